Context: an optimization exercise on an open-source flow, tuned for small area and a short achievable clock period. The choices shown serve that exercise and are no tape-out recipe. RTL that was checked went through simulation tests only; none was proved equivalent to the original. Order is by start time. A run may have started before the one above it ended, and the first run may already hold edits. The series may have gaps, and a smaller design here may also do less where the tests do not look. The RTL of runs 2 and 5 to 10 was laid out without a check of its function. Power is estimated from default activity; no workload was simulated.

File: design/flow/config.mk
export PLATFORM = sky130hd
export DESIGN_NAME = multiplier_pipelined
export DESIGN_NICKNAME = multiplier_pipelined
export VERILOG_FILES = /design/flow/design.v
export SDC_FILE = /design/flow/constraint.sdc
export NUM_CORES = 4
export LEC_CHECK = 0
export CAP_MARGIN = 20
export CORE_MARGIN = 2
export CORE_UTILIZATION = 40
export SLEW_MARGIN = 20
File: design/flow/constraint.sdc
create_clock -name core_clock -period 9.0 [get_ports {clk}]
set_input_delay 1.8000 -clock core_clock [delete_from_list [all_inputs] [get_ports {clk}]]
set_output_delay 1.8000 -clock core_clock [all_outputs]
set_load 0.01 [all_outputs]
File: design/flow/design.v
module multiplier_pipelined(
    input logic clk,
    input logic[31:0] a,
    input logic[31:0] b,
    output logic[63:0] r
);
    logic [32:0][63:0] acc;
    logic [32:0][63:0] mp;
    logic [32:0][31:0] mc;
    always_ff @(posedge clk) begin
        mp[0] <= a;
        mc[0] <= b;
    end
    assign acc[0]=0;
    genvar i;
    for(i=0; i<32; i++) begin
        assign acc[i+1] = acc[i] + ((mc[i]&1) ? mp[i] : 0);
        assign mp[i+1] = mp[i]<<1;
        assign mc[i+1] = mc[i]>>1;
    end
    always_ff @(posedge clk) begin
        r <= acc[32];
    end
endmodule
File: design/flow/run.sh
#!/bin/bash
# synth_recipe.tcl (not shown) runs the flow's synth.tcl, then flattens the netlist and writes it again
# the make line also repeats each setting of config.mk as NAME=value (left out here)
make -C /OpenROAD-flow-scripts/flow DESIGN_CONFIG=/design/flow/config.mk WORK_HOME=/design/flow/orfs CLKGATE_MAP_FILE= SYNTH_SCRIPT=/design/flow/synth_recipe.tcl finish
==> flow_summary.toml, run 1 <==
[clock_tree]
cts_made_buffers = 17
root_buffer = "clkbuf_16"
holdBufCountCts = 0
cts_tree = "done"
clk-insertion-delay-late_ns = 0.53
htree_levels = 4
postCtsSetupRepairBufs = 0
cts_max_path_buffers = 2
clkSlewWorstSetupHoldPaths_ns = 0.07
cts-resized-gates = 0
cts_sinks = 128

[hold_path]
hold_path.class = "reg -> reg"

[synthesis]
yosysTopAreaCell = "fa_1"
ys.flop_type = "dfxtp_1"
synth_seq_cells = 128
netlist_area_mm2 = 0.03502
yosys.area.top_type_share_pct = 51.56
avgSynthCellArea_um2 = 9.253
ys_top_cells_by_area = "fa_1, inv_1, ha_1"
synth-edff-count = 0
seq_area_frac_synth_pct = 7.317
syn_inst = 3785
synth_warnings = 65
ys_types = 54
async_flop_share_pct = 0

[die]
die_y_um = 299.9
num_rows = 108
start_util_pct = 40.37
coreArea_mm2 = 0.08675
chipWidth_um = 299.9
die-area_mm2 = 0.08994
io_pins = 129

[global_route]
grt_max_degree = 33
antenna_found_initial = 2
grt_pass1_vias = 28441
grt.overflow.total = 0
grt_pass1_wl_um = 168500
grtUsageTotal_pct = 25.44

[critical_path]
cp-start-kind = "flip-flop"
crit_type = "reg -> reg"
end_kind = "flip-flop"
arrival_ns = 8.44
cp_max_fo = 21
required_ns = 9.40

[sta]
period_needed_ns = 8.040
timing.slew.headroom_pct = 27.54
rsz0062_at_grt = "false"
hold_viol = 0
tightest_slew_ns = 1.085
slew_viol_final = 0
max_freq_ghz = 0.1244
setup_viol = 0
setup_tns_ns = 0
fin_crit_sh_pct = 89.34
whs_ns = 0.8402
finalClockSkew_ns = 0.02429

[run]
drv_cap = 0

[drt]
wl_per_cell_um = 21.83
postRouteAntennaNets = 0
drcViolationCount = 0
viasPerCell = 5.204
vias = 26087
wirelength_um = 109400
drt_iter0_markers = 1623
firstDrtPassIters = 5

[place]
dp_hpwl_um = 85590
port_buffers = 128
place_congestion = 0.9072

[layout]
fillers = 8507
area_growth_pct = 10.04
seqCellArea_mm2 = 0.002562
diodes = 0
multi_input_area_mm2 = 0.02844
fin_nets = 5070
drive_above_1_share_pct = 4.199

[status]
status = "complete, no violations"
-- path summary, 6_finish.rpt --
path                            slack, ns  cells after the start    from  endpoint
worst max-delay path                 0.96                     23  mc[17]     r[57]
worst min-delay path                 0.84                      1   mc[0]      r[0]
worst max register to register       0.96                     23  mc[17]     r[57]
worst min register to register       0.84                      1   mc[0]      r[0]
-- state kept, by name, indices dropped and copies added (netlist names) --
signal	flops
r	64
mc	32
mp	32
-- layer usage --
layer  part of all wire, %  global-route usage, %  vias to the layer above
met1                    36                  29.74                    13652
met5                     0                      0                        -
met4                   6.3                  14.86                        0
met3                   5.9                  3.411                      327
li1                      -                      -                    11077
met2                    52                  44.75                     1031
-- final cells by class --
class | count | area share [%]
multi-input cells | 2590 | 73.80
clock inverters | 12 | 0.4091
clock buffers | 19 | 1.175
well taps | 1155 | 3.750
repair buffers | 252 | 5.870
inverters | 857 | 8.347
flip-flops and latches | 128 | 6.649
-- cell families after synthesis --
kind of cell / share of synthesized area [%]
and+or+nand+nor: 15.24
adders and majority gates: 60.74
buffers and inverters: 11.47
AOI/OAI and AO/OA: 3.823
DFF: 7.317
xor gates and xnor gates: 1.375
muxes: 0.02858
-- metrics by stage --
stage / util (%) / cells / area (um2) / setup slack (ns)
after floorplan: - / 3785 / 35020 / 1.925
after global placement: 43.72 / 4982 / 37930 / 1.028
after detailed placement: 43.72 / 4982 / 37930 / 0.9724
after CTS: 44.42 / 5013 / 38540 / 0.9501
after global routing: 44.42 / 5013 / 38540 / 0.5317
final: 44.42 / 5013 / 38540 / 0.9598
-- Yosys cell counts (2+ instances only) --
cell	count
nand2b_1	5
xnor2_1	37
a31oi_1	12
or2_1	2
o211ai_1	5
nand4_1	14
a211oi_1	9
o2111ai_1	3
nor4_1	3
buf_2	10
nor3_1	8
ha_1	257
o21ai_0	26
o21a_1	4
o41ai_1	2
and2_1	317
xor2_1	18
o21ai_1	18
and3_1	12
a21o_1	25
o21bai_1	10
a221oi_1	4
nand3_1	16
nor2b_1	2
a21oi_1	64
o31ai_1	3
nor2_1	32
dfxtp_1	128
nand2_1	757
and4_1	2
clkbuf_1	200
inv_1	857
fa_1	902
-- placed cells by master (no fill, tap or decap), drive strengths merged, types with 5 or more instances in the layout --
cell type | netlist | final
ha | 257 | 257
nand2 | 757 | 757
a21o | 25 | 25
o211ai | 5 | 5
inv | 857 | 860
clkdlybuf4s50 | 0 | 128
o21bai | 10 | 10
and2 | 317 | 317
nand4 | 14 | 14
a31oi | 13 | 13
and3 | 12 | 12
nor3 | 8 | 8
o21ai | 44 | 44
nand3 | 16 | 16
fa | 902 | 902
nand2b | 5 | 5
a21oi | 64 | 64
a211oi | 9 | 9
buf | 10 | 124
dfxtp | 128 | 128
nor2 | 32 | 32
xnor2 | 37 | 37
xor2 | 18 | 18
a221oi | 5 | 5
clkbuf | 200 | 19
-- worst max-delay path, cell delays in order (launching register included) --
cell       delay, ns
dfxtp_1         1.00
nand2_1         0.28
fa_1            0.58
inv_1           0.05
fa_1            0.41
fa_1            0.52
inv_1           0.05
fa_1            0.51
fa_1            0.61
fa_1            0.51
inv_1           0.06
fa_1            0.48
inv_1           0.05
fa_1            0.47
inv_1           0.04
ha_1            0.43
and4_1          0.26
and3_1          0.18
a22oi_2         0.10
a2111oi_4       0.38
a221oi_2        0.18
o41ai_4         0.45
a31oi_1         0.16
xnor2_1         0.15
Power of run 1 is not shown: default switching activity piles up to over one toggle a cycle in this logic, so the estimate is an artifact.
## Run 2: large edit since run 1, in outline
design/flow/design.v: 24 -> 2118 lines; modules unchanged: 0
  multiplier_pipelined: edited, 24 -> 2110 lines, shown in part
  mul_fa: new, 4 lines
  mul_ha: new, 4 lines
==> module multiplier_pipelined, changes in run 2, first 100 of 2123 lines <==
@@ -4,21 +4,2107 @@
     input logic[31:0] b,
     output logic[63:0] r
 );
-    logic [32:0][63:0] acc;
-    logic [32:0][63:0] mp;
-    logic [32:0][31:0] mc;
+    logic ra1;
+    logic ra2;
+    logic ra3;
+    logic ra4;
+    logic ra5;
+    logic ra6;
+    logic ra7;
+    logic ra8;
+    logic ra9;
+    logic ra10;
+    logic ra11;
+    logic ra12;
+    logic ra13;
+    logic ra14;
+    logic ra15;
+    logic ra16;
+    logic ra17;
+    logic ra18;
+    logic ra19;
+    logic ra20;
+    logic ra21;
+    logic ra22;
+    logic ra23;
+    logic ra24;
+    logic ra25;
+    logic ra26;
+    logic ra27;
+    logic ra28;
+    logic ra29;
+    logic ra30;
+    logic ra31;
+    logic ra32;
+    logic rt34;
+    logic rt35;
+    logic rt36;
+    logic rt37;
+    logic rt38;
+    logic rt39;
+    logic rt40;
+    logic rt41;
+    logic rt42;
+    logic rt43;
+    logic rt44;
+    logic rt45;
+    logic rt46;
+    logic rt47;
+    logic rt48;
+    logic rt49;
+    logic rt50;
+    logic rt51;
+    logic rt52;
+    logic rt53;
+    logic rt54;
+    logic rt55;
+    logic rt56;
+    logic rt57;
+    logic rt58;
+    logic rt59;
+    logic rt60;
+    logic rt61;
+    logic rt62;
+    logic rt63;
+    logic rt64;
+    logic rt65;
+    logic rt66;
+    logic rs1_67;
+    logic rs2_68;
+    logic rs3_69;
+    logic rs4_70;
+    logic rneg71;
+    logic rs1_72;
+    logic rs2_73;
+    logic rs3_74;
+    logic rs4_75;
+    logic rneg76;
+    logic rs1_77;
+    logic rs2_78;
+    logic rs3_79;
+    logic rs4_80;
+    logic rneg81;
+    logic rs1_82;
+    logic rs2_83;
+    logic rs3_84;
+    logic rs4_85;
+    logic rneg86;
+    logic rs1_87;
+    logic rs2_88;
+    logic rs3_89;
+    logic rs4_90;
+    logic rneg91;
+    logic rs1_92;
+    logic rs2_93;
+    logic rs3_94;
==> module mul_fa as of run 2 <==
module mul_fa(input logic x, input logic y, input logic z, output logic s, output logic c);
    assign s = x ^ y ^ z;
    assign c = (x & y) | (z & (x ^ y));
endmodule
==> module mul_ha as of run 2 <==
module mul_ha(input logic x, input logic y, output logic s, output logic c);
    assign s = x ^ y;
    assign c = x & y;
endmodule
--- a/design/flow/config.mk
+++ b/design/flow/config.mk
@@ -8,4 +8,7 @@
 export CAP_MARGIN = 20
 export CORE_MARGIN = 2
 export CORE_UTILIZATION = 40
+export SETUP_SLACK_MARGIN = 3.5
 export SLEW_MARGIN = 20
+export SYNTH_HIERARCHICAL = 1
+export SYNTH_MINIMUM_KEEP_SIZE = 0
==> flow_summary.toml, run 2 <==
[place]
port_buffers = 128
dp_hpwl_um = 78420
place_congestion = 0.9930
dp_cells = 3565

[synthesis]
yosys.area.top_type_share_pct = 20.44
ys_top_cells_by_area = "fa_1, dfxtp_1, xnor2_1"
synth-edff-count = 0
synth_seq_cells = 183
netlist_area_mm2 = 0.02645
ys.flop_type = "dfxtp_1"
yosysMostFrequentCell = "xnor2_1"
ys_types = 68
async_flop_share_pct = 0
synth_warnings = 7
seq_area_frac_synth_pct = 13.85
synthTopCellsByCount = "xnor2_1, clkbuf_1, a221oi_1"
yosysTopAreaCell = "fa_1"
syn_inst = 2857
avgSynthCellArea_um2 = 9.257

[drt]
firstDrtPassIters = 8
wirelength_um = 122300
viasPerCell = 6.991
wl_per_cell_um = 32.18
drcViolationCount = 0
drt_iter0_markers = 4278
postRouteAntennaNets = 0
vias = 26578

[critical_path]
rrSetupSlack_ns = 2.77
slowest_delay_ns = 0.64
end_kind = "flip-flop"
crit_type = "reg -> reg"
required_ns = 9.40
crit_chain = "buf_12 -> a222oi_1 -> xnor2_1 -> fa_2 -> fa_2 -> fa_2 -> fa_2 -> fa_2 -> fa_2 -> ha_4 -> a21o_1 -> a21oi_2 -> o211a_1 -> a211oi_4 -> buf_4 -> nor4_4 -> buf_6 -> buf_6 -> o2111ai_4 -> nand3_4 -> a21o_1 -> a211o_1"
cp-start-kind = "flip-flop"
cp_max_fo = 5
cpMaxStageDelayCell = "a222oi_1"
cp_common_cell = "fa_2"
arrival_ns = 6.63

[sta]
whs_ns = 0.8641
setup_tns_ns = 0
hold_viol = 0
rsz0062_at_grt = "true"
period_needed_ns = 6.226
slew_viol_final = 0
timing.slew.headroom_pct = 30.31
setup_viol = 0
tightest_slew_ns = 1.045
fin_crit_sh_pct = 69.18
max_freq_ghz = 0.1606
finalClockSkew_ns = 0.01970

[layout]
area_growth_pct = 27.17
fillers = 5998
largest_reg_flops = 64
fin_nets = 3420
drive_above_1_share_pct = 26.48
post-route-util_pct = 51.24
mostFrequentLayoutCell = "xnor2_1"
multi_input_area_mm2 = 0.02336
instances_no_fill = 3802
seqCellArea_mm2 = 0.003989
layout_common_cells = "xnor2_1, a22o_1, fa_1"
diodes = 0
top_register = "r"

[run]
drv_cap = 0

[status]
status = "complete, no violations"

[die]
chipWidth_um = 261.1
num_rows = 94
io_pins = 129
start_util_pct = 40.30
die-area_mm2 = 0.06819
die_y_um = 261.1
coreArea_mm2 = 0.06563

[clock_tree]
clkSlewWorstSetupHoldPaths_ns = 0.08
cts_made_buffers = 17
root_buffer = "clkbuf_16"
cts_sinks = 183
clk-insertion-delay-late_ns = 0.52
holdBufCountCts = 0
cts_max_path_buffers = 2
htree_levels = 4
cts_tree = "done"

[global_route]
antenna_found_initial = 1
grt.overflow.total = 0
grt_pass1_wl_um = 175400
grt_max_degree = 35
grtUsageTotal_pct = 35.01
grt_pass1_vias = 25985

[hold_path]
hold_path.class = "reg -> reg"
run 2: kinds of logic (layout without fill, tap and decap cells):
group	after synthesis	in the layout	synth area share, %
AO/OA/AOI/OAI	1018	1018	30.56
XOR/XNOR	446	446	14.77
buffers and inverters	432	513	6.160
adder cells (fa/ha/maj)	430	430	28.01
AND/OR/NAND/NOR	346	346	6.562
flip-flops	183	183	13.85
multiplexers	2	2	0.08515
run 2: area by class of cell:
| cell class | instances | area share, % |
|---|---|---|
| multi-input cells | 2242 | 69.47 |
| repair buffers | 397 | 12.62 |
| flip-flops and latches | 183 | 11.86 |
| well taps | 864 | 3.214 |
| clock buffers | 18 | 1.306 |
| inverters | 84 | 0.9413 |
| clock inverters | 14 | 0.5953 |
run 2: layer usage:
layer / GRT usage [%] / vias up / wire, um
met4: 14.82 / 4 / 6800
met3: 15.23 / 507 / 18350
li1: - / 10842 / -
met1: 45.06 / 13042 / 46730
met2: 50.94 / 2183 / 50360
met5: 0 / - / 86
run 2: path summary, 6_finish.rpt:
path | startpoint | end | cells after the start
hold reg to reg | rneg71 | r[0] | 2
setup reg to reg | ra2 | r[60] | 22
hold / removal | rneg71 | r[0] | 2
setup / recovery | ra2 | r[60] | 22
run 2: per-module statistics from Yosys (local to each module, per instance):
module	copies in the design	flip-flops and latches
mul_ha	46	0
multiplier_pipelined	1	183
mul_fa	269	0
run 2: repair_timing:
item | in CTS | in global routing
endpoints found under the setup margin | 42 | 35
gates resized for setup | 401 | 136
hold endpoints to repair | 0 | 0
buffers inserted | 160 | 42
gates cloned | 3 | 0
pin swaps | 85 | 106
run 2: critical path: cells and delay by family (launching register included):
| kind | cells | cell delay (ns) |
|---|---|---|
| adders and majority gates | 7 | 2.73 |
| AOI/OAI and AO/OA | 8 | 2.05 |
| buffers and inverters | 4 | 0.55 |
| DFF | 1 | 0.36 |
| xor gates and xnor gates | 1 | 0.24 |
| and+or+nand+nor | 2 | 0.17 |
run 2: through the flow:
| stage | worst slack (ns) | area, um2 |
|---|---|---|
| floorplan | 3.339 | 27270 |
| global placement | 1.788 | 28610 |
| detailed placement | 1.684 | 28610 |
| CTS | 2.940 | 32560 |
| global route | 2.664 | 33630 |
| finish | 2.774 | 33630 |
Power of run 2 is left out for the same reason.
==> run 3: changes to the inputs <==
--- a/design/flow/design.v
+++ b/design/flow/design.v
@@ -123,6 +123,77 @@
     logic rs2_118;
     logic rs3_119;
     logic rs4_120;
+    logic rs1178;
+    logic rs1179;
+    logic rs1180;
+    logic rs1181;
+    logic rs1182;
+    logic rs1183;
+    logic rs1184;
+    logic rs1185;
+    logic rc1186;
+    logic rs1188;
+    logic rs1189;
+    logic rs1190;
+    logic rs1191;
+    logic rs1192;
+    logic rs1193;
+    logic rs1194;
+    logic rs1195;
+    logic rc1196;
+    logic rs1198;
+    logic rs1199;
+    logic rs1200;
+    logic rs1201;
+    logic rs1202;
+    logic rs1203;
+    logic rs1204;
+    logic rs1205;
+    logic rc1206;
+    logic rs1208;
+    logic rs1209;
+    logic rs1210;
+    logic rs1211;
+    logic rs1212;
+    logic rs1213;
+    logic rs1214;
+    logic rs1215;
+    logic rc1216;
+    logic rs1218;
+    logic rs1219;
+    logic rs1220;
+    logic rs1221;
+    logic rs1222;
+    logic rs1223;
+    logic rs1224;
+    logic rs1225;
+    logic rc1226;
+    logic rs1228;
+    logic rs1229;
+    logic rs1230;
+    logic rs1231;
+    logic rs1232;
+    logic rs1233;
+    logic rs1234;
+    logic rs1235;
+    logic rc1236;
+    logic rs1238;
+    logic rs1239;
+    logic rs1240;
+    logic rs1241;
+    logic rs1242;
+    logic rs1243;
+    logic rs1244;
+    logic rs1245;
+    logic rc1246;
+    logic rs1248;
+    logic rs1249;
+    logic rs1250;
+    logic rs1251;
+    logic rs1252;
+    logic rs1253;
+    logic rs1254;
+    logic rs1255;
     logic pp121;
     logic pp122;
     logic pp123;
@@ -1299,70 +1370,77 @@
         rs2_118 <= (~b[31] & b[30] & b[29]) | (b[31] & ~b[30] & ~b[29]);
         rs3_119 <= (b[31] & ~b[30] & b[29]) | (b[31] & b[30] & ~b[29]);
         rs4_120 <= (b[31] & b[30] & b[29]);
-        r[0] <= sum1177[0];
-        r[1] <= sum1177[1];
-        r[2] <= sum1177[2];
-        r[3] <= sum1177[3];
-        r[4] <= sum1177[4];
-        r[5] <= sum1177[5];
-        r[6] <= sum1177[6];
-        r[7] <= sum1177[7];
-        r[8] <= sum1177[8];
-        r[9] <= sum1177[9];
-        r[10] <= sum1177[10];
-        r[11] <= sum1177[11];
-        r[12] <= sum1177[12];
-        r[13] <= sum1177[13];
-        r[14] <= sum1177[14];
-        r[15] <= sum1177[15];
-        r[16] <= sum1177[16];
-        r[17] <= sum1177[17];
-        r[18] <= sum1177[18];
-        r[19] <= sum1177[19];
-        r[20] <= sum1177[20];
-        r[21] <= sum1177[21];
-        r[22] <= sum1177[22];
-        r[23] <= sum1177[23];
-        r[24] <= sum1177[24];
-        r[25] <= sum1177[25];
-        r[26] <= sum1177[26];
-        r[27] <= sum1177[27];
-        r[28] <= sum1177[28];
-        r[29] <= sum1177[29];
-        r[30] <= sum1177[30];
-        r[31] <= sum1177[31];
-        r[32] <= sum1177[32];
-        r[33] <= sum1177[33];
-        r[34] <= sum1177[34];
-        r[35] <= sum1177[35];
-        r[36] <= sum1177[36];
-        r[37] <= sum1177[37];
-        r[38] <= sum1177[38];
-        r[39] <= sum1177[39];
-        r[40] <= sum1177[40];
-        r[41] <= sum1177[41];
-        r[42] <= sum1177[42];
-        r[43] <= sum1177[43];
-        r[44] <= sum1177[44];
-        r[45] <= sum1177[45];
-        r[46] <= sum1177[46];
-        r[47] <= sum1177[47];
-        r[48] <= sum1177[48];
-        r[49] <= sum1177[49];
-        r[50] <= sum1177[50];
-        r[51] <= sum1177[51];
-        r[52] <= sum1177[52];
-        r[53] <= sum1177[53];
-        r[54] <= sum1177[54];
-        r[55] <= sum1177[55];
-        r[56] <= sum1177[56];
-        r[57] <= sum1177[57];
-        r[58] <= sum1177[58];
-        r[59] <= sum1177[59];
-        r[60] <= sum1177[60];
-        r[61] <= sum1177[61];
-        r[62] <= sum1177[62];
-        r[63] <= sum1177[63];
+        rs1178 <= bs1177[0];
+        rs1179 <= bs1177[1];
+        rs1180 <= bs1177[2];
+        rs1181 <= bs1177[3];
+        rs1182 <= bs1177[4];
+        rs1183 <= bs1177[5];
+        rs1184 <= bs1177[6];
+        rs1185 <= bs1177[7];
+        rc1186 <= bs1177[8];
+        rs1188 <= bs1187[0];
+        rs1189 <= bs1187[1];
+        rs1190 <= bs1187[2];
+        rs1191 <= bs1187[3];
+        rs1192 <= bs1187[4];
+        rs1193 <= bs1187[5];
+        rs1194 <= bs1187[6];
+        rs1195 <= bs1187[7];
+        rc1196 <= bs1187[8];
+        rs1198 <= bs1197[0];
+        rs1199 <= bs1197[1];
+        rs1200 <= bs1197[2];
+        rs1201 <= bs1197[3];
+        rs1202 <= bs1197[4];
+        rs1203 <= bs1197[5];
+        rs1204 <= bs1197[6];
+        rs1205 <= bs1197[7];
+        rc1206 <= bs1197[8];
+        rs1208 <= bs1207[0];
+        rs1209 <= bs1207[1];
+        rs1210 <= bs1207[2];
+        rs1211 <= bs1207[3];
+        rs1212 <= bs1207[4];
+        rs1213 <= bs1207[5];
+        rs1214 <= bs1207[6];
+        rs1215 <= bs1207[7];
+        rc1216 <= bs1207[8];
+        rs1218 <= bs1217[0];
+        rs1219 <= bs1217[1];
+        rs1220 <= bs1217[2];
+        rs1221 <= bs1217[3];
+        rs1222 <= bs1217[4];
+        rs1223 <= bs1217[5];
+        rs1224 <= bs1217[6];
+        rs1225 <= bs1217[7];
+        rc1226 <= bs1217[8];
+        rs1228 <= bs1227[0];
+        rs1229 <= bs1227[1];
+        rs1230 <= bs1227[2];
+        rs1231 <= bs1227[3];
+        rs1232 <= bs1227[4];
+        rs1233 <= bs1227[5];
+        rs1234 <= bs1227[6];
+        rs1235 <= bs1227[7];
+        rc1236 <= bs1227[8];
+        rs1238 <= bs1237[0];
+        rs1239 <= bs1237[1];
+        rs1240 <= bs1237[2];
+        rs1241 <= bs1237[3];
+        rs1242 <= bs1237[4];
+        rs1243 <= bs1237[5];
+        rs1244 <= bs1237[6];
+        rs1245 <= bs1237[7];
+        rc1246 <= bs1237[8];
+        rs1248 <= bs1247[0];
+        rs1249 <= bs1247[1];
+        rs1250 <= bs1247[2];
+        rs1251 <= bs1247[3];
+        rs1252 <= bs1247[4];
+        rs1253 <= bs1247[5];
+        rs1254 <= bs1247[6];
+        rs1255 <= bs1247[7];
     end
     wire [33:0] t333 = {2'b0, a} + {1'b0, a, 1'b0};
     assign pp121 = ((rs1_67 & ra1) | (rs3_69 & ra1)) ^ rneg71;
@@ -1791,7 +1869,15 @@
     assign c1174 = pp503 | c1172;
     assign s1175 = ~(pp504 ^ c1174);
     assign c1176 = pp504 | c1174;
-    wire [63:0] sum1177 = {s1175, s1173, c1170, c1166, c1162, c1158, c1152, c1146, c1140, c1132, c1124, c1116, c1106, c1096, c1086, c1074, c1062, c1050, c1036, c1022, c1008, c992, c976, c960, c942, c924, c906, c886, c866, c846, c828, c810, c792, c774, c756, s753, c720, c704, c688, c672, c658, c644, c630, c618, s615, c594, c584, c574, c564, c556, s553, c540, c534, c528, s525, c518, c514, s511, c508, c506, pp156, pp123, pp122, pp121} + {1'b0, 1'b0, s1171, s1169, s1165, s1161, s1157, s1151, s1145, s1139, s1131, s1123, s1115, s1105, s1095, s1085, s1073, s1061, s1049, s1035, s1021, s1007, s991, s975, s959, s941, s923, s905, s885, s865, s845, s827, s809, s791, s773, s755, s737, s719, s703, s687, s671, s657, s643, s629, s617, s605, s593, s583, s573, s563, s555, s547, s539, s533, s527, s521, s517, s513, s509, s507, s505, 1'b0, 1'b0, rneg71};
+    wire [8:0] bs1177 = {c514, s511, c508, c506, pp156, pp123, pp122, pp121} + {s517, s513, s509, s507, s505, 1'b0, 1'b0, rneg71};
+    wire [8:0] bs1187 = {c564, c556, s553, c540, c534, c528, s525, c518} + {s573, s563, s555, s547, s539, s533, s527, s521};
+    wire [8:0] bs1197 = {c658, c644, c630, c618, s615, c594, c584, c574} + {s671, s657, s643, s629, s617, s605, s593, s583};
+    wire [8:0] bs1207 = {c792, c774, c756, s753, c720, c704, c688, c672} + {s809, s791, s773, s755, s737, s719, s703, s687};
+    wire [8:0] bs1217 = {c942, c924, c906, c886, c866, c846, c828, c810} + {s959, s941, s923, s905, s885, s865, s845, s827};
+    wire [8:0] bs1227 = {c1062, c1050, c1036, c1022, c1008, c992, c976, c960} + {s1073, s1061, s1049, s1035, s1021, s1007, s991, s975};
+    wire [8:0] bs1237 = {c1140, c1132, c1124, c1116, c1106, c1096, c1086, c1074} + {s1145, s1139, s1131, s1123, s1115, s1105, s1095, s1085};
+    wire [8:0] bs1247 = {s1175, s1173, c1170, c1166, c1162, c1158, c1152, c1146} + {1'b0, 1'b0, s1171, s1169, s1165, s1161, s1157, s1151};
+    wire [63:0] sum1256 = {rs1255, rs1254, rs1253, rs1252, rs1251, rs1250, rs1249, rs1248, rs1245, rs1244, rs1243, rs1242, rs1241, rs1240, rs1239, rs1238, rs1235, rs1234, rs1233, rs1232, rs1231, rs1230, rs1229, rs1228, rs1225, rs1224, rs1223, rs1222, rs1221, rs1220, rs1219, rs1218, rs1215, rs1214, rs1213, rs1212, rs1211, rs1210, rs1209, rs1208, rs1205, rs1204, rs1203, rs1202, rs1201, rs1200, rs1199, rs1198, rs1195, rs1194, rs1193, rs1192, rs1191, rs1190, rs1189, rs1188, rs1185, rs1184, rs1183, rs1182, rs1181, rs1180, rs1179, rs1178} + {1'b0, 1'b0, 1'b0, 1'b0, 1'b0, 1'b0, 1'b0, rc1246, 1'b0, 1'b0, 1'b0, 1'b0, 1'b0, 1'b0, 1'b0, rc1236, 1'b0, 1'b0, 1'b0, 1'b0, 1'b0, 1'b0, 1'b0, rc1226, 1'b0, 1'b0, 1'b0, 1'b0, 1'b0, 1'b0, 1'b0, rc1216, 1'b0, 1'b0, 1'b0, 1'b0, 1'b0, 1'b0, 1'b0, rc1206, 1'b0, 1'b0, 1'b0, 1'b0, 1'b0, 1'b0, 1'b0, rc1196, 1'b0, 1'b0, 1'b0, 1'b0, 1'b0, 1'b0, 1'b0, rc1186, 1'b0, 1'b0, 1'b0, 1'b0, 1'b0, 1'b0, 1'b0, 1'b0};
     mul_ha us505 (.x(rneg76), .y(pp124), .s(s505), .c(c506));
     mul_ha us507 (.x(pp125), .y(pp157), .s(s507), .c(c508));
     mul_ha us509 (.x(pp126), .y(pp158), .s(s509), .c(c510));
@@ -2107,6 +2193,7 @@
     mul_ha us1165 (.x(s1163), .y(c1160), .s(s1165), .c(c1166));
     mul_ha us1169 (.x(c1164), .y(s1167), .s(s1169), .c(c1170));
     mul_fa us1171 (.x(pp470), .y(pp502), .z(c1168), .s(s1171), .c(c1172));
+    assign r = {sum1256[63], sum1256[62], sum1256[61], sum1256[60], sum1256[59], sum1256[58], sum1256[57], sum1256[56], sum1256[55], sum1256[54], sum1256[53], sum1256[52], sum1256[51], sum1256[50], sum1256[49], sum1256[48], sum1256[47], sum1256[46], sum1256[45], sum1256[44], sum1256[43], sum1256[42], sum1256[41], sum1256[40], sum1256[39], sum1256[38], sum1256[37], sum1256[36], sum1256[35], sum1256[34], sum1256[33], sum1256[32], sum1256[31], sum1256[30], sum1256[29], sum1256[28], sum1256[27], sum1256[26], sum1256[25], sum1256[24], sum1256[23], sum1256[22], sum1256[21], sum1256[20], sum1256[19], sum1256[18], sum1256[17], sum1256[16], sum1256[15], sum1256[14], sum1256[13], sum1256[12], sum1256[11], sum1256[10], sum1256[9], sum1256[8], sum1256[7], sum1256[6], sum1256[5], sum1256[4], sum1256[3], sum1256[2], sum1256[1], sum1256[0]};
 endmodule
 module mul_fa(input logic x, input logic y, input logic z, output logic s, output logic c);
     assign s = x ^ y ^ z;
==> design/flow/flow/run.sh (new file) <==
#!/bin/bash
# Standard ORFS layout (standard.sh, unchanged synthesis), with the port
# buffers that global placement inserts made plain buffers instead of the
# default delay-cell choice. Each tool's output goes to a log file here.
set -euo pipefail
export BUFFER_PORTS_ARGS="-buffer_cell sky130_fd_sc_hd__buf_4"
bash standard.sh > standard_flow.log 2>&1
==> design/flow/standard.sh (new file) <==
#!/bin/bash
# synth_recipe.tcl (not shown) runs the flow's synth.tcl, then flattens the netlist and writes it again
# the make line also repeats each setting of config.mk as NAME=value (left out here)
make -C /OpenROAD-flow-scripts/flow DESIGN_CONFIG=/design/flow/config.mk WORK_HOME=/design/flow/orfs CLKGATE_MAP_FILE= SYNTH_SCRIPT=/design/flow/synth_recipe.tcl "${@:-finish}"
--- a/design/flow/config.mk
+++ b/design/flow/config.mk
@@ -8,7 +8,7 @@
 export CAP_MARGIN = 20
 export CORE_MARGIN = 2
 export CORE_UTILIZATION = 40
-export SETUP_SLACK_MARGIN = 3.5
+export SETUP_SLACK_MARGIN = 4.0
 export SLEW_MARGIN = 20
 export SYNTH_HIERARCHICAL = 1
 export SYNTH_MINIMUM_KEEP_SIZE = 0
removed: design/flow/run.sh
==> flow_summary.toml, run 3 <==
[synthesis]
yosysMostFrequentCell = "xnor2_1"
synth-edff-count = 0
ys_types = 65
syn_inst = 2768
synth_seq_cells = 190
yosysTopAreaCell = "fa_1"
synth_warnings = 7
avgSynthCellArea_um2 = 9.532
ys_top_cells_by_area = "fa_1, xnor2_1, dfxtp_1"
async_flop_share_pct = 0
yosys.area.top_type_share_pct = 21.02
netlist_area_mm2 = 0.02638
seq_area_frac_synth_pct = 14.42
synthTopCellsByCount = "xnor2_1, clkbuf_1, a221oi_1"
ys.flop_type = "dfxtp_1"

[drt]
postRouteAntennaNets = 0
wl_per_cell_um = 30.13
vias = 24772
wirelength_um = 109000
viasPerCell = 6.849
drcViolationCount = 0
drt_iter0_markers = 3749
firstDrtPassIters = 12

[layout]
fin_nets = 3249
drive_above_1_share_pct = 20.60
layout_common_cells = "xnor2_1, a22o_1, a221oi_1"
final_cell_area_mm2 = 0.03098
mostFrequentLayoutCell = "xnor2_1"
fillers = 6107
area_growth_pct = 17.43

[place]
place_area_mm2 = 0.02790
port_buffers = 128
dp_hpwl_um = 68890
place_congestion = 0.9739

[critical_path]
cp-startpoint = "rt63"
crit_chain = "a22o_1 -> a221oi_4 -> xnor2_1 -> ha_1 -> inv_2 -> fa_1 -> fa_1 -> fa_1 -> fa_2 -> fa_2 -> ha_4 -> fa_2 -> a21o_1 -> a21oi_2 -> o21bai_1 -> a21oi_2 -> nor2b_1 -> o21ai_1 -> nand2b_1"
r2r_start = "rt63"
ff2ff_path_depth = 19
arrival_ns = 5.67
cp_top_family = "adder cells"
rrSetupSlack_ns = 3.74
cp-start-kind = "flip-flop"
cpMaxStageDelayCell = "dfxtp_2"
end_kind = "flip-flop"
crit_type = "reg -> reg"
r2r-end = "rc1236"
worst-path-buf-inv = 1
slowest_delay_ns = 0.62
cp_max_fo = 11
required_ns = 9.42

[sta]
setup_tns_ns = 0
tightest_slew_ns = 0.9210
period_needed_ns = 5.258
finalClockSkew_ns = 0.03316
fin_crit_sh_pct = 58.42
timing.slew.headroom_pct = 38.52
slew_viol_final = 0
setup_viol = 0
rsz0062_at_grt = "true"
max_freq_ghz = 0.1902
hold_viol = 0

[clock_tree]
cts_max_path_buffers = 2
htree_levels = 4
holdBufCountCts = 0
clkSlewWorstSetupHoldPaths_ns = 0.08
cts_sinks = 190
root_buffer = "clkbuf_16"
clk-insertion-delay-late_ns = 0.54
cts_made_buffers = 17
cts_tree = "done"

[die]
die_y_um = 260.8
chipWidth_um = 260.8
die-area_mm2 = 0.06803
io_pins = 129
num_rows = 94
start_util_pct = 40.27
coreArea_mm2 = 0.06551

[hold_path]
holdPathStages = 1
whs_endpoint = "rs1178"
hp-start = "rneg71"
hold_path.class = "reg -> reg"

[run]
drv_cap = 0

[global_route]
grt_pass1_vias = 24393
grtUsageTotal_pct = 31.13
grt.overflow.total = 0
grt_max_degree = 35
grt_pass1_wl_um = 158000
antenna_found_initial = 2

[status]
status = "complete, no violations"
## run 3: cell types whose count changed in the layout (fill, tap and decap cells not counted), sizes merged, moves of 8 or more
cell / delta
clkdlybuf4s50: -128
xnor2: +35
a21oi: -29
o21ai: -26
nor2: -22
buf: +15
a21o: -12
nand2: -12
nand3: -11
xor2: +10
ha: +8
nand4: -8
## run 3: Yosys stat by module, one instance, submodules excluded
module                cell area [um2]  cells  flip-flops and latches  copies in the design
multiplier_pipelined            20420   2453                     190                     1
mul_fa                          20.02      1                       0                   269
mul_ha                          12.51      1                       0                    46
## run 3: repair_timing
action / in CTS / in global routing
buffers inserted: 48 / 26
pin swaps: 57 / 40
gates resized for setup: 238 / 79
endpoints found under the setup margin: 37 / 24
gates cloned: 11 / 4
## run 3: layout make-up
class                      instances  area (um2)  area share, %
sequential                       190        3973          12.82
antenna                            1       2.502       0.008077
tap                              864        1081          3.489
clock buffer                      17       425.4          1.373
clock inverter                    15       207.7         0.6704
timing repair buffer             296        3138          10.13
multi-input combinational       2153       21840          70.49
inverter                          81       316.6          1.022
## run 3: worst max path at each step
stage          cells after the start  slack, ns     end
2_1_floorplan                     20       4.01  rc1236
3_3_place_gp                      19       3.36  rc1236
3_5_place_dp                      19       3.36  rc1236
4_1_cts                           20       3.83  rc1236
5_1_grt                           20       3.55  rc1236
6_report                          19       3.74  rc1236
## run 3: stage by stage
| step | worst slack (ns) | util (%) | hold slack, ns | instances |
|---|---|---|---|---|
| 2_1_floorplan | 4.005 | - | 0.5765 | 2768 |
| 3_3_place_gp | 3.361 | 42.58 | 0.7165 | 3495 |
| 3_5_place_dp | 3.364 | 42.58 | 0.7405 | 3495 |
| 4_1_cts | 3.834 | 46.07 | 0.6985 | 3586 |
| 5_1_grt | 3.554 | 47.29 | 0.7013 | 3616 |
| 6_report | 3.742 | 47.29 | 0.7042 | 3617 |
## run 3: cell families (layout without fill, tap and decap cells)
| logic type | count (synthesis) | count (layout) | synth area share, % |
|---|---|---|---|
| buffers and inverters | 425 | 409 | 6.189 |
| AO/OA/AOI/OAI | 927 | 927 | 28.45 |
| flip-flops | 190 | 190 | 14.42 |
| adder cells (fa/ha/maj) | 445 | 445 | 28.98 |
| AND/OR/NAND/NOR | 290 | 290 | 5.658 |
| XOR/XNOR | 491 | 491 | 16.30 |
| other | 0 | 1 | 0 |
## run 3: routing by layer
layer  vias to the layer above  GRT usage, %  share of wire (%)
li1                      10218             -                  -
met1                     12011         39.65                 38
met2                      1992         45.00                 41
met3                       545         13.12                 14
met4                         6         15.27                6.2
met5                         -        0.4986              0.073
## run 3: worst register-to-register path: stages, from the launching register on
cell	delay, ns
dfxtp_2	0.62
a22o_1	0.29
a221oi_4	0.06
xnor2_1	0.17
ha_1	0.30
inv_2	0.04
fa_1	0.47
fa_1	0.57
fa_1	0.45
fa_2	0.36
fa_2	0.47
ha_4	0.19
fa_2	0.34
a21o_1	0.17
a21oi_2	0.16
o21bai_1	0.10
a21oi_2	0.17
nor2b_1	0.06
o21ai_1	0.12
nand2b_1	0.06
Power of run 3 is not shown: the default activity estimate is doubtful for this run.
==> run 4: changes to the inputs <==
==> design/flow/run.sh (new file) <==
#!/bin/bash
# synth_recipe.tcl (not shown) runs the flow's synth.tcl, then flattens the netlist and writes it again
# the make line also repeats each setting of config.mk as NAME=value (left out here)
make -C /OpenROAD-flow-scripts/flow DESIGN_CONFIG=/design/flow/config.mk WORK_HOME=/design/flow/orfs CLKGATE_MAP_FILE= SYNTH_SCRIPT=/design/flow/synth_recipe.tcl finish
removed: design/flow/flow/run.sh
removed: design/flow/standard.sh
==> flow_summary.toml, run 4 <==
[synthesis]
yosys.area.top_type_share_pct = 21.02
syn_inst = 2768
ys_top_cells_by_area = "fa_1, xnor2_1, dfxtp_1"
async_flop_share_pct = 0
synth_seq_cells = 190
synth_warnings = 7
synthTopCellsByCount = "xnor2_1, clkbuf_1, a221oi_1"
ys_types = 65
seq_area_frac_synth_pct = 14.42
yosysTopAreaCell = "fa_1"
synth-edff-count = 0
avgSynthCellArea_um2 = 9.532
netlist_area_mm2 = 0.02638
ys.flop_type = "dfxtp_1"
yosysMostFrequentCell = "xnor2_1"

[layout]
area_growth_pct = 18.03
mostFrequentLayoutCell = "xnor2_1"
fin_nets = 3234
layout_common_cells = "xnor2_1, a22o_1, a221oi_1"
drive_above_1_share_pct = 16.84
diodes = 0

[drt]
met1Wirelength_um = 42010
drt_iter0_markers = 3440
viasPerCell = 6.845
vias = 24650
top_layer = "met5"
met3_length_um = 15130
postRouteAntennaNets = 0
drcViolationCount = 0
wirelength_um = 109200
dr_wl_met2_um = 45090
wl_per_cell_um = 30.33
firstDrtPassIters = 8

[die]
chipWidth_um = 260.8
start_util_pct = 40.27
io_pins = 129
die-area_mm2 = 0.06803
coreArea_mm2 = 0.06551
num_rows = 94
die_y_um = 260.8

[place]
place_congestion = 0.9932
port_buffers = 128
dp_hpwl_um = 70480

[global_route]
grt_pass1_wl_um = 158400
grt.overflow.total = 0
grt_max_degree = 39
antenna_found_initial = 2
grt_pass1_vias = 24010
grtUsageTotal_pct = 31.17

[critical_path]
ff2ff_path_depth = 20
arrival_ns = 5.66
cp-start-kind = "flip-flop"
crit_type = "reg -> reg"
required_ns = 9.39
cp_max_fo = 32
end_kind = "flip-flop"

[clock_tree]
root_buffer = "clkbuf_16"
cts_tree = "done"
cts_max_path_buffers = 2
cts_sinks = 190
htree_levels = 4
cts_made_buffers = 17
clkSlewWorstSetupHoldPaths_ns = 0.09
clk-insertion-delay-late_ns = 0.51

[run]
drv_cap = 0

[sta]
timing.slew.headroom_pct = 41.07
rsz0062_at_grt = "true"
fin_crit_sh_pct = 58.51
max_freq_ghz = 0.1899
period_needed_ns = 5.266
setup_tns_ns = 0
finalClockSkew_ns = 0.02538
slew_viol_final = 0
hold_viol = 0
setup_viol = 0
tightest_slew_ns = 0.8617

[hold_path]
holdPathStages = 2
hold_path.class = "reg -> reg"

[status]
status = "complete, no violations"
run 4: path summary, 6_finish.rpt:
| kind | start | endpoint | slack (ns) |
|---|---|---|---|
| setup / recovery | rs1_82 | rs1232 | 3.73 |
| hold / removal | rneg71 | rs1178 | 0.97 |
| setup reg to reg | rs1_82 | rs1232 | 3.73 |
| hold reg to reg | rneg71 | rs1178 | 0.97 |
run 4: per-module statistics from Yosys (local to each module, per instance):
module                flops+latches  copies in the design
multiplier_pipelined            190                     1
mul_fa                            0                   269
mul_ha                            0                    46
run 4: what timing repair did:
item | in CTS | in global routing
pin swaps | 62 | 70
gates cloned | 8 | 2
hold buffers | 0 | 0
endpoints found under the setup margin | 52 | 29
setup buffers | 38 | 23
resized for setup | 265 | 107
run 4: logic make-up (layout without fill, tap and decap cells):
| family | count (synthesis) | count (layout) | synth area share, % |
|---|---|---|---|
| xor+xnor | 491 | 491 | 16.30 |
| simple gates | 290 | 290 | 5.658 |
| compound gates | 927 | 927 | 28.45 |
| flops | 190 | 190 | 14.42 |
| buf+inv | 425 | 394 | 6.189 |
| fa+ha+maj | 445 | 445 | 28.98 |
run 4: layout make-up:
type / count / area [um2]
fill: 5991 / 34370
multi-input combinational: 2153 / 22080
sequential: 190 / 3940
timing repair buffer: 281 / 3088
tap: 864 / 1081
clock buffer: 18 / 439.2
inverter: 81 / 312.8
clock inverter: 14 / 203.9
run 4: worst max-delay path, cell delays in order, from the launching register on:
cell and delay (ns):
dfxtp_1 0.32, buf_4 0.45, a221oi_2 0.17, xnor2_1 0.21
ha_2 0.21, inv_2 0.04, fa_1 0.58, fa_1 0.48
fa_1 0.49, fa_2 0.35, fa_2 0.45, ha_4 0.18
fa_2 0.34, a21o_1 0.17, a21oi_2 0.16, buf_4 0.14
buf_6 0.08, buf_6 0.08, buf_6 0.08, buf_6 0.08
xnor2_2 0.05
run 4: stage by stage:
| step | hold WS [ns] | instances | setup slack (ns) | cell area, um2 | utilization (%) |
|---|---|---|---|---|---|
| after floorplan | 0.5765 | 2768 | 4.005 | 26660 | - |
| after global placement | 0.9465 | 3498 | 3.221 | 28240 | 43.10 |
| after detailed placement | 0.9472 | 3498 | 3.305 | 28240 | 43.10 |
| after CTS | 0.9673 | 3576 | 3.812 | 30450 | 46.49 |
| after global routing | 0.9806 | 3601 | 3.647 | 31140 | 47.54 |
| final | 0.9728 | 3601 | 3.734 | 31140 | 47.54 |
run 4: per-layer routing:
layer	up-vias	GRT usage, %
met5	-	0.7123
met4	6	15.90
met2	1979	44.97
li1	10196	-
met3	510	11.52
met1	11959	40.54
Power of run 4 is left out: the tool's default activity adds up to more than one toggle a clock period on the data nets, which glitch-free logic cannot reach.
==> run 5: changes to the inputs <==
--- a/design/flow/design.v
+++ b/design/flow/design.v
@@ -123,77 +123,130 @@
     logic rs2_118;
     logic rs3_119;
     logic rs4_120;
-    logic rs1178;
-    logic rs1179;
-    logic rs1180;
-    logic rs1181;
-    logic rs1182;
-    logic rs1183;
-    logic rs1184;
-    logic rs1185;
-    logic rc1186;
-    logic rs1188;
-    logic rs1189;
-    logic rs1190;
-    logic rs1191;
-    logic rs1192;
-    logic rs1193;
-    logic rs1194;
-    logic rs1195;
-    logic rc1196;
-    logic rs1198;
-    logic rs1199;
-    logic rs1200;
-    logic rs1201;
-    logic rs1202;
-    logic rs1203;
-    logic rs1204;
-    logic rs1205;
-    logic rc1206;
-    logic rs1208;
-    logic rs1209;
-    logic rs1210;
-    logic rs1211;
-    logic rs1212;
-    logic rs1213;
-    logic rs1214;
-    logic rs1215;
-    logic rc1216;
-    logic rs1218;
-    logic rs1219;
-    logic rs1220;
-    logic rs1221;
-    logic rs1222;
-    logic rs1223;
-    logic rs1224;
-    logic rs1225;
-    logic rc1226;
-    logic rs1228;
-    logic rs1229;
-    logic rs1230;
-    logic rs1231;
-    logic rs1232;
-    logic rs1233;
-    logic rs1234;
-    logic rs1235;
-    logic rc1236;
-    logic rs1238;
-    logic rs1239;
-    logic rs1240;
-    logic rs1241;
-    logic rs1242;
-    logic rs1243;
-    logic rs1244;
-    logic rs1245;
-    logic rc1246;
-    logic rs1248;
-    logic rs1249;
-    logic rs1250;
-    logic rs1251;
-    logic rs1252;
-    logic rs1253;
-    logic rs1254;
-    logic rs1255;
+    logic rx1177;
+    logic rx1178;
+    logic rx1179;
+    logic rx1180;
+    logic rx1181;
+    logic rx1182;
+    logic rx1183;
+    logic rx1184;
+    logic rx1185;
+    logic rx1186;
+    logic rx1187;
+    logic rx1188;
+    logic rx1189;
+    logic rx1190;
+    logic rx1191;
+    logic rx1192;
+    logic rx1193;
+    logic rx1194;
+    logic rx1195;
+    logic rx1196;
+    logic rx1197;
+    logic rx1198;
+    logic rx1199;
+    logic rx1200;
+    logic rx1201;
+    logic rx1202;
+    logic rx1203;
+    logic rx1204;
+    logic rx1205;
+    logic rx1206;
+    logic rx1207;
+    logic rx1208;
+    logic rx1209;
+    logic rx1210;
+    logic rx1211;
+    logic rx1212;
+    logic rx1213;
+    logic rx1214;
+    logic rx1215;
+    logic rx1216;
+    logic rx1217;
+    logic rx1218;
+    logic rx1219;
+    logic rx1220;
+    logic rx1221;
+    logic rx1222;
+    logic rx1223;
+    logic rx1224;
+    logic rx1225;
+    logic rx1226;
+    logic rx1227;
+    logic rx1228;
+    logic rx1229;
+    logic rx1230;
+    logic rx1231;
+    logic rx1232;
+    logic rx1233;
+    logic rx1234;
+    logic rx1235;
+    logic rx1236;
+    logic rx1237;
+    logic rx1238;
+    logic rx1239;
+    logic rx1240;
+    logic ry1241;
+    logic ry1242;
+    logic ry1243;
+    logic ry1244;
+    logic ry1245;
+    logic ry1246;
+    logic ry1247;
+    logic ry1248;
+    logic ry1249;
+    logic ry1250;
+    logic ry1251;
+    logic ry1252;
+    logic ry1253;
+    logic ry1254;
+    logic ry1255;
+    logic ry1256;
+    logic ry1257;
+    logic ry1258;
+    logic ry1259;
+    logic ry1260;
+    logic ry1261;
+    logic ry1262;
+    logic ry1263;
+    logic ry1264;
+    logic ry1265;
+    logic ry1266;
+    logic ry1267;
+    logic ry1268;
+    logic ry1269;
+    logic ry1270;
+    logic ry1271;
+    logic ry1272;
+    logic ry1273;
+    logic ry1274;
+    logic ry1275;
+    logic ry1276;
+    logic ry1277;
+    logic ry1278;
+    logic ry1279;
+    logic ry1280;
+    logic ry1281;
+    logic ry1282;
+    logic ry1283;
+    logic ry1284;
+    logic ry1285;
+    logic ry1286;
+    logic ry1287;
+    logic ry1288;
+    logic ry1289;
+    logic ry1290;
+    logic ry1291;
+    logic ry1292;
+    logic ry1293;
+    logic ry1294;
+    logic ry1295;
+    logic ry1296;
+    logic ry1297;
+    logic ry1298;
+    logic ry1299;
+    logic ry1300;
     logic pp121;
     logic pp122;
     logic pp123;
@@ -1370,77 +1423,130 @@
         rs2_118 <= (~b[31] & b[30] & b[29]) | (b[31] & ~b[30] & ~b[29]);
         rs3_119 <= (b[31] & ~b[30] & b[29]) | (b[31] & b[30] & ~b[29]);
         rs4_120 <= (b[31] & b[30] & b[29]);
-        rs1178 <= bs1177[0];
-        rs1179 <= bs1177[1];
-        rs1180 <= bs1177[2];
-        rs1181 <= bs1177[3];
-        rs1182 <= bs1177[4];
-        rs1183 <= bs1177[5];
-        rs1184 <= bs1177[6];
-        rs1185 <= bs1177[7];
-        rc1186 <= bs1177[8];
-        rs1188 <= bs1187[0];
-        rs1189 <= bs1187[1];
-        rs1190 <= bs1187[2];
-        rs1191 <= bs1187[3];
-        rs1192 <= bs1187[4];
-        rs1193 <= bs1187[5];
-        rs1194 <= bs1187[6];
-        rs1195 <= bs1187[7];
-        rc1196 <= bs1187[8];
-        rs1198 <= bs1197[0];
-        rs1199 <= bs1197[1];
-        rs1200 <= bs1197[2];
-        rs1201 <= bs1197[3];
-        rs1202 <= bs1197[4];
-        rs1203 <= bs1197[5];
-        rs1204 <= bs1197[6];
-        rs1205 <= bs1197[7];
-        rc1206 <= bs1197[8];
-        rs1208 <= bs1207[0];
-        rs1209 <= bs1207[1];
-        rs1210 <= bs1207[2];
-        rs1211 <= bs1207[3];
-        rs1212 <= bs1207[4];
-        rs1213 <= bs1207[5];
-        rs1214 <= bs1207[6];
-        rs1215 <= bs1207[7];
-        rc1216 <= bs1207[8];
-        rs1218 <= bs1217[0];
-        rs1219 <= bs1217[1];
-        rs1220 <= bs1217[2];
-        rs1221 <= bs1217[3];
-        rs1222 <= bs1217[4];
-        rs1223 <= bs1217[5];
-        rs1224 <= bs1217[6];
-        rs1225 <= bs1217[7];
-        rc1226 <= bs1217[8];
-        rs1228 <= bs1227[0];
-        rs1229 <= bs1227[1];
-        rs1230 <= bs1227[2];
-        rs1231 <= bs1227[3];
-        rs1232 <= bs1227[4];
-        rs1233 <= bs1227[5];
-        rs1234 <= bs1227[6];
-        rs1235 <= bs1227[7];
-        rc1236 <= bs1227[8];
-        rs1238 <= bs1237[0];
-        rs1239 <= bs1237[1];
-        rs1240 <= bs1237[2];
-        rs1241 <= bs1237[3];
-        rs1242 <= bs1237[4];
-        rs1243 <= bs1237[5];
-        rs1244 <= bs1237[6];
-        rs1245 <= bs1237[7];
-        rc1246 <= bs1237[8];
-        rs1248 <= bs1247[0];
-        rs1249 <= bs1247[1];
-        rs1250 <= bs1247[2];
-        rs1251 <= bs1247[3];
-        rs1252 <= bs1247[4];
-        rs1253 <= bs1247[5];
-        rs1254 <= bs1247[6];
-        rs1255 <= bs1247[7];
+        rx1177 <= pp121;
+        rx1178 <= pp122;
+        rx1179 <= pp123;
+        rx1180 <= pp156;
+        rx1181 <= c506;
+        rx1182 <= c508;
+        rx1183 <= s511;
+        rx1184 <= c514;
+        rx1185 <= c518;
+        rx1186 <= s525;
+        rx1187 <= c528;
+        rx1188 <= c534;
+        rx1189 <= c540;
+        rx1190 <= s553;
+        rx1191 <= c556;
+        rx1192 <= c564;
+        rx1193 <= c574;
+        rx1194 <= c584;
+        rx1195 <= c594;
+        rx1196 <= s615;
+        rx1197 <= c618;
+        rx1198 <= c630;
+        rx1199 <= c644;
+        rx1200 <= c658;
+        rx1201 <= c672;
+        rx1202 <= c688;
+        rx1203 <= c704;
+        rx1204 <= c720;
+        rx1205 <= s753;
+        rx1206 <= c756;
+        rx1207 <= c774;
+        rx1208 <= c792;
+        rx1209 <= c810;
+        rx1210 <= c828;
+        rx1211 <= c846;
+        rx1212 <= c866;
+        rx1213 <= c886;
+        rx1214 <= c906;
+        rx1215 <= c924;
+        rx1216 <= c942;
+        rx1217 <= c960;
+        rx1218 <= c976;
+        rx1219 <= c992;
+        rx1220 <= c1008;
+        rx1221 <= c1022;
+        rx1222 <= c1036;
+        rx1223 <= c1050;
+        rx1224 <= c1062;
+        rx1225 <= c1074;
+        rx1226 <= c1086;
+        rx1227 <= c1096;
+        rx1228 <= c1106;
+        rx1229 <= c1116;
+        rx1230 <= c1124;
+        rx1231 <= c1132;
+        rx1232 <= c1140;
+        rx1233 <= c1146;
+        rx1234 <= c1152;
+        rx1235 <= c1158;
+        rx1236 <= c1162;
+        rx1237 <= c1166;
+        rx1238 <= c1170;
+        rx1239 <= s1173;
+        rx1240 <= s1175;
+        ry1241 <= rneg71;
+        ry1242 <= s505;
+        ry1243 <= s507;
+        ry1244 <= s509;
+        ry1245 <= s513;
+        ry1246 <= s517;
+        ry1247 <= s521;
+        ry1248 <= s527;
+        ry1249 <= s533;
+        ry1250 <= s539;
+        ry1251 <= s547;
+        ry1252 <= s555;
+        ry1253 <= s563;
+        ry1254 <= s573;
+        ry1255 <= s583;
+        ry1256 <= s593;
+        ry1257 <= s605;
+        ry1258 <= s617;
+        ry1259 <= s629;
+        ry1260 <= s643;
+        ry1261 <= s657;
+        ry1262 <= s671;
+        ry1263 <= s687;
+        ry1264 <= s703;
+        ry1265 <= s719;
+        ry1266 <= s737;
+        ry1267 <= s755;
+        ry1268 <= s773;
+        ry1269 <= s791;
+        ry1270 <= s809;
+        ry1271 <= s827;
+        ry1272 <= s845;
+        ry1273 <= s865;
+        ry1274 <= s885;
+        ry1275 <= s905;
+        ry1276 <= s923;
+        ry1277 <= s941;
+        ry1278 <= s959;
+        ry1279 <= s975;
+        ry1280 <= s991;
+        ry1281 <= s1007;
+        ry1282 <= s1021;
+        ry1283 <= s1035;
+        ry1284 <= s1049;
+        ry1285 <= s1061;
+        ry1286 <= s1073;
+        ry1287 <= s1085;
+        ry1288 <= s1095;
+        ry1289 <= s1105;
+        ry1290 <= s1115;
+        ry1291 <= s1123;
+        ry1292 <= s1131;
+        ry1293 <= s1139;
+        ry1294 <= s1145;
+        ry1295 <= s1151;
+        ry1296 <= s1157;
+        ry1297 <= s1161;
+        ry1298 <= s1165;
+        ry1299 <= s1169;
+        ry1300 <= s1171;
     end
     wire [33:0] t333 = {2'b0, a} + {1'b0, a, 1'b0};
     assign pp121 = ((rs1_67 & ra1) | (rs3_69 & ra1)) ^ rneg71;
@@ -1869,15 +1975,7 @@
     assign c1174 = pp503 | c1172;
     assign s1175 = ~(pp504 ^ c1174);
     assign c1176 = pp504 | c1174;
-    wire [8:0] bs1177 = {c514, s511, c508, c506, pp156, pp123, pp122, pp121} + {s517, s513, s509, s507, s505, 1'b0, 1'b0, rneg71};
-    wire [8:0] bs1187 = {c564, c556, s553, c540, c534, c528, s525, c518} + {s573, s563, s555, s547, s539, s533, s527, s521};
-    wire [8:0] bs1197 = {c658, c644, c630, c618, s615, c594, c584, c574} + {s671, s657, s643, s629, s617, s605, s593, s583};
-    wire [8:0] bs1207 = {c792, c774, c756, s753, c720, c704, c688, c672} + {s809, s791, s773, s755, s737, s719, s703, s687};
-    wire [8:0] bs1217 = {c942, c924, c906, c886, c866, c846, c828, c810} + {s959, s941, s923, s905, s885, s865, s845, s827};
-    wire [8:0] bs1227 = {c1062, c1050, c1036, c1022, c1008, c992, c976, c960} + {s1073, s1061, s1049, s1035, s1021, s1007, s991, s975};
-    wire [8:0] bs1237 = {c1140, c1132, c1124, c1116, c1106, c1096, c1086, c1074} + {s1145, s1139, s1131, s1123, s1115, s1105, s1095, s1085};
-    wire [8:0] bs1247 = {s1175, s1173, c1170, c1166, c1162, c1158, c1152, c1146} + {1'b0, 1'b0, s1171, s1169, s1165, s1161, s1157, s1151};
-    wire [63:0] sum1256 = {rs1255, rs1254, rs1253, rs1252, rs1251, rs1250, rs1249, rs1248, rs1245, rs1244, rs1243, rs1242, rs1241, rs1240, rs1239, rs1238, rs1235, rs1234, rs1233, rs1232, rs1231, rs1230, rs1229, rs1228, rs1225, rs1224, rs1223, rs1222, rs1221, rs1220, rs1219, rs1218, rs1215, rs1214, rs1213, rs1212, rs1211, rs1210, rs1209, rs1208, rs1205, rs1204, rs1203, rs1202, rs1201, rs1200, rs1199, rs1198, rs1195, rs1194, rs1193, rs1192, rs1191, rs1190, rs1189, rs1188, rs1185, rs1184, rs1183, rs1182, rs1181, rs1180, rs1179, rs1178} + {1'b0, 1'b0, 1'b0, 1'b0, 1'b0, 1'b0, 1'b0, rc1246, 1'b0, 1'b0, 1'b0, 1'b0, 1'b0, 1'b0, 1'b0, rc1236, 1'b0, 1'b0, 1'b0, 1'b0, 1'b0, 1'b0, 1'b0, rc1226, 1'b0, 1'b0, 1'b0, 1'b0, 1'b0, 1'b0, 1'b0, rc1216, 1'b0, 1'b0, 1'b0, 1'b0, 1'b0, 1'b0, 1'b0, rc1206, 1'b0, 1'b0, 1'b0, 1'b0, 1'b0, 1'b0, 1'b0, rc1196, 1'b0, 1'b0, 1'b0, 1'b0, 1'b0, 1'b0, 1'b0, rc1186, 1'b0, 1'b0, 1'b0, 1'b0, 1'b0, 1'b0, 1'b0, 1'b0};
+    wire [63:0] sum1301 = {rx1240, rx1239, rx1238, rx1237, rx1236, rx1235, rx1234, rx1233, rx1232, rx1231, rx1230, rx1229, rx1228, rx1227, rx1226, rx1225, rx1224, rx1223, rx1222, rx1221, rx1220, rx1219, rx1218, rx1217, rx1216, rx1215, rx1214, rx1213, rx1212, rx1211, rx1210, rx1209, rx1208, rx1207, rx1206, rx1205, rx1204, rx1203, rx1202, rx1201, rx1200, rx1199, rx1198, rx1197, rx1196, rx1195, rx1194, rx1193, rx1192, rx1191, rx1190, rx1189, rx1188, rx1187, rx1186, rx1185, rx1184, rx1183, rx1182, rx1181, rx1180, rx1179, rx1178, rx1177} + {1'b0, 1'b0, ry1300, ry1299, ry1298, ry1297, ry1296, ry1295, ry1294, ry1293, ry1292, ry1291, ry1290, ry1289, ry1288, ry1287, ry1286, ry1285, ry1284, ry1283, ry1282, ry1281, ry1280, ry1279, ry1278, ry1277, ry1276, ry1275, ry1274, ry1273, ry1272, ry1271, ry1270, ry1269, ry1268, ry1267, ry1266, ry1265, ry1264, ry1263, ry1262, ry1261, ry1260, ry1259, ry1258, ry1257, ry1256, ry1255, ry1254, ry1253, ry1252, ry1251, ry1250, ry1249, ry1248, ry1247, ry1246, ry1245, ry1244, ry1243, ry1242, 1'b0, 1'b0, ry1241};
     mul_ha us505 (.x(rneg76), .y(pp124), .s(s505), .c(c506));
     mul_ha us507 (.x(pp125), .y(pp157), .s(s507), .c(c508));
     mul_ha us509 (.x(pp126), .y(pp158), .s(s509), .c(c510));
@@ -2193,7 +2291,7 @@
     mul_ha us1165 (.x(s1163), .y(c1160), .s(s1165), .c(c1166));
     mul_ha us1169 (.x(c1164), .y(s1167), .s(s1169), .c(c1170));
     mul_fa us1171 (.x(pp470), .y(pp502), .z(c1168), .s(s1171), .c(c1172));
-    assign r = {sum1256[63], sum1256[62], sum1256[61], sum1256[60], sum1256[59], sum1256[58], sum1256[57], sum1256[56], sum1256[55], sum1256[54], sum1256[53], sum1256[52], sum1256[51], sum1256[50], sum1256[49], sum1256[48], sum1256[47], sum1256[46], sum1256[45], sum1256[44], sum1256[43], sum1256[42], sum1256[41], sum1256[40], sum1256[39], sum1256[38], sum1256[37], sum1256[36], sum1256[35], sum1256[34], sum1256[33], sum1256[32], sum1256[31], sum1256[30], sum1256[29], sum1256[28], sum1256[27], sum1256[26], sum1256[25], sum1256[24], sum1256[23], sum1256[22], sum1256[21], sum1256[20], sum1256[19], sum1256[18], sum1256[17], sum1256[16], sum1256[15], sum1256[14], sum1256[13], sum1256[12], sum1256[11], sum1256[10], sum1256[9], sum1256[8], sum1256[7], sum1256[6], sum1256[5], sum1256[4], sum1256[3], sum1256[2], sum1256[1], sum1256[0]};
+    assign r = {sum1301[63], sum1301[62], sum1301[61], sum1301[60], sum1301[59], sum1301[58], sum1301[57], sum1301[56], sum1301[55], sum1301[54], sum1301[53], sum1301[52], sum1301[51], sum1301[50], sum1301[49], sum1301[48], sum1301[47], sum1301[46], sum1301[45], sum1301[44], sum1301[43], sum1301[42], sum1301[41], sum1301[40], sum1301[39], sum1301[38], sum1301[37], sum1301[36], sum1301[35], sum1301[34], sum1301[33], sum1301[32], sum1301[31], sum1301[30], sum1301[29], sum1301[28], sum1301[27], sum1301[26], sum1301[25], sum1301[24], sum1301[23], sum1301[22], sum1301[21], sum1301[20], sum1301[19], sum1301[18], sum1301[17], sum1301[16], sum1301[15], sum1301[14], sum1301[13], sum1301[12], sum1301[11], sum1301[10], sum1301[9], sum1301[8], sum1301[7], sum1301[6], sum1301[5], sum1301[4], sum1301[3], sum1301[2], sum1301[1], sum1301[0]};
 endmodule
 module mul_fa(input logic x, input logic y, input logic z, output logic s, output logic c);
     assign s = x ^ y ^ z;
==> design/flow/flow/run.sh (new file) <==
#!/bin/bash
# Standard ORFS layout (standard.sh, unchanged synthesis), with the port
# buffers that global placement inserts made plain buffers instead of the
# default delay-cell choice. Each tool's output goes to a log file here.
set -euo pipefail
export BUFFER_PORTS_ARGS="-buffer_cell sky130_fd_sc_hd__buf_4"
bash standard.sh > standard_flow.log 2>&1
==> design/flow/standard.sh (new file) <==
#!/bin/bash
# synth_recipe.tcl (not shown) runs the flow's synth.tcl, then flattens the netlist and writes it again
# the make line also repeats each setting of config.mk as NAME=value (left out here)
make -C /OpenROAD-flow-scripts/flow DESIGN_CONFIG=/design/flow/config.mk WORK_HOME=/design/flow/orfs CLKGATE_MAP_FILE= SYNTH_SCRIPT=/design/flow/synth_recipe.tcl "${@:-finish}"
--- a/design/flow/config.mk
+++ b/design/flow/config.mk
@@ -8,7 +8,7 @@
 export CAP_MARGIN = 20
 export CORE_MARGIN = 2
 export CORE_UTILIZATION = 40
-export SETUP_SLACK_MARGIN = 4.0
+export SETUP_SLACK_MARGIN = 4.6
 export SLEW_MARGIN = 20
 export SYNTH_HIERARCHICAL = 1
 export SYNTH_MINIMUM_KEEP_SIZE = 0
removed: design/flow/run.sh
==> flow_summary.toml, run 5 <==
[status]
status = "complete, no violations"

[sta]
tightest_slew_ns = 0.9669
max_freq_ghz = 0.1952
fin_crit_sh_pct = 56.91
slew_viol_final = 0
whs_ns = 0.7802
hold_viol = 0
period_needed_ns = 5.122
rsz0062_at_grt = "true"
timing.slew.headroom_pct = 35.54
setup_tns_ns = 0
finalClockSkew_ns = 0.01266
setup_viol = 0

[drt]
wl_per_cell_um = 28.56
postRouteAntennaNets = 0
firstDrtPassIters = 12
viasPerCell = 6.702
drt_iter0_markers = 3380
drcViolationCount = 0
vias = 25367
wirelength_um = 108100

[global_route]
use_met3_pct = 12.02
grt_pass1_wl_um = 161300
grtUsageTotal_pct = 29.33
met1_usage_pct = 38.56
grt_pass1_vias = 25226
antenna_found_initial = 1
grt.overflow.total = 0
use_met2_pct = 42.82
grt_max_degree = 37
top_usage_layer = "met2"

[layout]
fin_nets = 3331
seqCellArea_mm2 = 0.005001
layout_common_cells = "xnor2_1, a22o_1, a221oi_1"
diodes = 0
final_cell_area_mm2 = 0.03173
multi_input_area_mm2 = 0.02245
instances_no_fill = 3785
fillers = 6489
mostFrequentLayoutCell = "xnor2_1"
area_growth_pct = 14.08
drive_above_1_share_pct = 19.03

[synthesis]
avgSynthCellArea_um2 = 9.523
synthTopCellsByCount = "xnor2_1, clkbuf_1, a221oi_1"
yosysTopAreaCell = "fa_1"
yosysMostFrequentCell = "xnor2_1"
ys_types = 83
yosys.area.top_type_share_pct = 19.43
synth-edff-count = 0
ys_top_cells_by_area = "fa_1, dfxtp_1, xnor2_1"
ys.flop_type = "dfxtp_1"
netlist_area_mm2 = 0.02782
seq_area_frac_synth_pct = 17.49
synth_warnings = 7
async_flop_share_pct = 0
synth_seq_cells = 243
syn_inst = 2921

[die]
die-area_mm2 = 0.07166
die_y_um = 267.7
chipWidth_um = 267.7
num_rows = 96
coreArea_mm2 = 0.06871
io_pins = 129
start_util_pct = 40.48

[place]
port_buffers = 128
dp_hpwl_um = 70890
dp_cells = 3692
place_congestion = 0.9272
place_area_mm2 = 0.02914

[critical_path]
crit_type = "reg -> out"
end_kind = "output pin"
cp-start-kind = "flip-flop"
required_ns = 7.20
cp_max_fo = 3
arrival_ns = 3.32
rrSetupSlack_ns = 4.66

[clock_tree]
holdBufCountCts = 0
clkSlewWorstSetupHoldPaths_ns = 0.07
cts_tree = "done"
htree_levels = 1
clk-insertion-delay-late_ns = 0.56
cts_sinks = 243
cts_made_buffers = 24
cts_max_path_buffers = 3
root_buffer = "clkbuf_16"

[hold_path]
hold_path.class = "reg -> reg"

[run]
drv_cap = 0
-- run 5: per-stage QoR --
stage / worst slack, ns / util [%]
floorplan: 4.866 / -
global placement: 4.039 / 42.41
detailed placement: 3.983 / 42.41
CTS: 3.824 / 45.22
global route: 3.793 / 46.19
finish: 3.878 / 46.19
-- run 5: cells by family after synthesis --
family | count (synthesis) | synth area share (%)
and+or+nand+nor | 339 | 6.100
xor gates and xnor gates | 445 | 14.01
AOI/OAI and AO/OA | 1033 | 29.85
adders and majority gates | 430 | 26.63
buffers and inverters | 431 | 5.924
DFF | 243 | 17.49
-- run 5: path summary, 6_finish.rpt --
check / endpoint / cells after the start / startpoint
worst max-delay path: r[52] / 12 / ry1242
worst min-delay path: ry1241 / 1 / rneg71
worst max register to register: ry1269 / 8 / ra5
worst min register to register: ry1241 / 1 / rneg71
-- run 5: modules after synthesis (local to each module, per instance) --
module	flops+latches	area, um2	cells
multiplier_pipelined	243	21850	2606
mul_ha	0	12.51	1
mul_fa	0	20.02	1
-- run 5: area by class of cell --
cell class	instances	area share, %
clock buffers	30	2.125
flip-flops and latches	243	15.76
clock inverters	14	0.5954
well taps	931	3.671
multi-input cells	2247	70.73
repair buffers	244	6.194
inverters	76	0.9226
-- run 5: repair_timing --
action                                  4_1_cts  5_1_grt
endpoints found under the setup margin       55       57
resized for setup                           177      113
hold endpoints to repair                      0        0
buffers inserted                             26       23
pin swaps                                    65       50
-- run 5: critical path, cell delays in order (launching register included) --
cell	delay, ns
dfxtp_2	0.33
ha_4	0.28
nand3_2	0.09
a221o_1	0.39
a21oi_4	0.27
or3_4	0.20
a32oi_4	0.11
buf_12	0.17
o211ai_4	0.30
buf_4	0.17
a21oi_2	0.05
xnor2_1	0.23
buf_4	0.17
-- run 5: per-layer routing --
layer	routed length, um	vias up
met4	4747	8
met2	44840	1913
li1	-	10700
met1	42430	12352
met3	15960	394
met5	130	-
Power of run 5 is not shown: the default activity estimate is doubtful for this run.
==> run 6: changes to the inputs <==
--- a/design/flow/design.v
+++ b/design/flow/design.v
@@ -123,130 +123,101 @@
     logic rs2_118;
     logic rs3_119;
     logic rs4_120;
-    logic rx1177;
-    logic rx1178;
-    logic rx1179;
-    logic rx1180;
-    logic rx1181;
-    logic rx1182;
-    logic rx1183;
-    logic rx1184;
-    logic rx1185;
-    logic rx1186;
-    logic rx1187;
-    logic rx1188;
-    logic rx1189;
-    logic rx1190;
-    logic rx1191;
-    logic rx1192;
-    logic rx1193;
-    logic rx1194;
-    logic rx1195;
-    logic rx1196;
-    logic rx1197;
-    logic rx1198;
-    logic rx1199;
-    logic rx1200;
-    logic rx1201;
-    logic rx1202;
-    logic rx1203;
-    logic rx1204;
-    logic rx1205;
-    logic rx1206;
-    logic rx1207;
-    logic rx1208;
-    logic rx1209;
-    logic rx1210;
-    logic rx1211;
-    logic rx1212;
-    logic rx1213;
-    logic rx1214;
-    logic rx1215;
-    logic rx1216;
-    logic rx1217;
-    logic rx1218;
-    logic rx1219;
-    logic rx1220;
-    logic rx1221;
-    logic rx1222;
-    logic rx1223;
-    logic rx1224;
-    logic rx1225;
-    logic rx1226;
-    logic rx1227;
-    logic rx1228;
-    logic rx1229;
-    logic rx1230;
-    logic rx1231;
-    logic rx1232;
-    logic rx1233;
-    logic rx1234;
-    logic rx1235;
-    logic rx1236;
-    logic rx1237;
-    logic rx1238;
-    logic rx1239;
-    logic rx1240;
-    logic ry1241;
-    logic ry1242;
-    logic ry1243;
-    logic ry1244;
-    logic ry1245;
-    logic ry1246;
-    logic ry1247;
-    logic ry1248;
-    logic ry1249;
-    logic ry1250;
-    logic ry1251;
-    logic ry1252;
-    logic ry1253;
-    logic ry1254;
-    logic ry1255;
-    logic ry1256;
-    logic ry1257;
-    logic ry1258;
-    logic ry1259;
-    logic ry1260;
-    logic ry1261;
-    logic ry1262;
-    logic ry1263;
-    logic ry1264;
-    logic ry1265;
-    logic ry1266;
-    logic ry1267;
-    logic ry1268;
-    logic ry1269;
-    logic ry1270;
-    logic ry1271;
-    logic ry1272;
-    logic ry1273;
-    logic ry1274;
-    logic ry1275;
-    logic ry1276;
-    logic ry1277;
-    logic ry1278;
-    logic ry1279;
-    logic ry1280;
-    logic ry1281;
-    logic ry1282;
-    logic ry1283;
-    logic ry1284;
-    logic ry1285;
-    logic ry1286;
-    logic ry1287;
-    logic ry1288;
-    logic ry1289;
-    logic ry1290;
-    logic ry1291;
-    logic ry1292;
-    logic ry1293;
-    logic ry1294;
-    logic ry1295;
-    logic ry1296;
-    logic ry1297;
-    logic ry1298;
-    logic ry1299;
-    logic ry1300;
+    logic rs1178;
+    logic rs1179;
+    logic rc1180;
+    logic rs1182;
+    logic rs1183;
+    logic rc1184;
+    logic rs1186;
+    logic rs1187;
+    logic rc1188;
+    logic rs1190;
+    logic rs1191;
+    logic rc1192;
+    logic rs1194;
+    logic rs1195;
+    logic rc1196;
+    logic rs1198;
+    logic rs1199;
+    logic rc1200;
+    logic rs1202;
+    logic rs1203;
+    logic rc1204;
+    logic rs1206;
+    logic rs1207;
+    logic rc1208;
+    logic rs1210;
+    logic rs1211;
+    logic rc1212;
+    logic rs1214;
+    logic rs1215;
+    logic rc1216;
+    logic rs1218;
+    logic rs1219;
+    logic rc1220;
+    logic rs1222;
+    logic rs1223;
+    logic rc1224;
+    logic rs1226;
+    logic rs1227;
+    logic rc1228;
+    logic rs1230;
+    logic rs1231;
+    logic rc1232;
+    logic rs1234;
+    logic rs1235;
+    logic rc1236;
+    logic rs1238;
+    logic rs1239;
+    logic rc1240;
+    logic rs1242;
+    logic rs1243;
+    logic rc1244;
+    logic rs1246;
+    logic rs1247;
+    logic rc1248;
+    logic rs1250;
+    logic rs1251;
+    logic rc1252;
+    logic rs1254;
+    logic rs1255;
+    logic rc1256;
+    logic rs1258;
+    logic rs1259;
+    logic rc1260;
+    logic rs1262;
+    logic rs1263;
+    logic rc1264;
+    logic rs1266;
+    logic rs1267;
+    logic rc1268;
+    logic rs1270;
+    logic rs1271;
+    logic rc1272;
+    logic rs1274;
+    logic rs1275;
+    logic rc1276;
+    logic rs1278;
+    logic rs1279;
+    logic rc1280;
+    logic rs1282;
+    logic rs1283;
+    logic rc1284;
+    logic rs1286;
+    logic rs1287;
+    logic rc1288;
+    logic rs1290;
+    logic rs1291;
+    logic rc1292;
+    logic rs1294;
+    logic rs1295;
+    logic rc1296;
+    logic rs1298;
+    logic rs1299;
+    logic rc1300;
+    logic rs1302;
+    logic rs1303;
     logic pp121;
     logic pp122;
     logic pp123;
@@ -1303,6 +1274,188 @@
     logic c1174;
     logic s1175;
     logic c1176;
+    logic bp1304;
+    logic bp1305;
+    logic bp1306;
+    logic bp1307;
+    logic bp1308;
+    logic bp1309;
+    logic bp1310;
+    logic bp1311;
+    logic bp1312;
+    logic bp1313;
+    logic bp1314;
+    logic bp1315;
+    logic bp1316;
+    logic bp1317;
+    logic bp1318;
+    logic bp1319;
+    logic bp1320;
+    logic bp1321;
+    logic bp1322;
+    logic bp1323;
+    logic bp1324;
+    logic bp1325;
+    logic bp1326;
+    logic bp1327;
+    logic bp1328;
+    logic bp1329;
+    logic bp1330;
+    logic bp1331;
+    logic bp1332;
+    logic bp1333;
+    logic bp1334;
+    logic bp1335;
+    logic bg1336;
+    logic bq1337;
+    logic bg1338;
+    logic bq1339;
+    logic bg1340;
+    logic bq1341;
+    logic bg1342;
+    logic bq1343;
+    logic bg1344;
+    logic bq1345;
+    logic bg1346;
+    logic bq1347;
+    logic bg1348;
+    logic bq1349;
+    logic bg1350;
+    logic bq1351;
+    logic bg1352;
+    logic bq1353;
+    logic bg1354;
+    logic bq1355;
+    logic bg1356;
+    logic bq1357;
+    logic bg1358;
+    logic bq1359;
+    logic bg1360;
+    logic bq1361;
+    logic bg1362;
+    logic bq1363;
+    logic bg1364;
+    logic bq1365;
+    logic bg1366;
+    logic bq1367;
+    logic bg1368;
+    logic bq1369;
+    logic bg1370;
+    logic bq1371;
+    logic bg1372;
+    logic bq1373;
+    logic bg1374;
+    logic bq1375;
+    logic bg1376;
+    logic bq1377;
+    logic bg1378;
+    logic bq1379;
+    logic bg1380;
+    logic bq1381;
+    logic bg1382;
+    logic bq1383;
+    logic bg1384;
+    logic bq1385;
+    logic bg1386;
+    logic bq1387;
+    logic bg1388;
+    logic bq1389;
+    logic bg1390;
+    logic bq1391;
+    logic bg1392;
+    logic bq1393;
+    logic bg1394;
+    logic bq1395;
+    logic bg1396;
+    logic bq1397;
+    logic bg1398;
+    logic bq1399;
+    logic bg1400;
+    logic bq1401;
+    logic bg1402;
+    logic bq1403;
+    logic bg1404;
+    logic bq1405;
+    logic bg1406;
+    logic bq1407;
+    logic bg1408;
+    logic bq1409;
+    logic bg1410;
+    logic bq1411;
+    logic bg1412;
+    logic bq1413;
+    logic bg1414;
+    logic bq1415;
+    logic bg1416;
+    logic bq1417;
+    logic bg1418;
+    logic bq1419;
+    logic bg1420;
+    logic bq1421;
+    logic bg1422;
+    logic bq1423;
+    logic bg1424;
+    logic bq1425;
+    logic bg1426;
+    logic bq1427;
+    logic bg1428;
+    logic bq1429;
+    logic bg1430;
+    logic bq1431;
+    logic bg1432;
+    logic bq1433;
+    logic bg1434;
+    logic bq1435;
+    logic bg1436;
+    logic bq1437;
+    logic bg1438;
+    logic bq1439;
+    logic bg1440;
+    logic bq1441;
+    logic bg1442;
+    logic bq1443;
+    logic bg1444;
+    logic bq1445;
+    logic bg1446;
+    logic bq1447;
+    logic bg1448;
+    logic bq1449;
+    logic bg1450;
+    logic bq1451;
+    logic bg1452;
+    logic bq1453;
+    logic bg1454;
+    logic bq1455;
+    logic bg1456;
+    logic bq1457;
+    logic bg1458;
+    logic bq1459;
+    logic bg1460;
+    logic bq1461;
+    logic bg1462;
+    logic bq1463;
+    logic bg1464;
+    logic bq1465;
+    logic bg1466;
+    logic bq1467;
+    logic bg1468;
+    logic bq1469;
+    logic bg1470;
+    logic bq1471;
+    logic bg1472;
+    logic bq1473;
+    logic bg1474;
+    logic bq1475;
+    logic bg1476;
+    logic bq1477;
+    logic bg1478;
+    logic bq1479;
+    logic bg1480;
+    logic bq1481;
+    logic bg1482;
+    logic bq1483;
+    logic bg1484;
+    logic bq1485;
     always_ff @(posedge clk) begin
         ra1 <= a[0];
         ra2 <= a[1];
@@ -1423,130 +1576,101 @@
         rs2_118 <= (~b[31] & b[30] & b[29]) | (b[31] & ~b[30] & ~b[29]);
         rs3_119 <= (b[31] & ~b[30] & b[29]) | (b[31] & b[30] & ~b[29]);
         rs4_120 <= (b[31] & b[30] & b[29]);
-        rx1177 <= pp121;
-        rx1178 <= pp122;
-        rx1179 <= pp123;
-        rx1180 <= pp156;
-        rx1181 <= c506;
-        rx1182 <= c508;
-        rx1183 <= s511;
-        rx1184 <= c514;
-        rx1185 <= c518;
-        rx1186 <= s525;
-        rx1187 <= c528;
-        rx1188 <= c534;
-        rx1189 <= c540;
-        rx1190 <= s553;
-        rx1191 <= c556;
-        rx1192 <= c564;
-        rx1193 <= c574;
-        rx1194 <= c584;
-        rx1195 <= c594;
-        rx1196 <= s615;
-        rx1197 <= c618;
-        rx1198 <= c630;
-        rx1199 <= c644;
-        rx1200 <= c658;
-        rx1201 <= c672;
-        rx1202 <= c688;
-        rx1203 <= c704;
-        rx1204 <= c720;
-        rx1205 <= s753;
-        rx1206 <= c756;
-        rx1207 <= c774;
-        rx1208 <= c792;
-        rx1209 <= c810;
-        rx1210 <= c828;
-        rx1211 <= c846;
-        rx1212 <= c866;
-        rx1213 <= c886;
-        rx1214 <= c906;
-        rx1215 <= c924;
-        rx1216 <= c942;
-        rx1217 <= c960;
-        rx1218 <= c976;
-        rx1219 <= c992;
-        rx1220 <= c1008;
-        rx1221 <= c1022;
-        rx1222 <= c1036;
-        rx1223 <= c1050;
-        rx1224 <= c1062;
-        rx1225 <= c1074;
-        rx1226 <= c1086;
-        rx1227 <= c1096;
-        rx1228 <= c1106;
-        rx1229 <= c1116;
-        rx1230 <= c1124;
-        rx1231 <= c1132;
-        rx1232 <= c1140;
-        rx1233 <= c1146;
-        rx1234 <= c1152;
-        rx1235 <= c1158;
-        rx1236 <= c1162;
-        rx1237 <= c1166;
-        rx1238 <= c1170;
-        rx1239 <= s1173;
-        rx1240 <= s1175;
-        ry1241 <= rneg71;
-        ry1242 <= s505;
-        ry1243 <= s507;
-        ry1244 <= s509;
-        ry1245 <= s513;
-        ry1246 <= s517;
-        ry1247 <= s521;
-        ry1248 <= s527;
-        ry1249 <= s533;
-        ry1250 <= s539;
-        ry1251 <= s547;
-        ry1252 <= s555;
-        ry1253 <= s563;
-        ry1254 <= s573;
-        ry1255 <= s583;
-        ry1256 <= s593;
-        ry1257 <= s605;
-        ry1258 <= s617;
-        ry1259 <= s629;
-        ry1260 <= s643;
-        ry1261 <= s657;
-        ry1262 <= s671;
-        ry1263 <= s687;
-        ry1264 <= s703;
-        ry1265 <= s719;
-        ry1266 <= s737;
-        ry1267 <= s755;
-        ry1268 <= s773;
-        ry1269 <= s791;
-        ry1270 <= s809;
-        ry1271 <= s827;
-        ry1272 <= s845;
-        ry1273 <= s865;
-        ry1274 <= s885;
-        ry1275 <= s905;
-        ry1276 <= s923;
-        ry1277 <= s941;
-        ry1278 <= s959;
-        ry1279 <= s975;
-        ry1280 <= s991;
-        ry1281 <= s1007;
-        ry1282 <= s1021;
-        ry1283 <= s1035;
-        ry1284 <= s1049;
-        ry1285 <= s1061;
-        ry1286 <= s1073;
-        ry1287 <= s1085;
-        ry1288 <= s1095;
-        ry1289 <= s1105;
-        ry1290 <= s1115;
-        ry1291 <= s1123;
-        ry1292 <= s1131;
-        ry1293 <= s1139;
-        ry1294 <= s1145;
-        ry1295 <= s1151;
-        ry1296 <= s1157;
-        ry1297 <= s1161;
-        ry1298 <= s1165;
-        ry1299 <= s1169;
-        ry1300 <= s1171;
+        rs1178 <= bs1177[0];
+        rs1179 <= bs1177[1];
+        rc1180 <= bs1177[2];
+        rs1182 <= bs1181[0];
+        rs1183 <= bs1181[1];
+        rc1184 <= bs1181[2];
+        rs1186 <= bs1185[0];
+        rs1187 <= bs1185[1];
+        rc1188 <= bs1185[2];
+        rs1190 <= bs1189[0];
+        rs1191 <= bs1189[1];
+        rc1192 <= bs1189[2];
+        rs1194 <= bs1193[0];
+        rs1195 <= bs1193[1];
+        rc1196 <= bs1193[2];
+        rs1198 <= bs1197[0];
+        rs1199 <= bs1197[1];
+        rc1200 <= bs1197[2];
+        rs1202 <= bs1201[0];
+        rs1203 <= bs1201[1];
+        rc1204 <= bs1201[2];
+        rs1206 <= bs1205[0];
+        rs1207 <= bs1205[1];
+        rc1208 <= bs1205[2];
+        rs1210 <= bs1209[0];
+        rs1211 <= bs1209[1];
+        rc1212 <= bs1209[2];
+        rs1214 <= bs1213[0];
+        rs1215 <= bs1213[1];
+        rc1216 <= bs1213[2];
+        rs1218 <= bs1217[0];
+        rs1219 <= bs1217[1];
+        rc1220 <= bs1217[2];
+        rs1222 <= bs1221[0];
+        rs1223 <= bs1221[1];
+        rc1224 <= bs1221[2];
+        rs1226 <= bs1225[0];
+        rs1227 <= bs1225[1];
+        rc1228 <= bs1225[2];
+        rs1230 <= bs1229[0];
+        rs1231 <= bs1229[1];
+        rc1232 <= bs1229[2];
+        rs1234 <= bs1233[0];
+        rs1235 <= bs1233[1];
+        rc1236 <= bs1233[2];
+        rs1238 <= bs1237[0];
+        rs1239 <= bs1237[1];
+        rc1240 <= bs1237[2];
+        rs1242 <= bs1241[0];
+        rs1243 <= bs1241[1];
+        rc1244 <= bs1241[2];
+        rs1246 <= bs1245[0];
+        rs1247 <= bs1245[1];
+        rc1248 <= bs1245[2];
+        rs1250 <= bs1249[0];
+        rs1251 <= bs1249[1];
+        rc1252 <= bs1249[2];
+        rs1254 <= bs1253[0];
+        rs1255 <= bs1253[1];
+        rc1256 <= bs1253[2];
+        rs1258 <= bs1257[0];
+        rs1259 <= bs1257[1];
+        rc1260 <= bs1257[2];
+        rs1262 <= bs1261[0];
+        rs1263 <= bs1261[1];
+        rc1264 <= bs1261[2];
+        rs1266 <= bs1265[0];
+        rs1267 <= bs1265[1];
+        rc1268 <= bs1265[2];
+        rs1270 <= bs1269[0];
+        rs1271 <= bs1269[1];
+        rc1272 <= bs1269[2];
+        rs1274 <= bs1273[0];
+        rs1275 <= bs1273[1];
+        rc1276 <= bs1273[2];
+        rs1278 <= bs1277[0];
+        rs1279 <= bs1277[1];
+        rc1280 <= bs1277[2];
+        rs1282 <= bs1281[0];
+        rs1283 <= bs1281[1];
+        rc1284 <= bs1281[2];
+        rs1286 <= bs1285[0];
+        rs1287 <= bs1285[1];
+        rc1288 <= bs1285[2];
+        rs1290 <= bs1289[0];
+        rs1291 <= bs1289[1];
+        rc1292 <= bs1289[2];
+        rs1294 <= bs1293[0];
+        rs1295 <= bs1293[1];
+        rc1296 <= bs1293[2];
+        rs1298 <= bs1297[0];
+        rs1299 <= bs1297[1];
+        rc1300 <= bs1297[2];
+        rs1302 <= bs1301[0];
+        rs1303 <= bs1301[1];
     end
     wire [33:0] t333 = {2'b0, a} + {1'b0, a, 1'b0};
     assign pp121 = ((rs1_67 & ra1) | (rs3_69 & ra1)) ^ rneg71;
@@ -1975,7 +2099,220 @@
     assign c1174 = pp503 | c1172;
     assign s1175 = ~(pp504 ^ c1174);
     assign c1176 = pp504 | c1174;
-    wire [63:0] sum1301 = {rx1240, rx1239, rx1238, rx1237, rx1236, rx1235, rx1234, rx1233, rx1232, rx1231, rx1230, rx1229, rx1228, rx1227, rx1226, rx1225, rx1224, rx1223, rx1222, rx1221, rx1220, rx1219, rx1218, rx1217, rx1216, rx1215, rx1214, rx1213, rx1212, rx1211, rx1210, rx1209, rx1208, rx1207, rx1206, rx1205, rx1204, rx1203, rx1202, rx1201, rx1200, rx1199, rx1198, rx1197, rx1196, rx1195, rx1194, rx1193, rx1192, rx1191, rx1190, rx1189, rx1188, rx1187, rx1186, rx1185, rx1184, rx1183, rx1182, rx1181, rx1180, rx1179, rx1178, rx1177} + {1'b0, 1'b0, ry1300, ry1299, ry1298, ry1297, ry1296, ry1295, ry1294, ry1293, ry1292, ry1291, ry1290, ry1289, ry1288, ry1287, ry1286, ry1285, ry1284, ry1283, ry1282, ry1281, ry1280, ry1279, ry1278, ry1277, ry1276, ry1275, ry1274, ry1273, ry1272, ry1271, ry1270, ry1269, ry1268, ry1267, ry1266, ry1265, ry1264, ry1263, ry1262, ry1261, ry1260, ry1259, ry1258, ry1257, ry1256, ry1255, ry1254, ry1253, ry1252, ry1251, ry1250, ry1249, ry1248, ry1247, ry1246, ry1245, ry1244, ry1243, ry1242, 1'b0, 1'b0, ry1241};
+    wire [2:0] bs1177 = {pp122, pp121} + {1'b0, rneg71};
+    wire [2:0] bs1181 = {pp156, pp123} + {s505, 1'b0};
+    wire [2:0] bs1185 = {c508, c506} + {s509, s507};
+    wire [2:0] bs1189 = {c514, s511} + {s517, s513};
+    wire [2:0] bs1193 = {s525, c518} + {s527, s521};
+    wire [2:0] bs1197 = {c534, c528} + {s539, s533};
+    wire [2:0] bs1201 = {s553, c540} + {s555, s547};
+    wire [2:0] bs1205 = {c564, c556} + {s573, s563};
+    wire [2:0] bs1209 = {c584, c574} + {s593, s583};
+    wire [2:0] bs1213 = {s615, c594} + {s617, s605};
+    wire [2:0] bs1217 = {c630, c618} + {s643, s629};
+    wire [2:0] bs1221 = {c658, c644} + {s671, s657};
+    wire [2:0] bs1225 = {c688, c672} + {s703, s687};
+    wire [2:0] bs1229 = {c720, c704} + {s737, s719};
+    wire [2:0] bs1233 = {c756, s753} + {s773, s755};
+    wire [2:0] bs1237 = {c792, c774} + {s809, s791};
+    wire [2:0] bs1241 = {c828, c810} + {s845, s827};
+    wire [2:0] bs1245 = {c866, c846} + {s885, s865};
+    wire [2:0] bs1249 = {c906, c886} + {s923, s905};
+    wire [2:0] bs1253 = {c942, c924} + {s959, s941};
+    wire [2:0] bs1257 = {c976, c960} + {s991, s975};
+    wire [2:0] bs1261 = {c1008, c992} + {s1021, s1007};
+    wire [2:0] bs1265 = {c1036, c1022} + {s1049, s1035};
+    wire [2:0] bs1269 = {c1062, c1050} + {s1073, s1061};
+    wire [2:0] bs1273 = {c1086, c1074} + {s1095, s1085};
+    wire [2:0] bs1277 = {c1106, c1096} + {s1115, s1105};
+    wire [2:0] bs1281 = {c1124, c1116} + {s1131, s1123};
+    wire [2:0] bs1285 = {c1140, c1132} + {s1145, s1139};
+    wire [2:0] bs1289 = {c1152, c1146} + {s1157, s1151};
+    wire [2:0] bs1293 = {c1162, c1158} + {s1165, s1161};
+    wire [2:0] bs1297 = {c1170, c1166} + {s1171, s1169};
+    wire [2:0] bs1301 = {s1175, s1173} + {1'b0, 1'b0};
+    assign bp1304 = &{rs1178, rs1179};
+    assign bp1305 = &{rs1182, rs1183};
+    assign bp1306 = &{rs1186, rs1187};
+    assign bp1307 = &{rs1190, rs1191};
+    assign bp1308 = &{rs1194, rs1195};
+    assign bp1309 = &{rs1198, rs1199};
+    assign bp1310 = &{rs1202, rs1203};
+    assign bp1311 = &{rs1206, rs1207};
+    assign bp1312 = &{rs1210, rs1211};
+    assign bp1313 = &{rs1214, rs1215};
+    assign bp1314 = &{rs1218, rs1219};
+    assign bp1315 = &{rs1222, rs1223};
+    assign bp1316 = &{rs1226, rs1227};
+    assign bp1317 = &{rs1230, rs1231};
+    assign bp1318 = &{rs1234, rs1235};
+    assign bp1319 = &{rs1238, rs1239};
+    assign bp1320 = &{rs1242, rs1243};
+    assign bp1321 = &{rs1246, rs1247};
+    assign bp1322 = &{rs1250, rs1251};
+    assign bp1323 = &{rs1254, rs1255};
+    assign bp1324 = &{rs1258, rs1259};
+    assign bp1325 = &{rs1262, rs1263};
+    assign bp1326 = &{rs1266, rs1267};
+    assign bp1327 = &{rs1270, rs1271};
+    assign bp1328 = &{rs1274, rs1275};
+    assign bp1329 = &{rs1278, rs1279};
+    assign bp1330 = &{rs1282, rs1283};
+    assign bp1331 = &{rs1286, rs1287};
+    assign bp1332 = &{rs1290, rs1291};
+    assign bp1333 = &{rs1294, rs1295};
+    assign bp1334 = &{rs1298, rs1299};
+    assign bp1335 = &{rs1302, rs1303};
+    assign bg1336 = rc1184 | (bp1305 & rc1180);
+    assign bq1337 = bp1305 & bp1304;
+    assign bg1338 = rc1192 | (bp1307 & rc1188);
+    assign bq1339 = bp1307 & bp1306;
+    assign bg1340 = rc1200 | (bp1309 & rc1196);
+    assign bq1341 = bp1309 & bp1308;
+    assign bg1342 = rc1208 | (bp1311 & rc1204);
+    assign bq1343 = bp1311 & bp1310;
+    assign bg1344 = rc1216 | (bp1313 & rc1212);
+    assign bq1345 = bp1313 & bp1312;
+    assign bg1346 = rc1224 | (bp1315 & rc1220);
+    assign bq1347 = bp1315 & bp1314;
+    assign bg1348 = rc1232 | (bp1317 & rc1228);
+    assign bq1349 = bp1317 & bp1316;
+    assign bg1350 = rc1240 | (bp1319 & rc1236);
+    assign bq1351 = bp1319 & bp1318;
+    assign bg1352 = rc1248 | (bp1321 & rc1244);
+    assign bq1353 = bp1321 & bp1320;
+    assign bg1354 = rc1256 | (bp1323 & rc1252);
+    assign bq1355 = bp1323 & bp1322;
+    assign bg1356 = rc1264 | (bp1325 & rc1260);
+    assign bq1357 = bp1325 & bp1324;
+    assign bg1358 = rc1272 | (bp1327 & rc1268);
+    assign bq1359 = bp1327 & bp1326;
+    assign bg1360 = rc1280 | (bp1329 & rc1276);
+    assign bq1361 = bp1329 & bp1328;
+    assign bg1362 = rc1288 | (bp1331 & rc1284);
+    assign bq1363 = bp1331 & bp1330;
+    assign bg1364 = rc1296 | (bp1333 & rc1292);
+    assign bq1365 = bp1333 & bp1332;
+    assign bg1366 = rc1188 | (bp1306 & bg1336);
+    assign bq1367 = bp1306 & bq1337;
+    assign bg1368 = bg1338 | (bq1339 & bg1336);
+    assign bq1369 = bq1339 & bq1337;
+    assign bg1370 = rc1204 | (bp1310 & bg1340);
+    assign bq1371 = bp1310 & bq1341;
+    assign bg1372 = bg1342 | (bq1343 & bg1340);
+    assign bq1373 = bq1343 & bq1341;
+    assign bg1374 = rc1220 | (bp1314 & bg1344);
+    assign bq1375 = bp1314 & bq1345;
+    assign bg1376 = bg1346 | (bq1347 & bg1344);
+    assign bq1377 = bq1347 & bq1345;
+    assign bg1378 = rc1236 | (bp1318 & bg1348);
+    assign bq1379 = bp1318 & bq1349;
+    assign bg1380 = bg1350 | (bq1351 & bg1348);
+    assign bq1381 = bq1351 & bq1349;
+    assign bg1382 = rc1252 | (bp1322 & bg1352);
+    assign bq1383 = bp1322 & bq1353;
+    assign bg1384 = bg1354 | (bq1355 & bg1352);
+    assign bq1385 = bq1355 & bq1353;
+    assign bg1386 = rc1268 | (bp1326 & bg1356);
+    assign bq1387 = bp1326 & bq1357;
+    assign bg1388 = bg1358 | (bq1359 & bg1356);
+    assign bq1389 = bq1359 & bq1357;
+    assign bg1390 = rc1284 | (bp1330 & bg1360);
+    assign bq1391 = bp1330 & bq1361;
+    assign bg1392 = bg1362 | (bq1363 & bg1360);
+    assign bq1393 = bq1363 & bq1361;
+    assign bg1394 = rc1300 | (bp1334 & bg1364);
+    assign bq1395 = bp1334 & bq1365;
+    assign bg1396 = rc1196 | (bp1308 & bg1368);
+    assign bq1397 = bp1308 & bq1369;
+    assign bg1398 = bg1340 | (bq1341 & bg1368);
+    assign bq1399 = bq1341 & bq1369;
+    assign bg1400 = bg1370 | (bq1371 & bg1368);
+    assign bq1401 = bq1371 & bq1369;
+    assign bg1402 = bg1372 | (bq1373 & bg1368);
+    assign bq1403 = bq1373 & bq1369;
+    assign bg1404 = rc1228 | (bp1316 & bg1376);
+    assign bq1405 = bp1316 & bq1377;
+    assign bg1406 = bg1348 | (bq1349 & bg1376);
+    assign bq1407 = bq1349 & bq1377;
+    assign bg1408 = bg1378 | (bq1379 & bg1376);
+    assign bq1409 = bq1379 & bq1377;
+    assign bg1410 = bg1380 | (bq1381 & bg1376);
+    assign bq1411 = bq1381 & bq1377;
+    assign bg1412 = rc1260 | (bp1324 & bg1384);
+    assign bq1413 = bp1324 & bq1385;
+    assign bg1414 = bg1356 | (bq1357 & bg1384);
+    assign bq1415 = bq1357 & bq1385;
+    assign bg1416 = bg1386 | (bq1387 & bg1384);
+    assign bq1417 = bq1387 & bq1385;
+    assign bg1418 = bg1388 | (bq1389 & bg1384);
+    assign bq1419 = bq1389 & bq1385;
+    assign bg1420 = rc1292 | (bp1332 & bg1392);
+    assign bq1421 = bp1332 & bq1393;
+    assign bg1422 = bg1364 | (bq1365 & bg1392);
+    assign bq1423 = bq1365 & bq1393;
+    assign bg1424 = bg1394 | (bq1395 & bg1392);
+    assign bq1425 = bq1395 & bq1393;
+    assign bg1426 = rc1212 | (bp1312 & bg1402);
+    assign bq1427 = bp1312 & bq1403;
+    assign bg1428 = bg1344 | (bq1345 & bg1402);
+    assign bq1429 = bq1345 & bq1403;
+    assign bg1430 = bg1374 | (bq1375 & bg1402);
+    assign bq1431 = bq1375 & bq1403;
+    assign bg1432 = bg1376 | (bq1377 & bg1402);
+    assign bq1433 = bq1377 & bq1403;
+    assign bg1434 = bg1404 | (bq1405 & bg1402);
+    assign bq1435 = bq1405 & bq1403;
+    assign bg1436 = bg1406 | (bq1407 & bg1402);
+    assign bq1437 = bq1407 & bq1403;
+    assign bg1438 = bg1408 | (bq1409 & bg1402);
+    assign bq1439 = bq1409 & bq1403;
+    assign bg1440 = bg1410 | (bq1411 & bg1402);
+    assign bq1441 = bq1411 & bq1403;
+    assign bg1442 = rc1276 | (bp1328 & bg1418);
+    assign bq1443 = bp1328 & bq1419;
+    assign bg1444 = bg1360 | (bq1361 & bg1418);
+    assign bq1445 = bq1361 & bq1419;
+    assign bg1446 = bg1390 | (bq1391 & bg1418);
+    assign bq1447 = bq1391 & bq1419;
+    assign bg1448 = bg1392 | (bq1393 & bg1418);
+    assign bq1449 = bq1393 & bq1419;
+    assign bg1450 = bg1420 | (bq1421 & bg1418);
+    assign bq1451 = bq1421 & bq1419;
+    assign bg1452 = bg1422 | (bq1423 & bg1418);
+    assign bq1453 = bq1423 & bq1419;
+    assign bg1454 = bg1424 | (bq1425 & bg1418);
+    assign bq1455 = bq1425 & bq1419;
+    assign bg1456 = rc1244 | (bp1320 & bg1440);
+    assign bq1457 = bp1320 & bq1441;
+    assign bg1458 = bg1352 | (bq1353 & bg1440);
+    assign bq1459 = bq1353 & bq1441;
+    assign bg1460 = bg1382 | (bq1383 & bg1440);
+    assign bq1461 = bq1383 & bq1441;
+    assign bg1462 = bg1384 | (bq1385 & bg1440);
+    assign bq1463 = bq1385 & bq1441;
+    assign bg1464 = bg1412 | (bq1413 & bg1440);
+    assign bq1465 = bq1413 & bq1441;
+    assign bg1466 = bg1414 | (bq1415 & bg1440);
+    assign bq1467 = bq1415 & bq1441;
+    assign bg1468 = bg1416 | (bq1417 & bg1440);
+    assign bq1469 = bq1417 & bq1441;
+    assign bg1470 = bg1418 | (bq1419 & bg1440);
+    assign bq1471 = bq1419 & bq1441;
+    assign bg1472 = bg1442 | (bq1443 & bg1440);
+    assign bq1473 = bq1443 & bq1441;
+    assign bg1474 = bg1444 | (bq1445 & bg1440);
+    assign bq1475 = bq1445 & bq1441;
+    assign bg1476 = bg1446 | (bq1447 & bg1440);
+    assign bq1477 = bq1447 & bq1441;
+    assign bg1478 = bg1448 | (bq1449 & bg1440);
+    assign bq1479 = bq1449 & bq1441;
+    assign bg1480 = bg1450 | (bq1451 & bg1440);
+    assign bq1481 = bq1451 & bq1441;
+    assign bg1482 = bg1452 | (bq1453 & bg1440);
+    assign bq1483 = bq1453 & bq1441;
+    assign bg1484 = bg1454 | (bq1455 & bg1440);
+    assign bq1485 = bq1455 & bq1441;
     mul_ha us505 (.x(rneg76), .y(pp124), .s(s505), .c(c506));
     mul_ha us507 (.x(pp125), .y(pp157), .s(s507), .c(c508));
     mul_ha us509 (.x(pp126), .y(pp158), .s(s509), .c(c510));
@@ -2291,7 +2628,7 @@
     mul_ha us1165 (.x(s1163), .y(c1160), .s(s1165), .c(c1166));
     mul_ha us1169 (.x(c1164), .y(s1167), .s(s1169), .c(c1170));
     mul_fa us1171 (.x(pp470), .y(pp502), .z(c1168), .s(s1171), .c(c1172));
-    assign r = {sum1301[63], sum1301[62], sum1301[61], sum1301[60], sum1301[59], sum1301[58], sum1301[57], sum1301[56], sum1301[55], sum1301[54], sum1301[53], sum1301[52], sum1301[51], sum1301[50], sum1301[49], sum1301[48], sum1301[47], sum1301[46], sum1301[45], sum1301[44], sum1301[43], sum1301[42], sum1301[41], sum1301[40], sum1301[39], sum1301[38], sum1301[37], sum1301[36], sum1301[35], sum1301[34], sum1301[33], sum1301[32], sum1301[31], sum1301[30], sum1301[29], sum1301[28], sum1301[27], sum1301[26], sum1301[25], sum1301[24], sum1301[23], sum1301[22], sum1301[21], sum1301[20], sum1301[19], sum1301[18], sum1301[17], sum1301[16], sum1301[15], sum1301[14], sum1301[13], sum1301[12], sum1301[11], sum1301[10], sum1301[9], sum1301[8], sum1301[7], sum1301[6], sum1301[5], sum1301[4], sum1301[3], sum1301[2], sum1301[1], sum1301[0]};
+    assign r = {(rs1303 ^ (bg1484 & rs1302)), (rs1302 ^ bg1484), (rs1299 ^ (bg1482 & rs1298)), (rs1298 ^ bg1482), (rs1295 ^ (bg1480 & rs1294)), (rs1294 ^ bg1480), (rs1291 ^ (bg1478 & rs1290)), (rs1290 ^ bg1478), (rs1287 ^ (bg1476 & rs1286)), (rs1286 ^ bg1476), (rs1283 ^ (bg1474 & rs1282)), (rs1282 ^ bg1474), (rs1279 ^ (bg1472 & rs1278)), (rs1278 ^ bg1472), (rs1275 ^ (bg1470 & rs1274)), (rs1274 ^ bg1470), (rs1271 ^ (bg1468 & rs1270)), (rs1270 ^ bg1468), (rs1267 ^ (bg1466 & rs1266)), (rs1266 ^ bg1466), (rs1263 ^ (bg1464 & rs1262)), (rs1262 ^ bg1464), (rs1259 ^ (bg1462 & rs1258)), (rs1258 ^ bg1462), (rs1255 ^ (bg1460 & rs1254)), (rs1254 ^ bg1460), (rs1251 ^ (bg1458 & rs1250)), (rs1250 ^ bg1458), (rs1247 ^ (bg1456 & rs1246)), (rs1246 ^ bg1456), (rs1243 ^ (bg1440 & rs1242)), (rs1242 ^ bg1440), (rs1239 ^ (bg1438 & rs1238)), (rs1238 ^ bg1438), (rs1235 ^ (bg1436 & rs1234)), (rs1234 ^ bg1436), (rs1231 ^ (bg1434 & rs1230)), (rs1230 ^ bg1434), (rs1227 ^ (bg1432 & rs1226)), (rs1226 ^ bg1432), (rs1223 ^ (bg1430 & rs1222)), (rs1222 ^ bg1430), (rs1219 ^ (bg1428 & rs1218)), (rs1218 ^ bg1428), (rs1215 ^ (bg1426 & rs1214)), (rs1214 ^ bg1426), (rs1211 ^ (bg1402 & rs1210)), (rs1210 ^ bg1402), (rs1207 ^ (bg1400 & rs1206)), (rs1206 ^ bg1400), (rs1203 ^ (bg1398 & rs1202)), (rs1202 ^ bg1398), (rs1199 ^ (bg1396 & rs1198)), (rs1198 ^ bg1396), (rs1195 ^ (bg1368 & rs1194)), (rs1194 ^ bg1368), (rs1191 ^ (bg1366 & rs1190)), (rs1190 ^ bg1366), (rs1187 ^ (bg1336 & rs1186)), (rs1186 ^ bg1336), (rs1183 ^ (rc1180 & rs1182)), (rs1182 ^ rc1180), (rs1179), (rs1178)};
 endmodule
 module mul_fa(input logic x, input logic y, input logic z, output logic s, output logic c);
     assign s = x ^ y ^ z;
--- a/design/flow/config.mk
+++ b/design/flow/config.mk
@@ -8,7 +8,7 @@
 export CAP_MARGIN = 20
 export CORE_MARGIN = 2
 export CORE_UTILIZATION = 40
-export SETUP_SLACK_MARGIN = 4.6
+export SETUP_SLACK_MARGIN = 4.4
 export SLEW_MARGIN = 20
 export SYNTH_HIERARCHICAL = 1
 export SYNTH_MINIMUM_KEEP_SIZE = 0
==> flow_summary.toml, run 6 <==
[status]
status = "complete, no violations"

[layout]
diodes = 0
drive_above_1_share_pct = 22.54
final_cell_area_mm2 = 0.03049
fin_nets = 3064
instances_no_fill = 3410
mostFrequentLayoutCell = "xnor2_1"
layout_common_cells = "xnor2_1, a22o_1, fa_1"
area_growth_pct = 18.39

[place]
place_congestion = 0.9563
port_buffers = 128
place_area_mm2 = 0.02720
dp_cells = 3309
dp_hpwl_um = 67110

[global_route]
grt.overflow.total = 0
grtUsageTotal_pct = 29.03
grt_pass1_vias = 22771
grt_max_degree = 37
antenna_found_initial = 0
grt_pass1_wl_um = 148600

[power_and_ir_drop]
p_per_area_mw_per_mm2 = 440.5
ir_drop_uv = 347.5
p_leak_nw = 11.55
finalPower_mw = 13.43

[critical_path]
cp-startpoint = "rs1183"
r2r-end = "rs1259"
ff2ff_path_depth = 13
rrSetupSlack_ns = 4.38
cpMaxStageDelayCell = "dfxtp_2"
crit_type = "reg -> out"
end_kind = "output pin"
cp_max_fo = 3
cp_top_family = "compound AO/OA/AOI/OAI gates"
slowest_delay_ns = 0.35
cp-start-kind = "flip-flop"
crit_end = "r[63]"
cp_common_cell = "buf_4"
path_depth = 13
arrival_ns = 3.49
crit_chain = "a31oi_4 -> a211oi_4 -> nor4b_4 -> buf_4 -> o211ai_4 -> a2111oi_4 -> buf_6 -> o21ai_4 -> o41ai_4 -> a31o_1 -> ha_1 -> xor2_1 -> buf_4"
r2r_start = "rs3_84"
required_ns = 7.20
worst-path-buf-inv = 3

[synthesis]
synth_seq_cells = 214
yosysTopAreaCell = "fa_1"
synthTopCellsByCount = "xnor2_1, clkbuf_1, a221oi_1, a22o_1, fa_1"
avgSynthCellArea_um2 = 9.994
synth-edff-count = 0
syn_inst = 2577
async_flop_share_pct = 0
synth_warnings = 7
netlist_area_mm2 = 0.02575
yosysMostFrequentCell = "xnor2_1"
seq_area_frac_synth_pct = 16.63
ys.flop_type = "dfxtp_1"
ys_types = 63
ys_top_cells_by_area = "fa_1, dfxtp_1, xnor2_1"
yosys.area.top_type_share_pct = 23.24

[clock_tree]
htree_levels = 1
cts_tree = "done"
cts_made_buffers = 25
cts_max_path_buffers = 3
clkSlewWorstSetupHoldPaths_ns = 0.06
cts_sinks = 214
clk-insertion-delay-late_ns = 0.59
root_buffer = "clkbuf_16"
holdBufCountCts = 0

[die]
chipWidth_um = 257.7
start_util_pct = 40.24
coreArea_mm2 = 0.06400
io_pins = 129
die_y_um = 257.7
num_rows = 93
die-area_mm2 = 0.06643

[sta]
period_needed_ns = 5.291
timing.slew.headroom_pct = 35.80
fin_crit_sh_pct = 58.79
slew_viol_final = 0
max_freq_ghz = 0.1890
finalClockSkew_ns = 0.01948
hold_viol = 0
setup_tns_ns = 0
tightest_slew_ns = 0.9629
rsz0062_at_grt = "true"
setup_viol = 0

[drt]
postRouteAntennaNets = 0
wl_per_cell_um = 29.78
viasPerCell = 6.740
firstDrtPassIters = 8
drcViolationCount = 0
drt_iter0_markers = 2888
wirelength_um = 101500
vias = 22982

[run]
drv_cap = 0

[hold_path]
hp-start = "rneg71"
hold_path.class = "reg -> reg"
==> run 6: cell types whose count changed in the layout (fill, tap and decap cells not counted), sizes merged, moves of 18 or more <==
cell,change
xnor2,-35
fa,+29
nand2,-43
a21oi,-74
buf,+18
o21ai,-39
dfxtp,-29
nor2,-28
a21o,-20
==> run 6: repair_timing <==
| action | 4_1_cts | 5_1_grt |
|---|---|---|
| pin swaps | 39 | 82 |
| gates cloned | 0 | 10 |
| endpoints found under the setup margin | 69 | 59 |
| resized for setup | 210 | 207 |
| buffers inserted | 13 | 34 |
==> run 6: through the flow <==
stage,util (%),hold slack [ns],worst slack (ns)
2_1_floorplan,-,0.5634,4.392
3_3_place_gp,42.49,0.8882,3.689
3_5_place_dp,42.49,0.8855,3.678
4_1_cts,45.35,0.8160,3.487
5_1_grt,47.64,0.8194,3.559
6_report,47.64,0.7868,3.709
==> run 6: logic make-up (layout without fill, tap and decap cells) <==
family,Yosys count,count (layout),share of synthesized area (%)
DFF,214,214,16.63
AOI/OAI and AO/OA,868,868,27.89
buffers and inverters,399,377,5.844
adders and majority gates,461,461,31.11
and+or+nand+nor,214,214,4.202
muxes,1,1,0.03887
xor gates and xnor gates,420,420,14.28
==> run 6: cell type report <==
type / count / area (um2)
fillers: 5879 / 33510
multi-input cells: 1964 / 21180
flip-flops and latches: 214 / 4409
repair buffers: 272 / 2734
well taps: 855 / 1070
clock buffers: 29 / 670.6
inverters: 61 / 231.5
clock inverters: 15 / 192.7
==> run 6: worst min-delay path by stage <==
stage,endpoint,cells after the start
after global routing,rs1182,2
final,rs1178,2
after global placement,rs1178,2
after CTS,rs1303,2
after floorplan,rs1183,2
after detailed placement,rs1178,2
==> run 6: worst register-to-register path: stages, from the launching register on <==
cell and delay, ns:
dfxtp_4 0.36, buf_12 0.15, a22o_1 0.22, a221oi_2 0.20, xnor2_1 0.13, ha_1 0.31
inv_2 0.04, fa_1 0.50, fa_1 0.62, fa_1 0.47, fa_2 0.40, fa_1 0.45
ha_2 0.20, fa_2 0.51
==> run 6: modules after synthesis (local to each module, per instance) <==
| module | flops+latches | cells inside |
|---|---|---|
| mul_ha | 0 | 1 |
| mul_fa | 0 | 1 |
| multiplier_pipelined | 214 | 2262 |
==> run 6: power breakdown <==
part	switching [mW]	internal [mW]
clock network	0.449	0.626
registers	0.427	1.54
logic	5.37	5.02
total	6.24	7.19
==> run 6: per-layer routing <==
layer	global-route usage, %	share of wire (%)	up-vias
met2	43.87	43	1639
met1	38.67	39	11411
met5	0	0	-
met4	12.25	5.1	0
met3	8.569	13	377
li1	-	-	9555
==> run 7: changes to the inputs <==
--- a/design/flow/design.v
+++ b/design/flow/design.v
@@ -123,101 +123,130 @@
     logic rs2_118;
     logic rs3_119;
     logic rs4_120;
-    logic rs1178;
-    logic rs1179;
-    logic rc1180;
-    logic rs1182;
-    logic rs1183;
-    logic rc1184;
-    logic rs1186;
-    logic rs1187;
-    logic rc1188;
-    logic rs1190;
-    logic rs1191;
-    logic rc1192;
-    logic rs1194;
-    logic rs1195;
-    logic rc1196;
-    logic rs1198;
-    logic rs1199;
-    logic rc1200;
-    logic rs1202;
-    logic rs1203;
-    logic rc1204;
-    logic rs1206;
-    logic rs1207;
-    logic rc1208;
-    logic rs1210;
-    logic rs1211;
-    logic rc1212;
-    logic rs1214;
-    logic rs1215;
-    logic rc1216;
-    logic rs1218;
-    logic rs1219;
-    logic rc1220;
-    logic rs1222;
-    logic rs1223;
-    logic rc1224;
-    logic rs1226;
-    logic rs1227;
-    logic rc1228;
-    logic rs1230;
-    logic rs1231;
-    logic rc1232;
-    logic rs1234;
-    logic rs1235;
-    logic rc1236;
-    logic rs1238;
-    logic rs1239;
-    logic rc1240;
-    logic rs1242;
-    logic rs1243;
-    logic rc1244;
-    logic rs1246;
-    logic rs1247;
-    logic rc1248;
-    logic rs1250;
-    logic rs1251;
-    logic rc1252;
-    logic rs1254;
-    logic rs1255;
-    logic rc1256;
-    logic rs1258;
-    logic rs1259;
-    logic rc1260;
-    logic rs1262;
-    logic rs1263;
-    logic rc1264;
-    logic rs1266;
-    logic rs1267;
-    logic rc1268;
-    logic rs1270;
-    logic rs1271;
-    logic rc1272;
-    logic rs1274;
-    logic rs1275;
-    logic rc1276;
-    logic rs1278;
-    logic rs1279;
-    logic rc1280;
-    logic rs1282;
-    logic rs1283;
-    logic rc1284;
-    logic rs1286;
-    logic rs1287;
-    logic rc1288;
-    logic rs1290;
-    logic rs1291;
-    logic rc1292;
-    logic rs1294;
-    logic rs1295;
-    logic rc1296;
-    logic rs1298;
-    logic rs1299;
-    logic rc1300;
-    logic rs1302;
-    logic rs1303;
+    logic rp1177;
+    logic rg1178;
+    logic rp1179;
+    logic rp1180;
+    logic rp1181;
+    logic rg1182;
+    logic rp1183;
+    logic rg1184;
+    logic rp1185;
+    logic rg1186;
+    logic rp1187;
+    logic rg1188;
+    logic rp1189;
+    logic rg1190;
+    logic rp1191;
+    logic rg1192;
+    logic rp1193;
+    logic rg1194;
+    logic rp1195;
+    logic rg1196;
+    logic rp1197;
+    logic rg1198;
+    logic rp1199;
+    logic rg1200;
+    logic rp1201;
+    logic rg1202;
+    logic rp1203;
+    logic rg1204;
+    logic rp1205;
+    logic rg1206;
+    logic rp1207;
+    logic rg1208;
+    logic rp1209;
+    logic rg1210;
+    logic rp1211;
+    logic rg1212;
+    logic rp1213;
+    logic rg1214;
+    logic rp1215;
+    logic rg1216;
+    logic rp1217;
+    logic rg1218;
+    logic rp1219;
+    logic rg1220;
+    logic rp1221;
+    logic rg1222;
+    logic rp1223;
+    logic rg1224;
+    logic rp1225;
+    logic rg1226;
+    logic rp1227;
+    logic rg1228;
+    logic rp1229;
+    logic rg1230;
+    logic rp1231;
+    logic rg1232;
+    logic rp1233;
+    logic rg1234;
+    logic rp1235;
+    logic rg1236;
+    logic rp1237;
+    logic rg1238;
+    logic rp1239;
+    logic rg1240;
+    logic rp1241;
+    logic rg1242;
+    logic rp1243;
+    logic rg1244;
+    logic rp1245;
+    logic rg1246;
+    logic rp1247;
+    logic rg1248;
+    logic rp1249;
+    logic rg1250;
+    logic rp1251;
+    logic rg1252;
+    logic rp1253;
+    logic rg1254;
+    logic rp1255;
+    logic rg1256;
+    logic rp1257;
+    logic rg1258;
+    logic rp1259;
+    logic rg1260;
+    logic rp1261;
+    logic rg1262;
+    logic rp1263;
+    logic rg1264;
+    logic rp1265;
+    logic rg1266;
+    logic rp1267;
+    logic rg1268;
+    logic rp1269;
+    logic rg1270;
+    logic rp1271;
+    logic rg1272;
+    logic rp1273;
+    logic rg1274;
+    logic rp1275;
+    logic rg1276;
+    logic rp1277;
+    logic rg1278;
+    logic rp1279;
+    logic rg1280;
+    logic rp1281;
+    logic rg1282;
+    logic rp1283;
+    logic rg1284;
+    logic rp1285;
+    logic rg1286;
+    logic rp1287;
+    logic rg1288;
+    logic rp1289;
+    logic rg1290;
+    logic rp1291;
+    logic rg1292;
+    logic rp1293;
+    logic rg1294;
+    logic rp1295;
+    logic rg1296;
+    logic rp1297;
+    logic rg1298;
+    logic rp1299;
+    logic rp1300;
     logic pp121;
     logic pp122;
     logic pp123;
@@ -1274,188 +1303,453 @@
     logic c1174;
     logic s1175;
     logic c1176;
-    logic bp1304;
-    logic bp1305;
-    logic bp1306;
-    logic bp1307;
-    logic bp1308;
-    logic bp1309;
-    logic bp1310;
-    logic bp1311;
-    logic bp1312;
-    logic bp1313;
-    logic bp1314;
-    logic bp1315;
-    logic bp1316;
-    logic bp1317;
-    logic bp1318;
-    logic bp1319;
-    logic bp1320;
-    logic bp1321;
-    logic bp1322;
-    logic bp1323;
-    logic bp1324;
-    logic bp1325;
-    logic bp1326;
-    logic bp1327;
-    logic bp1328;
-    logic bp1329;
-    logic bp1330;
-    logic bp1331;
-    logic bp1332;
-    logic bp1333;
-    logic bp1334;
-    logic bp1335;
-    logic bg1336;
-    logic bq1337;
-    logic bg1338;
-    logic bq1339;
-    logic bg1340;
-    logic bq1341;
-    logic bg1342;
-    logic bq1343;
-    logic bg1344;
-    logic bq1345;
-    logic bg1346;
-    logic bq1347;
-    logic bg1348;
-    logic bq1349;
-    logic bg1350;
-    logic bq1351;
-    logic bg1352;
-    logic bq1353;
-    logic bg1354;
-    logic bq1355;
-    logic bg1356;
-    logic bq1357;
-    logic bg1358;
-    logic bq1359;
-    logic bg1360;
-    logic bq1361;
-    logic bg1362;
-    logic bq1363;
-    logic bg1364;
-    logic bq1365;
-    logic bg1366;
-    logic bq1367;
-    logic bg1368;
-    logic bq1369;
-    logic bg1370;
-    logic bq1371;
-    logic bg1372;
-    logic bq1373;
-    logic bg1374;
-    logic bq1375;
-    logic bg1376;
-    logic bq1377;
-    logic bg1378;
-    logic bq1379;
-    logic bg1380;
-    logic bq1381;
-    logic bg1382;
-    logic bq1383;
-    logic bg1384;
-    logic bq1385;
-    logic bg1386;
-    logic bq1387;
-    logic bg1388;
-    logic bq1389;
-    logic bg1390;
-    logic bq1391;
-    logic bg1392;
-    logic bq1393;
-    logic bg1394;
-    logic bq1395;
-    logic bg1396;
-    logic bq1397;
-    logic bg1398;
-    logic bq1399;
-    logic bg1400;
-    logic bq1401;
-    logic bg1402;
-    logic bq1403;
-    logic bg1404;
-    logic bq1405;
-    logic bg1406;
-    logic bq1407;
-    logic bg1408;
-    logic bq1409;
-    logic bg1410;
-    logic bq1411;
-    logic bg1412;
-    logic bq1413;
-    logic bg1414;
-    logic bq1415;
-    logic bg1416;
-    logic bq1417;
-    logic bg1418;
-    logic bq1419;
-    logic bg1420;
-    logic bq1421;
-    logic bg1422;
-    logic bq1423;
-    logic bg1424;
-    logic bq1425;
-    logic bg1426;
-    logic bq1427;
-    logic bg1428;
-    logic bq1429;
-    logic bg1430;
-    logic bq1431;
-    logic bg1432;
-    logic bq1433;
-    logic bg1434;
-    logic bq1435;
-    logic bg1436;
-    logic bq1437;
-    logic bg1438;
-    logic bq1439;
-    logic bg1440;
-    logic bq1441;
-    logic bg1442;
-    logic bq1443;
-    logic bg1444;
-    logic bq1445;
-    logic bg1446;
-    logic bq1447;
-    logic bg1448;
-    logic bq1449;
-    logic bg1450;
-    logic bq1451;
-    logic bg1452;
-    logic bq1453;
-    logic bg1454;
-    logic bq1455;
-    logic bg1456;
-    logic bq1457;
-    logic bg1458;
-    logic bq1459;
-    logic bg1460;
-    logic bq1461;
-    logic bg1462;
-    logic bq1463;
-    logic bg1464;
-    logic bq1465;
-    logic bg1466;
-    logic bq1467;
-    logic bg1468;
-    logic bq1469;
-    logic bg1470;
-    logic bq1471;
-    logic bg1472;
-    logic bq1473;
-    logic bg1474;
-    logic bq1475;
-    logic bg1476;
-    logic bq1477;
-    logic bg1478;
-    logic bq1479;
-    logic bg1480;
-    logic bq1481;
-    logic bg1482;
-    logic bq1483;
-    logic bg1484;
-    logic bq1485;
+    logic G1301;
+    logic P1302;
+    logic G1303;
+    logic P1304;
+    logic G1305;
+    logic P1306;
+    logic G1307;
+    logic P1308;
+    logic G1309;
+    logic P1310;
+    logic G1311;
+    logic P1312;
+    logic G1313;
+    logic P1314;
+    logic G1315;
+    logic P1316;
+    logic G1317;
+    logic P1318;
+    logic G1319;
+    logic P1320;
+    logic G1321;
+    logic P1322;
+    logic G1323;
+    logic P1324;
+    logic G1325;
+    logic P1326;
+    logic G1327;
+    logic P1328;
+    logic G1329;
+    logic P1330;
+    logic G1331;
+    logic P1332;
+    logic G1333;
+    logic P1334;
+    logic G1335;
+    logic P1336;
+    logic G1337;
+    logic P1338;
+    logic G1339;
+    logic P1340;
+    logic G1341;
+    logic P1342;
+    logic G1343;
+    logic P1344;
+    logic G1345;
+    logic P1346;
+    logic G1347;
+    logic P1348;
+    logic G1349;
+    logic P1350;
+    logic G1351;
+    logic P1352;
+    logic G1353;
+    logic P1354;
+    logic G1355;
+    logic P1356;
+    logic G1357;
+    logic P1358;
+    logic G1359;
+    logic P1360;
+    logic G1361;
+    logic P1362;
+    logic G1363;
+    logic P1364;
+    logic G1365;
+    logic P1366;
+    logic G1367;
+    logic P1368;
+    logic G1369;
+    logic P1370;
+    logic G1371;
+    logic P1372;
+    logic G1373;
+    logic P1374;
+    logic G1375;
+    logic P1376;
+    logic G1377;
+    logic P1378;
+    logic G1379;
+    logic P1380;
+    logic G1381;
+    logic P1382;
+    logic G1383;
+    logic P1384;
+    logic G1385;
+    logic P1386;
+    logic G1387;
+    logic P1388;
+    logic G1389;
+    logic P1390;
+    logic G1391;
+    logic P1392;
+    logic G1393;
+    logic P1394;
+    logic G1395;
+    logic P1396;
+    logic G1397;
+    logic P1398;
+    logic G1399;
+    logic P1400;
+    logic G1401;
+    logic P1402;
+    logic G1403;
+    logic P1404;
+    logic G1405;
+    logic P1406;
+    logic G1407;
+    logic P1408;
+    logic G1409;
+    logic P1410;
+    logic G1411;
+    logic P1412;
+    logic G1413;
+    logic P1414;
+    logic G1415;
+    logic P1416;
+    logic G1417;
+    logic P1418;
+    logic G1419;
+    logic P1420;
+    logic G1421;
+    logic P1422;
+    logic G1423;
+    logic P1424;
+    logic G1425;
+    logic P1426;
+    logic G1427;
+    logic P1428;
+    logic G1429;
+    logic P1430;
+    logic G1431;
+    logic P1432;
+    logic G1433;
+    logic P1434;
+    logic G1435;
+    logic P1436;
+    logic G1437;
+    logic P1438;
+    logic G1439;
+    logic P1440;
+    logic G1441;
+    logic P1442;
+    logic G1443;
+    logic P1444;
+    logic G1445;
+    logic P1446;
+    logic G1447;
+    logic P1448;
+    logic G1449;
+    logic P1450;
+    logic G1451;
+    logic P1452;
+    logic G1453;
+    logic P1454;
+    logic G1455;
+    logic P1456;
+    logic G1457;
+    logic P1458;
+    logic G1459;
+    logic P1460;
+    logic G1461;
+    logic P1462;
+    logic G1463;
+    logic P1464;
+    logic G1465;
+    logic P1466;
+    logic G1467;
+    logic P1468;
+    logic G1469;
+    logic P1470;
+    logic G1471;
+    logic P1472;
+    logic G1473;
+    logic P1474;
+    logic G1475;
+    logic P1476;
+    logic G1477;
+    logic P1478;
+    logic G1479;
+    logic P1480;
+    logic G1481;
+    logic P1482;
+    logic G1483;
+    logic P1484;
+    logic G1485;
+    logic P1486;
+    logic G1487;
+    logic P1488;
+    logic G1489;
+    logic P1490;
+    logic G1491;
+    logic P1492;
+    logic G1493;
+    logic P1494;
+    logic G1495;
+    logic P1496;
+    logic G1497;
+    logic P1498;
+    logic G1499;
+    logic P1500;
+    logic G1501;
+    logic P1502;
+    logic G1503;
+    logic P1504;
+    logic G1505;
+    logic P1506;
+    logic G1507;
+    logic P1508;
+    logic G1509;
+    logic P1510;
+    logic G1511;
+    logic P1512;
+    logic G1513;
+    logic P1514;
+    logic G1515;
+    logic P1516;
+    logic G1517;
+    logic P1518;
+    logic G1519;
+    logic P1520;
+    logic G1521;
+    logic P1522;
+    logic G1523;
+    logic P1524;
+    logic G1525;
+    logic P1526;
+    logic G1527;
+    logic P1528;
+    logic G1529;
+    logic P1530;
+    logic G1531;
+    logic P1532;
+    logic G1533;
+    logic P1534;
+    logic G1535;
+    logic P1536;
+    logic G1537;
+    logic P1538;
+    logic G1539;
+    logic P1540;
+    logic G1541;
+    logic P1542;
+    logic G1543;
+    logic P1544;
+    logic G1545;
+    logic P1546;
+    logic G1547;
+    logic P1548;
+    logic G1549;
+    logic P1550;
+    logic G1551;
+    logic P1552;
+    logic G1553;
+    logic P1554;
+    logic G1555;
+    logic P1556;
+    logic G1557;
+    logic P1558;
+    logic G1559;
+    logic P1560;
+    logic G1561;
+    logic P1562;
+    logic G1563;
+    logic P1564;
+    logic G1565;
+    logic P1566;
+    logic G1567;
+    logic P1568;
+    logic G1569;
+    logic P1570;
+    logic G1571;
+    logic P1572;
+    logic G1573;
+    logic P1574;
+    logic G1575;
+    logic P1576;
+    logic G1577;
+    logic P1578;
+    logic G1579;
+    logic P1580;
+    logic G1581;
+    logic P1582;
+    logic G1583;
+    logic P1584;
+    logic G1585;
+    logic P1586;
+    logic G1587;
+    logic P1588;
+    logic G1589;
+    logic P1590;
+    logic G1591;
+    logic P1592;
+    logic G1593;
+    logic P1594;
+    logic G1595;
+    logic P1596;
+    logic G1597;
+    logic P1598;
+    logic G1599;
+    logic P1600;
+    logic G1601;
+    logic P1602;
+    logic G1603;
+    logic P1604;
+    logic G1605;
+    logic P1606;
+    logic G1607;
+    logic P1608;
+    logic G1609;
+    logic P1610;
+    logic G1611;
+    logic P1612;
+    logic G1613;
+    logic P1614;
+    logic G1615;
+    logic P1616;
+    logic G1617;
+    logic P1618;
+    logic G1619;
+    logic P1620;
+    logic G1621;
+    logic P1622;
+    logic G1623;
+    logic P1624;
+    logic G1625;
+    logic P1626;
+    logic G1627;
+    logic P1628;
+    logic G1629;
+    logic P1630;
+    logic G1631;
+    logic P1632;
+    logic G1633;
+    logic P1634;
+    logic G1635;
+    logic P1636;
+    logic G1637;
+    logic P1638;
+    logic G1639;
+    logic P1640;
+    logic G1641;
+    logic P1642;
+    logic G1643;
+    logic P1644;
+    logic G1645;
+    logic P1646;
+    logic G1647;
+    logic P1648;
+    logic G1649;
+    logic P1650;
+    logic G1651;
+    logic P1652;
+    logic G1653;
+    logic P1654;
+    logic G1655;
+    logic P1656;
+    logic G1657;
+    logic P1658;
+    logic G1659;
+    logic P1660;
+    logic G1661;
+    logic P1662;
+    logic G1663;
+    logic P1664;
+    logic G1665;
+    logic P1666;
+    logic G1667;
+    logic P1668;
+    logic G1669;
+    logic P1670;
+    logic G1671;
+    logic P1672;
+    logic G1673;
+    logic P1674;
+    logic G1675;
+    logic P1676;
+    logic G1677;
+    logic P1678;
+    logic G1679;
+    logic P1680;
+    logic G1681;
+    logic P1682;
+    logic G1683;
+    logic P1684;
+    logic r1685;
+    logic r1686;
+    logic r1687;
+    logic r1688;
+    logic r1689;
+    logic r1690;
+    logic r1691;
+    logic r1692;
+    logic r1693;
+    logic r1694;
+    logic r1695;
+    logic r1696;
+    logic r1697;
+    logic r1698;
+    logic r1699;
+    logic r1700;
+    logic r1701;
+    logic r1702;
+    logic r1703;
+    logic r1704;
+    logic r1705;
+    logic r1706;
+    logic r1707;
+    logic r1708;
+    logic r1709;
+    logic r1710;
+    logic r1711;
+    logic r1712;
+    logic r1713;
+    logic r1714;
+    logic r1715;
+    logic r1716;
+    logic r1717;
+    logic r1718;
+    logic r1719;
+    logic r1720;
+    logic r1721;
+    logic r1722;
+    logic r1723;
+    logic r1724;
+    logic r1725;
+    logic r1726;
+    logic r1727;
+    logic r1728;
+    logic r1729;
+    logic r1730;
+    logic r1731;
+    logic r1732;
+    logic r1733;
+    logic r1734;
+    logic r1735;
+    logic r1736;
+    logic r1737;
+    logic r1738;
+    logic r1739;
+    logic r1740;
+    logic r1741;
+    logic r1742;
+    logic r1743;
+    logic r1744;
+    logic r1745;
+    logic r1746;
+    logic r1747;
     always_ff @(posedge clk) begin
         ra1 <= a[0];
         ra2 <= a[1];
@@ -1576,101 +1870,130 @@
         rs2_118 <= (~b[31] & b[30] & b[29]) | (b[31] & ~b[30] & ~b[29]);
         rs3_119 <= (b[31] & ~b[30] & b[29]) | (b[31] & b[30] & ~b[29]);
         rs4_120 <= (b[31] & b[30] & b[29]);
-        rs1178 <= bs1177[0];
-        rs1179 <= bs1177[1];
-        rc1180 <= bs1177[2];
-        rs1182 <= bs1181[0];
-        rs1183 <= bs1181[1];
-        rc1184 <= bs1181[2];
-        rs1186 <= bs1185[0];
-        rs1187 <= bs1185[1];
-        rc1188 <= bs1185[2];
-        rs1190 <= bs1189[0];
-        rs1191 <= bs1189[1];
-        rc1192 <= bs1189[2];
-        rs1194 <= bs1193[0];
-        rs1195 <= bs1193[1];
-        rc1196 <= bs1193[2];
-        rs1198 <= bs1197[0];
-        rs1199 <= bs1197[1];
-        rc1200 <= bs1197[2];
-        rs1202 <= bs1201[0];
-        rs1203 <= bs1201[1];
-        rc1204 <= bs1201[2];
-        rs1206 <= bs1205[0];
-        rs1207 <= bs1205[1];
-        rc1208 <= bs1205[2];
-        rs1210 <= bs1209[0];
-        rs1211 <= bs1209[1];
-        rc1212 <= bs1209[2];
-        rs1214 <= bs1213[0];
-        rs1215 <= bs1213[1];
-        rc1216 <= bs1213[2];
-        rs1218 <= bs1217[0];
-        rs1219 <= bs1217[1];
-        rc1220 <= bs1217[2];
-        rs1222 <= bs1221[0];
-        rs1223 <= bs1221[1];
-        rc1224 <= bs1221[2];
-        rs1226 <= bs1225[0];
-        rs1227 <= bs1225[1];
-        rc1228 <= bs1225[2];
-        rs1230 <= bs1229[0];
-        rs1231 <= bs1229[1];
-        rc1232 <= bs1229[2];
-        rs1234 <= bs1233[0];
-        rs1235 <= bs1233[1];
-        rc1236 <= bs1233[2];
-        rs1238 <= bs1237[0];
-        rs1239 <= bs1237[1];
-        rc1240 <= bs1237[2];
-        rs1242 <= bs1241[0];
-        rs1243 <= bs1241[1];
-        rc1244 <= bs1241[2];
-        rs1246 <= bs1245[0];
-        rs1247 <= bs1245[1];
-        rc1248 <= bs1245[2];
-        rs1250 <= bs1249[0];
-        rs1251 <= bs1249[1];
-        rc1252 <= bs1249[2];
-        rs1254 <= bs1253[0];
-        rs1255 <= bs1253[1];
-        rc1256 <= bs1253[2];
-        rs1258 <= bs1257[0];
-        rs1259 <= bs1257[1];
-        rc1260 <= bs1257[2];
-        rs1262 <= bs1261[0];
-        rs1263 <= bs1261[1];
-        rc1264 <= bs1261[2];
-        rs1266 <= bs1265[0];
-        rs1267 <= bs1265[1];
-        rc1268 <= bs1265[2];
-        rs1270 <= bs1269[0];
-        rs1271 <= bs1269[1];
-        rc1272 <= bs1269[2];
-        rs1274 <= bs1273[0];
-        rs1275 <= bs1273[1];
-        rc1276 <= bs1273[2];
-        rs1278 <= bs1277[0];
-        rs1279 <= bs1277[1];
-        rc1280 <= bs1277[2];
-        rs1282 <= bs1281[0];
-        rs1283 <= bs1281[1];
-        rc1284 <= bs1281[2];
-        rs1286 <= bs1285[0];
-        rs1287 <= bs1285[1];
-        rc1288 <= bs1285[2];
-        rs1290 <= bs1289[0];
-        rs1291 <= bs1289[1];
-        rc1292 <= bs1289[2];
-        rs1294 <= bs1293[0];
-        rs1295 <= bs1293[1];
-        rc1296 <= bs1293[2];
-        rs1298 <= bs1297[0];
-        rs1299 <= bs1297[1];
-        rc1300 <= bs1297[2];
-        rs1302 <= bs1301[0];
-        rs1303 <= bs1301[1];
+        rp1177 <= pp121 ^ rneg71;
+        rg1178 <= pp121 & rneg71;
+        rp1179 <= pp122;
+        rp1180 <= pp123;
+        rp1181 <= pp156 ^ s505;
+        rg1182 <= pp156 & s505;
+        rp1183 <= c506 ^ s507;
+        rg1184 <= c506 & s507;
+        rp1185 <= c508 ^ s509;
+        rg1186 <= c508 & s509;
+        rp1187 <= s511 ^ s513;
+        rg1188 <= s511 & s513;
+        rp1189 <= c514 ^ s517;
+        rg1190 <= c514 & s517;
+        rp1191 <= c518 ^ s521;
+        rg1192 <= c518 & s521;
+        rp1193 <= s525 ^ s527;
+        rg1194 <= s525 & s527;
+        rp1195 <= c528 ^ s533;
+        rg1196 <= c528 & s533;
+        rp1197 <= c534 ^ s539;
+        rg1198 <= c534 & s539;
+        rp1199 <= c540 ^ s547;
+        rg1200 <= c540 & s547;
+        rp1201 <= s553 ^ s555;
+        rg1202 <= s553 & s555;
+        rp1203 <= c556 ^ s563;
+        rg1204 <= c556 & s563;
+        rp1205 <= c564 ^ s573;
+        rg1206 <= c564 & s573;
+        rp1207 <= c574 ^ s583;
+        rg1208 <= c574 & s583;
+        rp1209 <= c584 ^ s593;
+        rg1210 <= c584 & s593;
+        rp1211 <= c594 ^ s605;
+        rg1212 <= c594 & s605;
+        rp1213 <= s615 ^ s617;
+        rg1214 <= s615 & s617;
+        rp1215 <= c618 ^ s629;
+        rg1216 <= c618 & s629;
+        rp1217 <= c630 ^ s643;
+        rg1218 <= c630 & s643;
+        rp1219 <= c644 ^ s657;
+        rg1220 <= c644 & s657;
+        rp1221 <= c658 ^ s671;
+        rg1222 <= c658 & s671;
+        rp1223 <= c672 ^ s687;
+        rg1224 <= c672 & s687;
+        rp1225 <= c688 ^ s703;
+        rg1226 <= c688 & s703;
+        rp1227 <= c704 ^ s719;
+        rg1228 <= c704 & s719;
+        rp1229 <= c720 ^ s737;
+        rg1230 <= c720 & s737;
+        rp1231 <= s753 ^ s755;
+        rg1232 <= s753 & s755;
+        rp1233 <= c756 ^ s773;
+        rg1234 <= c756 & s773;
+        rp1235 <= c774 ^ s791;
+        rg1236 <= c774 & s791;
+        rp1237 <= c792 ^ s809;
+        rg1238 <= c792 & s809;
+        rp1239 <= c810 ^ s827;
+        rg1240 <= c810 & s827;
+        rp1241 <= c828 ^ s845;
+        rg1242 <= c828 & s845;
+        rp1243 <= c846 ^ s865;
+        rg1244 <= c846 & s865;
+        rp1245 <= c866 ^ s885;
+        rg1246 <= c866 & s885;
+        rp1247 <= c886 ^ s905;
+        rg1248 <= c886 & s905;
+        rp1249 <= c906 ^ s923;
+        rg1250 <= c906 & s923;
+        rp1251 <= c924 ^ s941;
+        rg1252 <= c924 & s941;
+        rp1253 <= c942 ^ s959;
+        rg1254 <= c942 & s959;
+        rp1255 <= c960 ^ s975;
+        rg1256 <= c960 & s975;
+        rp1257 <= c976 ^ s991;
+        rg1258 <= c976 & s991;
+        rp1259 <= c992 ^ s1007;
+        rg1260 <= c992 & s1007;
+        rp1261 <= c1008 ^ s1021;
+        rg1262 <= c1008 & s1021;
+        rp1263 <= c1022 ^ s1035;
+        rg1264 <= c1022 & s1035;
+        rp1265 <= c1036 ^ s1049;
+        rg1266 <= c1036 & s1049;
+        rp1267 <= c1050 ^ s1061;
+        rg1268 <= c1050 & s1061;
+        rp1269 <= c1062 ^ s1073;
+        rg1270 <= c1062 & s1073;
+        rp1271 <= c1074 ^ s1085;
+        rg1272 <= c1074 & s1085;
+        rp1273 <= c1086 ^ s1095;
+        rg1274 <= c1086 & s1095;
+        rp1275 <= c1096 ^ s1105;
+        rg1276 <= c1096 & s1105;
+        rp1277 <= c1106 ^ s1115;
+        rg1278 <= c1106 & s1115;
+        rp1279 <= c1116 ^ s1123;
+        rg1280 <= c1116 & s1123;
+        rp1281 <= c1124 ^ s1131;
+        rg1282 <= c1124 & s1131;
+        rp1283 <= c1132 ^ s1139;
+        rg1284 <= c1132 & s1139;
+        rp1285 <= c1140 ^ s1145;
+        rg1286 <= c1140 & s1145;
+        rp1287 <= c1146 ^ s1151;
+        rg1288 <= c1146 & s1151;
+        rp1289 <= c1152 ^ s1157;
+        rg1290 <= c1152 & s1157;
+        rp1291 <= c1158 ^ s1161;
+        rg1292 <= c1158 & s1161;
+        rp1293 <= c1162 ^ s1165;
+        rg1294 <= c1162 & s1165;
+        rp1295 <= c1166 ^ s1169;
+        rg1296 <= c1166 & s1169;
+        rp1297 <= c1170 ^ s1171;
+        rg1298 <= c1170 & s1171;
+        rp1299 <= s1173;
+        rp1300 <= s1175;
     end
     wire [33:0] t333 = {2'b0, a} + {1'b0, a, 1'b0};
     assign pp121 = ((rs1_67 & ra1) | (rs3_69 & ra1)) ^ rneg71;
@@ -2099,220 +2422,453 @@
     assign c1174 = pp503 | c1172;
     assign s1175 = ~(pp504 ^ c1174);
     assign c1176 = pp504 | c1174;
-    wire [2:0] bs1177 = {pp122, pp121} + {1'b0, rneg71};
-    wire [2:0] bs1181 = {pp156, pp123} + {s505, 1'b0};
-    wire [2:0] bs1185 = {c508, c506} + {s509, s507};
-    wire [2:0] bs1189 = {c514, s511} + {s517, s513};
-    wire [2:0] bs1193 = {s525, c518} + {s527, s521};
-    wire [2:0] bs1197 = {c534, c528} + {s539, s533};
-    wire [2:0] bs1201 = {s553, c540} + {s555, s547};
-    wire [2:0] bs1205 = {c564, c556} + {s573, s563};
-    wire [2:0] bs1209 = {c584, c574} + {s593, s583};
-    wire [2:0] bs1213 = {s615, c594} + {s617, s605};
-    wire [2:0] bs1217 = {c630, c618} + {s643, s629};
-    wire [2:0] bs1221 = {c658, c644} + {s671, s657};
-    wire [2:0] bs1225 = {c688, c672} + {s703, s687};
-    wire [2:0] bs1229 = {c720, c704} + {s737, s719};
-    wire [2:0] bs1233 = {c756, s753} + {s773, s755};
-    wire [2:0] bs1237 = {c792, c774} + {s809, s791};
-    wire [2:0] bs1241 = {c828, c810} + {s845, s827};
-    wire [2:0] bs1245 = {c866, c846} + {s885, s865};
-    wire [2:0] bs1249 = {c906, c886} + {s923, s905};
-    wire [2:0] bs1253 = {c942, c924} + {s959, s941};
-    wire [2:0] bs1257 = {c976, c960} + {s991, s975};
-    wire [2:0] bs1261 = {c1008, c992} + {s1021, s1007};
-    wire [2:0] bs1265 = {c1036, c1022} + {s1049, s1035};
-    wire [2:0] bs1269 = {c1062, c1050} + {s1073, s1061};
-    wire [2:0] bs1273 = {c1086, c1074} + {s1095, s1085};
-    wire [2:0] bs1277 = {c1106, c1096} + {s1115, s1105};
-    wire [2:0] bs1281 = {c1124, c1116} + {s1131, s1123};
-    wire [2:0] bs1285 = {c1140, c1132} + {s1145, s1139};
-    wire [2:0] bs1289 = {c1152, c1146} + {s1157, s1151};
-    wire [2:0] bs1293 = {c1162, c1158} + {s1165, s1161};
-    wire [2:0] bs1297 = {c1170, c1166} + {s1171, s1169};
-    wire [2:0] bs1301 = {s1175, s1173} + {1'b0, 1'b0};
-    assign bp1304 = &{rs1178, rs1179};
-    assign bp1305 = &{rs1182, rs1183};
-    assign bp1306 = &{rs1186, rs1187};
-    assign bp1307 = &{rs1190, rs1191};
-    assign bp1308 = &{rs1194, rs1195};
-    assign bp1309 = &{rs1198, rs1199};
-    assign bp1310 = &{rs1202, rs1203};
-    assign bp1311 = &{rs1206, rs1207};
-    assign bp1312 = &{rs1210, rs1211};
-    assign bp1313 = &{rs1214, rs1215};
-    assign bp1314 = &{rs1218, rs1219};
-    assign bp1315 = &{rs1222, rs1223};
-    assign bp1316 = &{rs1226, rs1227};
-    assign bp1317 = &{rs1230, rs1231};
-    assign bp1318 = &{rs1234, rs1235};
-    assign bp1319 = &{rs1238, rs1239};
-    assign bp1320 = &{rs1242, rs1243};
-    assign bp1321 = &{rs1246, rs1247};
-    assign bp1322 = &{rs1250, rs1251};
-    assign bp1323 = &{rs1254, rs1255};
-    assign bp1324 = &{rs1258, rs1259};
-    assign bp1325 = &{rs1262, rs1263};
-    assign bp1326 = &{rs1266, rs1267};
-    assign bp1327 = &{rs1270, rs1271};
-    assign bp1328 = &{rs1274, rs1275};
-    assign bp1329 = &{rs1278, rs1279};
-    assign bp1330 = &{rs1282, rs1283};
-    assign bp1331 = &{rs1286, rs1287};
-    assign bp1332 = &{rs1290, rs1291};
-    assign bp1333 = &{rs1294, rs1295};
-    assign bp1334 = &{rs1298, rs1299};
-    assign bp1335 = &{rs1302, rs1303};
-    assign bg1336 = rc1184 | (bp1305 & rc1180);
-    assign bq1337 = bp1305 & bp1304;
-    assign bg1338 = rc1192 | (bp1307 & rc1188);
-    assign bq1339 = bp1307 & bp1306;
-    assign bg1340 = rc1200 | (bp1309 & rc1196);
-    assign bq1341 = bp1309 & bp1308;
-    assign bg1342 = rc1208 | (bp1311 & rc1204);
-    assign bq1343 = bp1311 & bp1310;
-    assign bg1344 = rc1216 | (bp1313 & rc1212);
-    assign bq1345 = bp1313 & bp1312;
-    assign bg1346 = rc1224 | (bp1315 & rc1220);
-    assign bq1347 = bp1315 & bp1314;
-    assign bg1348 = rc1232 | (bp1317 & rc1228);
-    assign bq1349 = bp1317 & bp1316;
-    assign bg1350 = rc1240 | (bp1319 & rc1236);
-    assign bq1351 = bp1319 & bp1318;
-    assign bg1352 = rc1248 | (bp1321 & rc1244);
-    assign bq1353 = bp1321 & bp1320;
-    assign bg1354 = rc1256 | (bp1323 & rc1252);
-    assign bq1355 = bp1323 & bp1322;
-    assign bg1356 = rc1264 | (bp1325 & rc1260);
-    assign bq1357 = bp1325 & bp1324;
-    assign bg1358 = rc1272 | (bp1327 & rc1268);
-    assign bq1359 = bp1327 & bp1326;
-    assign bg1360 = rc1280 | (bp1329 & rc1276);
-    assign bq1361 = bp1329 & bp1328;
-    assign bg1362 = rc1288 | (bp1331 & rc1284);
-    assign bq1363 = bp1331 & bp1330;
-    assign bg1364 = rc1296 | (bp1333 & rc1292);
-    assign bq1365 = bp1333 & bp1332;
-    assign bg1366 = rc1188 | (bp1306 & bg1336);
-    assign bq1367 = bp1306 & bq1337;
-    assign bg1368 = bg1338 | (bq1339 & bg1336);
-    assign bq1369 = bq1339 & bq1337;
-    assign bg1370 = rc1204 | (bp1310 & bg1340);
-    assign bq1371 = bp1310 & bq1341;
-    assign bg1372 = bg1342 | (bq1343 & bg1340);
-    assign bq1373 = bq1343 & bq1341;
-    assign bg1374 = rc1220 | (bp1314 & bg1344);
-    assign bq1375 = bp1314 & bq1345;
-    assign bg1376 = bg1346 | (bq1347 & bg1344);
-    assign bq1377 = bq1347 & bq1345;
-    assign bg1378 = rc1236 | (bp1318 & bg1348);
-    assign bq1379 = bp1318 & bq1349;
-    assign bg1380 = bg1350 | (bq1351 & bg1348);
-    assign bq1381 = bq1351 & bq1349;
-    assign bg1382 = rc1252 | (bp1322 & bg1352);
-    assign bq1383 = bp1322 & bq1353;
-    assign bg1384 = bg1354 | (bq1355 & bg1352);
-    assign bq1385 = bq1355 & bq1353;
-    assign bg1386 = rc1268 | (bp1326 & bg1356);
-    assign bq1387 = bp1326 & bq1357;
-    assign bg1388 = bg1358 | (bq1359 & bg1356);
-    assign bq1389 = bq1359 & bq1357;
-    assign bg1390 = rc1284 | (bp1330 & bg1360);
-    assign bq1391 = bp1330 & bq1361;
-    assign bg1392 = bg1362 | (bq1363 & bg1360);
-    assign bq1393 = bq1363 & bq1361;
-    assign bg1394 = rc1300 | (bp1334 & bg1364);
-    assign bq1395 = bp1334 & bq1365;
-    assign bg1396 = rc1196 | (bp1308 & bg1368);
-    assign bq1397 = bp1308 & bq1369;
-    assign bg1398 = bg1340 | (bq1341 & bg1368);
-    assign bq1399 = bq1341 & bq1369;
-    assign bg1400 = bg1370 | (bq1371 & bg1368);
-    assign bq1401 = bq1371 & bq1369;
-    assign bg1402 = bg1372 | (bq1373 & bg1368);
-    assign bq1403 = bq1373 & bq1369;
-    assign bg1404 = rc1228 | (bp1316 & bg1376);
-    assign bq1405 = bp1316 & bq1377;
-    assign bg1406 = bg1348 | (bq1349 & bg1376);
-    assign bq1407 = bq1349 & bq1377;
-    assign bg1408 = bg1378 | (bq1379 & bg1376);
-    assign bq1409 = bq1379 & bq1377;
-    assign bg1410 = bg1380 | (bq1381 & bg1376);
-    assign bq1411 = bq1381 & bq1377;
-    assign bg1412 = rc1260 | (bp1324 & bg1384);
-    assign bq1413 = bp1324 & bq1385;
-    assign bg1414 = bg1356 | (bq1357 & bg1384);
-    assign bq1415 = bq1357 & bq1385;
-    assign bg1416 = bg1386 | (bq1387 & bg1384);
-    assign bq1417 = bq1387 & bq1385;
-    assign bg1418 = bg1388 | (bq1389 & bg1384);
-    assign bq1419 = bq1389 & bq1385;
-    assign bg1420 = rc1292 | (bp1332 & bg1392);
-    assign bq1421 = bp1332 & bq1393;
-    assign bg1422 = bg1364 | (bq1365 & bg1392);
-    assign bq1423 = bq1365 & bq1393;
-    assign bg1424 = bg1394 | (bq1395 & bg1392);
-    assign bq1425 = bq1395 & bq1393;
-    assign bg1426 = rc1212 | (bp1312 & bg1402);
-    assign bq1427 = bp1312 & bq1403;
-    assign bg1428 = bg1344 | (bq1345 & bg1402);
-    assign bq1429 = bq1345 & bq1403;
-    assign bg1430 = bg1374 | (bq1375 & bg1402);
-    assign bq1431 = bq1375 & bq1403;
-    assign bg1432 = bg1376 | (bq1377 & bg1402);
-    assign bq1433 = bq1377 & bq1403;
-    assign bg1434 = bg1404 | (bq1405 & bg1402);
-    assign bq1435 = bq1405 & bq1403;
-    assign bg1436 = bg1406 | (bq1407 & bg1402);
-    assign bq1437 = bq1407 & bq1403;
-    assign bg1438 = bg1408 | (bq1409 & bg1402);
-    assign bq1439 = bq1409 & bq1403;
-    assign bg1440 = bg1410 | (bq1411 & bg1402);
-    assign bq1441 = bq1411 & bq1403;
-    assign bg1442 = rc1276 | (bp1328 & bg1418);
-    assign bq1443 = bp1328 & bq1419;
-    assign bg1444 = bg1360 | (bq1361 & bg1418);
-    assign bq1445 = bq1361 & bq1419;
-    assign bg1446 = bg1390 | (bq1391 & bg1418);
-    assign bq1447 = bq1391 & bq1419;
-    assign bg1448 = bg1392 | (bq1393 & bg1418);
-    assign bq1449 = bq1393 & bq1419;
-    assign bg1450 = bg1420 | (bq1421 & bg1418);
-    assign bq1451 = bq1421 & bq1419;
-    assign bg1452 = bg1422 | (bq1423 & bg1418);
-    assign bq1453 = bq1423 & bq1419;
-    assign bg1454 = bg1424 | (bq1425 & bg1418);
-    assign bq1455 = bq1425 & bq1419;
-    assign bg1456 = rc1244 | (bp1320 & bg1440);
-    assign bq1457 = bp1320 & bq1441;
-    assign bg1458 = bg1352 | (bq1353 & bg1440);
-    assign bq1459 = bq1353 & bq1441;
-    assign bg1460 = bg1382 | (bq1383 & bg1440);
-    assign bq1461 = bq1383 & bq1441;
-    assign bg1462 = bg1384 | (bq1385 & bg1440);
-    assign bq1463 = bq1385 & bq1441;
-    assign bg1464 = bg1412 | (bq1413 & bg1440);
-    assign bq1465 = bq1413 & bq1441;
-    assign bg1466 = bg1414 | (bq1415 & bg1440);
-    assign bq1467 = bq1415 & bq1441;
-    assign bg1468 = bg1416 | (bq1417 & bg1440);
-    assign bq1469 = bq1417 & bq1441;
-    assign bg1470 = bg1418 | (bq1419 & bg1440);
-    assign bq1471 = bq1419 & bq1441;
-    assign bg1472 = bg1442 | (bq1443 & bg1440);
-    assign bq1473 = bq1443 & bq1441;
-    assign bg1474 = bg1444 | (bq1445 & bg1440);
-    assign bq1475 = bq1445 & bq1441;
-    assign bg1476 = bg1446 | (bq1447 & bg1440);
-    assign bq1477 = bq1447 & bq1441;
-    assign bg1478 = bg1448 | (bq1449 & bg1440);
-    assign bq1479 = bq1449 & bq1441;
-    assign bg1480 = bg1450 | (bq1451 & bg1440);
-    assign bq1481 = bq1451 & bq1441;
-    assign bg1482 = bg1452 | (bq1453 & bg1440);
-    assign bq1483 = bq1453 & bq1441;
-    assign bg1484 = bg1454 | (bq1455 & bg1440);
-    assign bq1485 = bq1455 & bq1441;
+    assign G1301 = 1'b0 | (rp1179 & rg1178);
+    assign P1302 = rp1179 & rp1177;
+    assign G1303 = rg1182 | (rp1181 & 1'b0);
+    assign P1304 = rp1181 & rp1180;
+    assign G1305 = rg1186 | (rp1185 & rg1184);
+    assign P1306 = rp1185 & rp1183;
+    assign G1307 = rg1190 | (rp1189 & rg1188);
+    assign P1308 = rp1189 & rp1187;
+    assign G1309 = rg1194 | (rp1193 & rg1192);
+    assign P1310 = rp1193 & rp1191;
+    assign G1311 = rg1198 | (rp1197 & rg1196);
+    assign P1312 = rp1197 & rp1195;
+    assign G1313 = rg1202 | (rp1201 & rg1200);
+    assign P1314 = rp1201 & rp1199;
+    assign G1315 = rg1206 | (rp1205 & rg1204);
+    assign P1316 = rp1205 & rp1203;
+    assign G1317 = rg1210 | (rp1209 & rg1208);
+    assign P1318 = rp1209 & rp1207;
+    assign G1319 = rg1214 | (rp1213 & rg1212);
+    assign P1320 = rp1213 & rp1211;
+    assign G1321 = rg1218 | (rp1217 & rg1216);
+    assign P1322 = rp1217 & rp1215;
+    assign G1323 = rg1222 | (rp1221 & rg1220);
+    assign P1324 = rp1221 & rp1219;
+    assign G1325 = rg1226 | (rp1225 & rg1224);
+    assign P1326 = rp1225 & rp1223;
+    assign G1327 = rg1230 | (rp1229 & rg1228);
+    assign P1328 = rp1229 & rp1227;
+    assign G1329 = rg1234 | (rp1233 & rg1232);
+    assign P1330 = rp1233 & rp1231;
+    assign G1331 = rg1238 | (rp1237 & rg1236);
+    assign P1332 = rp1237 & rp1235;
+    assign G1333 = rg1242 | (rp1241 & rg1240);
+    assign P1334 = rp1241 & rp1239;
+    assign G1335 = rg1246 | (rp1245 & rg1244);
+    assign P1336 = rp1245 & rp1243;
+    assign G1337 = rg1250 | (rp1249 & rg1248);
+    assign P1338 = rp1249 & rp1247;
+    assign G1339 = rg1254 | (rp1253 & rg1252);
+    assign P1340 = rp1253 & rp1251;
+    assign G1341 = rg1258 | (rp1257 & rg1256);
+    assign P1342 = rp1257 & rp1255;
+    assign G1343 = rg1262 | (rp1261 & rg1260);
+    assign P1344 = rp1261 & rp1259;
+    assign G1345 = rg1266 | (rp1265 & rg1264);
+    assign P1346 = rp1265 & rp1263;
+    assign G1347 = rg1270 | (rp1269 & rg1268);
+    assign P1348 = rp1269 & rp1267;
+    assign G1349 = rg1274 | (rp1273 & rg1272);
+    assign P1350 = rp1273 & rp1271;
+    assign G1351 = rg1278 | (rp1277 & rg1276);
+    assign P1352 = rp1277 & rp1275;
+    assign G1353 = rg1282 | (rp1281 & rg1280);
+    assign P1354 = rp1281 & rp1279;
+    assign G1355 = rg1286 | (rp1285 & rg1284);
+    assign P1356 = rp1285 & rp1283;
+    assign G1357 = rg1290 | (rp1289 & rg1288);
+    assign P1358 = rp1289 & rp1287;
+    assign G1359 = rg1294 | (rp1293 & rg1292);
+    assign P1360 = rp1293 & rp1291;
+    assign G1361 = rg1298 | (rp1297 & rg1296);
+    assign P1362 = rp1297 & rp1295;
+    assign G1363 = 1'b0 | (rp1300 & 1'b0);
+    assign P1364 = rp1300 & rp1299;
+    assign G1365 = 1'b0 | (rp1180 & G1301);
+    assign P1366 = rp1180 & P1302;
+    assign G1367 = G1303 | (P1304 & G1301);
+    assign P1368 = P1304 & P1302;
+    assign G1369 = rg1188 | (rp1187 & G1305);
+    assign P1370 = rp1187 & P1306;
+    assign G1371 = G1307 | (P1308 & G1305);
+    assign P1372 = P1308 & P1306;
+    assign G1373 = rg1196 | (rp1195 & G1309);
+    assign P1374 = rp1195 & P1310;
+    assign G1375 = G1311 | (P1312 & G1309);
+    assign P1376 = P1312 & P1310;
+    assign G1377 = rg1204 | (rp1203 & G1313);
+    assign P1378 = rp1203 & P1314;
+    assign G1379 = G1315 | (P1316 & G1313);
+    assign P1380 = P1316 & P1314;
+    assign G1381 = rg1212 | (rp1211 & G1317);
+    assign P1382 = rp1211 & P1318;
+    assign G1383 = G1319 | (P1320 & G1317);
+    assign P1384 = P1320 & P1318;
+    assign G1385 = rg1220 | (rp1219 & G1321);
+    assign P1386 = rp1219 & P1322;
+    assign G1387 = G1323 | (P1324 & G1321);
+    assign P1388 = P1324 & P1322;
+    assign G1389 = rg1228 | (rp1227 & G1325);
+    assign P1390 = rp1227 & P1326;
+    assign G1391 = G1327 | (P1328 & G1325);
+    assign P1392 = P1328 & P1326;
+    assign G1393 = rg1236 | (rp1235 & G1329);
+    assign P1394 = rp1235 & P1330;
+    assign G1395 = G1331 | (P1332 & G1329);
+    assign P1396 = P1332 & P1330;
+    assign G1397 = rg1244 | (rp1243 & G1333);
+    assign P1398 = rp1243 & P1334;
+    assign G1399 = G1335 | (P1336 & G1333);
+    assign P1400 = P1336 & P1334;
+    assign G1401 = rg1252 | (rp1251 & G1337);
+    assign P1402 = rp1251 & P1338;
+    assign G1403 = G1339 | (P1340 & G1337);
+    assign P1404 = P1340 & P1338;
+    assign G1405 = rg1260 | (rp1259 & G1341);
+    assign P1406 = rp1259 & P1342;
+    assign G1407 = G1343 | (P1344 & G1341);
+    assign P1408 = P1344 & P1342;
+    assign G1409 = rg1268 | (rp1267 & G1345);
+    assign P1410 = rp1267 & P1346;
+    assign G1411 = G1347 | (P1348 & G1345);
+    assign P1412 = P1348 & P1346;
+    assign G1413 = rg1276 | (rp1275 & G1349);
+    assign P1414 = rp1275 & P1350;
+    assign G1415 = G1351 | (P1352 & G1349);
+    assign P1416 = P1352 & P1350;
+    assign G1417 = rg1284 | (rp1283 & G1353);
+    assign P1418 = rp1283 & P1354;
+    assign G1419 = G1355 | (P1356 & G1353);
+    assign P1420 = P1356 & P1354;
+    assign G1421 = rg1292 | (rp1291 & G1357);
+    assign P1422 = rp1291 & P1358;
+    assign G1423 = G1359 | (P1360 & G1357);
+    assign P1424 = P1360 & P1358;
+    assign G1425 = 1'b0 | (rp1299 & G1361);
+    assign P1426 = rp1299 & P1362;
+    assign G1427 = G1363 | (P1364 & G1361);
+    assign P1428 = P1364 & P1362;
+    assign G1429 = rg1184 | (rp1183 & G1367);
+    assign P1430 = rp1183 & P1368;
+    assign G1431 = G1305 | (P1306 & G1367);
+    assign P1432 = P1306 & P1368;
+    assign G1433 = G1369 | (P1370 & G1367);
+    assign P1434 = P1370 & P1368;
+    assign G1435 = G1371 | (P1372 & G1367);
+    assign P1436 = P1372 & P1368;
+    assign G1437 = rg1200 | (rp1199 & G1375);
+    assign P1438 = rp1199 & P1376;
+    assign G1439 = G1313 | (P1314 & G1375);
+    assign P1440 = P1314 & P1376;
+    assign G1441 = G1377 | (P1378 & G1375);
+    assign P1442 = P1378 & P1376;
+    assign G1443 = G1379 | (P1380 & G1375);
+    assign P1444 = P1380 & P1376;
+    assign G1445 = rg1216 | (rp1215 & G1383);
+    assign P1446 = rp1215 & P1384;
+    assign G1447 = G1321 | (P1322 & G1383);
+    assign P1448 = P1322 & P1384;
+    assign G1449 = G1385 | (P1386 & G1383);
+    assign P1450 = P1386 & P1384;
+    assign G1451 = G1387 | (P1388 & G1383);
+    assign P1452 = P1388 & P1384;
+    assign G1453 = rg1232 | (rp1231 & G1391);
+    assign P1454 = rp1231 & P1392;
+    assign G1455 = G1329 | (P1330 & G1391);
+    assign P1456 = P1330 & P1392;
+    assign G1457 = G1393 | (P1394 & G1391);
+    assign P1458 = P1394 & P1392;
+    assign G1459 = G1395 | (P1396 & G1391);
+    assign P1460 = P1396 & P1392;
+    assign G1461 = rg1248 | (rp1247 & G1399);
+    assign P1462 = rp1247 & P1400;
+    assign G1463 = G1337 | (P1338 & G1399);
+    assign P1464 = P1338 & P1400;
+    assign G1465 = G1401 | (P1402 & G1399);
+    assign P1466 = P1402 & P1400;
+    assign G1467 = G1403 | (P1404 & G1399);
+    assign P1468 = P1404 & P1400;
+    assign G1469 = rg1264 | (rp1263 & G1407);
+    assign P1470 = rp1263 & P1408;
+    assign G1471 = G1345 | (P1346 & G1407);
+    assign P1472 = P1346 & P1408;
+    assign G1473 = G1409 | (P1410 & G1407);
+    assign P1474 = P1410 & P1408;
+    assign G1475 = G1411 | (P1412 & G1407);
+    assign P1476 = P1412 & P1408;
+    assign G1477 = rg1280 | (rp1279 & G1415);
+    assign P1478 = rp1279 & P1416;
+    assign G1479 = G1353 | (P1354 & G1415);
+    assign P1480 = P1354 & P1416;
+    assign G1481 = G1417 | (P1418 & G1415);
+    assign P1482 = P1418 & P1416;
+    assign G1483 = G1419 | (P1420 & G1415);
+    assign P1484 = P1420 & P1416;
+    assign G1485 = rg1296 | (rp1295 & G1423);
+    assign P1486 = rp1295 & P1424;
+    assign G1487 = G1361 | (P1362 & G1423);
+    assign P1488 = P1362 & P1424;
+    assign G1489 = G1425 | (P1426 & G1423);
+    assign P1490 = P1426 & P1424;
+    assign G1491 = G1427 | (P1428 & G1423);
+    assign P1492 = P1428 & P1424;
+    assign G1493 = rg1192 | (rp1191 & G1435);
+    assign P1494 = rp1191 & P1436;
+    assign G1495 = G1309 | (P1310 & G1435);
+    assign P1496 = P1310 & P1436;
+    assign G1497 = G1373 | (P1374 & G1435);
+    assign P1498 = P1374 & P1436;
+    assign G1499 = G1375 | (P1376 & G1435);
+    assign P1500 = P1376 & P1436;
+    assign G1501 = G1437 | (P1438 & G1435);
+    assign P1502 = P1438 & P1436;
+    assign G1503 = G1439 | (P1440 & G1435);
+    assign P1504 = P1440 & P1436;
+    assign G1505 = G1441 | (P1442 & G1435);
+    assign P1506 = P1442 & P1436;
+    assign G1507 = G1443 | (P1444 & G1435);
+    assign P1508 = P1444 & P1436;
+    assign G1509 = rg1224 | (rp1223 & G1451);
+    assign P1510 = rp1223 & P1452;
+    assign G1511 = G1325 | (P1326 & G1451);
+    assign P1512 = P1326 & P1452;
+    assign G1513 = G1389 | (P1390 & G1451);
+    assign P1514 = P1390 & P1452;
+    assign G1515 = G1391 | (P1392 & G1451);
+    assign P1516 = P1392 & P1452;
+    assign G1517 = G1453 | (P1454 & G1451);
+    assign P1518 = P1454 & P1452;
+    assign G1519 = G1455 | (P1456 & G1451);
+    assign P1520 = P1456 & P1452;
+    assign G1521 = G1457 | (P1458 & G1451);
+    assign P1522 = P1458 & P1452;
+    assign G1523 = G1459 | (P1460 & G1451);
+    assign P1524 = P1460 & P1452;
+    assign G1525 = rg1256 | (rp1255 & G1467);
+    assign P1526 = rp1255 & P1468;
+    assign G1527 = G1341 | (P1342 & G1467);
+    assign P1528 = P1342 & P1468;
+    assign G1529 = G1405 | (P1406 & G1467);
+    assign P1530 = P1406 & P1468;
+    assign G1531 = G1407 | (P1408 & G1467);
+    assign P1532 = P1408 & P1468;
+    assign G1533 = G1469 | (P1470 & G1467);
+    assign P1534 = P1470 & P1468;
+    assign G1535 = G1471 | (P1472 & G1467);
+    assign P1536 = P1472 & P1468;
+    assign G1537 = G1473 | (P1474 & G1467);
+    assign P1538 = P1474 & P1468;
+    assign G1539 = G1475 | (P1476 & G1467);
+    assign P1540 = P1476 & P1468;
+    assign G1541 = rg1288 | (rp1287 & G1483);
+    assign P1542 = rp1287 & P1484;
+    assign G1543 = G1357 | (P1358 & G1483);
+    assign P1544 = P1358 & P1484;
+    assign G1545 = G1421 | (P1422 & G1483);
+    assign P1546 = P1422 & P1484;
+    assign G1547 = G1423 | (P1424 & G1483);
+    assign P1548 = P1424 & P1484;
+    assign G1549 = G1485 | (P1486 & G1483);
+    assign P1550 = P1486 & P1484;
+    assign G1551 = G1487 | (P1488 & G1483);
+    assign P1552 = P1488 & P1484;
+    assign G1553 = G1489 | (P1490 & G1483);
+    assign P1554 = P1490 & P1484;
+    assign G1555 = G1491 | (P1492 & G1483);
+    assign P1556 = P1492 & P1484;
+    assign G1557 = rg1208 | (rp1207 & G1507);
+    assign P1558 = rp1207 & P1508;
+    assign G1559 = G1317 | (P1318 & G1507);
+    assign P1560 = P1318 & P1508;
+    assign G1561 = G1381 | (P1382 & G1507);
+    assign P1562 = P1382 & P1508;
+    assign G1563 = G1383 | (P1384 & G1507);
+    assign P1564 = P1384 & P1508;
+    assign G1565 = G1445 | (P1446 & G1507);
+    assign P1566 = P1446 & P1508;
+    assign G1567 = G1447 | (P1448 & G1507);
+    assign P1568 = P1448 & P1508;
+    assign G1569 = G1449 | (P1450 & G1507);
+    assign P1570 = P1450 & P1508;
+    assign G1571 = G1451 | (P1452 & G1507);
+    assign P1572 = P1452 & P1508;
+    assign G1573 = G1509 | (P1510 & G1507);
+    assign P1574 = P1510 & P1508;
+    assign G1575 = G1511 | (P1512 & G1507);
+    assign P1576 = P1512 & P1508;
+    assign G1577 = G1513 | (P1514 & G1507);
+    assign P1578 = P1514 & P1508;
+    assign G1579 = G1515 | (P1516 & G1507);
+    assign P1580 = P1516 & P1508;
+    assign G1581 = G1517 | (P1518 & G1507);
+    assign P1582 = P1518 & P1508;
+    assign G1583 = G1519 | (P1520 & G1507);
+    assign P1584 = P1520 & P1508;
+    assign G1585 = G1521 | (P1522 & G1507);
+    assign P1586 = P1522 & P1508;
+    assign G1587 = G1523 | (P1524 & G1507);
+    assign P1588 = P1524 & P1508;
+    assign G1589 = rg1272 | (rp1271 & G1539);
+    assign P1590 = rp1271 & P1540;
+    assign G1591 = G1349 | (P1350 & G1539);
+    assign P1592 = P1350 & P1540;
+    assign G1593 = G1413 | (P1414 & G1539);
+    assign P1594 = P1414 & P1540;
+    assign G1595 = G1415 | (P1416 & G1539);
+    assign P1596 = P1416 & P1540;
+    assign G1597 = G1477 | (P1478 & G1539);
+    assign P1598 = P1478 & P1540;
+    assign G1599 = G1479 | (P1480 & G1539);
+    assign P1600 = P1480 & P1540;
+    assign G1601 = G1481 | (P1482 & G1539);
+    assign P1602 = P1482 & P1540;
+    assign G1603 = G1483 | (P1484 & G1539);
+    assign P1604 = P1484 & P1540;
+    assign G1605 = G1541 | (P1542 & G1539);
+    assign P1606 = P1542 & P1540;
+    assign G1607 = G1543 | (P1544 & G1539);
+    assign P1608 = P1544 & P1540;
+    assign G1609 = G1545 | (P1546 & G1539);
+    assign P1610 = P1546 & P1540;
+    assign G1611 = G1547 | (P1548 & G1539);
+    assign P1612 = P1548 & P1540;
+    assign G1613 = G1549 | (P1550 & G1539);
+    assign P1614 = P1550 & P1540;
+    assign G1615 = G1551 | (P1552 & G1539);
+    assign P1616 = P1552 & P1540;
+    assign G1617 = G1553 | (P1554 & G1539);
+    assign P1618 = P1554 & P1540;
+    assign G1619 = G1555 | (P1556 & G1539);
+    assign P1620 = P1556 & P1540;
+    assign G1621 = rg1240 | (rp1239 & G1587);
+    assign P1622 = rp1239 & P1588;
+    assign G1623 = G1333 | (P1334 & G1587);
+    assign P1624 = P1334 & P1588;
+    assign G1625 = G1397 | (P1398 & G1587);
+    assign P1626 = P1398 & P1588;
+    assign G1627 = G1399 | (P1400 & G1587);
+    assign P1628 = P1400 & P1588;
+    assign G1629 = G1461 | (P1462 & G1587);
+    assign P1630 = P1462 & P1588;
+    assign G1631 = G1463 | (P1464 & G1587);
+    assign P1632 = P1464 & P1588;
+    assign G1633 = G1465 | (P1466 & G1587);
+    assign P1634 = P1466 & P1588;
+    assign G1635 = G1467 | (P1468 & G1587);
+    assign P1636 = P1468 & P1588;
+    assign G1637 = G1525 | (P1526 & G1587);
+    assign P1638 = P1526 & P1588;
+    assign G1639 = G1527 | (P1528 & G1587);
+    assign P1640 = P1528 & P1588;
+    assign G1641 = G1529 | (P1530 & G1587);
+    assign P1642 = P1530 & P1588;
+    assign G1643 = G1531 | (P1532 & G1587);
+    assign P1644 = P1532 & P1588;
+    assign G1645 = G1533 | (P1534 & G1587);
+    assign P1646 = P1534 & P1588;
+    assign G1647 = G1535 | (P1536 & G1587);
+    assign P1648 = P1536 & P1588;
+    assign G1649 = G1537 | (P1538 & G1587);
+    assign P1650 = P1538 & P1588;
+    assign G1651 = G1539 | (P1540 & G1587);
+    assign P1652 = P1540 & P1588;
+    assign G1653 = G1589 | (P1590 & G1587);
+    assign P1654 = P1590 & P1588;
+    assign G1655 = G1591 | (P1592 & G1587);
+    assign P1656 = P1592 & P1588;
+    assign G1657 = G1593 | (P1594 & G1587);
+    assign P1658 = P1594 & P1588;
+    assign G1659 = G1595 | (P1596 & G1587);
+    assign P1660 = P1596 & P1588;
+    assign G1661 = G1597 | (P1598 & G1587);
+    assign P1662 = P1598 & P1588;
+    assign G1663 = G1599 | (P1600 & G1587);
+    assign P1664 = P1600 & P1588;
+    assign G1665 = G1601 | (P1602 & G1587);
+    assign P1666 = P1602 & P1588;
+    assign G1667 = G1603 | (P1604 & G1587);
+    assign P1668 = P1604 & P1588;
+    assign G1669 = G1605 | (P1606 & G1587);
+    assign P1670 = P1606 & P1588;
+    assign G1671 = G1607 | (P1608 & G1587);
+    assign P1672 = P1608 & P1588;
+    assign G1673 = G1609 | (P1610 & G1587);
+    assign P1674 = P1610 & P1588;
+    assign G1675 = G1611 | (P1612 & G1587);
+    assign P1676 = P1612 & P1588;
+    assign G1677 = G1613 | (P1614 & G1587);
+    assign P1678 = P1614 & P1588;
+    assign G1679 = G1615 | (P1616 & G1587);
+    assign P1680 = P1616 & P1588;
+    assign G1681 = G1617 | (P1618 & G1587);
+    assign P1682 = P1618 & P1588;
+    assign G1683 = G1619 | (P1620 & G1587);
+    assign P1684 = P1620 & P1588;
+    assign r1685 = rp1179 ^ rg1178;
+    assign r1686 = rp1180 ^ G1301;
+    assign r1687 = rp1181 ^ G1365;
+    assign r1688 = rp1183 ^ G1367;
+    assign r1689 = rp1185 ^ G1429;
+    assign r1690 = rp1187 ^ G1431;
+    assign r1691 = rp1189 ^ G1433;
+    assign r1692 = rp1191 ^ G1435;
+    assign r1693 = rp1193 ^ G1493;
+    assign r1694 = rp1195 ^ G1495;
+    assign r1695 = rp1197 ^ G1497;
+    assign r1696 = rp1199 ^ G1499;
+    assign r1697 = rp1201 ^ G1501;
+    assign r1698 = rp1203 ^ G1503;
+    assign r1699 = rp1205 ^ G1505;
+    assign r1700 = rp1207 ^ G1507;
+    assign r1701 = rp1209 ^ G1557;
+    assign r1702 = rp1211 ^ G1559;
+    assign r1703 = rp1213 ^ G1561;
+    assign r1704 = rp1215 ^ G1563;
+    assign r1705 = rp1217 ^ G1565;
+    assign r1706 = rp1219 ^ G1567;
+    assign r1707 = rp1221 ^ G1569;
+    assign r1708 = rp1223 ^ G1571;
+    assign r1709 = rp1225 ^ G1573;
+    assign r1710 = rp1227 ^ G1575;
+    assign r1711 = rp1229 ^ G1577;
+    assign r1712 = rp1231 ^ G1579;
+    assign r1713 = rp1233 ^ G1581;
+    assign r1714 = rp1235 ^ G1583;
+    assign r1715 = rp1237 ^ G1585;
+    assign r1716 = rp1239 ^ G1587;
+    assign r1717 = rp1241 ^ G1621;
+    assign r1718 = rp1243 ^ G1623;
+    assign r1719 = rp1245 ^ G1625;
+    assign r1720 = rp1247 ^ G1627;
+    assign r1721 = rp1249 ^ G1629;
+    assign r1722 = rp1251 ^ G1631;
+    assign r1723 = rp1253 ^ G1633;
+    assign r1724 = rp1255 ^ G1635;
+    assign r1725 = rp1257 ^ G1637;
+    assign r1726 = rp1259 ^ G1639;
+    assign r1727 = rp1261 ^ G1641;
+    assign r1728 = rp1263 ^ G1643;
+    assign r1729 = rp1265 ^ G1645;
+    assign r1730 = rp1267 ^ G1647;
+    assign r1731 = rp1269 ^ G1649;
+    assign r1732 = rp1271 ^ G1651;
+    assign r1733 = rp1273 ^ G1653;
+    assign r1734 = rp1275 ^ G1655;
+    assign r1735 = rp1277 ^ G1657;
+    assign r1736 = rp1279 ^ G1659;
+    assign r1737 = rp1281 ^ G1661;
+    assign r1738 = rp1283 ^ G1663;
+    assign r1739 = rp1285 ^ G1665;
+    assign r1740 = rp1287 ^ G1667;
+    assign r1741 = rp1289 ^ G1669;
+    assign r1742 = rp1291 ^ G1671;
+    assign r1743 = rp1293 ^ G1673;
+    assign r1744 = rp1295 ^ G1675;
+    assign r1745 = rp1297 ^ G1677;
+    assign r1746 = rp1299 ^ G1679;
+    assign r1747 = rp1300 ^ G1681;
     mul_ha us505 (.x(rneg76), .y(pp124), .s(s505), .c(c506));
     mul_ha us507 (.x(pp125), .y(pp157), .s(s507), .c(c508));
     mul_ha us509 (.x(pp126), .y(pp158), .s(s509), .c(c510));
@@ -2628,7 +3184,7 @@
     mul_ha us1165 (.x(s1163), .y(c1160), .s(s1165), .c(c1166));
     mul_ha us1169 (.x(c1164), .y(s1167), .s(s1169), .c(c1170));
     mul_fa us1171 (.x(pp470), .y(pp502), .z(c1168), .s(s1171), .c(c1172));
-    assign r = {(rs1303 ^ (bg1484 & rs1302)), (rs1302 ^ bg1484), (rs1299 ^ (bg1482 & rs1298)), (rs1298 ^ bg1482), (rs1295 ^ (bg1480 & rs1294)), (rs1294 ^ bg1480), (rs1291 ^ (bg1478 & rs1290)), (rs1290 ^ bg1478), (rs1287 ^ (bg1476 & rs1286)), (rs1286 ^ bg1476), (rs1283 ^ (bg1474 & rs1282)), (rs1282 ^ bg1474), (rs1279 ^ (bg1472 & rs1278)), (rs1278 ^ bg1472), (rs1275 ^ (bg1470 & rs1274)), (rs1274 ^ bg1470), (rs1271 ^ (bg1468 & rs1270)), (rs1270 ^ bg1468), (rs1267 ^ (bg1466 & rs1266)), (rs1266 ^ bg1466), (rs1263 ^ (bg1464 & rs1262)), (rs1262 ^ bg1464), (rs1259 ^ (bg1462 & rs1258)), (rs1258 ^ bg1462), (rs1255 ^ (bg1460 & rs1254)), (rs1254 ^ bg1460), (rs1251 ^ (bg1458 & rs1250)), (rs1250 ^ bg1458), (rs1247 ^ (bg1456 & rs1246)), (rs1246 ^ bg1456), (rs1243 ^ (bg1440 & rs1242)), (rs1242 ^ bg1440), (rs1239 ^ (bg1438 & rs1238)), (rs1238 ^ bg1438), (rs1235 ^ (bg1436 & rs1234)), (rs1234 ^ bg1436), (rs1231 ^ (bg1434 & rs1230)), (rs1230 ^ bg1434), (rs1227 ^ (bg1432 & rs1226)), (rs1226 ^ bg1432), (rs1223 ^ (bg1430 & rs1222)), (rs1222 ^ bg1430), (rs1219 ^ (bg1428 & rs1218)), (rs1218 ^ bg1428), (rs1215 ^ (bg1426 & rs1214)), (rs1214 ^ bg1426), (rs1211 ^ (bg1402 & rs1210)), (rs1210 ^ bg1402), (rs1207 ^ (bg1400 & rs1206)), (rs1206 ^ bg1400), (rs1203 ^ (bg1398 & rs1202)), (rs1202 ^ bg1398), (rs1199 ^ (bg1396 & rs1198)), (rs1198 ^ bg1396), (rs1195 ^ (bg1368 & rs1194)), (rs1194 ^ bg1368), (rs1191 ^ (bg1366 & rs1190)), (rs1190 ^ bg1366), (rs1187 ^ (bg1336 & rs1186)), (rs1186 ^ bg1336), (rs1183 ^ (rc1180 & rs1182)), (rs1182 ^ rc1180), (rs1179), (rs1178)};
+    assign r = {r1747, r1746, r1745, r1744, r1743, r1742, r1741, r1740, r1739, r1738, r1737, r1736, r1735, r1734, r1733, r1732, r1731, r1730, r1729, r1728, r1727, r1726, r1725, r1724, r1723, r1722, r1721, r1720, r1719, r1718, r1717, r1716, r1715, r1714, r1713, r1712, r1711, r1710, r1709, r1708, r1707, r1706, r1705, r1704, r1703, r1702, r1701, r1700, r1699, r1698, r1697, r1696, r1695, r1694, r1693, r1692, r1691, r1690, r1689, r1688, r1687, r1686, r1685, rp1177};
 endmodule
 module mul_fa(input logic x, input logic y, input logic z, output logic s, output logic c);
     assign s = x ^ y ^ z;
==> flow_summary.toml, run 7 <==
[sta]
setup_viol = 0
fin_ws_ns = 3.935
hold_viol = 0
max_freq_ghz = 0.1974
fin_crit_sh_pct = 56.27
slew_viol_final = 0
period_needed_ns = 5.065
rsz0062_at_grt = "true"
finalClockSkew_ns = 0.01757
tightest_slew_ns = 1.072
timing.slew.headroom_pct = 28.56
setup_tns_ns = 0

[global_route]
antenna_found_initial = 2
use_met2_pct = 41.59
grt.overflow.total = 0
grt_pass1_wl_um = 148600
grt_max_degree = 37
use_met3_pct = 8.911
top_usage_layer = "met2"
grtUsageTotal_pct = 27.43
met1_usage_pct = 36.18
grt_pass1_vias = 23459

[place]
place_ws_ns = 3.856
dp_hpwl_um = 63880
place_congestion = 0.9416
port_buffers = 128

[critical_path]
crit_chain = "ha_4 -> nand4_1 -> a211oi_4 -> o2111ai_4 -> a211oi_4 -> buf_6 -> o21ai_4 -> buf_12 -> a21oi_4 -> o211ai_1 -> o21ai_1 -> xor2_1 -> buf_4"
r2r_start = "rt50"
cp_common_cell = "a211oi_4"
cp-start-kind = "flip-flop"
required_ns = 7.20
cp-startpoint = "rp1179"
end_kind = "output pin"
slowest_delay_ns = 0.35
cp_max_fo = 3
crit_type = "reg -> out"
arrival_ns = 3.26
cpMaxStageDelayCell = "dfxtp_2"

[layout]
fillers = 6329
drive_above_1_share_pct = 16.67
layout_common_cells = "xnor2_1, a22o_1, a221oi_1"
mostFrequentLayoutCell = "xnor2_1"
fin_nets = 3125
area_growth_pct = 10.71

[die]
coreArea_mm2 = 0.06704
io_pins = 129
chipWidth_um = 263.8
die-area_mm2 = 0.06960
die_y_um = 263.8
num_rows = 95
start_util_pct = 40.28

[clock_tree]
clkSlewWorstSetupHoldPaths_ns = 0.06
cts_max_path_buffers = 3
root_buffer = "clkbuf_16"
cts_sinks = 243
clk-insertion-delay-late_ns = 0.60
cts_tree = "done"
htree_levels = 1
cts_made_buffers = 28

[drt]
postRouteAntennaNets = 0
viasPerCell = 6.696
drt_iter0_markers = 3090
vias = 23571
wl_per_cell_um = 28.20
wirelength_um = 99250
firstDrtPassIters = 10
drcViolationCount = 0

[hold_path]
hold_path.class = "reg -> reg"
hp-start = "rneg71"

[synthesis]
ys_types = 64
synth_seq_cells = 243
yosysMostFrequentCell = "xnor2_1"
yosysTopAreaCell = "fa_1"
synth-edff-count = 0
syn_inst = 2752
synthTopCellsByCount = "xnor2_1, clkbuf_1, a221oi_1"
ys_top_cells_by_area = "fa_1, dfxtp_1, xnor2_1"
seq_area_frac_synth_pct = 18.02
ys.flop_type = "dfxtp_1"
synth_warnings = 7
yosys.area.top_type_share_pct = 20.02
netlist_area_mm2 = 0.02700
async_flop_share_pct = 0
avgSynthCellArea_um2 = 9.812

[power_and_ir_drop]
p_leak_nw = 11.53
ir_drop_uv = 244.3
p_per_area_mw_per_mm2 = 419.6

[status]
status = "complete, no violations"

[run]
drv_cap = 0
run 7: cell count changes after synthesis, moves of 9 or more:
cell / before / now
a31o_2: 11 / 2
dfxtp_1: 214 / 243
o21ai_1: 0 / 10
fa_1: 299 / 270
xnor2_1: 380 / 411
a21oi_1: 30 / 51
buf_4: 2 / 64
inv_1: 53 / 66
a31oi_1: 18 / 9
a21o_1: 19 / 41
run 7: worst paths after layout:
check | cells after the start | slack [ns] | endpoint
worst max-delay path | 13 | 3.94 | r[61]
worst max register to register | 10 | 4.42 | rp1249
worst min register to register | 2 | 0.86 | rp1177
worst min-delay path | 2 | 0.86 | rp1177
run 7: timing repair:
action,4_1_cts,5_1_grt
buffers inserted,21,11
endpoints found under the setup margin,54,63
hold buffers,0,0
resized for setup,63,89
pin swaps,46,25
run 7: cell families (layout without fill, tap and decap cells):
family	count (synthesis)	after routing	share of synthesized area (%)
compound gates	917	917	27.88
simple gates	239	239	4.499
buf+inv	472	365	7.465
flops	243	243	18.02
other cells	0	2	0
xor+xnor	444	444	14.40
fa+ha+maj	435	435	27.66
mux	2	2	0.07414
run 7: modules after synthesis (local to each module, per instance):
| module | cell area [um2] | cells inside | flip-flops and latches |
|---|---|---|---|
| mul_fa | 20.02 | 1 | 0 |
| mul_ha | 12.51 | 1 | 0 |
| multiplier_pipelined | 21040 | 2437 | 243 |
run 7: area by class of cell:
class                   instances  area [um2]  share of cell area (%)
multi-input cells            2037       20640                   69.05
flip-flops and latches        243        4952                   16.57
repair buffers                241        1919                   6.421
well taps                     873        1092                   3.654
clock buffers                  34       753.2                   2.520
inverters                      74       284.0                  0.9501
clock inverters                16       246.5                  0.8245
diodes                          2       5.005                 0.01674
run 7: layer usage:
metal,share of wire (%),vias up
met5,0,-
li1,-,9852
met4,4.4,0
met2,43,1749
met3,13,337
met1,39,11633
run 7: metrics by stage:
step	utilization, %	area, um2	hold WS (ns)	cells	total power [mW]
floorplan	-	27000	0.4937	2752	8.271
global placement	41.73	27970	0.8609	3436	10.93
detailed placement	41.73	27970	0.8577	3436	11.02
CTS	43.92	29450	0.8762	3507	12.54
global route	44.59	29890	0.8972	3520	14.06
finish	44.59	29890	0.8577	3520	12.54
run 7: worst max-delay path: cells and delay by family (launching register included):
| family | cells | cell delay (ns) |
|---|---|---|
| AO/OA/AOI/OAI | 7 | 1.38 |
| XOR/XNOR | 1 | 0.17 |
| adder cells (fa/ha/maj) | 1 | 0.14 |
| buffers and inverters | 3 | 0.46 |
| flip-flops | 1 | 0.35 |
| AND/OR/NAND/NOR | 1 | 0.14 |
run 7: report_power, final:
group | total (mW) | switching [mW] | internal, mW
registers | 2.14 | 0.482 | 1.66
clock network | 1.23 | 0.488 | 0.740
logic | 9.18 | 4.80 | 4.38
total | 12.5 | 5.77 | 6.78
## Run 8: large edit since run 7, in outline
design/flow/design.v: 3196 -> 3633 lines; modules unchanged: 2
  multiplier_pipelined: edited, 3188 -> 3610 lines, shown in part
  mul_aoi21: new, 3 lines
  mul_inv: new, 3 lines
  mul_nand2: new, 3 lines
  mul_nor2: new, 3 lines
  mul_oai21: new, 3 lines
==> module multiplier_pipelined, changes in run 8, first 99 of 2231 lines <==
@@ -1303,453 +1303,664 @@
     logic c1174;
     logic s1175;
     logic c1176;
-    logic G1301;
-    logic P1302;
-    logic G1303;
-    logic P1304;
-    logic G1305;
-    logic P1306;
-    logic G1307;
-    logic P1308;
-    logic G1309;
-    logic P1310;
-    logic G1311;
-    logic P1312;
-    logic G1313;
-    logic P1314;
-    logic G1315;
-    logic P1316;
-    logic G1317;
-    logic P1318;
-    logic G1319;
-    logic P1320;
-    logic G1321;
-    logic P1322;
-    logic G1323;
-    logic P1324;
-    logic G1325;
-    logic P1326;
-    logic G1327;
-    logic P1328;
-    logic G1329;
-    logic P1330;
-    logic G1331;
-    logic P1332;
-    logic G1333;
-    logic P1334;
-    logic G1335;
-    logic P1336;
-    logic G1337;
-    logic P1338;
-    logic G1339;
-    logic P1340;
-    logic G1341;
-    logic P1342;
-    logic G1343;
-    logic P1344;
-    logic G1345;
-    logic P1346;
-    logic G1347;
-    logic P1348;
-    logic G1349;
-    logic P1350;
-    logic G1351;
-    logic P1352;
-    logic G1353;
-    logic P1354;
-    logic G1355;
-    logic P1356;
-    logic G1357;
-    logic P1358;
-    logic G1359;
-    logic P1360;
-    logic G1361;
-    logic P1362;
-    logic G1363;
-    logic P1364;
-    logic G1365;
-    logic P1366;
-    logic G1367;
-    logic P1368;
-    logic G1369;
-    logic P1370;
-    logic G1371;
-    logic P1372;
-    logic G1373;
-    logic P1374;
-    logic G1375;
-    logic P1376;
-    logic G1377;
-    logic P1378;
-    logic G1379;
-    logic P1380;
-    logic G1381;
-    logic P1382;
-    logic G1383;
-    logic P1384;
-    logic G1385;
-    logic P1386;
-    logic G1387;
-    logic P1388;
-    logic G1389;
-    logic P1390;
-    logic G1391;
-    logic P1392;
-    logic G1393;
-    logic P1394;
-    logic G1395;
==> module mul_aoi21 as of run 8 <==
module mul_aoi21(input logic i0, input logic i1, input logic i2, output logic o);
    assign o = ~((i0 & i1) | i2);
endmodule
==> module mul_inv as of run 8 <==
module mul_inv(input logic i0, output logic o);
    assign o = ~i0;
endmodule
==> module mul_nand2 as of run 8 <==
module mul_nand2(input logic i0, input logic i1, output logic o);
    assign o = ~(i0 & i1);
endmodule
==> module mul_nor2 as of run 8 <==
module mul_nor2(input logic i0, input logic i1, output logic o);
    assign o = ~(i0 | i1);
endmodule
==> module mul_oai21 as of run 8 <==
module mul_oai21(input logic i0, input logic i1, input logic i2, output logic o);
    assign o = ~((i0 | i1) & i2);
endmodule
--- a/design/flow/config.mk
+++ b/design/flow/config.mk
@@ -8,7 +8,7 @@
 export CAP_MARGIN = 20
 export CORE_MARGIN = 2
 export CORE_UTILIZATION = 40
-export SETUP_SLACK_MARGIN = 4.4
+export SETUP_SLACK_MARGIN = 4.5
 export SLEW_MARGIN = 20
 export SYNTH_HIERARCHICAL = 1
 export SYNTH_MINIMUM_KEEP_SIZE = 0
==> flow_summary.toml, run 8 <==
[status]
status = "complete, no violations"

[synthesis]
yosys.area.top_type_share_pct = 18.62
async_flop_share_pct = 0
netlist_area_mm2 = 0.02904
ys_types = 56
yosysTopAreaCell = "fa_1"
synth_warnings = 7
ys.flop_type = "dfxtp_1"
synth-edff-count = 0
yosysMostFrequentCell = "xnor2_1"
syn_inst = 3147
synthTopCellsByCount = "xnor2_1, a221oi_1, a22o_1, clkbuf_1, fa_1"
avgSynthCellArea_um2 = 9.226
ys_top_cells_by_area = "fa_1, dfxtp_1, xnor2_1"
seq_area_frac_synth_pct = 16.75
synth_seq_cells = 243

[die]
io_pins = 129
num_rows = 98
coreArea_mm2 = 0.07173
die-area_mm2 = 0.07476
chipWidth_um = 273.4
die_y_um = 273.4
start_util_pct = 40.48

[global_route]
grtUsageTotal_pct = 29.65
met1_usage_pct = 40.00
grt_pass1_wl_um = 169300
use_met3_pct = 8.026
antenna_found_initial = 0
grt_max_degree = 37
use_met2_pct = 45.51
grt_pass1_vias = 25546
top_usage_layer = "met2"
grt.overflow.total = 0

[hold_path]
holdPathStages = 2
hold_path.class = "reg -> reg"

[clock_tree]
cts_sinks = 243
root_buffer = "clkbuf_16"
clkSlewWorstSetupHoldPaths_ns = 0.06
cts_max_path_buffers = 3
cts_made_buffers = 26
postCtsSetupRepairBufs = 0
cts_tree = "done"
htree_levels = 1
clk-insertion-delay-late_ns = 0.58
holdBufCountCts = 0

[drt]
wl_per_cell_um = 28.78
drt_iter0_markers = 3483
firstDrtPassIters = 6
viasPerCell = 6.600
drcViolationCount = 0
vias = 26194
wirelength_um = 114200
postRouteAntennaNets = 0

[layout]
post-route-util_pct = 44.05
drive_above_1_share_pct = 18.39
mostFrequentLayoutCell = "xnor2_1"
fin_nets = 3494
layout_common_cells = "xnor2_1, a22o_1, a221oi_1"
area_growth_pct = 8.834
fillers = 7032

[sta]
setup_viol = 0
setup_tns_ns = 0
slew_viol_final = 0
fin_crit_sh_pct = 50.39
tightest_slew_ns = 0.9622
max_freq_ghz = 0.2205
timing.slew.headroom_pct = 35.85
hold_viol = 0
finalClockSkew_ns = 0.009669
period_needed_ns = 4.535
rsz0062_at_grt = "true"

[place]
port_buffers = 128
place_congestion = 1.012
dp_hpwl_um = 82660

[critical_path]
crit_type = "reg -> reg"
ff2ff_path_depth = 9
end_kind = "flip-flop"
cp_max_fo = 11
cp-start-kind = "flip-flop"
arrival_ns = 4.99
required_ns = 9.46

[run]
drv_cap = 0
[run 8: cell count changes after synthesis, sizes merged, moves of 10 or more]
cell | previous run | this run
a21oi | 56 | 205
nor2 | 38 | 126
nand3 | 25 | 15
a21o | 41 | 11
xor2 | 33 | 50
nand2 | 71 | 204
o21ai | 59 | 192
o21bai | 17 | 4
[run 8: critical path, stage by stage, from the launching register on]
cell and delay, ns:
dfxtp_1 0.90, a222oi_1 0.28, xnor2_1 0.19, fa_1 0.45, fa_1 0.44, fa_1 0.45
fa_1 0.45, fa_1 0.46, fa_1 0.49, ha_1 0.30
[run 8: routing by layer]
metal | wire length, um | share of wire (%)
met1 | 46880 | 41
met2 | 48550 | 43
met3 | 13640 | 12
met5 | 87 | 0.076
met4 | 5071 | 4.4
[run 8: layout make-up]
class / count / area, um2 / area share (%)
inverter: 75 / 289.0 / 0.9146
timing repair buffer: 216 / 1759 / 5.567
tap: 950 / 1189 / 3.761
antenna: 1 / 2.502 / 0.007919
clock inverter: 13 / 182.7 / 0.5781
multi-input combinational: 2438 / 22590 / 71.48
clock buffer: 33 / 686.9 / 2.174
sequential: 243 / 4903 / 15.52
[run 8: kinds of logic after synthesis]
logic type	count (synthesis)	synth area share (%)
buffers and inverters	470	6.912
DFF	243	16.75
and+or+nand+nor	417	6.123
AOI/OAI and AO/OA	1135	31.10
xor gates and xnor gates	452	13.63
adders and majority gates	429	25.47
other	1	0.01292
[run 8: path summary, 6_finish.rpt]
path / from / endpoint / slack [ns]
max reg2reg: rt65 / rp1249 / 4.47
max: rt65 / rp1249 / 4.47
min reg2reg: rneg71 / rp1177 / 0.90
min: rneg71 / rp1177 / 0.90
[run 8: stage by stage]
step	cell area [um2]	std cells	hold WS, ns	setup slack (ns)
2_1_floorplan	29050	3151	0.4937	4.613
3_3_place_gp	30150	3922	0.8881	4.392
3_5_place_dp	30150	3922	0.8856	4.380
4_1_cts	31200	3968	0.8888	4.471
5_1_grt	31600	3968	0.9389	4.420
6_report	31600	3969	0.9025	4.465
[run 8: Yosys stat by module (local to each module, per instance)]
| module | cell area, um2 | times used | flip-flops and latches | cells inside |
|---|---|---|---|---|
| mul_nor2 | 3.754 | 106 | 0 | 1 |
| mul_nand2 | 3.754 | 147 | 0 | 1 |
| mul_fa | 20.02 | 269 | 0 | 1 |
| multiplier_pipelined | 19860 | 1 | 243 | 2248 |
| mul_ha | 12.51 | 46 | 0 | 1 |
| mul_aoi21 | 8.758 | 168 | 0 | 1 |
| mul_inv | 3.754 | 16 | 0 | 1 |
| mul_oai21 | 5.005 | 147 | 0 | 1 |
[run 8: what timing repair did]
item                       4_1_cts  5_1_grt
gates resized for setup         53      104
pin swaps                        1        1
setup endpoints to repair       38       48
Power of run 8 is not shown: the default activity estimate is doubtful for this run.
## Run 9: large edit since run 8, in outline
design/flow/design.v: 3633 -> 3813 lines; modules unchanged: 7
  multiplier_pipelined: edited, 3610 -> 3790 lines, shown in part
==> module multiplier_pipelined as of run 9, first 106 of 3790 lines <==
module multiplier_pipelined(
    input logic clk,
    input logic[31:0] a,
    input logic[31:0] b,
    output logic[63:0] r
);
    logic ra1;
    logic ra2;
    logic ra3;
    logic ra4;
    logic ra5;
    logic ra6;
    logic ra7;
    logic ra8;
    logic ra9;
    logic ra10;
    logic ra11;
    logic ra12;
    logic ra13;
    logic ra14;
    logic ra15;
    logic ra16;
    logic ra17;
    logic ra18;
    logic ra19;
    logic ra20;
    logic ra21;
    logic ra22;
    logic ra23;
    logic ra24;
    logic ra25;
    logic ra26;
    logic ra27;
    logic ra28;
    logic ra29;
    logic ra30;
    logic ra31;
    logic ra32;
    logic rt34;
    logic rt35;
    logic rt36;
    logic rt37;
    logic rt38;
    logic rt39;
    logic rt40;
    logic rt41;
    logic rt42;
    logic rt43;
    logic rt44;
    logic rt45;
    logic rt46;
    logic rt47;
    logic rt48;
    logic rt49;
    logic rt50;
    logic rt51;
    logic rt52;
    logic rt53;
    logic rt54;
    logic rt55;
    logic rt56;
    logic rt57;
    logic rt58;
    logic rt59;
    logic rt60;
    logic rt61;
    logic rt62;
    logic rt63;
    logic rt64;
    logic rt65;
    logic rt66;
    logic rs1_67;
    logic rs2_68;
    logic rs3_69;
    logic rs4_70;
    logic rneg71;
    logic rs1_72;
    logic rs2_73;
    logic rs3_74;
    logic rs4_75;
    logic rneg76;
    logic rs1_77;
    logic rs2_78;
    logic rs3_79;
    logic rs4_80;
    logic rneg81;
    logic rs1_82;
    logic rs2_83;
    logic rs3_84;
    logic rs4_85;
    logic rneg86;
    logic rs1_87;
    logic rs2_88;
    logic rs3_89;
    logic rs4_90;
    logic rneg91;
    logic rs1_92;
    logic rs2_93;
    logic rs3_94;
    logic rs4_95;
    logic rneg96;
    logic rs1_97;
    logic rs2_98;
    logic rs3_99;
    logic rs4_100;
    logic rneg101;
--- a/design/flow/config.mk
+++ b/design/flow/config.mk
@@ -8,7 +8,7 @@
 export CAP_MARGIN = 20
 export CORE_MARGIN = 2
 export CORE_UTILIZATION = 40
-export SETUP_SLACK_MARGIN = 4.5
+export SETUP_SLACK_MARGIN = 4.6
 export SLEW_MARGIN = 20
 export SYNTH_HIERARCHICAL = 1
 export SYNTH_MINIMUM_KEEP_SIZE = 0
==> flow_summary.toml, run 9 <==
[critical_path]
arrival_ns = 2.64
worst-path-buf-inv = 4
cpMaxStageDelayCell = "dfxtp_2"
cp_top_family = "compound AO/OA/AOI/OAI gates"
cp_max_fo = 5
slowest_delay_ns = 0.33
end_kind = "output pin"
cp-start-kind = "flip-flop"
crit_chain = "ha_4 -> a21oi_4 -> inv_1 -> a21oi_2 -> inv_1 -> a21oi_4 -> buf_4 -> xnor2_1 -> buf_4"
required_ns = 7.20
crit_type = "reg -> out"

[synthesis]
synthAdderAreaFrac_pct = 25.37
ys.flop_type = "dfxtp_1"
syn_inst = 3168
synth_top_family_by_area = "compound AO/OA/AOI/OAI gates"
synth.area.mux_share_pct = 0.03435
seq_area_frac_synth_pct = 16.69
synth_seq_cells = 243
ys_top_cells_by_area = "fa_1, dfxtp_1, xnor2_1"
synth_warnings = 7
synth-edff-count = 0
netlist_area_mm2 = 0.02914
synthTopCellsByCount = "xnor2_1, clkbuf_1, a22o_1"
synth_compound_area_share_pct = 31.04
ys_types = 58
synth-xor-area-share_pct = 13.49
avgSynthCellArea_um2 = 9.199
synth-simple-area-share_pct = 6.431
yosysTopAreaCell = "fa_1"
async_flop_share_pct = 0
yosysMostFrequentCell = "xnor2_1"
yosys.area.top_type_share_pct = 18.55

[drt]
viasPerCell = 6.733
wirelength_um = 121400
wl_per_cell_um = 30.13
firstDrtPassIters = 8
drt_iter0_markers = 3047
vias = 27134
drcViolationCount = 0
postRouteAntennaNets = 0

[sta]
finalClockSkew_ns = 0.01257
hold_viol = 0
setup_tns_ns = 0
max_freq_ghz = 0.2251
setup_viol = 0
period_needed_ns = 4.443
slew_viol_final = 0
fin_crit_sh_pct = 49.37
tightest_slew_ns = 1.015
rsz0062_at_grt = "true"
fin_ws_ns = 4.557
timing.slew.headroom_pct = 32.33

[die]
die-area_mm2 = 0.07503
coreArea_mm2 = 0.07185
chipWidth_um = 273.9
die_y_um = 273.9
start_util_pct = 40.56
io_pins = 129
num_rows = 98

[global_route]
use_met3_pct = 10.02
grt_pass1_wl_um = 176800
grt_pass1_vias = 27070
top_usage_layer = "met2"
grtUsageTotal_pct = 31.02
met1_usage_pct = 40.00
grt_max_degree = 37
antenna_found_initial = 1
use_met2_pct = 47.71
grt.overflow.total = 0

[place]
port_buffers = 128
place_congestion = 0.9832
place_area_mm2 = 0.03021
dp_hpwl_um = 81000
place_ws_ns = 4.047
dp_cells = 3934

[layout]
drive_above_1_share_pct = 28.05
area_growth_pct = 17.93
instances_no_fill = 4030
fin_nets = 3554
diodes = 0
fillers = 6787
layout_common_cells = "xnor2_1, a22o_1, a221oi_1"
final_cell_area_mm2 = 0.03437
mostFrequentLayoutCell = "xnor2_1"

[status]
status = "complete, no violations"

[clock_tree]
clk-insertion-delay-late_ns = 0.57
cts_sinks = 243
cts_made_buffers = 28
htree_levels = 1
clkSlewWorstSetupHoldPaths_ns = 0.07
cts_max_path_buffers = 3
cts_tree = "done"
root_buffer = "clkbuf_16"

[run]
drv_cap = 0

[hold_path]
hold_path.class = "reg -> reg"
## run 9: cell count changes in the layout (fill, tap and decap cells not counted), moves of 64 or more
cell / delta
nand2_1: -81
nand2_2: +64
nor2_4: +68
o21ai_1: -71
## run 9: routing by layer
layer  routed length (um)  up-vias  share of wire [%]
met4                 6218        2                5.1
met5                   13        -              0.011
met1                46880    13323                 39
li1                     -    11343                  -
met2                52740     2019                 43
met3                15560      447                 13
## run 9: layout make-up
type                            count  area [um2]  share of cell area (%)
Multi-Input combinational cell   2456       25010                   72.76
Timing Repair Buffer              254        1971                   5.734
Inverter                           77       296.5                  0.8628
Clock buffer                       39       813.3                   2.366
Sequential cell                   243        4921                   14.32
Clock inverter                     11       171.4                  0.4988
Tap cell                          950        1189                   3.459
## run 9: what timing repair did
item                       4_1_cts  5_1_grt
hold endpoints to repair         0        0
setup endpoints to repair       55       56
setup buffers                   25       21
pin swaps                       44       70
gates resized for setup        384      234
hold buffers                     0        0
## run 9: final timing paths
path	from	endpoint	slack (ns)	cells after the start
max reg2reg	rt52	ry1276	4.65	9
min	rneg71	ry1241	0.80	1
min reg2reg	rneg71	ry1241	0.80	1
max	ry1241	r[22]	4.56	9
## run 9: metrics by stage
| step | hold slack [ns] | util, % |
|---|---|---|
| after floorplan | 0.3540 | - |
| after global placement | 0.8014 | 42.04 |
| after detailed placement | 0.8011 | 42.04 |
| after CTS | 0.8201 | 45.96 |
| after global routing | 0.8179 | 47.83 |
| final | 0.7981 | 47.83 |
## run 9: kinds of logic (layout without fill, tap and decap cells)
kind of cell,count (synthesis),after routing
AOI/OAI and AO/OA,1137,1137
xor gates and xnor gates,449,449
other,1,5
adders and majority gates,429,429
DFF,243,243
buffers and inverters,473,381
and+or+nand+nor,435,435
muxes,1,1
## run 9: per-module statistics from Yosys, one instance, submodules excluded
| module | flops+latches | area, um2 | cells inside | copies in the design |
|---|---|---|---|---|
| mul_ha | 0 | 12.51 | 1 | 106 |
| mul_aoi21 | 0 | 8.758 | 1 | 168 |
| mul_nor2 | 0 | 3.754 | 1 | 106 |
| multiplier_pipelined | 243 | 19210 | 2209 | 1 |
| mul_fa | 0 | 20.02 | 1 | 269 |
| mul_nand2 | 0 | 3.754 | 1 | 147 |
| mul_oai21 | 0 | 5.005 | 1 | 147 |
| mul_inv | 0 | 3.754 | 1 | 16 |
Power of run 9 is not shown: the default activity estimate is doubtful for this run.
--- run 10: outline of the changes from run 9 ---
design/flow/design.v: 3813 -> 3803 lines; modules unchanged: 7
  multiplier_pipelined: edited, 3790 -> 3780 lines, shown in part
==> module multiplier_pipelined, changes in run 10, first 96 of 1884 lines <==
@@ -123,6 +123,16 @@
     logic rs2_118;
     logic rs3_119;
     logic rs4_120;
+    logic rx1167;
+    logic rx1168;
+    logic rx1169;
+    logic rx1170;
+    logic rx1171;
+    logic rx1172;
+    logic rx1173;
+    logic rx1174;
+    logic rx1175;
+    logic rx1176;
     logic rx1177;
     logic rx1178;
     logic rx1179;
@@ -177,16 +187,16 @@
     logic rx1228;
     logic rx1229;
     logic rx1230;
-    logic rx1231;
-    logic rx1232;
-    logic rx1233;
-    logic rx1234;
-    logic rx1235;
-    logic rx1236;
-    logic rx1237;
-    logic rx1238;
-    logic rx1239;
-    logic rx1240;
+    logic ry1231;
+    logic ry1232;
+    logic ry1233;
+    logic ry1234;
+    logic ry1235;
+    logic ry1236;
+    logic ry1237;
+    logic ry1238;
+    logic ry1239;
+    logic ry1240;
     logic ry1241;
     logic ry1242;
     logic ry1243;
@@ -239,14 +249,6 @@
     logic ry1290;
     logic ry1291;
     logic ry1292;
-    logic ry1293;
-    logic ry1294;
-    logic ry1295;
-    logic ry1296;
-    logic ry1297;
-    logic ry1298;
-    logic ry1299;
-    logic ry1300;
     logic pp121;
     logic pp122;
     logic pp123;
@@ -698,7 +700,7 @@
     logic s569;
     logic c570;
     logic s571;
-    logic c572;
+    logic s572;
     logic s573;
     logic c574;
     logic s575;
@@ -882,7 +884,7 @@
     logic s753;
     logic c754;
     logic s755;
-    logic c756;
+    logic s756;
     logic s757;
     logic c758;
     logic s759;
@@ -1064,7 +1066,7 @@
     logic s935;
     logic c936;
     logic s937;
-    logic c938;
+    logic s938;
     logic s939;
     logic c940;
     logic s941;
@@ -1172,7 +1174,7 @@
     logic s1043;
     logic c1044;
     logic s1045;
-    logic c1046;
+    logic s1046;
     logic s1047;
     logic c1048;
     logic s1049;
@@ -1292,17 +1294,15 @@
--- a/design/flow/config.mk
+++ b/design/flow/config.mk
@@ -8,7 +8,7 @@
 export CAP_MARGIN = 20
 export CORE_MARGIN = 2
 export CORE_UTILIZATION = 40
-export SETUP_SLACK_MARGIN = 4.6
+export SETUP_SLACK_MARGIN = 4.7
 export SLEW_MARGIN = 20
 export SYNTH_HIERARCHICAL = 1
 export SYNTH_MINIMUM_KEEP_SIZE = 0
==> flow_summary.toml, run 10 <==
[clock_tree]
cts_tree = "done"
root_buffer = "clkbuf_16"
holdBufCountCts = 0
cts_sinks = 245
cts_made_buffers = 28
clkSlewWorstSetupHoldPaths_ns = 0.07
htree_levels = 1
clk-insertion-delay-late_ns = 0.59
cts_max_path_buffers = 3

[sta]
timing.slew.headroom_pct = 29.67
slew_viol_final = 0
fin_crit_sh_pct = 50.05
hold_viol = 0
setup_tns_ns = 0
whs_ns = 0.7979
max_freq_ghz = 0.2220
period_needed_ns = 4.505
tightest_slew_ns = 1.054
finalClockSkew_ns = 0.02320
setup_viol = 0
rsz0062_at_grt = "true"

[critical_path]
end_kind = "output pin"
crit_chain = "ha_4 -> nand2_4 -> nor2_4 -> nand2_4 -> nor2_4 -> nand2_1 -> o21ai_1 -> xor2_1 -> buf_4"
cp_max_fo = 4
slowest_delay_ns = 0.34
cp-start-kind = "flip-flop"
cpMaxStageDelayCell = "ha_4"
required_ns = 7.20
arrival_ns = 2.70
crit_type = "reg -> out"

[synthesis]
synth-edff-count = 0
synth_seq_cells = 245
synth_warnings = 7
yosysMostFrequentCell = "xnor2_1"
ys_top_cells_by_area = "fa_1, dfxtp_1, xnor2_1"
avgSynthCellArea_um2 = 9.209
ys_types = 62
ys.flop_type = "dfxtp_1"
synthTopCellsByCount = "xnor2_1, a221oi_1, a22o_1"
yosys.area.top_type_share_pct = 19.00
netlist_area_mm2 = 0.02928
seq_area_frac_synth_pct = 16.75
syn_inst = 3180
async_flop_share_pct = 0
yosysTopAreaCell = "fa_1"

[die]
die-area_mm2 = 0.07539
chipWidth_um = 274.6
io_pins = 129
die_y_um = 274.6
num_rows = 99
coreArea_mm2 = 0.07271
start_util_pct = 40.27

[layout]
multi_input_area_mm2 = 0.02581
seqCellArea_mm2 = 0.004962
layout_common_cells = "xnor2_1, a221oi_1, a22o_1"
area_growth_pct = 21.44
mostFrequentLayoutCell = "xnor2_1"
drive_above_1_share_pct = 30.86
fillers = 6531
fin_nets = 3600

[global_route]
grt_max_degree = 37
grt_pass1_wl_um = 180400
use_met2_pct = 49.03
grt.overflow.total = 0
grt_pass1_vias = 28273
grtUsageTotal_pct = 31.46
use_met3_pct = 10.60
antenna_found_initial = 3
met1_usage_pct = 38.78
top_usage_layer = "met2"

[drt]
wl_per_cell_um = 30.05
drcViolationCount = 0
postRouteAntennaNets = 0
viasPerCell = 6.750
firstDrtPassIters = 9
drt_iter0_markers = 3144
wirelength_um = 123000
vias = 27635

[hold_path]
hold_path.class = "reg -> reg"

[place]
place_congestion = 1.012
dp_hpwl_um = 80680
port_buffers = 128

[run]
drv_cap = 0

[status]
status = "complete, no violations"
-- run 10: cell count changes after synthesis, moves of 4 or more --
cell	before	now
ha_1	159	144
a21oi_1	26	37
clkbuf_1	308	299
fa_1	270	278
o21ai_1	158	150
buf_1	24	30
clkinv_1	8	2
nand2_1	202	208
nor2_1	133	127
o21ai_0	37	43
a21o_1	13	8
buf_2	0	5
nand3_1	15	19
nor2b_1	14	18
-- run 10: routing by layer --
layer	vias up	share of wire (%)	routed length, um
met2	2089	44	54110
met5	-	0.096	118
met1	13524	38	46560
met3	537	12	15060
met4	8	5.8	7162
li1	11477	-	-
-- run 10: Yosys stat by module, one instance, submodules excluded --
module | flip-flops and latches | copies in the design
multiplier_pipelined | 245 | 1
mul_nand2 | 0 | 147
mul_nor2 | 0 | 106
mul_ha | 0 | 100
mul_oai21 | 0 | 147
mul_fa | 0 | 277
mul_inv | 0 | 16
mul_aoi21 | 0 | 168
-- run 10: timing repair --
item                                    in CTS  in global routing
pin swaps                                  142                116
endpoints found under the setup margin      58                 51
gates resized for setup                    584                169
buffers inserted                            57                 26
endpoints found under the hold margin        0                  0
-- run 10: worst paths after layout --
path | startpoint | end | slack, ns | cells after the start
min reg2reg | rneg71 | rx1167 | 0.80 | 1
max reg2reg | rt60 | ry1257 | 4.78 | 8
max | ry1241 | r[34] | 4.50 | 9
min | rneg71 | rx1167 | 0.80 | 1
-- run 10: final cells by class --
type                    count  area share [%]
diodes                      2         0.01407
clock inverters            16          0.6790
multi-input cells        2471           72.56
clock buffers              34           2.122
inverters                  68          0.7353
repair buffers            299           6.558
well taps                 959           3.374
flip-flops and latches    245           13.95
-- run 10: worst max-delay path: cells and delay by family (launching register included) --
family	cells	cell delay, ns
adder cells (fa/ha/maj)	1	0.34
AO/OA/AOI/OAI	1	0.18
flip-flops	1	0.33
buffers and inverters	1	0.19
AND/OR/NAND/NOR	5	0.76
XOR/XNOR	1	0.31
-- run 10: cells by family after synthesis --
group,after synthesis,share of synthesized area [%]
other,1,0.01281
XOR/XNOR,448,13.40
multiplexers,1,0.03418
AND/OR/NAND/NOR,448,6.670
buffers and inverters,467,6.840
flip-flops,245,16.75
adder cells (fa/ha/maj),422,25.16
AO/OA/AOI/OAI,1148,31.14
-- run 10: stage by stage --
stage          cells  cell area, um2  util (%)  setup WS [ns]
2_1_floorplan   3183           29300         -          5.169
3_3_place_gp    3959           30390     41.79          4.298
3_5_place_dp    3959           30390     41.79          4.363
4_1_cts         4066           34470     47.40          4.590
5_1_grt         4092           35560     48.90          4.454
6_report        4094           35560     48.91          4.495
Power of run 10 is not shown: the default activity estimate is doubtful for this run.
## Run 11: large edit since run 10, in outline
design/flow/design.v: 3803 -> 3615 lines; modules unchanged: 7
  multiplier_pipelined: edited, 3780 -> 3592 lines, shown in part
==> module multiplier_pipelined as of run 11, first 106 of 3592 lines <==
module multiplier_pipelined(
    input logic clk,
    input logic[31:0] a,
    input logic[31:0] b,
    output logic[63:0] r
);
    logic ra1;
    logic ra2;
    logic ra3;
    logic ra4;
    logic ra5;
    logic ra6;
    logic ra7;
    logic ra8;
    logic ra9;
    logic ra10;
    logic ra11;
    logic ra12;
    logic ra13;
    logic ra14;
    logic ra15;
    logic ra16;
    logic ra17;
    logic ra18;
    logic ra19;
    logic ra20;
    logic ra21;
    logic ra22;
    logic ra23;
    logic ra24;
    logic ra25;
    logic ra26;
    logic ra27;
    logic ra28;
    logic ra29;
    logic ra30;
    logic ra31;
    logic ra32;
    logic rt34;
    logic rt35;
    logic rt36;
    logic rt37;
    logic rt38;
    logic rt39;
    logic rt40;
    logic rt41;
    logic rt42;
    logic rt43;
    logic rt44;
    logic rt45;
    logic rt46;
    logic rt47;
    logic rt48;
    logic rt49;
    logic rt50;
    logic rt51;
    logic rt52;
    logic rt53;
    logic rt54;
    logic rt55;
    logic rt56;
    logic rt57;
    logic rt58;
    logic rt59;
    logic rt60;
    logic rt61;
    logic rt62;
    logic rt63;
    logic rt64;
    logic rt65;
    logic rt66;
    logic rs1_67;
    logic rs2_68;
    logic rs3_69;
    logic rs4_70;
    logic rneg71;
    logic rs1_72;
    logic rs2_73;
    logic rs3_74;
    logic rs4_75;
    logic rneg76;
    logic rs1_77;
    logic rs2_78;
    logic rs3_79;
    logic rs4_80;
    logic rneg81;
    logic rs1_82;
    logic rs2_83;
    logic rs3_84;
    logic rs4_85;
    logic rneg86;
    logic rs1_87;
    logic rs2_88;
    logic rs3_89;
    logic rs4_90;
    logic rneg91;
    logic rs1_92;
    logic rs2_93;
    logic rs3_94;
    logic rs4_95;
    logic rneg96;
    logic rs1_97;
    logic rs2_98;
    logic rs3_99;
    logic rs4_100;
    logic rneg101;
--- a/design/flow/config.mk
+++ b/design/flow/config.mk
@@ -8,7 +8,7 @@
 export CAP_MARGIN = 20
 export CORE_MARGIN = 2
 export CORE_UTILIZATION = 40
-export SETUP_SLACK_MARGIN = 4.7
+export SETUP_SLACK_MARGIN = 4.5
 export SLEW_MARGIN = 20
 export SYNTH_HIERARCHICAL = 1
 export SYNTH_MINIMUM_KEEP_SIZE = 0
==> flow_summary.toml, run 11 <==
[drt]
met1Wirelength_um = 45440
viasPerCell = 6.725
met3_length_um = 15890
wirelength_um = 118500
firstDrtPassIters = 6
vias = 26518
top_layer = "met4"
drcViolationCount = 0
postRouteAntennaNets = 0
drt_iter0_markers = 3064
dr_wl_met2_um = 50620
wl_per_cell_um = 30.04

[synthesis]
yosysMostFrequentCell = "xnor2_1"
netlist_area_mm2 = 0.02903
yosys.area.top_type_share_pct = 19.17
synthTopCellsByCount = "xnor2_1, a221oi_1, a22o_1"
synth_warnings = 7
syn_inst = 3137
yosysTopAreaCell = "fa_1"
async_flop_share_pct = 0
seq_area_frac_synth_pct = 16.83
ys_top_cells_by_area = "fa_1, dfxtp_1, xnor2_1"
synth_seq_cells = 244
ys.flop_type = "dfxtp_1"
ys_types = 59
synth-edff-count = 0
avgSynthCellArea_um2 = 9.253

[critical_path]
end_kind = "output pin"
arrival_ns = 2.70
cp_max_fo = 4
ff2ff_path_depth = 9
crit_type = "reg -> out"
cp-start-kind = "flip-flop"
required_ns = 7.20

[clock_tree]
cts_tree = "done"
clkSlewWorstSetupHoldPaths_ns = 0.06
htree_levels = 1
postCtsSetupRepairBufs = 0
clk-insertion-delay-late_ns = 0.57
cts_sinks = 244
root_buffer = "clkbuf_16"
cts_max_path_buffers = 3
cts_made_buffers = 27

[sta]
slew_viol_final = 0
max_freq_ghz = 0.2222
fin_crit_sh_pct = 50.01
tightest_slew_ns = 1.049
period_needed_ns = 4.501
whs_ns = 0.9192
setup_tns_ns = 0
rsz0062_at_grt = "true"
timing.slew.headroom_pct = 30.09
finalClockSkew_ns = 0.01305
hold_viol = 0
setup_viol = 0

[die]
io_pins = 129
die_y_um = 273.4
num_rows = 98
start_util_pct = 40.54
coreArea_mm2 = 0.07161
die-area_mm2 = 0.07474
chipWidth_um = 273.4

[global_route]
grt_pass1_vias = 26683
grt_max_degree = 37
grt_pass1_wl_um = 174800
grtUsageTotal_pct = 30.83
antenna_found_initial = 0
grt.overflow.total = 0

[layout]
drive_above_1_share_pct = 17.47
final_cell_area_mm2 = 0.03130
area_growth_pct = 7.815
diodes = 0
mostFrequentLayoutCell = "xnor2_1"
fin_nets = 3459
layout_common_cells = "xnor2_1, a221oi_1, a22o_1"

[place]
place_area_mm2 = 0.03004
port_buffers = 128
place_congestion = 1.067
dp_hpwl_um = 81490

[run]
drv_cap = 0

[status]
status = "complete, no violations"

[hold_path]
holdPathStages = 2
hold_path.class = "reg -> reg"
[run 11: per-stage QoR]
step | utilization (%) | setup WS [ns] | instances
after floorplan | - | 4.942 | 3140
after CTS | 43.49 | 4.393 | 3943
after global placement | 41.95 | 4.541 | 3894
after global routing | 43.70 | 4.438 | 3943
after detailed placement | 41.95 | 4.582 | 3894
final | 43.70 | 4.499 | 3943
[run 11: area by class of cell]
class                   instances  area (um2)
clock inverters                19       310.3
clock buffers                  30       706.9
multi-input cells            2431       22390
fillers                      6964       40310
repair buffers                205        1539
flip-flops and latches        244        4925
inverters                      64       240.2
well taps                     950        1189
[run 11: Yosys stat by module, one instance, submodules excluded]
module / flip-flops and latches / times used
mul_oai21: 0 / 147
multiplier_pipelined: 244 / 1
mul_nand2: 0 / 147
mul_inv: 0 / 16
mul_fa: 0 / 277
mul_ha: 0 / 38
mul_aoi21: 0 / 168
mul_nor2: 0 / 106
[run 11: metal layers]
layer  up-vias  track usage (%)
li1      11119                -
met1     12989            39.03
met2      1972            47.12
met3       438            10.82
met4         0            13.91
met5         -           0.1926
[run 11: worst paths after layout]
check,startpoint,end,slack (ns)
worst max-delay path,rp1213,r[39],4.50
worst min-delay path,rneg71,rp1167,0.92
worst max register to register,rt61,rp1249,4.57
worst min register to register,rneg71,rp1167,0.92
[run 11: logic make-up (layout without fill, tap and decap cells)]
| family | after synthesis | count (layout) | synth area share, % |
|---|---|---|---|
| other cells | 1 | 4 | 0.01292 |
| flops | 244 | 244 | 16.83 |
| xor+xnor | 452 | 452 | 13.64 |
| buf+inv | 465 | 318 | 6.879 |
| compound gates | 1131 | 1131 | 31.10 |
| fa+ha+maj | 421 | 421 | 25.34 |
| simple gates | 423 | 423 | 6.203 |
[run 11: what timing repair did]
item                       4_1_cts  5_1_grt
resized for setup               25       47
setup endpoints to repair       24       32
hold buffers                     0        0
[run 11: critical path: stages, from the launching register on]
cell     delay (ns)
dfxtp_1        0.48
nand2_1        0.14
nor2_1         0.25
nand2_1        0.18
nor2_2         0.33
nand2_1        0.12
o21ai_2        0.25
xor2_1         0.23
buf_4          0.16
Power of run 11 is not shown: the default activity estimate is doubtful for this run.
--- run 12: outline of the changes from run 11 ---
design/flow/design.v: 3615 -> 3015 lines; modules unchanged: 7
  multiplier_pipelined: edited, 3592 -> 2992 lines, shown in part
==> module multiplier_pipelined as of run 12, first 106 of 2992 lines <==
module multiplier_pipelined(
    input logic clk,
    input logic[31:0] a,
    input logic[31:0] b,
    output logic[63:0] r
);
    logic ra1;
    logic ra2;
    logic ra3;
    logic ra4;
    logic ra5;
    logic ra6;
    logic ra7;
    logic ra8;
    logic ra9;
    logic ra10;
    logic ra11;
    logic ra12;
    logic ra13;
    logic ra14;
    logic ra15;
    logic ra16;
    logic ra17;
    logic ra18;
    logic ra19;
    logic ra20;
    logic ra21;
    logic ra22;
    logic ra23;
    logic ra24;
    logic ra25;
    logic ra26;
    logic ra27;
    logic ra28;
    logic ra29;
    logic ra30;
    logic ra31;
    logic ra32;
    logic rt34;
    logic rt35;
    logic rt36;
    logic rt37;
    logic rt38;
    logic rt39;
    logic rt40;
    logic rt41;
    logic rt42;
    logic rt43;
    logic rt44;
    logic rt45;
    logic rt46;
    logic rt47;
    logic rt48;
    logic rt49;
    logic rt50;
    logic rt51;
    logic rt52;
    logic rt53;
    logic rt54;
    logic rt55;
    logic rt56;
    logic rt57;
    logic rt58;
    logic rt59;
    logic rt60;
    logic rt61;
    logic rt62;
    logic rt63;
    logic rt64;
    logic rt65;
    logic rt66;
    logic rs1_67;
    logic rs2_68;
    logic rs3_69;
    logic rs4_70;
    logic rneg71;
    logic rs1_72;
    logic rs2_73;
    logic rs3_74;
    logic rs4_75;
    logic rneg76;
    logic rs1_77;
    logic rs2_78;
    logic rs3_79;
    logic rs4_80;
    logic rneg81;
    logic rs1_82;
    logic rs2_83;
    logic rs3_84;
    logic rs4_85;
    logic rneg86;
    logic rs1_87;
    logic rs2_88;
    logic rs3_89;
    logic rs4_90;
    logic rneg91;
    logic rs1_92;
    logic rs2_93;
    logic rs3_94;
    logic rs4_95;
    logic rneg96;
    logic rs1_97;
    logic rs2_98;
    logic rs3_99;
    logic rs4_100;
    logic rneg101;
==> flow_summary.toml, run 12 <==
[status]
status = "complete, no violations"

[die]
io_pins = 129
die_y_um = 264.5
chipWidth_um = 264.5
die-area_mm2 = 0.06995
num_rows = 95
start_util_pct = 40.41
coreArea_mm2 = 0.06716

[drt]
postRouteAntennaNets = 0
wirelength_um = 103200
viasPerCell = 6.733
drcViolationCount = 0
wl_per_cell_um = 28.95
firstDrtPassIters = 7
vias = 24004
drt_iter0_markers = 3114

[global_route]
grt.overflow.total = 0
grtUsageTotal_pct = 28.60
grt_max_degree = 37
grt_pass1_vias = 23713
antenna_found_initial = 0
grt_pass1_wl_um = 153500

[sta]
max_freq_ghz = 0.2246
whs_ns = 0.9955
fin_crit_sh_pct = 49.47
rsz0062_at_grt = "true"
period_needed_ns = 4.452
hold_viol = 0
fin_ws_ns = 4.548
slew_viol_final = 0
setup_tns_ns = 0
tightest_slew_ns = 1.044
finalClockSkew_ns = 0.02111
setup_viol = 0
timing.slew.headroom_pct = 30.33

[clock_tree]
clkSlewWorstSetupHoldPaths_ns = 0.06
htree_levels = 1
root_buffer = "clkbuf_16"
cts_sinks = 231
cts_max_path_buffers = 3
cts_made_buffers = 25
clk-insertion-delay-late_ns = 0.58
cts_tree = "done"
holdBufCountCts = 0

[synthesis]
yosysTopAreaCell = "fa_1"
synth_warnings = 8
ys_top_cells_by_area = "fa_1, dfxtp_1, xnor2_1"
yosys.area.top_type_share_pct = 20.51
ys.flop_type = "dfxtp_1"
yosysMostFrequentCell = "xnor2_1"
syn_inst = 2818
synth-edff-count = 0
async_flop_share_pct = 0
seq_area_frac_synth_pct = 17.04
synthTopCellsByCount = "xnor2_1, clkbuf_1, a221oi_1"
netlist_area_mm2 = 0.02714
ys_types = 57
avgSynthCellArea_um2 = 9.631
synth_seq_cells = 231

[critical_path]
required_ns = 9.46
crit_type = "reg -> reg"
cp-start-kind = "flip-flop"
arrival_ns = 4.91
slowest_delay_ns = 0.94
cpMaxStageDelayCell = "dfxtp_2"
cp_max_fo = 33
worst-path-buf-inv = 0
crit_chain = "a22o_1 -> a221oi_1 -> xnor2_1 -> fa_1 -> fa_1 -> fa_1 -> fa_1 -> fa_1 -> ha_1"
cp_top_family = "adder cells"
cp_common_cell = "fa_1"
ff2ff_path_depth = 9
path_depth = 9
rrSetupSlack_ns = 4.55
end_kind = "flip-flop"

[layout]
mostFrequentLayoutCell = "xnor2_1"
diodes = 0
area_growth_pct = 7.795
final_cell_area_mm2 = 0.02926
drive_above_1_share_pct = 15.82
fin_nets = 3160
top_register = "r"
largest_reg_flops = 16
layout_common_cells = "xnor2_1, a221oi_1, a22o_1"

[place]
place_area_mm2 = 0.02815
place_ws_ns = 4.502
dp_hpwl_um = 67200
place_congestion = 0.9101
port_buffers = 128

[power_and_ir_drop]
switching_share_pct = 49.21
power_switching_mw = 6.318
p_per_area_mw_per_mm2 = 438.8
internal_power_mw = 6.521
p_leak_nw = 10.82
comb_power_share_pct = 75.7
clockPowerShare_pct = 8.2
ir_drop_uv = 254.3
seqPwrFrac_pct = 16.1

[hold_path]
hold_path.class = "reg -> reg"
holdPathStages = 3

[run]
drv_cap = 0
run 12: power groups by stage:
stage                     registers, mW  clock network [mW]  logic [mW]
after CTS                          2.04                1.07        9.68
after global routing               2.08                1.12        10.8
after floorplan                    1.80                   0        6.49
after detailed placement           2.06                   0        9.49
after global placement             2.05                   0        9.35
final                              2.07                1.05        9.72
run 12: kinds of logic (layout without fill, tap and decap cells):
| logic type | count (synthesis) | count (layout) | share of synthesized area, % |
|---|---|---|---|
| adder cells (fa/ha/maj) | 421 | 421 | 27.10 |
| XOR/XNOR | 452 | 452 | 14.59 |
| flip-flops | 231 | 231 | 17.04 |
| buffers and inverters | 452 | 324 | 6.947 |
| AND/OR/NAND/NOR | 276 | 276 | 4.605 |
| other | 1 | 3 | 0.01382 |
| AO/OA/AOI/OAI | 985 | 985 | 29.71 |
run 12: path summary, 6_finish.rpt:
path / from / endpoint
worst max-delay path: ra14 / rp1294
worst min-delay path: rs3_119 / rp1358
worst max register to register: ra14 / rp1294
worst min register to register: rs3_119 / rp1358
run 12: final cells by class:
class / count / area [um2]
clock buffers: 33 / 725.7
repair buffers: 210 / 1602
flip-flops and latches: 231 / 4672
clock inverters: 12 / 122.6
well taps: 873 / 1092
fillers: 6339 / 37900
inverters: 69 / 259.0
multi-input cells: 2137 / 20780
run 12: routing by layer:
metal	wire, um	vias to the layer above	track usage, %	share of wire [%]
met5	0	-	0	0
met4	4352	0	10.58	4.2
met3	14040	370	10.26	14
met2	43390	1823	42.54	42
met1	41430	11788	38.01	40
li1	-	10023	-	-
run 12: timing repair:
action,4_1_cts,5_1_grt
resized for setup,20,20
pin swaps,2,2
endpoints found under the setup margin,30,29
gates cloned,0,0
setup buffers,5,4
run 12: per-module statistics from Yosys, one instance, submodules excluded, excerpt:
module,cell area (um2),times used
mul_fa,20.02,277
mul_nor2,3.754,44
mul_ha,12.51,52
mul_aoi21,8.758,106
mul_nand2,3.754,62
mul_oai21,5.005,62
multiplier_pipelined,19230,1
run 12: through the flow:
step | util [%] | power (mW) | std cells
2_1_floorplan | - | 8.290 | 2820
4_1_cts | 43.39 | 12.79 | 3560
5_1_grt | 43.56 | 14.02 | 3565
3_5_place_dp | 41.91 | 11.55 | 3510
6_report | 43.56 | 12.84 | 3565
3_3_place_gp | 41.91 | 11.40 | 3510
run 12: tightest hold or removal path, delay by kind of cell (launching register included):
family	cells	cell delay [ns]
AO/OA/AOI/OAI	1	0.24
XOR/XNOR	1	0.13
buffers and inverters	1	0.25
flip-flops	1	0.30
==> run 13: changes to the inputs <==
--- a/design/flow/config.mk
+++ b/design/flow/config.mk
@@ -8,7 +8,7 @@
 export CAP_MARGIN = 20
 export CORE_MARGIN = 2
 export CORE_UTILIZATION = 40
-export SETUP_SLACK_MARGIN = 4.5
+export SETUP_SLACK_MARGIN = 4.2
 export SLEW_MARGIN = 20
 export SYNTH_HIERARCHICAL = 1
 export SYNTH_MINIMUM_KEEP_SIZE = 0
==> flow_summary.toml, run 13 <==
[status]
status = "complete, no violations"

[sta]
period_needed_ns = 4.661
slew_viol_final = 0
fin_ws_ns = 4.339
tightest_slew_ns = 1.093
finalClockSkew_ns = 0.02116
timing.slew.headroom_pct = 27.00
hold_viol = 0
setup_viol = 0
whs_ns = 1.003
fin_crit_sh_pct = 51.79
rsz0062_at_grt = "true"
max_freq_ghz = 0.2146
setup_tns_ns = 0

[run]
drv_cap = 0

[synthesis]
syn_inst = 2818
synth_seq_cells = 231
synth_warnings = 8
yosys.area.top_type_share_pct = 20.51
async_flop_share_pct = 0
yosysTopAreaCell = "fa_1"
netlist_area_mm2 = 0.02714
synth-edff-count = 0
synthTopCellsByCount = "xnor2_1, clkbuf_1, a221oi_1"
seq_area_frac_synth_pct = 17.04
ys.flop_type = "dfxtp_1"
yosysMostFrequentCell = "xnor2_1"
ys_types = 57
avgSynthCellArea_um2 = 9.631
ys_top_cells_by_area = "fa_1, dfxtp_1, xnor2_1"

[clock_tree]
root_buffer = "clkbuf_16"
postCtsSetupRepairBufs = 0
clkSlewWorstSetupHoldPaths_ns = 0.06
clk-insertion-delay-late_ns = 0.59
cts_made_buffers = 25
cts_tree = "done"
cts_sinks = 231
cts_max_path_buffers = 3
htree_levels = 1

[drt]
postRouteAntennaNets = 0
firstDrtPassIters = 9
drcViolationCount = 0
wirelength_um = 103000
vias = 23957
wl_per_cell_um = 28.96
viasPerCell = 6.737
drt_iter0_markers = 3230

[die]
coreArea_mm2 = 0.06716
die_y_um = 264.5
num_rows = 95
chipWidth_um = 264.5
start_util_pct = 40.41
die-area_mm2 = 0.06995
io_pins = 129

[power_and_ir_drop]
clockPowerShare_pct = 8.2
power_switching_mw = 6.287
ir_drop_uv = 256.4
switching_share_pct = 49.31
seqPwrFrac_pct = 16.2
comb_power_share_pct = 75.5
p_leak_nw = 10.76
p_per_area_mw_per_mm2 = 438.6
finalPower_mw = 12.75
internal_power_mw = 6.463

[layout]
top_register = "r"
area_growth_pct = 7.099
mostFrequentLayoutCell = "xnor2_1"
fin_nets = 3151
layout_common_cells = "xnor2_1, a221oi_1, a22o_1"
diodes = 0
fillers = 6351
drive_above_1_share_pct = 14.83
largest_reg_flops = 16

[global_route]
grtUsageTotal_pct = 28.57
grt_pass1_wl_um = 153400
use_met3_pct = 10.05
antenna_found_initial = 0
grt_max_degree = 37
grt.overflow.total = 0
top_usage_layer = "met2"
grt_pass1_vias = 23695
met1_usage_pct = 38.05
use_met2_pct = 42.43

[place]
place_congestion = 0.9101
place_ws_ns = 4.502
dp_hpwl_um = 67200
port_buffers = 128

[critical_path]
arrival_ns = 2.86
crit_type = "reg -> out"
end_kind = "output pin"
required_ns = 7.20
cp_max_fo = 3
cp-start-kind = "flip-flop"

[hold_path]
hold_path.class = "reg -> reg"
run 13: cell counts after synthesis:
Identical to the previous run, type by type.
run 13: power by group through the flow:
stage	clock network, mW	registers (mW)	logic, mW
2_1_floorplan	0	1.80	6.49
3_3_place_gp	0	2.05	9.35
3_5_place_dp	0	2.06	9.49
4_1_cts	1.07	2.04	9.61
5_1_grt	1.12	2.08	10.7
6_report	1.05	2.07	9.63
run 13: final timing paths:
kind	cells past startpoint	slack (ns)	start	endpoint
setup / recovery	9	4.34	rp1296	r[56]
hold / removal	3	1.00	rs3_119	rp1358
setup reg to reg	9	4.46	rs4_95	rp1298
hold reg to reg	3	1.00	rs3_119	rp1358
run 13: what timing repair did:
action | CTS | global route
setup endpoints to repair | 9 | 9
resized for setup | 6 | 4
hold endpoints to repair | 0 | 0
hold buffers | 0 | 0
run 13: per-module statistics from Yosys, one instance, submodules excluded:
module | area, um2 | cells inside | flip-flops and latches
mul_ha | 12.51 | 1 | 0
multiplier_pipelined | 19230 | 2195 | 231
mul_nand2 | 3.754 | 1 | 0
mul_nor2 | 3.754 | 1 | 0
mul_oai21 | 5.005 | 1 | 0
mul_aoi21 | 8.758 | 1 | 0
mul_inv | 3.754 | 1 | 0
mul_fa | 20.02 | 1 | 0
run 13: layer usage:
layer	share of wire, %	wire length [um]
met2	42	43680
met3	14	14170
met5	0	0
met4	4.1	4193
met1	40	40940
run 13: final cells by class:
| cell class | count | area (um2) | share of cell area [%] |
|---|---|---|---|
| multi-input cells | 2137 | 20690 | 71.18 |
| flip-flops and latches | 231 | 4656 | 16.02 |
| repair buffers | 201 | 1521 | 5.234 |
| well taps | 873 | 1092 | 3.758 |
| clock buffers | 33 | 725.7 | 2.497 |
| inverters | 69 | 259.0 | 0.8910 |
| clock inverters | 12 | 122.6 | 0.4218 |
run 13: cell families (layout without fill, tap and decap cells):
logic type	Yosys count	count (layout)	share of synthesized area (%)
AOI/OAI and AO/OA	985	985	29.71
xor gates and xnor gates	452	452	14.59
buffers and inverters	452	315	6.947
adders and majority gates	421	421	27.10
and+or+nand+nor	276	276	4.605
DFF	231	231	17.04
other	1	3	0.01382
run 13: critical path: stages, from the launching register on:
cell and delay [ns]:
dfxtp_1 0.41, nand2_1 0.13, nor2_1 0.35, nand2_1 0.21, nor2_1 0.26, nand2_1 0.08, o21ai_1 0.42, a21oi_2 0.11
xnor2_1 0.17, buf_4 0.14
run 13: stage by stage:
| step | std cells | utilization [%] | instance area [um2] |
|---|---|---|---|
| 6_report | 3556 | 43.28 | 29070 |
| 5_1_grt | 3556 | 43.28 | 29070 |
| 4_1_cts | 3555 | 43.23 | 29030 |
| 3_5_place_dp | 3510 | 41.91 | 28150 |
| 3_3_place_gp | 3510 | 41.91 | 28150 |
| 2_1_floorplan | 2820 | - | 27150 |
==> run 14: changes to the inputs <==
--- a/design/flow/config.mk
+++ b/design/flow/config.mk
@@ -8,7 +8,7 @@
 export CAP_MARGIN = 20
 export CORE_MARGIN = 2
 export CORE_UTILIZATION = 40
-export SETUP_SLACK_MARGIN = 4.2
+export SETUP_SLACK_MARGIN = 4.8
 export SLEW_MARGIN = 20
 export SYNTH_HIERARCHICAL = 1
 export SYNTH_MINIMUM_KEEP_SIZE = 0
==> flow_summary.toml, run 14 <==
[status]
status = "complete, no violations"

[synthesis]
synth-edff-count = 0
synth_top_family_by_area = "compound AO/OA/AOI/OAI gates"
async_flop_share_pct = 0
synthAdderAreaFrac_pct = 27.10
netlist_area_mm2 = 0.02714
avgSynthCellArea_um2 = 9.631
synthTopCellsByCount = "xnor2_1, clkbuf_1, a221oi_1"
yosysMostFrequentCell = "xnor2_1"
synth_seq_cells = 231
ys.flop_type = "dfxtp_1"
yosys.area.top_type_share_pct = 20.51
synth_warnings = 8
seq_area_frac_synth_pct = 17.04
synth-xor-area-share_pct = 14.59
synth.area.mux_share_pct = 0
synth_compound_area_share_pct = 29.71
yosysTopAreaCell = "fa_1"
syn_inst = 2818
ys_top_cells_by_area = "fa_1, dfxtp_1, xnor2_1"
ys_types = 57
synth-simple-area-share_pct = 4.605

[global_route]
grt_pass1_vias = 23991
grt_pass1_wl_um = 154600
antenna_found_initial = 1
top_usage_layer = "met2"
use_met2_pct = 42.97
met1_usage_pct = 38.08
grt_max_degree = 37
grt.overflow.total = 0
use_met3_pct = 10.07
grtUsageTotal_pct = 28.79

[clock_tree]
cts_max_path_buffers = 3
cts_tree = "done"
cts_sinks = 231
root_buffer = "clkbuf_16"
cts_made_buffers = 25
holdBufCountCts = 0
clk-insertion-delay-late_ns = 0.58
clkSlewWorstSetupHoldPaths_ns = 0.06
htree_levels = 1

[drt]
postRouteAntennaNets = 0
firstDrtPassIters = 9
wirelength_um = 104100
drcViolationCount = 0
vias = 24093
wl_per_cell_um = 29.03
drt_iter0_markers = 3002
viasPerCell = 6.717

[sta]
setup_tns_ns = 0
finalClockSkew_ns = 0.01966
max_freq_ghz = 0.2353
fin_crit_sh_pct = 47.21
period_needed_ns = 4.249
slew_viol_final = 0
setup_viol = 0
timing.slew.headroom_pct = 29.86
tightest_slew_ns = 1.051
rsz0062_at_grt = "true"
hold_viol = 0

[place]
place_congestion = 0.9101
port_buffers = 128
dp_hpwl_um = 67200

[layout]
diodes = 0
largest_reg_flops = 16
fin_nets = 3182
post-route-util_pct = 45.53
layout_common_cells = "xnor2_1, a22o_1, fa_1"
mostFrequentLayoutCell = "xnor2_1"
drive_above_1_share_pct = 23.73
top_register = "r"
area_growth_pct = 12.66

[die]
io_pins = 129
num_rows = 95
chipWidth_um = 264.5
die_y_um = 264.5
coreArea_mm2 = 0.06716
die-area_mm2 = 0.06995
start_util_pct = 40.41

[critical_path]
rrSetupSlack_ns = 4.86
cpMaxStageDelayCell = "dfxtp_4"
slowest_delay_ns = 0.36
required_ns = 7.20
crit_chain = "a21oi_4 -> buf_6 -> o21ai_4 -> a21oi_4 -> buf_12 -> o21ai_4 -> a21oi_2 -> inv_1 -> a21oi_2 -> xnor2_2 -> buf_4"
cp_top_family = "compound AO/OA/AOI/OAI gates"
cp_max_fo = 3
worst-path-buf-inv = 4
crit_type = "reg -> out"
arrival_ns = 2.45
cp-start-kind = "flip-flop"
end_kind = "output pin"

[hold_path]
hold_path.class = "reg -> reg"

[run]
drv_cap = 0
## run 14: layout make-up
| class | count | area (um2) |
|---|---|---|
| multi-input combinational | 2137 | 21630 |
| clock buffer | 33 | 725.7 |
| timing repair buffer | 232 | 1954 |
| fill | 6202 | 36580 |
| tap | 873 | 1092 |
| inverter | 69 | 265.3 |
| sequential | 231 | 4786 |
| clock inverter | 12 | 122.6 |
## run 14: cell families (layout without fill, tap and decap cells)
family / after synthesis / after routing
other: 1 / 3
buffers and inverters: 452 / 346
XOR/XNOR: 452 / 452
adder cells (fa/ha/maj): 421 / 421
AO/OA/AOI/OAI: 985 / 985
flip-flops: 231 / 231
AND/OR/NAND/NOR: 276 / 276
## run 14: repair_timing
action                                  CTS  global route
endpoints found under the setup margin   76            59
gates resized for setup                 206           133
pin swaps                                31            59
buffers inserted                         23             9
## run 14: routing by layer
metal	vias up	part of all wire [%]
met5	-	0
met1	11790	39
met3	359	14
met4	0	4.2
li1	10078	-
met2	1866	43
## run 14: final timing paths
| kind | cells after the start | start | to |
|---|---|---|---|
| worst max register to register | 9 | ra32 | rp1298 |
| worst max-delay path | 11 | rp1272 | r[48] |
| worst min register to register | 2 | rt66 | rp1358 |
| worst min-delay path | 2 | rt66 | rp1358 |
## run 14: modules after synthesis, one instance, submodules excluded
| module | copies in the design | flops+latches | cell area (um2) | cells |
|---|---|---|---|---|
| multiplier_pipelined | 1 | 231 | 19230 | 2195 |
| mul_fa | 277 | 0 | 20.02 | 1 |
| mul_ha | 52 | 0 | 12.51 | 1 |
| mul_aoi21 | 106 | 0 | 8.758 | 1 |
| mul_oai21 | 62 | 0 | 5.005 | 1 |
| mul_inv | 20 | 0 | 3.754 | 1 |
| mul_nand2 | 62 | 0 | 3.754 | 1 |
| mul_nor2 | 44 | 0 | 3.754 | 1 |
## run 14: worst min-delay path, stage by stage (launching register included)
cell	delay, ns
dfxtp_2	0.45
a22oi_1	0.22
xnor2_1	0.13
## run 14: metrics by stage
step	hold slack, ns	cell area, um2	setup WS (ns)	instances
after global placement	0.9652	28150	4.488	3510
after floorplan	0.4692	27150	4.942	2820
after detailed placement	0.9613	28150	4.502	3510
after CTS	0.8478	29880	4.747	3578
after global routing	0.9484	30580	4.682	3587
final	0.8707	30580	4.751	3587
Power of run 14 is not shown: the default activity estimate is doubtful for this run.
==> run 15: changes to the inputs <==
--- a/design/flow/config.mk
+++ b/design/flow/config.mk
@@ -8,7 +8,7 @@
 export CAP_MARGIN = 20
 export CORE_MARGIN = 2
 export CORE_UTILIZATION = 40
-export SETUP_SLACK_MARGIN = 4.8
+export SETUP_SLACK_MARGIN = 5.0
 export SLEW_MARGIN = 20
 export SYNTH_HIERARCHICAL = 1
 export SYNTH_MINIMUM_KEEP_SIZE = 0
==> flow_summary.toml, run 15 <==
[drt]
vias = 25016
viasPerCell = 6.770
drt_iter0_markers = 3773
wl_per_cell_um = 30.52
wirelength_um = 112800
postRouteAntennaNets = 0
firstDrtPassIters = 10
drcViolationCount = 0

[synthesis]
synthAdderAreaFrac_pct = 27.10
seq_area_frac_synth_pct = 17.04
synth_top_family_by_area = "compound AO/OA/AOI/OAI gates"
synthTopCellsByCount = "xnor2_1, clkbuf_1, a221oi_1"
synth-xor-area-share_pct = 14.59
yosys.area.top_type_share_pct = 20.51
syn_inst = 2818
yosysTopAreaCell = "fa_1"
yosysMostFrequentCell = "xnor2_1"
ys.flop_type = "dfxtp_1"
synth_compound_area_share_pct = 29.71
async_flop_share_pct = 0
ys_types = 57
synth-edff-count = 0
avgSynthCellArea_um2 = 9.631
synth_warnings = 8
synth.area.mux_share_pct = 0
netlist_area_mm2 = 0.02714
synth-simple-area-share_pct = 4.605
synth_seq_cells = 231
ys_top_cells_by_area = "fa_1, dfxtp_1, xnor2_1"

[place]
dp_hpwl_um = 67450
dp_cells = 3505
place_congestion = 0.9329
place_area_mm2 = 0.02812
port_buffers = 128

[layout]
top_register = "r"
mostFrequentLayoutCell = "xnor2_1"
area_growth_pct = 21.65
layout_common_cells = "xnor2_1, a22o_1, a221oi_1"
final_cell_area_mm2 = 0.03302
post-route-util_pct = 49.16
largest_reg_flops = 16
fillers = 5906
drive_above_1_share_pct = 31.19
fin_nets = 3289
instances_no_fill = 3695

[clock_tree]
cts_sinks = 231
holdBufCountCts = 0
clk-insertion-delay-late_ns = 0.58
clkSlewWorstSetupHoldPaths_ns = 0.06
root_buffer = "clkbuf_16"
cts_tree = "done"
htree_levels = 1
cts_made_buffers = 26
cts_max_path_buffers = 3

[die]
coreArea_mm2 = 0.06716
start_util_pct = 40.41
die-area_mm2 = 0.06995
chipWidth_um = 264.5
num_rows = 95
die_y_um = 264.5
io_pins = 129

[sta]
setup_viol = 0
fin_crit_sh_pct = 47.07
slew_viol_final = 0
finalClockSkew_ns = 0.01386
tightest_slew_ns = 1.002
rsz0062_at_grt = "true"
setup_tns_ns = 0
max_freq_ghz = 0.2361
timing.slew.headroom_pct = 33.13
hold_viol = 0
period_needed_ns = 4.236

[power_and_ir_drop]
p_per_area_mw_per_mm2 = 434.6
p_leak_nw = 12.25
finalPower_mw = 14.35
ir_drop_uv = 399.2

[run]
drv_cap = 0

[global_route]
grt.overflow.total = 0
grtUsageTotal_pct = 29.69
grt_max_degree = 37
antenna_found_initial = 0
grt_pass1_wl_um = 158700
grt_pass1_vias = 24633

[critical_path]
required_ns = 7.20
cp-start-kind = "flip-flop"
crit_type = "reg -> out"
arrival_ns = 2.44
end_kind = "output pin"
cp_max_fo = 3

[hold_path]
hold_path.class = "reg -> reg"

[status]
status = "complete, no violations"
==> run 15: final timing paths <==
kind         startpoint      to  slack [ns]  cells past startpoint
min reg2reg        rt66  rp1358        0.88                      2
min                rt66  rp1358        0.88                      2
max reg2reg        ra24  rp1296        4.94                     11
max              rp1272   r[50]        4.76                     10
==> run 15: what timing repair did <==
item                                    in CTS  in global routing
endpoints found under the setup margin      86                 71
gates cloned                                 4                 14
pin swaps                                  105                144
resized for setup                          410                206
buffers inserted                            43                 82
==> run 15: where the power goes <==
| part | switching [mW] | internal, mW | total [mW] | leakage [nW] |
|---|---|---|---|---|
| clock | 0.447 | 0.650 | 1.10 | 0.421 |
| sequential | 0.610 | 1.62 | 2.23 | 1.96 |
| combinational | 5.86 | 5.16 | 11.0 | 9.87 |
| total | 6.92 | 7.43 | 14.3 | 12.3 |
==> run 15: layer usage <==
metal,GRT usage [%],up-vias,share of wire [%]
li1,-,10308,-
met1,38.22,12123,38
met2,43.41,2061,42
met3,11.36,518,15
met4,14.45,6,6.1
met5,0.9702,-,0.11
==> run 15: area by class of cell <==
| type | instances | area [um2] | area share (%) |
|---|---|---|---|
| antenna | 1 | 2.502 | 0.007579 |
| clock buffer | 35 | 724.4 | 2.194 |
| clock inverter | 11 | 156.4 | 0.4737 |
| inverter | 69 | 272.8 | 0.8261 |
| multi-input combinational | 2137 | 22310 | 67.56 |
| sequential | 231 | 4923 | 14.91 |
| tap | 873 | 1092 | 3.308 |
| timing repair buffer | 338 | 3540 | 10.72 |
==> run 15: per-stage QoR <==
stage,setup slack [ns],hold slack (ns)
after floorplan,5.002,0.4692
after global placement,4.506,0.9749
after detailed placement,4.496,0.9602
after CTS,4.757,0.8481
after global routing,4.682,0.9177
final,4.764,0.8755
==> run 15: modules after synthesis (local to each module, per instance), excerpt <==
| module | cells inside | times used | flops+latches |
|---|---|---|---|
| mul_nand2 | 1 | 62 | 0 |
| mul_oai21 | 1 | 62 | 0 |
| mul_aoi21 | 1 | 106 | 0 |
| mul_inv | 1 | 20 | 0 |
| mul_nor2 | 1 | 44 | 0 |
| multiplier_pipelined | 2195 | 1 | 231 |
| mul_fa | 1 | 277 | 0 |
==> run 15: worst max-delay path, cell delays in order, from the launching register on <==
cell and delay [ns]:
dfxtp_4 0.37, a21oi_4 0.22, o21ai_4 0.12, a21oi_4 0.19, buf_6 0.13, o21ai_4 0.06, a21oi_2 0.19, o21ai_4 0.12
a21oi_2 0.18, xnor2_2 0.14, buf_4 0.15
==> run 15: cell families after synthesis <==
group	count (synthesis)
compound gates	985
xor+xnor	452
fa+ha+maj	421
buf+inv	452
flops	231
other cells	1
simple gates	276
==> run 16: changes to the inputs <==
==> design/flow/flow/run.sh (replaced) <==
#!/bin/bash
# Standard ORFS layout (standard.sh, unchanged synthesis), with the port
# buffers that global placement inserts made plain buffers instead of the
# default delay-cell choice. Each tool's output goes to a log file here.
set -euo pipefail
export BUFFER_PORTS_ARGS="-buffer_cell sky130_fd_sc_hd__buf_2"
bash standard.sh > standard_flow.log 2>&1
--- a/design/flow/config.mk
+++ b/design/flow/config.mk
@@ -8,7 +8,7 @@
 export CAP_MARGIN = 20
 export CORE_MARGIN = 2
 export CORE_UTILIZATION = 40
-export SETUP_SLACK_MARGIN = 5.0
+export SETUP_SLACK_MARGIN = 4.8
 export SLEW_MARGIN = 20
 export SYNTH_HIERARCHICAL = 1
 export SYNTH_MINIMUM_KEEP_SIZE = 0
==> flow_summary.toml, run 16 <==
[critical_path]
crit_chain = "a21oi_4 -> o21ai_4 -> a21oi_2 -> buf_4 -> o21ai_4 -> a21oi_2 -> o21ai_4 -> a21oi_2 -> xnor2_1 -> buf_2"
slowest_delay_ns = 0.37
ff2ff_path_depth = 9
worst-path-buf-inv = 2
arrival_ns = 2.45
crit_type = "reg -> out"
cp_top_family = "compound AO/OA/AOI/OAI gates"
cp-start-kind = "flip-flop"
end_kind = "output pin"
cpMaxStageDelayCell = "dfxtp_4"
path_depth = 10
cp_max_fo = 3
required_ns = 7.20

[synthesis]
yosysTopAreaCell = "fa_1"
netlist_area_mm2 = 0.02714
syn_inst = 2818
synth-edff-count = 0
synthTopCellsByCount = "xnor2_1, clkbuf_1, a221oi_1"
yosysMostFrequentCell = "xnor2_1"
seq_area_frac_synth_pct = 17.04
avgSynthCellArea_um2 = 9.631
synth_warnings = 8
async_flop_share_pct = 0
ys_types = 57
yosys.area.top_type_share_pct = 20.51
ys_top_cells_by_area = "fa_1, dfxtp_1, xnor2_1"
synth_seq_cells = 231
ys.flop_type = "dfxtp_1"

[global_route]
antenna_found_initial = 1
grt_pass1_wl_um = 154400
grt_max_degree = 37
grt_pass1_vias = 24008
grtUsageTotal_pct = 28.74
grt.overflow.total = 0

[clock_tree]
clk-insertion-delay-late_ns = 0.60
cts_tree = "done"
htree_levels = 1
clkSlewWorstSetupHoldPaths_ns = 0.07
cts_max_path_buffers = 3
cts_sinks = 231
root_buffer = "clkbuf_16"
cts_made_buffers = 27
holdBufCountCts = 0

[hold_path]
holdPathStages = 2
hold_path.class = "reg -> reg"

[die]
start_util_pct = 40.41
coreArea_mm2 = 0.06716
io_pins = 129
num_rows = 95
chipWidth_um = 264.5
die_y_um = 264.5
die-area_mm2 = 0.06995

[power_and_ir_drop]
p_leak_nw = 11.13
p_per_area_mw_per_mm2 = 434.9
ir_drop_uv = 303.1

[place]
port_buffers = 128
dp_cells = 3511
place_congestion = 0.9166
dp_hpwl_um = 67630

[drt]
wirelength_um = 105100
viasPerCell = 6.771
postRouteAntennaNets = 0
drcViolationCount = 0
vias = 24293
drt_iter0_markers = 3340
wl_per_cell_um = 29.30
firstDrtPassIters = 9

[layout]
largest_reg_flops = 16
mostFrequentLayoutCell = "xnor2_1"
fin_nets = 3180
area_growth_pct = 11.96
drive_above_1_share_pct = 24.13
instances_no_fill = 3588
top_register = "r"
layout_common_cells = "xnor2_1, a22o_1, a221oi_1"

[sta]
whs_ns = 0.9184
slew_viol_final = 0
tightest_slew_ns = 0.9937
setup_viol = 0
fin_crit_sh_pct = 47.21
rsz0062_at_grt = "true"
hold_viol = 0
period_needed_ns = 4.249
finalClockSkew_ns = 0.01414
max_freq_ghz = 0.2354
timing.slew.headroom_pct = 33.66
setup_tns_ns = 0

[status]
status = "complete, no violations"

[run]
drv_cap = 0
-- run 16: cell types whose count changed in the layout (fill, tap and decap cells not counted), moves of 32 or more --
cell and change:
fa_1 +34, buf_4 -181, dfxtp_1 +35, buf_2 +128, dfxtp_4 -32, fa_2 -34
-- run 16: stage by stage --
step / setup WS, ns / util [%] / instance area, um2 / total power [mW]
after floorplan: 4.942 / - / 27150 / 8.290
after global placement: 4.364 / 41.45 / 27840 / 11.04
after detailed placement: 4.347 / 41.45 / 27840 / 11.25
after CTS: 4.706 / 44.29 / 29740 / 12.92
after global routing: 4.672 / 45.25 / 30390 / 14.49
final: 4.751 / 45.25 / 30390 / 13.22
-- run 16: power by group --
group          switching (mW)  leakage [nW]  total (mW)  internal (mW)
combinational            5.45          8.73        9.87           4.43
clock                   0.478         0.453        1.16          0.682
sequential              0.570          1.95        2.18           1.61
-- run 16: per-module statistics from Yosys, one instance, submodules excluded --
module	flops+latches	area, um2	cells inside
mul_nand2	0	3.754	1
multiplier_pipelined	231	19230	2195
mul_nor2	0	3.754	1
mul_fa	0	20.02	1
mul_inv	0	3.754	1
mul_oai21	0	5.005	1
mul_aoi21	0	8.758	1
mul_ha	0	12.51	1
-- run 16: final cells by class --
cell class                 instances  area [um2]
sequential                       231        4800
clock inverter                    15       186.4
clock buffer                      34       752.0
antenna                            1       2.502
tap                              873        1092
timing repair buffer             228        1574
fill                            6301       36770
multi-input combinational       2137       21720
inverter                          69       262.8
-- run 16: layer usage --
layer / up-vias / wire (um) / track usage, %
met2: 1865 / 44930 / 43.59
met5: - / 218 / 2.426
met1: 11947 / 41060 / 37.88
li1: 10073 / - / -
met3: 402 / 14220 / 9.484
met4: 6 / 4687 / 10.46
-- run 16: final timing paths --
kind | to | slack [ns] | start
worst max-delay path | r[60] | 4.75 | rp1292
worst min register to register | rp1358 | 0.92 | rt66
worst min-delay path | rp1358 | 0.92 | rt66
worst max register to register | rp1294 | 4.76 | rt54
-- run 16: worst reg2reg max path, cell delays in order (launching register included) --
cell	delay, ns
dfxtp_1	0.82
a22o_1	0.26
a221oi_2	0.05
xnor2_1	0.25
fa_1	0.49
fa_1	0.52
fa_1	0.45
fa_1	0.50
fa_1	0.51
ha_1	0.30
-- run 16: what timing repair did --
| item | 4_1_cts | 5_1_grt |
|---|---|---|
| endpoints found under the setup margin | 71 | 56 |
| pin swaps | 35 | 50 |
| buffers inserted | 21 | 6 |
| resized for setup | 237 | 130 |
-- run 16: logic make-up after synthesis --
family	synth area share [%]
AND/OR/NAND/NOR	4.605
AO/OA/AOI/OAI	29.71
other	0.01382
buffers and inverters	6.947
adder cells (fa/ha/maj)	27.10
XOR/XNOR	14.59
flip-flops	17.04
==> run 17: changes to the inputs <==
--- a/design/flow/config.mk
+++ b/design/flow/config.mk
@@ -8,6 +8,8 @@
 export CAP_MARGIN = 20
 export CORE_MARGIN = 2
 export CORE_UTILIZATION = 40
+export CTS_CLUSTER_DIAMETER = 150
+export CTS_CLUSTER_SIZE = 30
 export SETUP_SLACK_MARGIN = 4.8
 export SLEW_MARGIN = 20
 export SYNTH_HIERARCHICAL = 1
==> flow_summary.toml, run 17 <==
[critical_path]
required_ns = 7.20
cp-start-kind = "flip-flop"
crit_type = "reg -> out"
cpMaxStageDelayCell = "dfxtp_2"
slowest_delay_ns = 0.38
crit_chain = "nand2_2 -> o21ai_2 -> a21oi_2 -> o21ai_1 -> buf_4 -> inv_1 -> o21ai_4 -> a21oi_2 -> xnor2_1 -> buf_2"
worst-path-buf-inv = 3
end_kind = "output pin"
arrival_ns = 2.37
cp_common_cell = "a21oi_2"
cp_max_fo = 4
cp_top_family = "compound AO/OA/AOI/OAI gates"

[power_and_ir_drop]
p_leak_nw = 10.83
p_per_area_mw_per_mm2 = 425.0
finalPower_mw = 12.65
ir_drop_uv = 292.2

[sta]
setup_viol = 0
max_freq_ghz = 0.2395
rsz0062_at_grt = "true"
hold_viol = 0
slew_viol_final = 0
setup_tns_ns = 0
finalClockSkew_ns = 0.02342
period_needed_ns = 4.175
tightest_slew_ns = 1.013
fin_crit_sh_pct = 46.39
timing.slew.headroom_pct = 32.39

[synthesis]
yosys.area.top_type_share_pct = 20.51
synth_warnings = 8
synth-edff-count = 0
ys.flop_type = "dfxtp_1"
seq_area_frac_synth_pct = 17.04
async_flop_share_pct = 0
synth_seq_cells = 231
yosysMostFrequentCell = "xnor2_1"
avgSynthCellArea_um2 = 9.631
netlist_area_mm2 = 0.02714
ys_types = 57
ys_top_cells_by_area = "fa_1, dfxtp_1, xnor2_1"
yosysTopAreaCell = "fa_1"
synthTopCellsByCount = "xnor2_1, clkbuf_1, a221oi_1"
syn_inst = 2818

[die]
die-area_mm2 = 0.06995
start_util_pct = 40.41
io_pins = 129
die_y_um = 264.5
num_rows = 95
coreArea_mm2 = 0.06716
chipWidth_um = 264.5

[global_route]
use_met2_pct = 43.29
antenna_found_initial = 1
grt_pass1_wl_um = 153400
grt_max_degree = 37
grt.overflow.total = 0
met1_usage_pct = 37.57
top_usage_layer = "met2"
grt_pass1_vias = 23792
use_met3_pct = 10.13
grtUsageTotal_pct = 28.59

[clock_tree]
cts_made_buffers = 12
clkSlewWorstSetupHoldPaths_ns = 0.11
cts_max_path_buffers = 3
cts_sinks = 231
clk-insertion-delay-late_ns = 0.54
root_buffer = "clkbuf_16"
htree_levels = 1
cts_tree = "done"

[drt]
firstDrtPassIters = 10
wl_per_cell_um = 29.38
vias = 24188
drcViolationCount = 0
drt_iter0_markers = 3244
viasPerCell = 6.802
wirelength_um = 104500
postRouteAntennaNets = 0

[layout]
fin_nets = 3165
largest_reg_flops = 16
area_growth_pct = 9.695
top_register = "r"
layout_common_cells = "xnor2_1, a22o_1, a221oi_1"
mostFrequentLayoutCell = "xnor2_1"
drive_above_1_share_pct = 23.19

[place]
dp_hpwl_um = 67630
port_buffers = 128
place_congestion = 0.9166

[run]
drv_cap = 0

[status]
status = "complete, no violations"

[hold_path]
hold_path.class = "reg -> reg"
-- run 17: changes by cell type in the layout (fill, tap and decap cells not counted), moves of 5 or more --
cell / change
clkbuf_16: -14
dfxtp_2: +8
nand2_4: -7
a221oi_2: +6
buf_6: -6
a221oi_1: -5
clkbuf_8: -5
-- run 17: final cells by class --
cell class | count | area (um2)
sequential | 231 | 4795
multi-input combinational | 2137 | 21600
fill | 6345 | 37390
inverter | 69 | 262.8
clock buffer | 13 | 325.3
clock inverter | 4 | 96.34
antenna | 1 | 2.502
tap | 873 | 1092
timing repair buffer | 228 | 1597
-- run 17: logic make-up after synthesis --
family	share of synthesized area (%)
AO/OA/AOI/OAI	29.71
adder cells (fa/ha/maj)	27.10
buffers and inverters	6.947
XOR/XNOR	14.59
flip-flops	17.04
other	0.01382
AND/OR/NAND/NOR	4.605
-- run 17: path summary, 6_finish.rpt --
check | start | end | slack (ns) | depth (start not counted)
min reg2reg | rt66 | rp1358 | 0.90 | 2
max | rp1280 | r[58] | 4.83 | 10
min | rt66 | rp1358 | 0.90 | 2
max reg2reg | rs1_72 | rp1298 | 4.84 | 9
-- run 17: per-layer routing --
layer  vias up  share of wire (%)
met5         -              0.028
met4         2                4.6
met3       411                 14
met2      1800                 42
met1     11945                 39
li1      10030                  -
-- run 17: worst reg2reg max path: cells and delay by family (launching register included) --
kind / cells / cell delay (ns)
XOR/XNOR: 1 / 0.33
buffers and inverters: 1 / 0.44
AO/OA/AOI/OAI: 1 / 0.16
adder cells (fa/ha/maj): 6 / 2.81
flip-flops: 1 / 0.32
-- run 17: power by group --
group          internal, mW  switching (mW)  leakage (nW)  total (mW)
sequential             1.61           0.551          1.95        2.16
clock                 0.331           0.377         0.206       0.707
combinational          4.37            5.41          8.67        9.79
total                  6.31            6.34          10.8        12.7
-- run 17: metrics by stage --
step | hold slack, ns | setup WS, ns | std cells | area, um2 | util (%)
after CTS | 0.8915 | 4.774 | 3547 | 29080 | 43.30
after detailed placement | 0.9843 | 4.347 | 3511 | 27840 | 41.45
after global placement | 0.9284 | 4.364 | 3511 | 27840 | 41.45
after global routing | 0.9093 | 4.721 | 3556 | 29770 | 44.33
final | 0.8962 | 4.825 | 3556 | 29770 | 44.33
after floorplan | 0.4692 | 4.942 | 2820 | 27150 | -
-- run 17: what timing repair did --
action / 4_1_cts / 5_1_grt
buffers inserted: 19 / 8
pin swaps: 25 / 52
hold buffers: 0 / 0
setup endpoints to repair: 72 / 53
resized for setup: 204 / 144
-- run 17: per-module statistics from Yosys (local to each module, per instance) --
module / area [um2] / times used
mul_aoi21: 8.758 / 106
mul_fa: 20.02 / 277
mul_ha: 12.51 / 52
mul_inv: 3.754 / 20
mul_nand2: 3.754 / 62
mul_nor2: 3.754 / 44
mul_oai21: 5.005 / 62
multiplier_pipelined: 19230 / 1
==> run 18: changes to the inputs <==
--- a/design/flow/config.mk
+++ b/design/flow/config.mk
@@ -10,6 +10,7 @@
 export CORE_UTILIZATION = 40
 export CTS_CLUSTER_DIAMETER = 150
 export CTS_CLUSTER_SIZE = 30
+export PLACE_DENSITY = 0.75
 export SETUP_SLACK_MARGIN = 4.8
 export SLEW_MARGIN = 20
 export SYNTH_HIERARCHICAL = 1
==> flow_summary.toml, run 18 <==
[critical_path]
arrival_ns = 2.44
cp_max_fo = 4
required_ns = 7.20
end_kind = "output pin"
crit_type = "reg -> out"
cp-start-kind = "flip-flop"

[power_and_ir_drop]
power_switching_mw = 6.221
seqPwrFrac_pct = 17.0
internal_power_mw = 6.109
switching_share_pct = 50.45
p_leak_nw = 10.83
comb_power_share_pct = 78.4
clockPowerShare_pct = 4.6
p_per_area_mw_per_mm2 = 415.9
ir_drop_uv = 295.5

[drt]
wl_per_cell_um = 27.85
vias = 24519
firstDrtPassIters = 12
viasPerCell = 6.885
postRouteAntennaNets = 0
drt_iter0_markers = 4129
drcViolationCount = 0
wirelength_um = 99160

[synthesis]
ys.flop_type = "dfxtp_1"
seq_area_frac_synth_pct = 17.04
netlist_area_mm2 = 0.02714
yosys.area.top_type_share_pct = 20.51
synth-edff-count = 0
async_flop_share_pct = 0
synth_seq_cells = 231
avgSynthCellArea_um2 = 9.631
syn_inst = 2818
ys_types = 57
synthTopCellsByCount = "xnor2_1, clkbuf_1, a221oi_1"
yosysMostFrequentCell = "xnor2_1"
yosysTopAreaCell = "fa_1"
synth_warnings = 8
ys_top_cells_by_area = "fa_1, dfxtp_1, xnor2_1"

[layout]
final_cell_area_mm2 = 0.02964
drive_above_1_share_pct = 22.59
mostFrequentLayoutCell = "xnor2_1"
layout_common_cells = "xnor2_1, a22o_1, fa_1"
top_register = "r"
fillers = 6197
fin_nets = 3174
largest_reg_flops = 16
area_growth_pct = 9.220

[global_route]
grt_pass1_vias = 23463
top_usage_layer = "met2"
grt_max_degree = 37
use_met3_pct = 11.18
use_met2_pct = 39.07
met1_usage_pct = 34.63
grt.overflow.total = 0
antenna_found_initial = 0
grtUsageTotal_pct = 26.76
grt_pass1_wl_um = 146200

[place]
place_ws_ns = 4.629
place_area_mm2 = 0.02788
dp_hpwl_um = 64050
place_congestion = 0.9839
port_buffers = 128

[sta]
setup_viol = 0
timing.slew.headroom_pct = 34.18
finalClockSkew_ns = 0.02517
slew_viol_final = 0
rsz0062_at_grt = "true"
fin_crit_sh_pct = 47.15
hold_viol = 0
fin_ws_ns = 4.757
period_needed_ns = 4.243
whs_ns = 1.026
setup_tns_ns = 0
max_freq_ghz = 0.2357
tightest_slew_ns = 0.9860

[die]
io_pins = 129
die_y_um = 264.5
num_rows = 95
start_util_pct = 40.41
coreArea_mm2 = 0.06716
die-area_mm2 = 0.06995
chipWidth_um = 264.5

[run]
drv_cap = 0

[clock_tree]
cts_tree = "done"
htree_levels = 1
cts_sinks = 231
clkSlewWorstSetupHoldPaths_ns = 0.12
cts_max_path_buffers = 3
root_buffer = "clkbuf_16"
cts_made_buffers = 11
clk-insertion-delay-late_ns = 0.53

[status]
status = "complete, no violations"

[hold_path]
hold_path.class = "reg -> reg"
==> run 18: cell families after synthesis <==
family | after synthesis | share of synthesized area, %
AO/OA/AOI/OAI | 985 | 29.71
XOR/XNOR | 452 | 14.59
adder cells (fa/ha/maj) | 421 | 27.10
buffers and inverters | 452 | 6.947
flip-flops | 231 | 17.04
other | 1 | 0.01382
AND/OR/NAND/NOR | 276 | 4.605
==> run 18: metal layers <==
layer	part of all wire, %	vias to the layer above
li1	-	10050
met1	37	11622
met2	41	2202
met3	16	641
met4	6.5	4
met5	0.081	-
==> run 18: per-stage QoR <==
step           instances  utilization, %  power [mW]
2_1_floorplan       2820               -       8.290
3_3_place_gp        3518           41.52       10.59
3_5_place_dp        3518           41.52       11.03
4_1_cts             3543           42.88       11.95
5_1_grt             3560           44.14       13.48
6_report            3561           44.14       12.33
==> run 18: critical path, stage by stage, from the launching register on <==
cell     delay (ns)
dfxtp_2        0.35
a21oi_4        0.27
o21ai_4        0.14
a21oi_4        0.27
o21ai_4        0.12
a21oi_2        0.21
inv_1          0.08
a21oi_2        0.17
xnor2_2        0.14
buf_2          0.17
==> run 18: worst paths after layout <==
kind / from / slack, ns / cells past startpoint / endpoint
setup / recovery: rp1264 / 4.76 / 9 / r[48]
hold / removal: rs3_119 / 1.03 / 3 / rp1358
setup reg to reg: rs2_83 / 4.76 / 9 / rp1294
hold reg to reg: rs3_119 / 1.03 / 3 / rp1358
==> run 18: Yosys stat by module (local to each module, per instance) <==
module / flip-flops and latches / cells / copies in the design / cell area [um2]
mul_aoi21: 0 / 1 / 106 / 8.758
mul_fa: 0 / 1 / 277 / 20.02
mul_ha: 0 / 1 / 52 / 12.51
mul_inv: 0 / 1 / 20 / 3.754
mul_nand2: 0 / 1 / 62 / 3.754
mul_nor2: 0 / 1 / 44 / 3.754
mul_oai21: 0 / 1 / 62 / 5.005
multiplier_pipelined: 231 / 2195 / 1 / 19230
==> run 18: what timing repair did <==
item	CTS	global route
pin swaps	22	41
endpoints found under the setup margin	60	63
gates resized for setup	150	163
gates cloned	0	0
endpoints found under the hold margin	0	0
setup buffers	13	17
hold buffers	0	0
==> run 18: area by class of cell <==
cell class                 count  area, um2  share of cell area [%]
antenna                        1      2.502                0.008442
clock buffer                  11      275.3                  0.9286
clock inverter                 1      11.26                 0.03799
inverter                      69      261.5                  0.8822
multi-input combinational   2137      21590                   72.83
sequential                   231       4758                   16.05
tap                          873       1092                   3.685
timing repair buffer         238       1654                   5.580
==> run 18: power by group through the flow <==
stage / combinational [mW] / sequential, mW / clock [mW]
3_5_place_dp: 9.02 / 2.01 / 0
2_1_floorplan: 6.49 / 1.80 / 0
6_report: 9.67 / 2.09 / 0.566
4_1_cts: 9.37 / 2.01 / 0.577
3_3_place_gp: 8.59 / 2.00 / 0
5_1_grt: 10.8 / 2.09 / 0.607

## what the ideal ports hide
Ports are ideal in the flow. The routed layouts listed here were re-timed in OpenROAD.
Step 1 (the two cells are an assumption about what drives the block):
set clk [get_ports {clk}]
set_driving_cell -lib_cell sky130_fd_sc_hd__clkbuf_16 $clk
set_driving_cell -lib_cell sky130_fd_sc_hd__buf_2 [delete_from_list [all_inputs] $clk]
Step 2 times the ports against the registers' clock, not the clock port: input delays grow and output delays shrink by t, the midpoint of the rising clock arrivals with the driver on.
Slacks: ideal ports / drivers / drivers and shift; pairs: ideal ports / drivers.
run	t, ns	setup WS [ns]	cell pins on the clock port's net
run 1	0.589	0.960 / 0.960 / 0.960	1
run 2	0.568	2.774 / 2.774 / 2.774	1
run 3	0.585	3.742 / 3.742 / 3.742	1
run 4	0.565	3.734 / 3.734 / 3.734	1
run 5	0.622	3.878 / 3.816 / 4.393	1
run 6	0.643	3.709 / 3.647 / 3.990	1
run 7	0.657	3.935 / 3.873 / 4.354	1
run 8	0.635	4.465 / 4.465 / 4.465	1
run 9	0.631	4.557 / 4.489 / 4.405	1
run 10	0.642	4.495 / 4.433 / 4.683	1
run 11	0.625	4.499 / 4.435 / 4.550	1
run 12	0.641	4.548 / 4.490 / 4.548	1
run 13	0.640	4.339 / 4.275 / 4.464	1
run 14	0.641	4.751 / 4.683 / 4.607	1
run 15	0.643	4.764 / 4.697 / 4.572	1
run 16	0.656	4.751 / 4.686 / 4.617	1
run 17	0.597	4.825 / 4.761 / 4.649	1
run 18	0.581	4.757 / 4.691 / 4.700	1
After both steps setup and hold are still met in every run listed. For run 15, which loses most, drivers alone change the setup slack by -0.067 ns; drivers and shift together by -0.192 ns.
